From an optimization exercise on the open Yosys and OpenROAD flow, aimed at small area; shortcuts taken in it are not production practice.
The RTL was checked by simulation tests, not by an equivalence proof against the original design.
Runs are listed by start time; runs that overlapped did not see each other's results, and the first one shown may already differ from the original design.
Some runs may be left out. An edit can pass the tests and still lose a function that they never use.
Power and IR drop assume default switching activity.

[flow/design.v]
module fifo_registered #(
    parameter WIDTH_IN_BYTES = 4,
    parameter DEPTH_EXP = 16,
    parameter TID_WIDTH = 8,
    parameter WRITE_WHEN_FULL = 1
) (
    input clk,
    input reset_n,
    input in_tvalid,
    output in_tready,
    input [8*WIDTH_IN_BYTES-1:0] in_tdata,
    input [WIDTH_IN_BYTES-1:0] in_tkeep,
    input in_tlast,
    input [TID_WIDTH-1:0] in_tid,
    output reg out_tvalid,
    input out_tready,
    output reg [8*WIDTH_IN_BYTES-1:0] out_tdata,
    output reg [WIDTH_IN_BYTES-1:0] out_tkeep,
    output reg out_tlast,
    output reg [TID_WIDTH-1:0] out_tid,
    output [DEPTH_EXP:0] num_free,
    output reg [DEPTH_EXP:0] num_used
);
    reg [DEPTH_EXP:0] next_num_used;
    reg [DEPTH_EXP-1:0] newest;
    reg [DEPTH_EXP-1:0] oldest;
    reg [WIDTH_IN_BYTES*8-1:0] storage [0:2**DEPTH_EXP-1];
    reg tlast [0:2**DEPTH_EXP-1];
    reg [WIDTH_IN_BYTES-1:0] tkeep [0:2**DEPTH_EXP-1];
    reg [TID_WIDTH-1:0] tid [0:2**DEPTH_EXP-1];
    assign num_free = 2**DEPTH_EXP - num_used;
    assign in_tready = !num_used[DEPTH_EXP] || WRITE_WHEN_FULL;
    always @(posedge clk)
    begin
        if (!reset_n)
        begin
            oldest <= 0;
            newest <= 0;
            out_tvalid <= 0;
            num_used <= 0;
        end
        else
        begin
            next_num_used = num_used;
            if (out_tready && out_tvalid)
            begin
                out_tvalid <= 0;
                next_num_used = next_num_used - 1;
            end
            if (in_tvalid && in_tready)
            begin
                storage[newest] <= in_tdata;
                tlast[newest] <= in_tlast;
                tkeep[newest] <= in_tkeep;
                tid[newest] <= in_tid;
                newest <= newest + 1;
                if (num_used[DEPTH_EXP])
                    oldest <= oldest + 1;
                if (!next_num_used[DEPTH_EXP])
                    next_num_used = next_num_used + 1;
            end
            if (!out_tvalid || out_tready)
            begin
                if (newest != oldest)
                begin
                    out_tvalid <= 1;
                    out_tdata <= storage[oldest];
                    out_tlast <= tlast[oldest];
                    out_tkeep <= tkeep[oldest];
                    out_tid <= tid[oldest];
                    oldest <= oldest + 1;
                end
            end
            num_used <= next_num_used;
        end
    end
endmodule
module labeler #(
    parameter DATA_WIDTH = 8
) (
    input aclk,
    input aresetn,
    input in_tvalid,
    output in_tready,
    input [DATA_WIDTH-1:0] in_tdata,
    input in_tlast,
    input [DATA_WIDTH-1:0] in_tid,
    output reg out_tvalid,
    input out_tready,
    output reg [DATA_WIDTH-1:0] out_tdata,
    output reg out_tlast
);
    reg next_beat_is_first;
    assign in_tready = (!out_tvalid || out_tready) && !hold_valid;
    reg hold_valid;
    reg [7:0] hold_data;
    reg hold_last;
    always @(posedge aclk)
    begin
        if (!aresetn)
        begin
            out_tvalid <= 0;
            next_beat_is_first <= 1;
            hold_valid <= 0;
        end
        else
        begin
            if (out_tready)
                out_tvalid <= 0;
            if (in_tready && in_tvalid)
            begin
                if (next_beat_is_first)
                begin
                    out_tvalid <= 1;
                    out_tdata <= in_tid;
                    out_tlast <= 0;
                    hold_valid <= 1;
                    hold_data <= in_tdata;
                    hold_last <= in_tlast;
                    next_beat_is_first <= 0;
                end
                else
                begin
                    out_tvalid <= 1;
                    out_tdata <= in_tdata;
                    out_tlast <= in_tlast;
                end
                if (in_tlast)
                    next_beat_is_first <= 1;
            end
            if (hold_valid && (!out_tvalid || out_tready))
            begin
                out_tvalid <= 1;
                out_tdata <= hold_data;
                out_tlast <= hold_last;
                hold_valid <= 0;
            end
        end
    end
endmodule
module unlabeler #(
    parameter DATA_WIDTH = 8
) (
    input aclk,
    input aresetn,
    input in_tvalid,
    output in_tready,
    input [DATA_WIDTH-1:0] in_tdata,
    input in_tlast,
    output reg out_tvalid,
    input out_tready,
    output reg [DATA_WIDTH-1:0] out_tdata,
    output reg out_tlast,
    output reg [DATA_WIDTH-1:0] out_tid
);
    reg next_beat_is_first;
    assign in_tready = !out_tvalid || out_tready;
    always @(posedge aclk)
    begin
        if (!aresetn)
        begin
            out_tvalid <= 0;
            next_beat_is_first <= 1;
        end
        else
        begin
            if (out_tready)
                out_tvalid <= 0;
            if (in_tready && in_tvalid)
            begin
                if (next_beat_is_first)
                begin
                    out_tid <= in_tdata;
                    next_beat_is_first <= 0;
                end
                else
                begin
                    out_tvalid <= 1;
                    out_tdata <= in_tdata;
                    out_tlast <= in_tlast;
                end
                if (in_tlast)
                    next_beat_is_first <= 1;
            end
        end
    end
endmodule
module axi_esdi_cmd_controller #(
    parameter DATA_SETUP = 6,  
    parameter ACK_TO_NREQ = 6,  
    parameter ATTN_TO_CMPL = 10,
    parameter BIT_TIMEOUT = 10_000_00  
) (
    input csr_aclk,
    input csr_aresetn,
    input csr_awvalid,
    output csr_awready,
    input [4:0] csr_awaddr,
    input [2:0] csr_awprot,
    input csr_wvalid,
    output csr_wready,
    input [31:0] csr_wdata,
    input [3:0] csr_wstrb,
    output reg csr_bvalid,
    input csr_bready,
    output reg [1:0] csr_bresp,
    input csr_arvalid,
    output csr_arready,
    input [4:0] csr_araddr,
    input [2:0] csr_arprot,
    output reg csr_rvalid,
    input csr_rready,
    output reg [31:0] csr_rdata,
    output reg [1:0] csr_rresp,
    (* X_INTERFACE_INFO = "xilinx.com:signal:interrupt:1.0 intr INTERRUPT" *) 
    (* X_INTERFACE_PARAMETER = "SENSITIVITY LEVEL_HIGH" *)
    output interrupt,
    input esdi_transfer_req,
    input esdi_command_data,
    output esdi_transfer_ack,
    output esdi_confstat_data,
    output esdi_command_complete,
    output esdi_attention,
    output esdi_ready,
    output esdi_drive_selected
);
    reg write_addr_valid;
    reg write_data_valid;
    reg [4:0] write_addr;
    reg [31:0] write_data;
    assign csr_awready = !write_addr_valid;
    assign csr_wready = !write_data_valid;
    assign csr_arready = !csr_rvalid || csr_rready;
    reg [31:0] control_register;
    wire soft_reset = control_register[0];
    wire interface_enable = control_register[1];
    wire drive_selected = control_register[2];
    wire drive_ready = control_register[3];
    reg buffered_data_out_valid;
    reg [31:0] buffered_data_out;
    reg buffered_data_in_valid;
    reg [31:0] buffered_data_in;
    reg [2:0] state;
    reg sending;
    reg [5:0] bit_count;
    reg [31:0] cycle_count;
    reg [16:0] data_out;     
    reg [16:0] data_in;
    reg transfer_ack;
    reg confstat_data;
    reg command_complete;
    reg command_pending;
    reg attention;
    reg [2:0] esdi_transfer_req_shift;
    reg [2:0] esdi_command_data_shift;
    assign esdi_transfer_ack = transfer_ack && drive_selected;
    assign esdi_confstat_data = confstat_data && drive_selected;
    assign esdi_command_complete = command_complete && interface_enable && drive_selected;
    assign esdi_attention = attention && drive_selected;
    assign esdi_ready = drive_ready && drive_selected;
    assign esdi_drive_selected = drive_selected;
    assign interrupt = command_pending;
    always @(posedge csr_aclk)
    begin
        if (!csr_aresetn)
        begin
            control_register <= 0;
            transfer_ack <= 0;
            confstat_data <= 0;
            command_complete <= 1;
            attention <= 0;
            state <= 0;
            bit_count <= 0;
            sending <= 0;
            buffered_data_out_valid <= 0;
            buffered_data_in_valid <= 0;
            buffered_data_in <= 0;
            command_pending <= 0;
            write_addr_valid <= 0;
            write_data_valid <= 0;
            csr_bvalid <= 0;
            csr_rvalid <= 0;
            csr_rdata <= 0;
        end
        else
        begin
            cycle_count <= cycle_count + 1;
            esdi_transfer_req_shift <= {esdi_transfer_req, esdi_transfer_req_shift[2:1]};
            esdi_command_data_shift <= {esdi_command_data, esdi_command_data_shift[2:1]};
            if (state == 0)
            begin
                if (esdi_transfer_req_shift[0] && interface_enable)
                begin
                    if (!sending)
                    begin
                        data_in <= {data_in[15:0], esdi_command_data_shift[0]};
                    end
                    else
                    begin
                        confstat_data <= data_out[16];
                        data_out <= data_out << 1;
                    end
                    bit_count <= bit_count + 1;
                    state <= 1;
                    cycle_count <= 0;
                    if (bit_count == 0)
                    begin
                        command_complete <= 0;
                    end
                end
                else if ((bit_count | sending) && (cycle_count == BIT_TIMEOUT))
                begin
                    state <= 4;
                    cycle_count <= 0;
                end
            end
            else if (state == 1)
            begin
                if (cycle_count == DATA_SETUP)
                begin
                    transfer_ack <= 1;
                    cycle_count <= 0;
                    state <= 2;
                end
            end
            else if (state == 2)
            begin
                if (!esdi_transfer_req_shift[0])
                begin
                    cycle_count <= 0;
                    transfer_ack <= 0;
                    if (bit_count == 17)
                    begin
                        bit_count <= 0;
                        if (!sending)
                        begin
                            buffered_data_in_valid <= 1;
                            buffered_data_in <= {15'h0, (~^data_in[16:1] != data_in[0]), data_in[16:1]};
                            command_pending <= 1;
                            state <= 3;
                        end
                        else
                        begin
                            command_complete <= 1;
                            confstat_data <= 0;
                            state <= 0;
                            sending <= 0;
                        end
                    end
                    else
                    begin
                        state <= 0;
                    end
                end
                else if (cycle_count == BIT_TIMEOUT)
                begin
                    state <= 4;
                    cycle_count <= 0;
                end
            end
            else if (state == 3)
            begin
                if (!command_pending)
                begin
                    state <= 0;
                    cycle_count <= 0;
                    if (buffered_data_out_valid)
                    begin
                        sending <= 1;
                        buffered_data_out_valid <= 0;
                        data_out <= {buffered_data_out[15:0], ~^buffered_data_out[15:0]};
                    end
                    else
                    begin
                        sending <= 0;
                        command_complete <= 1;
                    end
                end
            end
            else if (state == 4)
            begin
                if (cycle_count == 0)
                begin
                    attention <= 1;
                end
                else if (cycle_count == ATTN_TO_CMPL)
                begin
                    state <= 0;
                    bit_count <= 0;
                    sending <= 0;
                    command_complete <= 1;
                    transfer_ack <= 0;
                end
            end
            if (soft_reset)
            begin
                attention <= 0;
                command_pending <= 0;
                buffered_data_out_valid <= 0;
                buffered_data_in_valid <= 0;
            end
            if (csr_bready)
                csr_bvalid <= 0;
            if (csr_rready)
                csr_rvalid <= 0;
            if (csr_awvalid && csr_awready)
            begin
                write_addr_valid <= 1;
                write_addr <= csr_awaddr;
            end
            if (csr_wvalid && csr_wready)
            begin
                write_data_valid <= 1;
                write_data <= csr_wdata;
            end
            if (write_addr_valid && write_data_valid && (!csr_bvalid || csr_bready))
            begin
                write_addr_valid <= 0;
                write_data_valid <= 0;
                case (write_addr[4:2])
                    0 : control_register <= write_data;
                    2 : begin
                        buffered_data_out_valid <= 1;
                        buffered_data_out <= write_data;
                    end
                    3 : if (write_data[0] == 0) command_pending <= 0;    
                    4 : attention <= write_data[0];
                endcase
                csr_bvalid <= 1;
                csr_bresp <= 2'b00;
            end
            if (csr_arvalid && (!csr_rvalid || csr_rready))
            begin
                case (csr_araddr[4:2])
                    0 : csr_rdata <= control_register;
                    1 : csr_rdata <= {28'h0, attention, command_pending, buffered_data_in_valid, buffered_data_out_valid};
                    2 : begin
                        csr_rdata <= buffered_data_in;
                        buffered_data_in_valid <= 0;
                    end
                    3 : csr_rdata <= {31'h0, command_pending};
                    4 : csr_rdata <= {31'h0, attention};
                endcase
                csr_rvalid <= 1;
                csr_rresp <= 2'b00;
            end
        end
    end
endmodule
module sector_timer #(
    parameter PULSE_WIDTH = 500  
) (
    input csr_aclk,
    input csr_aresetn,
    input csr_awvalid,
    output csr_awready,
    input [4:0] csr_awaddr,
    input [2:0] csr_awprot,
    input csr_wvalid,
    output csr_wready,
    input [31:0] csr_wdata,
    input [3:0] csr_wstrb,
    output reg csr_bvalid,
    input csr_bready,
    output reg [1:0] csr_bresp,
    input csr_arvalid,
    output csr_arready,
    input [4:0] csr_araddr,
    input [2:0] csr_arprot,
    output reg csr_rvalid,
    input csr_rready,
    output reg [31:0] csr_rdata,
    output reg [1:0] csr_rresp,
    output reg esdi_index,
    output reg esdi_sector,
    output reg [31:0] cycle_count,
    output reg [7:0] sector_number,
    (* X_INTERFACE_INFO = "xilinx.com:signal:interrupt:1.0 intr INTERRUPT" *) 
    (* X_INTERFACE_PARAMETER = "SENSITIVITY LEVEL_HIGH" *)
    output interrupt
);
    reg write_addr_valid;
    reg write_data_valid;
    reg [4:0] write_addr;
    reg [31:0] write_data;
    assign csr_awready = !write_addr_valid;
    assign csr_wready = !write_data_valid;
    assign csr_arready = !csr_rvalid || csr_rready;
    reg [31:0] control_register;
    wire enable = control_register[0];
    wire interrupt_enable = control_register[1];
    reg [31:0] sector_length;
    reg [31:0] interrupt_time;
    reg [7:0] num_sectors;
    reg interrupt_time_reached;
    assign interrupt = interrupt_time_reached && interrupt_enable;
    always @(posedge csr_aclk)
    begin
        if (!csr_aresetn)
        begin
            control_register <= 32'b0000;
            sector_length <= 0;
            num_sectors <= 0;
            cycle_count <= 0;
            sector_number <= 0;
            esdi_index <= 0;
            esdi_sector <= 0;
            write_addr_valid <= 0;
            write_data_valid <= 0;
            csr_bvalid <= 0;
            csr_rvalid <= 0;
            csr_rdata <= 0;
            interrupt_time_reached <= 0;
            interrupt_time <= 0;
        end
        else
        begin
            if (enable)
            begin
                cycle_count <= cycle_count + 1;
                if (cycle_count == 0)
                begin
                    if (sector_number == 0)
                        esdi_index <= 1;
                    else
                        esdi_sector <= 1;
                end
                else if (cycle_count == PULSE_WIDTH)
                begin
                    esdi_index <= 0;
                    esdi_sector <= 0;
                end
                else if (cycle_count == sector_length)
                begin
                    cycle_count <= 0;
                    if (sector_number == (num_sectors - 1))
                    begin
                        sector_number <= 0;
                    end
                    else
                    begin
                        sector_number <= sector_number + 1;
                    end
                end
                if (cycle_count == interrupt_time)
                begin
                    interrupt_time_reached <= 1;
                end
            end
            else
            begin
                cycle_count <= 0;
                sector_number <= 0;
                esdi_index <= 0;
                esdi_sector <= 0;
            end
            if (csr_bready)
                csr_bvalid <= 0;
            if (csr_rready)
                csr_rvalid <= 0;
            if (csr_awvalid && csr_awready)
            begin
                write_addr_valid <= 1;
                write_addr <= csr_awaddr;
            end
            if (csr_wvalid && csr_wready)
            begin
                write_data_valid <= 1;
                write_data <= csr_wdata;
            end
            if (write_addr_valid && write_data_valid && (!csr_bvalid || csr_bready))
            begin
                write_addr_valid <= 0;
                write_data_valid <= 0;
                case (write_addr[4:2])
                    0 : control_register <= write_data;
                    1 : sector_length <= write_data;            
                    2 : num_sectors <= write_data[7:0];
                    5 : interrupt_time <= write_data;
                endcase
                csr_bvalid <= 1;
                csr_bresp <= 2'b00;
            end
            if (csr_arvalid && (!csr_rvalid || csr_rready))
            begin
                case (csr_araddr[4:2])
                    0 : begin
                        csr_rdata <= {29'b0, interrupt_time_reached, control_register[1:0]};
                        interrupt_time_reached <= 0;
                    end
                    1 : csr_rdata <= sector_length;
                    2 : csr_rdata <= {24'b0, num_sectors};
                    3 : csr_rdata <= {24'b0, sector_number};
                    4 : csr_rdata <= cycle_count;
                    5 : csr_rdata <= interrupt_time;
                endcase
                csr_rvalid <= 1;
                csr_rresp <= 2'b00;
            end
        end
    end
endmodule
module read_datapath (
    input csr_aclk,
    input csr_aresetn,
    output trig_out, 
    input trig_out_ack, 
    input trig_in, 
    output trig_in_ack, 
    input parallel_aclk,
    input parallel_aresetn,
    input csr_awvalid,
    output csr_awready,
    input [4:0] csr_awaddr,
    input [2:0] csr_awprot,
    input csr_wvalid,
    output csr_wready,
    input [31:0] csr_wdata,
    input [3:0] csr_wstrb,
    output reg csr_bvalid,
    input csr_bready,
    output reg [1:0] csr_bresp,
    input csr_arvalid,
    output csr_arready,
    input [4:0] csr_araddr,
    input [2:0] csr_arprot,
    output reg csr_rvalid,
    input csr_rready,
    output reg [31:0] csr_rdata,
    output reg [1:0] csr_rresp,
    input parallel_tvalid,
    output parallel_tready,
    input [7:0] parallel_tdata,
    input parallel_tlast,
    input [7:0] parallel_tid,
    input [7:0] sector_number,
    input [31:0] cycle_count,
    input esdi_read_gate,
    output esdi_read_data,
    output reg esdi_read_clock,
    output reg read_data_valid,
    output reg esdi_read_data_ungated
);
    reg write_addr_valid;
    reg write_data_valid;
    reg [4:0] write_addr;
    reg [31:0] write_data;
    assign csr_awready = !write_addr_valid;
    assign csr_wready = !write_data_valid;
    assign csr_arready = !csr_rvalid || csr_rready;
    reg [31:0] control_register;
    wire silence = control_register[0];
    reg [6:0] clocks_per_halfbit;
    reg [3:0] esdi_read_gate_shift;
    reg [7:0] clock_counter;
    reg reading;
    reg hold_valid;
    reg [7:0] hold_data;
    reg hold_last;
    reg [7:0] hold_id;
    reg [6:0] shift_reg;
    reg shift_reg_last;
    reg [2:0] bit_count;
    reg underflow;
    reg missed_deadline;
    assign parallel_tready = !hold_valid;
    assign esdi_read_data = esdi_read_data_ungated && !esdi_read_gate_shift[1] && !silence;
    always @(posedge csr_aclk)
    begin
        esdi_read_gate_shift <= {esdi_read_gate, esdi_read_gate_shift[3:1]};
        if (!csr_aresetn)
        begin
            control_register <= 0;
            clocks_per_halfbit <= 5;
            write_addr_valid <= 0;
            write_data_valid <= 0;
            csr_bvalid <= 0;
            csr_rvalid <= 0;
            csr_rdata <= 0;
            hold_valid <= 0;
            clock_counter <= 0;
            reading <= 0;
            underflow <= 0;
            missed_deadline <= 0;
            read_data_valid <= 0;
            esdi_read_clock <= 0;
            esdi_read_data_ungated <= 0;
        end
        else
        begin
            read_data_valid <= 0;
            if (parallel_tvalid && parallel_tready)
            begin
                hold_valid <= 1;
                hold_data <= parallel_tdata;
                hold_last <= parallel_tlast;
                hold_id <= parallel_tid;
            end
            if (cycle_count == 0 && hold_valid && hold_id == sector_number)
            begin
                reading <= 1;
                shift_reg_last <= 0;
                bit_count <= 3'b111;  
            end
            clock_counter <= clock_counter + 1;
            if (clock_counter == (clocks_per_halfbit - 1))
            begin
                esdi_read_clock <= 1;
            end
            else if (clock_counter == ((clocks_per_halfbit << 1) - 1))
            begin
                clock_counter <= 0;
                esdi_read_clock <= 0;
                read_data_valid <= 1;
                if (reading)
                begin
                    bit_count <= bit_count + 1;
                    if (bit_count == 3'b111)
                    begin
                        if (shift_reg_last)
                        begin
                            reading <= 0;
                            esdi_read_data_ungated <= 0;
                        end
                        else
                        begin
                            if (!hold_valid)
                                underflow <= 1;
                            shift_reg <= hold_data[6:0];
                            shift_reg_last <= hold_last;
                            hold_valid <= 0;
                            esdi_read_data_ungated <= hold_data[7];
                        end
                    end
                    else
                    begin
                        shift_reg <= {shift_reg[5:0], 1'b0};
                        esdi_read_data_ungated <= shift_reg[6];
                    end
                end
                else
                begin
                    esdi_read_data_ungated <= 0;
                end
            end
            if (!esdi_read_gate_shift[1] && esdi_read_gate_shift[0])
            begin
                if (!reading)
                    missed_deadline <= 1;
            end
            if (csr_bready)
                csr_bvalid <= 0;
            if (csr_rready)
                csr_rvalid <= 0;
            if (csr_awvalid && csr_awready)
            begin
                write_addr_valid <= 1;
                write_addr <= csr_awaddr;
            end
            if (csr_wvalid && csr_wready)
            begin
                write_data_valid <= 1;
                write_data <= csr_wdata;
            end
            if (write_addr_valid && write_data_valid && (!csr_bvalid || csr_bready))
            begin
                write_addr_valid <= 0;
                write_data_valid <= 0;
                case (write_addr[4:2])
                    0 : control_register <= write_data;
                    1 : begin
                            missed_deadline <= write_data[1];
                            underflow <= write_data[0];
                        end
                    2 : clocks_per_halfbit <= write_data[6:0];
                endcase
                csr_bvalid <= 1;
                csr_bresp <= 2'b00;
            end
            if (csr_arvalid && (!csr_rvalid || csr_rready))
            begin
                case (csr_araddr[4:2])
                    0 : csr_rdata <= control_register;
                    1 : csr_rdata <= {30'b0, missed_deadline, underflow};
                    2 : csr_rdata <= {25'h0, clocks_per_halfbit};
                endcase
                csr_rvalid <= 1;
                csr_rresp <= 2'b00;
            end
        end
    end
endmodule
module write_datapath (
    input aclk,
    input aresetn,
    input csr_awvalid,
    output csr_awready,
    input [4:0] csr_awaddr,
    input [2:0] csr_awprot,
    input csr_wvalid,
    output csr_wready,
    input [31:0] csr_wdata,
    input [3:0] csr_wstrb,
    output reg csr_bvalid,
    input csr_bready,
    output reg [1:0] csr_bresp,
    input csr_arvalid,
    output csr_arready,
    input [4:0] csr_araddr,
    input [2:0] csr_arprot,
    output reg csr_rvalid,
    input csr_rready,
    output reg [31:0] csr_rdata,
    output reg [1:0] csr_rresp,
    input [7:0] sector_number,
    input [31:0] cycle_count,
    input esdi_write_gate,
    input esdi_write_clock,
    input esdi_write_data,
    input esdi_read_data_ungated,
    input read_data_valid,
    (* X_INTERFACE_INFO = "xilinx.com:signal:interrupt:1.0 intr INTERRUPT" *) 
    (* X_INTERFACE_PARAMETER = "SENSITIVITY LEVEL_HIGH" *)
    output interrupt,
    output parallel_tvalid,
    input parallel_tready,
    output [7:0] parallel_tdata,
    output parallel_tlast,
    output reg [7:0] parallel_tid
);
    reg write_addr_valid;
    reg write_data_valid;
    reg [4:0] write_addr;
    reg [31:0] write_data;
    assign csr_awready = !write_addr_valid;
    assign csr_wready = !write_data_valid;
    assign csr_arready = !csr_rvalid || csr_rready;
    reg [3:0] esdi_write_gate_shift;
    reg [3:0] esdi_write_clock_shift;
    reg [3:0] esdi_write_data_shift;
    reg [31:0] control_register;
    wire enable;
    wire soft_reset;
    wire interrupt_enable;
    assign enable = control_register[0];
    assign soft_reset = control_register[1];
    assign interrupt_enable = control_register[2];
    reg [9:0] unformatted_sector_length;
    reg sector_complete;
    reg sector_dirty;
    reg send_out;
    reg sector_discard;
    reg fifo_in_valid;
    wire fifo_in_ready;
    reg [7:0] fifo_in_data;
    reg fifo_in_last;
    wire fifo_out_valid;
    reg write_clock_edge;
    reg new_bit_valid;
    reg new_bit;
    reg active;
    reg [7:0] current_sector;
    reg new_byte_valid;
    reg [7:0] data_in;
    reg [2:0] bit_count;
    reg [9:0] byte_count;
    reg overflow;
    reg new_sector;
    reg new_sector_dirty;
    reg sector_missed;
    reg [7:0] new_sector_number;
    assign interrupt = new_sector & interrupt_enable;
    fifo_registered #(1, 6, 8, 0) fifo_of_uncertainty (
        .clk            (aclk),
        .reset_n        (!(sector_discard | !aresetn | soft_reset)),
        .in_tvalid      (fifo_in_valid),
        .in_tready      (fifo_in_ready),
        .in_tdata       (fifo_in_data),
        .in_tkeep       (1'b1),
        .in_tlast       (fifo_in_last),
        .in_tid         (8'b0),
        .out_tvalid     (fifo_out_valid),
        .out_tready     (parallel_tready & send_out),
        .out_tdata      (parallel_tdata),
        .out_tlast      (parallel_tlast),
        .num_free       (),
        .num_used       ()
    );
    assign parallel_tvalid = fifo_out_valid & send_out;
    always @(posedge aclk)
    begin
        esdi_write_gate_shift <= {esdi_write_gate, esdi_write_gate_shift[3:1]};
        esdi_write_clock_shift <= {esdi_write_clock, esdi_write_clock_shift[3:1]};
        esdi_write_data_shift <= {esdi_write_data, esdi_write_data_shift[3:1]};
        write_clock_edge <= 0;
        new_bit_valid <= 0;
        new_byte_valid <= 0;
        sector_discard <= 0;
        if (!aresetn)
        begin
            control_register <= 0;
            write_addr_valid <= 0;
            write_data_valid <= 0;
            csr_bvalid <= 0;
            csr_rvalid <= 0;
            csr_rdata <= 0;
            active <= 0;
            overflow <= 0;
            new_sector <= 0;
            new_sector_dirty <= 0;
            sector_missed <= 0;
            fifo_in_valid <= 0;
            send_out <= 0;
            sector_complete <= 0;
            unformatted_sector_length <= 0;
            new_sector_number <= 0;
        end
        else
        begin
            if (!esdi_write_clock_shift[0] && esdi_write_clock_shift[1])         
                write_clock_edge <= 1;
            if (!esdi_write_gate_shift[0])
            begin
                if (write_clock_edge)
                begin
                    new_bit_valid <= 1;
                    new_bit <= esdi_write_data_shift[0];
                end
            end
            else if (read_data_valid)
            begin
                new_bit_valid <= 1;
                new_bit <= esdi_read_data_ungated;
            end
            if (fifo_in_ready)
                fifo_in_valid <= 0;
            if (parallel_tvalid && parallel_tready && parallel_tlast)
                send_out <= 0;
            if (enable)
            begin
                if (cycle_count == 2) 
                begin
                    active <= 1;
                    bit_count <= 0;
                    byte_count <= 0;
                    sector_dirty <= 0;
                    current_sector <= sector_number;
                end
                if (new_bit_valid && active)
                begin
                    bit_count <= bit_count + 1;
                    data_in <= {data_in[6:0], new_bit};
                    if (bit_count == 3'b111)
                    begin
                        byte_count <= byte_count + 1;
                        new_byte_valid <= 1;
                    end
                end
                if (new_byte_valid && active)
                begin
                    fifo_in_valid <= 1;
                    fifo_in_data <= data_in;
                    if (byte_count == unformatted_sector_length)
                    begin
                        fifo_in_last <= 1;
                        active <= 0;
                        sector_complete <= 1;
                    end
                    else
                    begin
                        fifo_in_last <= 0;
                    end
                    if (fifo_in_valid)
                        overflow <= 1;
                end
                if (!esdi_write_gate_shift[1] && active)
                    sector_dirty <= 1;
                if (sector_complete)
                begin
                    sector_complete <= 0;
                    new_sector <= 1;
                    if (new_sector)
                        sector_missed <= 1;
                    new_sector_dirty <= sector_dirty;
                    new_sector_number <= current_sector;
                    if (sector_dirty)
                    begin
                        send_out <= 1;
                        parallel_tid <= current_sector;
                    end
                    else
                    begin
                        fifo_in_valid <= 0;
                        sector_discard <= 1;
                    end
                end
            end
            if (soft_reset)
            begin
                control_register <= 0;
                active <= 0;
                fifo_in_valid <= 0;
                overflow <= 0;
                sector_complete <= 0;
                new_sector <= 0;
                new_sector_dirty <= 0;
                sector_missed <= 0;
                send_out <= 0;
            end
            if (csr_bready)
                csr_bvalid <= 0;
            if (csr_rready)
                csr_rvalid <= 0;
            if (csr_awvalid && csr_awready)
            begin
                write_addr_valid <= 1;
                write_addr <= csr_awaddr;
            end
            if (csr_wvalid && csr_wready)
            begin
                write_data_valid <= 1;
                write_data <= csr_wdata;
            end
            if (write_addr_valid && write_data_valid && (!csr_bvalid || csr_bready))
            begin
                write_addr_valid <= 0;
                write_data_valid <= 0;
                case (write_addr[4:2])
                    0 : control_register <= write_data;
                    1 : begin
                        sector_missed <= write_data[3];
                        new_sector <= write_data[1];
                        overflow <= write_data[0];
                    end
                    3 : unformatted_sector_length <= write_data[9:0];
                endcase
                csr_bvalid <= 1;
                csr_bresp <= 2'b00;
            end
            if (csr_arvalid && (!csr_rvalid || csr_rready))
            begin
                case (csr_araddr[4:2])
                    0 : csr_rdata <= control_register;
                    1 : csr_rdata <= {29'b0, sector_missed, new_sector_dirty, new_sector, overflow};
                    2 : csr_rdata <= {24'b0, new_sector_number};
                    3 : csr_rdata <= {22'b0, unformatted_sector_length};
                endcase
                csr_rvalid <= 1;
                csr_rresp <= 2'b00;
            end
        end
    end
endmodule
module esdi_core (
    input  clk,
    input  rst_n,
    input  cmd_awvalid,
    output cmd_awready,
    input  [4:0] cmd_awaddr,
    input  cmd_wvalid,
    output cmd_wready,
    input  [31:0] cmd_wdata,
    output cmd_bvalid,
    input  cmd_bready,
    output [1:0] cmd_bresp,
    input  cmd_arvalid,
    output cmd_arready,
    input  [4:0] cmd_araddr,
    output cmd_rvalid,
    input  cmd_rready,
    output [31:0] cmd_rdata,
    output [1:0] cmd_rresp,
    input  tmr_awvalid,
    output tmr_awready,
    input  [4:0] tmr_awaddr,
    input  tmr_wvalid,
    output tmr_wready,
    input  [31:0] tmr_wdata,
    output tmr_bvalid,
    input  tmr_bready,
    output [1:0] tmr_bresp,
    input  tmr_arvalid,
    output tmr_arready,
    input  [4:0] tmr_araddr,
    output tmr_rvalid,
    input  tmr_rready,
    output [31:0] tmr_rdata,
    output [1:0] tmr_rresp,
    input  rd_awvalid,
    output rd_awready,
    input  [4:0] rd_awaddr,
    input  rd_wvalid,
    output rd_wready,
    input  [31:0] rd_wdata,
    output rd_bvalid,
    input  rd_bready,
    output [1:0] rd_bresp,
    input  rd_arvalid,
    output rd_arready,
    input  [4:0] rd_araddr,
    output rd_rvalid,
    input  rd_rready,
    output [31:0] rd_rdata,
    output [1:0] rd_rresp,
    input  wr_awvalid,
    output wr_awready,
    input  [4:0] wr_awaddr,
    input  wr_wvalid,
    output wr_wready,
    input  [31:0] wr_wdata,
    output wr_bvalid,
    input  wr_bready,
    output [1:0] wr_bresp,
    input  wr_arvalid,
    output wr_arready,
    input  [4:0] wr_araddr,
    output wr_rvalid,
    input  wr_rready,
    output [31:0] wr_rdata,
    output [1:0] wr_rresp,
    input  mm2s_tvalid,
    output mm2s_tready,
    input  [7:0] mm2s_tdata,
    input  mm2s_tlast,
    output s2mm_tvalid,
    input  s2mm_tready,
    output [7:0] s2mm_tdata,
    output s2mm_tlast,
    output cmd_irq,
    output tmr_irq,
    output wr_irq,
    input  esdi_transfer_req,
    input  esdi_command_data,
    output esdi_transfer_ack,
    output esdi_confstat_data,
    output esdi_command_complete,
    output esdi_attention,
    output esdi_ready,
    output esdi_drive_selected,
    output esdi_index,
    output esdi_sector,
    input  esdi_read_gate,
    output esdi_read_data,
    output esdi_read_clock,
    input  esdi_write_gate,
    input  esdi_write_clock,
    input  esdi_write_data
);
    wire [31:0] cycle_count;
    wire [7:0]  sector_number;
    wire        rd_in_tvalid;
    wire        rd_in_tready;
    wire [7:0]  rd_in_tdata;
    wire        rd_in_tlast;
    wire [7:0]  rd_in_tid;
    wire        wr_out_tvalid;
    wire        wr_out_tready;
    wire [7:0]  wr_out_tdata;
    wire        wr_out_tlast;
    wire [7:0]  wr_out_tid;
    wire        read_data_valid;
    wire        esdi_read_data_ungated;
    axi_esdi_cmd_controller #(
        .BIT_TIMEOUT    (4000)
    ) u_cmd (
        .csr_aclk       (clk),
        .csr_aresetn    (rst_n),
        .csr_awvalid   (cmd_awvalid),
        .csr_awready   (cmd_awready),
        .csr_awaddr    (cmd_awaddr),
        .csr_wvalid    (cmd_wvalid),
        .csr_wready    (cmd_wready),
        .csr_wdata     (cmd_wdata),
        .csr_bvalid    (cmd_bvalid),
        .csr_bready    (cmd_bready),
        .csr_bresp     (cmd_bresp),
        .csr_arvalid   (cmd_arvalid),
        .csr_arready   (cmd_arready),
        .csr_araddr    (cmd_araddr),
        .csr_rvalid    (cmd_rvalid),
        .csr_rready    (cmd_rready),
        .csr_rdata     (cmd_rdata),
        .csr_rresp     (cmd_rresp),
        .csr_awprot    (3'b000),
        .csr_wstrb     (4'hf),
        .csr_arprot    (3'b000),
        .interrupt      (cmd_irq),
        .esdi_transfer_req      (esdi_transfer_req),
        .esdi_command_data      (esdi_command_data),
        .esdi_transfer_ack      (esdi_transfer_ack),
        .esdi_confstat_data     (esdi_confstat_data),
        .esdi_command_complete  (esdi_command_complete),
        .esdi_attention         (esdi_attention),
        .esdi_ready             (esdi_ready),
        .esdi_drive_selected    (esdi_drive_selected)
    );
    sector_timer u_tmr (
        .csr_aclk       (clk),
        .csr_aresetn    (rst_n),
        .csr_awvalid   (tmr_awvalid),
        .csr_awready   (tmr_awready),
        .csr_awaddr    (tmr_awaddr),
        .csr_wvalid    (tmr_wvalid),
        .csr_wready    (tmr_wready),
        .csr_wdata     (tmr_wdata),
        .csr_bvalid    (tmr_bvalid),
        .csr_bready    (tmr_bready),
        .csr_bresp     (tmr_bresp),
        .csr_arvalid   (tmr_arvalid),
        .csr_arready   (tmr_arready),
        .csr_araddr    (tmr_araddr),
        .csr_rvalid    (tmr_rvalid),
        .csr_rready    (tmr_rready),
        .csr_rdata     (tmr_rdata),
        .csr_rresp     (tmr_rresp),
        .csr_awprot    (3'b000),
        .csr_wstrb     (4'hf),
        .csr_arprot    (3'b000),
        .esdi_index     (esdi_index),
        .esdi_sector    (esdi_sector),
        .cycle_count    (cycle_count),
        .sector_number  (sector_number),
        .interrupt      (tmr_irq)
    );
    unlabeler u_unlabel (
        .aclk           (clk),
        .aresetn        (rst_n),
        .in_tvalid      (mm2s_tvalid),
        .in_tready      (mm2s_tready),
        .in_tdata       (mm2s_tdata),
        .in_tlast       (mm2s_tlast),
        .out_tvalid     (rd_in_tvalid),
        .out_tready     (rd_in_tready),
        .out_tdata      (rd_in_tdata),
        .out_tlast      (rd_in_tlast),
        .out_tid        (rd_in_tid)
    );
    read_datapath u_rd (
        .csr_aclk       (clk),
        .csr_aresetn    (rst_n),
        .trig_out       (),
        .trig_out_ack   (1'b0),
        .trig_in        (1'b0),
        .trig_in_ack    (),
        .parallel_aclk  (clk),
        .parallel_aresetn (rst_n),
        .csr_awvalid   (rd_awvalid),
        .csr_awready   (rd_awready),
        .csr_awaddr    (rd_awaddr),
        .csr_wvalid    (rd_wvalid),
        .csr_wready    (rd_wready),
        .csr_wdata     (rd_wdata),
        .csr_bvalid    (rd_bvalid),
        .csr_bready    (rd_bready),
        .csr_bresp     (rd_bresp),
        .csr_arvalid   (rd_arvalid),
        .csr_arready   (rd_arready),
        .csr_araddr    (rd_araddr),
        .csr_rvalid    (rd_rvalid),
        .csr_rready    (rd_rready),
        .csr_rdata     (rd_rdata),
        .csr_rresp     (rd_rresp),
        .csr_awprot    (3'b000),
        .csr_wstrb     (4'hf),
        .csr_arprot    (3'b000),
        .parallel_tvalid (rd_in_tvalid),
        .parallel_tready (rd_in_tready),
        .parallel_tdata  (rd_in_tdata),
        .parallel_tlast  (rd_in_tlast),
        .parallel_tid    (rd_in_tid),
        .sector_number  (sector_number),
        .cycle_count    (cycle_count),
        .esdi_read_gate (esdi_read_gate),
        .esdi_read_data (esdi_read_data),
        .esdi_read_clock (esdi_read_clock),
        .read_data_valid (read_data_valid),
        .esdi_read_data_ungated (esdi_read_data_ungated)
    );
    write_datapath u_wr (
        .aclk           (clk),
        .aresetn        (rst_n),
        .csr_awvalid   (wr_awvalid),
        .csr_awready   (wr_awready),
        .csr_awaddr    (wr_awaddr),
        .csr_wvalid    (wr_wvalid),
        .csr_wready    (wr_wready),
        .csr_wdata     (wr_wdata),
        .csr_bvalid    (wr_bvalid),
        .csr_bready    (wr_bready),
        .csr_bresp     (wr_bresp),
        .csr_arvalid   (wr_arvalid),
        .csr_arready   (wr_arready),
        .csr_araddr    (wr_araddr),
        .csr_rvalid    (wr_rvalid),
        .csr_rready    (wr_rready),
        .csr_rdata     (wr_rdata),
        .csr_rresp     (wr_rresp),
        .csr_awprot    (3'b000),
        .csr_wstrb     (4'hf),
        .csr_arprot    (3'b000),
        .sector_number  (sector_number),
        .cycle_count    (cycle_count),
        .esdi_write_gate  (esdi_write_gate),
        .esdi_write_clock (esdi_write_clock),
        .esdi_write_data  (esdi_write_data),
        .esdi_read_data_ungated (esdi_read_data_ungated),
        .read_data_valid (read_data_valid),
        .interrupt      (wr_irq),
        .parallel_tvalid (wr_out_tvalid),
        .parallel_tready (wr_out_tready),
        .parallel_tdata  (wr_out_tdata),
        .parallel_tlast  (wr_out_tlast),
        .parallel_tid    (wr_out_tid)
    );
    labeler u_label (
        .aclk           (clk),
        .aresetn        (rst_n),
        .in_tvalid      (wr_out_tvalid),
        .in_tready      (wr_out_tready),
        .in_tdata       (wr_out_tdata),
        .in_tlast       (wr_out_tlast),
        .in_tid         (wr_out_tid),
        .out_tvalid     (s2mm_tvalid),
        .out_tready     (s2mm_tready),
        .out_tdata      (s2mm_tdata),
        .out_tlast      (s2mm_tlast)
    );
endmodule
[flow/run.sh]
#!/bin/bash
# synth_recipe.tcl (not shown) runs the flow's synth.tcl, then flattens the netlist and writes it again
# the make line also repeats each setting of config.mk as NAME=value (left out here)
make -C /OpenROAD-flow-scripts/flow DESIGN_CONFIG=/design/flow/config.mk WORK_HOME=/design/flow/orfs CLKGATE_MAP_FILE= SYNTH_SCRIPT=/design/flow/synth_recipe.tcl finish
[flow/config.mk]
export PLATFORM = sky130hd
export DESIGN_NAME = esdi_core
export DESIGN_NICKNAME = esdi_core
export VERILOG_FILES = /design/flow/design.v
export SDC_FILE = /design/flow/constraint.sdc
export NUM_CORES = 4
export LEC_CHECK = 0
export CAP_MARGIN = 20
export CORE_MARGIN = 2
export CORE_UTILIZATION = 40
export SLEW_MARGIN = 20
[flow/constraint.sdc]
create_clock -name core_clock -period 10.0 [get_ports {clk}]
set_input_delay 2.0000 -clock core_clock [delete_from_list [all_inputs] [get_ports {clk}]]
set_output_delay 2.0000 -clock core_clock [all_outputs]
set_load 0.01 [all_outputs]
==> results of run 1 <==
[worst reg2reg max path, delay by kind of cell (launching register included)]
family	cells	cell delay [ns]
muxes	2	1.20
AOI/OAI and AO/OA	1	0.43
and+or+nand+nor	1	0.18
buffers and inverters	2	1.57
DFF	1	0.79
[how the worst max path moves through the flow]
stage          startpoint  cells after the start                                 endpoint  slack [ns]
4_1_cts        tmr_rready                      3                              tmr_arready        4.72
3_3_place_gp        rst_n                      7  u_wr.fifo_of_uncertainty.storage[26][6]        4.59
3_5_place_dp        rst_n                      7  u_wr.fifo_of_uncertainty.storage[28][2]        4.56
2_1_floorplan   wr_rready                      2                               wr_arready        5.75
6_report       tmr_rready                      3                              tmr_arready        4.74
5_1_grt        cmd_rready                      3                              cmd_arready        4.68
[metal layers]
metal  part of all wire [%]  wire [um]  track usage (%)
met5                  0.040         54                0
met4                    2.2       3010             5.53
met3                    6.1       8360             3.71
met2                     46      63100             29.1
met1                     45      62100             26.6
[cell families after synthesis]
logic type,after synthesis,synth area share [%]
AO/OA/AOI/OAI,534,5.99
XOR/XNOR,237,3.80
adder cells (fa/ha/maj),23,0.513
buffers and inverters,328,2.52
flip-flops,1408,66.7
multiplexers,296,9.32
other,1,0.00668
AND/OR/NAND/NOR,1357,11.2
[power by group]
part	switching (mW)	internal, mW	leakage [nW]	total, mW
clock	2.21	3.19	2.33	5.40
combinational	0.396	0.423	7.20	0.819
sequential	0.0846	6.23	12.1	6.31
total	2.69	9.84	21.6	12.5
[stage by stage]
stage / hold WS, ns / utilization, % / total power, mW
after detailed placement: 0.315 / 44.1 / 7.27
after global routing: 0.338 / 47.5 / 13.0
after CTS: 0.329 / 47.5 / 12.7
after floorplan: 0.310 / - / 6.97
after global placement: 0.318 / 44.1 / 7.27
final: 0.328 / 47.5 / 12.5
[final cells by class]
cell class	instances	share of cell area, %
Antenna cell	4	0.0151
Multi-Input combinational cell	2463	26.3
Inverter	53	0.312
Timing Repair Buffer	416	6.11
Tap cell	1876	3.54
Clock inverter	55	0.823
Clock buffer	208	6.36
Sequential cell	1408	56.5
[synthesized netlist by cell type (all sizes together), types with 23 or more instances]
master    n  area, um2
edfxtp  924      27700
dfxtp   484       9690
nor2    474       1780
nand2   448       1680
a21oi   244       1220
clkbuf  188        706
mux4    180       4050
xor2    123       1090
a22oi   114        856
xnor2   111        972
mux2i   103       1030
nand3    89        445
buf      87        512
nor3     64        335
inv      53        199
o21ai    52        260
nor4     50        375
nor3b    46        350
and3     38        239
nand2b   27        169
a221oi   26        228
nand4    26        181
nor2b    24        150
ha       23        288
==> run notes, run 1 <==
placed inst area 61500 um2; post_cts resized 0; worst r2r src u_wr.fifo_of_uncertainty.oldest[0]; Top Ports 395; Crit path arrival time 3.26 ns; Tmin final 5.26 ns; Cell variety after synth 81; Slew Limit Fails 0; pre-CTS setup slack 4.56 ns; flops & latches, synth 1408; Die ar. 143000 um2; reg2reg setup slack 5.55 ns; worst hold path class register to register; RSZ-0062 raised after global routing false; clock skew 0.0220 ns; Initial Util 40.3%; All-Layer GR Usage 18.7%; Mapped Avg Cell Area 13.4 um2; area grow syn2layout 18.0%; most frequent cells in the layout 924 x edfxtp_1, 481 x dfxtp_1, 471 x nor2_1, 448 x nand2_1, 360 x clkdlybuf4s50_1; PwrDens 189 nW/um2; Mapped Area 56100 um2; placer congestion estimate 0.816; Critical path buffers and inverters 2; crit-path most repeated cell clkdlybuf4s50_1; wire per inst 21.1 um; WS Path Type input pin to primary output; final setup vio count 0; total wire length 137000 um; Clock Root Buffer clkbuf_16; FP Rows 137; most common cell after layout, fill and taps aside edfxtp_1; die height 379 um; final hold violations 0; combined area of the multi-input logic cells 17400 um2; CTS max path bufs 3; worst hold endpoint u_wr.esdi_write_gate_shift[2]; global route overflow 0; relative slew slack 28.5%; Fill cells 12200; first-pass GRT wire length 204000 um; post-CTS setup buffer count 0; CTS tree done; Final WS setup 4.74 ns; Cell Chain, Critical Path clkdlybuf4s50_1 -> nand2b_1 -> clkdlybuf4s50_1; cells on worst reg2reg path 6; EDFF count, synth 924; latest clock arrival within the worst-skew pair 0.77 ns; 1st-iter DRT viols 2672; slowest CP cell clkdlybuf4s50_1; register with the most flip-flops u_wr.fifo_of_uncertainty.storage; status no timing/DRC/antenna violations; CP Launch Type input pin; hold wc startpoint u_wr.esdi_write_gate_shift[3]; f_max 190 MHz; Nets 4717; Port Buffers 362; Seq/Total Area, Yosys 66.7%; DRC 0; largest net degree at the start of global routing 193; Vias/cell 5.25; Routed Antenna Nets 0; # Max-Cap Violations 0; clock sinks 1408; core box area 139000 um2; Non-Filler Instances 6483; fin crit share 52.6%; Reg clk slew, reported paths 0.06 ns; drt first pass iters 5; Num CTS Buffers 145; CP max stage delay 0.58 ns; ys flop type edfxtp_1; critical path capture point type primary output; Reg area 37400 um2; Async SR Flop Fraction 0%; Syn. warnings 7; H-tree depth 4; leakage power 21.6 nW; initial antenna violation count 10; max FFs per register 512; finished layout cell area 66300 um2; detailed-route via count 34100; die width 379 um; Req. time, crit path 8.00 ns; r2r endpoint u_wr.fifo_of_uncertainty.out_tdata[6]; DP Wirelength 88500 um; CTS Hold Bufs 0; Hold Path Cell Cnt 0; critical path's top delay family buffers and inverters; worst-path fanout max 4; TNS Setup 0 ns; Regs by FF count u_wr.fifo_of_uncertainty.storage (512), u_wr.fifo_of_uncertainty.tlast (64); Syn Inst Count 4184; # placed instances 6216; Least-Margin Pin Slew 1.07 ns; Worst VDD drop 0.143 mV; vias in the first global route 32700; share of layout cells above drive strength 1 11.2%
==> inputs of run 2 (changes only) <==
--- a/flow/design.v
+++ b/flow/design.v
@@ -1,39 +1,33 @@
-module fifo_registered #(
-    parameter WIDTH_IN_BYTES = 4,
-    parameter DEPTH_EXP = 16,
-    parameter TID_WIDTH = 8,
-    parameter WRITE_WHEN_FULL = 1
-) (
+module fifo_registered (
     input clk,
     input reset_n,
     input in_tvalid,
     output in_tready,
-    input [8*WIDTH_IN_BYTES-1:0] in_tdata,
-    input [WIDTH_IN_BYTES-1:0] in_tkeep,
+    input [7:0] in_tdata,
     input in_tlast,
-    input [TID_WIDTH-1:0] in_tid,
     output reg out_tvalid,
     input out_tready,
-    output reg [8*WIDTH_IN_BYTES-1:0] out_tdata,
-    output reg [WIDTH_IN_BYTES-1:0] out_tkeep,
-    output reg out_tlast,
-    output reg [TID_WIDTH-1:0] out_tid,
-    output [DEPTH_EXP:0] num_free,
-    output reg [DEPTH_EXP:0] num_used
+    output [7:0] out_tdata,
+    output out_tlast
 );
-    reg [DEPTH_EXP:0] next_num_used;
-    reg [DEPTH_EXP-1:0] newest;
-    reg [DEPTH_EXP-1:0] oldest;
-    reg [WIDTH_IN_BYTES*8-1:0] storage [0:2**DEPTH_EXP-1];
-    reg tlast [0:2**DEPTH_EXP-1];
-    reg [WIDTH_IN_BYTES-1:0] tkeep [0:2**DEPTH_EXP-1];
-    reg [TID_WIDTH-1:0] tid [0:2**DEPTH_EXP-1];
-    assign num_free = 2**DEPTH_EXP - num_used;
-    assign in_tready = !num_used[DEPTH_EXP] || WRITE_WHEN_FULL;
+    reg [6:0] num_used;
+    reg [5:0] newest;
+    reg [5:0] head;          
+    reg [8:0] storage [0:63];
+    wire [5:0] oldest = head + 1'b1;
+    assign in_tready = !num_used[6];
+    assign {out_tlast, out_tdata} = storage[head];
+    wire wr = in_tvalid && !num_used[6];
+    wire rd = out_tready && out_tvalid;
+    always @(posedge clk)
+    begin
+        if (wr)
+            storage[newest] <= {in_tlast, in_tdata};
+    end
     always @(posedge clk)
     begin
         if (!reset_n)
         begin
-            oldest <= 0;
+            head <= 6'd63;
             newest <= 0;
             out_tvalid <= 0;
@@ -42,22 +36,8 @@
         else
         begin
-            next_num_used = num_used;
-            if (out_tready && out_tvalid)
-            begin
+            if (rd)
                 out_tvalid <= 0;
-                next_num_used = next_num_used - 1;
-            end
-            if (in_tvalid && in_tready)
-            begin
-                storage[newest] <= in_tdata;
-                tlast[newest] <= in_tlast;
-                tkeep[newest] <= in_tkeep;
-                tid[newest] <= in_tid;
-                newest <= newest + 1;
-                if (num_used[DEPTH_EXP])
-                    oldest <= oldest + 1;
-                if (!next_num_used[DEPTH_EXP])
-                    next_num_used = next_num_used + 1;
-            end
+            if (wr)
+                newest <= newest + 1'b1;
             if (!out_tvalid || out_tready)
             begin
@@ -65,12 +45,8 @@
                 begin
                     out_tvalid <= 1;
-                    out_tdata <= storage[oldest];
-                    out_tlast <= tlast[oldest];
-                    out_tkeep <= tkeep[oldest];
-                    out_tid <= tid[oldest];
-                    oldest <= oldest + 1;
+                    head <= oldest;
                 end
             end
-            num_used <= next_num_used;
+            num_used <= num_used + {{6{rd & ~wr}}, rd ^ wr};
         end
     end
@@ -187,32 +163,25 @@
 endmodule
 module axi_esdi_cmd_controller #(
-    parameter DATA_SETUP = 6,  
-    parameter ACK_TO_NREQ = 6,  
+    parameter DATA_SETUP = 6,
+    parameter ACK_TO_NREQ = 6,
     parameter ATTN_TO_CMPL = 10,
-    parameter BIT_TIMEOUT = 10_000_00  
+    parameter BIT_TIMEOUT = 4000
 ) (
-    input csr_aclk,
-    input csr_aresetn,
+    input clk,
+    input rst_n,
     input csr_awvalid,
     output csr_awready,
     input [4:0] csr_awaddr,
-    input [2:0] csr_awprot,
     input csr_wvalid,
     output csr_wready,
     input [31:0] csr_wdata,
-    input [3:0] csr_wstrb,
     output reg csr_bvalid,
     input csr_bready,
-    output reg [1:0] csr_bresp,
     input csr_arvalid,
     output csr_arready,
     input [4:0] csr_araddr,
-    input [2:0] csr_arprot,
     output reg csr_rvalid,
     input csr_rready,
     output reg [31:0] csr_rdata,
-    output reg [1:0] csr_rresp,
-    (* X_INTERFACE_INFO = "xilinx.com:signal:interrupt:1.0 intr INTERRUPT" *) 
-    (* X_INTERFACE_PARAMETER = "SENSITIVITY LEVEL_HIGH" *)
     output interrupt,
     input esdi_transfer_req,
@@ -227,5 +196,5 @@
     reg write_addr_valid;
     reg write_data_valid;
-    reg [4:0] write_addr;
+    reg [2:0] write_addr;
     reg [31:0] write_data;
     assign csr_awready = !write_addr_valid;
@@ -238,13 +207,12 @@
     wire drive_ready = control_register[3];
     reg buffered_data_out_valid;
-    reg [31:0] buffered_data_out;
+    reg [15:0] buffered_data_out;
     reg buffered_data_in_valid;
-    reg [31:0] buffered_data_in;
+    reg [16:0] buffered_data_in;
     reg [2:0] state;
     reg sending;
-    reg [5:0] bit_count;
-    reg [31:0] cycle_count;
-    reg [16:0] data_out;     
-    reg [16:0] data_in;
+    reg [4:0] bit_count;
+    reg [11:0] cycle_count;
+    reg [16:0] shreg;        
     reg transfer_ack;
     reg confstat_data;
@@ -261,7 +229,7 @@
     assign esdi_drive_selected = drive_selected;
     assign interrupt = command_pending;
-    always @(posedge csr_aclk)
+    always @(posedge clk)
     begin
-        if (!csr_aresetn)
+        if (!rst_n)
         begin
             control_register <= 0;
@@ -285,29 +253,21 @@
         else
         begin
-            cycle_count <= cycle_count + 1;
+            cycle_count <= cycle_count + 1'b1;
             esdi_transfer_req_shift <= {esdi_transfer_req, esdi_transfer_req_shift[2:1]};
             esdi_command_data_shift <= {esdi_command_data, esdi_command_data_shift[2:1]};
-            if (state == 0)
-            begin
+            case (state)
+            3'd0: begin
                 if (esdi_transfer_req_shift[0] && interface_enable)
                 begin
-                    if (!sending)
-                    begin
-                        data_in <= {data_in[15:0], esdi_command_data_shift[0]};
-                    end
-                    else
-                    begin
-                        confstat_data <= data_out[16];
-                        data_out <= data_out << 1;
-                    end
-                    bit_count <= bit_count + 1;
+                    shreg <= {shreg[15:0], esdi_command_data_shift[0]};
+                    if (sending)
+                        confstat_data <= shreg[16];
+                    bit_count <= bit_count + 1'b1;
                     state <= 1;
                     cycle_count <= 0;
                     if (bit_count == 0)
-                    begin
                         command_complete <= 0;
-                    end
                 end
-                else if ((bit_count | sending) && (cycle_count == BIT_TIMEOUT))
+                else if ((bit_count != 0 || sending) && (cycle_count == BIT_TIMEOUT))
                 begin
                     state <= 4;
@@ -315,6 +275,5 @@
                 end
             end
-            else if (state == 1)
-            begin
+            3'd1: begin
                 if (cycle_count == DATA_SETUP)
                 begin
@@ -324,6 +283,5 @@
                 end
             end
-            else if (state == 2)
-            begin
+            3'd2: begin
                 if (!esdi_transfer_req_shift[0])
                 begin
@@ -336,5 +294,5 @@
                         begin
                             buffered_data_in_valid <= 1;
-                            buffered_data_in <= {15'h0, (~^data_in[16:1] != data_in[0]), data_in[16:1]};
+                            buffered_data_in <= {(~^shreg[16:1] != shreg[0]), shreg[16:1]};
                             command_pending <= 1;
                             state <= 3;
@@ -349,7 +307,5 @@
                     end
                     else
-                    begin
                         state <= 0;
-                    end
                 end
                 else if (cycle_count == BIT_TIMEOUT)
@@ -359,6 +315,5 @@
                 end
             end
-            else if (state == 3)
-            begin
+            3'd3: begin
                 if (!command_pending)
                 begin
@@ -369,5 +324,5 @@
                         sending <= 1;
                         buffered_data_out_valid <= 0;
-                        data_out <= {buffered_data_out[15:0], ~^buffered_data_out[15:0]};
+                        shreg <= {buffered_data_out, ~^buffered_data_out};
                     end
                     else
@@ -378,10 +333,7 @@
                 end
             end
-            else if (state == 4)
-            begin
+            3'd4: begin
                 if (cycle_count == 0)
-                begin
                     attention <= 1;
-                end
                 else if (cycle_count == ATTN_TO_CMPL)
                 begin
@@ -393,4 +345,6 @@
                 end
             end
+            default: ;
+            endcase
             if (soft_reset)
             begin
@@ -404,10 +358,10 @@
             if (csr_rready)
                 csr_rvalid <= 0;
-            if (csr_awvalid && csr_awready)
+            if (csr_awvalid && !write_addr_valid)
             begin
                 write_addr_valid <= 1;
-                write_addr <= csr_awaddr;
+                write_addr <= csr_awaddr[4:2];
             end
-            if (csr_wvalid && csr_wready)
+            if (csr_wvalid && !write_data_valid)
             begin
                 write_data_valid <= 1;
@@ -418,15 +372,15 @@
                 write_addr_valid <= 0;
                 write_data_valid <= 0;
-                case (write_addr[4:2])
+                case (write_addr)
                     0 : control_register <= write_data;
                     2 : begin
                         buffered_data_out_valid <= 1;
-                        buffered_data_out <= write_data;
+                        buffered_data_out <= write_data[15:0];
                     end
-                    3 : if (write_data[0] == 0) command_pending <= 0;    
+                    3 : if (write_data[0] == 0) command_pending <= 0;
                     4 : attention <= write_data[0];
+                    default: ;
                 endcase
                 csr_bvalid <= 1;
-                csr_bresp <= 2'b00;
             end
             if (csr_arvalid && (!csr_rvalid || csr_rready))
@@ -436,12 +390,12 @@
                     1 : csr_rdata <= {28'h0, attention, command_pending, buffered_data_in_valid, buffered_data_out_valid};
                     2 : begin
-                        csr_rdata <= buffered_data_in;
+                        csr_rdata <= {15'h0, buffered_data_in};
                         buffered_data_in_valid <= 0;
                     end
                     3 : csr_rdata <= {31'h0, command_pending};
                     4 : csr_rdata <= {31'h0, attention};
+                    default: ;
                 endcase
                 csr_rvalid <= 1;
-                csr_rresp <= 2'b00;
             end
         end
@@ -449,45 +403,37 @@
 endmodule
 module sector_timer #(
-    parameter PULSE_WIDTH = 500  
+    parameter PULSE_WIDTH = 500
 ) (
-    input csr_aclk,
-    input csr_aresetn,
+    input clk,
+    input rst_n,
     input csr_awvalid,
     output csr_awready,
     input [4:0] csr_awaddr,
-    input [2:0] csr_awprot,
     input csr_wvalid,
     output csr_wready,
     input [31:0] csr_wdata,
-    input [3:0] csr_wstrb,
     output reg csr_bvalid,
     input csr_bready,
-    output reg [1:0] csr_bresp,
     input csr_arvalid,
     output csr_arready,
     input [4:0] csr_araddr,
-    input [2:0] csr_arprot,
     output reg csr_rvalid,
     input csr_rready,
     output reg [31:0] csr_rdata,
-    output reg [1:0] csr_rresp,
     output reg esdi_index,
     output reg esdi_sector,
     output reg [31:0] cycle_count,
     output reg [7:0] sector_number,
-    (* X_INTERFACE_INFO = "xilinx.com:signal:interrupt:1.0 intr INTERRUPT" *) 
-    (* X_INTERFACE_PARAMETER = "SENSITIVITY LEVEL_HIGH" *)
     output interrupt
 );
     reg write_addr_valid;
     reg write_data_valid;
-    reg [4:0] write_addr;
+    reg [2:0] write_addr;
     reg [31:0] write_data;
     assign csr_awready = !write_addr_valid;
     assign csr_wready = !write_data_valid;
     assign csr_arready = !csr_rvalid || csr_rready;
-    reg [31:0] control_register;
-    wire enable = control_register[0];
-    wire interrupt_enable = control_register[1];
+    reg enable;
+    reg interrupt_enable;
     reg [31:0] sector_length;
     reg [31:0] interrupt_time;
@@ -495,9 +441,10 @@
     reg interrupt_time_reached;
     assign interrupt = interrupt_time_reached && interrupt_enable;
-    always @(posedge csr_aclk)
+    always @(posedge clk)
     begin
-        if (!csr_aresetn)
+        if (!rst_n)
         begin
-            control_register <= 32'b0000;
+            enable <= 0;
+            interrupt_enable <= 0;
             sector_length <= 0;
             num_sectors <= 0;
@@ -518,5 +465,5 @@
             if (enable)
             begin
-                cycle_count <= cycle_count + 1;
+                cycle_count <= cycle_count + 1'b1;
                 if (cycle_count == 0)
                 begin
@@ -534,17 +481,11 @@
                 begin
                     cycle_count <= 0;
-                    if (sector_number == (num_sectors - 1))
-                    begin
+                    if (sector_number == num_sectors - 1'b1)
                         sector_number <= 0;
-                    end
                     else
-                    begin
-                        sector_number <= sector_number + 1;
-                    end
+                        sector_number <= sector_number + 1'b1;
                 end
                 if (cycle_count == interrupt_time)
-                begin
                     interrupt_time_reached <= 1;
-                end
             end
             else
@@ -559,10 +500,10 @@
             if (csr_rready)
                 csr_rvalid <= 0;
-            if (csr_awvalid && csr_awready)
+            if (csr_awvalid && !write_addr_valid)
             begin
                 write_addr_valid <= 1;
-                write_addr <= csr_awaddr;
+                write_addr <= csr_awaddr[4:2];
             end
-            if (csr_wvalid && csr_wready)
+            if (csr_wvalid && !write_data_valid)
             begin
                 write_data_valid <= 1;
@@ -573,12 +514,15 @@
                 write_addr_valid <= 0;
                 write_data_valid <= 0;
-                case (write_addr[4:2])
-                    0 : control_register <= write_data;
-                    1 : sector_length <= write_data;            
+                case (write_addr)
+                    0 : begin
+                        enable <= write_data[0];
+                        interrupt_enable <= write_data[1];
+                    end
+                    1 : sector_length <= write_data;
                     2 : num_sectors <= write_data[7:0];
                     5 : interrupt_time <= write_data;
+                    default: ;
                 endcase
                 csr_bvalid <= 1;
-                csr_bresp <= 2'b00;
             end
             if (csr_arvalid && (!csr_rvalid || csr_rready))
@@ -586,5 +530,5 @@
                 case (csr_araddr[4:2])
                     0 : begin
-                        csr_rdata <= {29'b0, interrupt_time_reached, control_register[1:0]};
+                        csr_rdata <= {29'b0, interrupt_time_reached, interrupt_enable, enable};
                         interrupt_time_reached <= 0;
                     end
@@ -594,7 +538,7 @@
                     4 : csr_rdata <= cycle_count;
                     5 : csr_rdata <= interrupt_time;
+                    default: ;
                 endcase
                 csr_rvalid <= 1;
-                csr_rresp <= 2'b00;
             end
         end
@@ -602,31 +546,20 @@
 endmodule
 module read_datapath (
-    input csr_aclk,
-    input csr_aresetn,
-    output trig_out, 
-    input trig_out_ack, 
-    input trig_in, 
-    output trig_in_ack, 
-    input parallel_aclk,
-    input parallel_aresetn,
+    input clk,
+    input rst_n,
     input csr_awvalid,
     output csr_awready,
     input [4:0] csr_awaddr,
-    input [2:0] csr_awprot,
     input csr_wvalid,
     output csr_wready,
     input [31:0] csr_wdata,
-    input [3:0] csr_wstrb,
     output reg csr_bvalid,
     input csr_bready,
-    output reg [1:0] csr_bresp,
     input csr_arvalid,
     output csr_arready,
     input [4:0] csr_araddr,
-    input [2:0] csr_arprot,
     output reg csr_rvalid,
     input csr_rready,
     output reg [31:0] csr_rdata,
-    output reg [1:0] csr_rresp,
     input parallel_tvalid,
     output parallel_tready,
@@ -635,5 +568,5 @@
     input [7:0] parallel_tid,
     input [7:0] sector_number,
-    input [31:0] cycle_count,
+    input cycle_count_zero,
     input esdi_read_gate,
     output esdi_read_data,
@@ -644,5 +577,5 @@
     reg write_addr_valid;
     reg write_data_valid;
-    reg [4:0] write_addr;
+    reg [2:0] write_addr;
     reg [31:0] write_data;
     assign csr_awready = !write_addr_valid;
@@ -666,8 +599,11 @@
     assign parallel_tready = !hold_valid;
     assign esdi_read_data = esdi_read_data_ungated && !esdi_read_gate_shift[1] && !silence;
-    always @(posedge csr_aclk)
+    wire cph_nz = |clocks_per_halfbit;
+    wire half_match = cph_nz && (clock_counter == {1'b0, clocks_per_halfbit} - 1'b1);
+    wire full_match = cph_nz && (clock_counter == {clocks_per_halfbit, 1'b0} - 1'b1);
+    always @(posedge clk)
     begin
         esdi_read_gate_shift <= {esdi_read_gate, esdi_read_gate_shift[3:1]};
-        if (!csr_aresetn)
+        if (!rst_n)
         begin
             control_register <= 0;
@@ -690,5 +626,5 @@
         begin
             read_data_valid <= 0;
-            if (parallel_tvalid && parallel_tready)
+            if (parallel_tvalid && !hold_valid)
             begin
                 hold_valid <= 1;
@@ -697,16 +633,16 @@
                 hold_id <= parallel_tid;
             end
-            if (cycle_count == 0 && hold_valid && hold_id == sector_number)
+            if (cycle_count_zero && hold_valid && hold_id == sector_number)
             begin
                 reading <= 1;
                 shift_reg_last <= 0;
-                bit_count <= 3'b111;  
+                bit_count <= 3'b111;
             end
-            clock_counter <= clock_counter + 1;
-            if (clock_counter == (clocks_per_halfbit - 1))
+            clock_counter <= clock_counter + 1'b1;
+            if (half_match)
             begin
                 esdi_read_clock <= 1;
             end
-            else if (clock_counter == ((clocks_per_halfbit << 1) - 1))
+            else if (full_match)
             begin
                 clock_counter <= 0;
@@ -715,5 +651,5 @@
                 if (reading)
                 begin
-                    bit_count <= bit_count + 1;
+                    bit_count <= bit_count + 1'b1;
                     if (bit_count == 3'b111)
                     begin
@@ -753,10 +689,10 @@
             if (csr_rready)
                 csr_rvalid <= 0;
-            if (csr_awvalid && csr_awready)
+            if (csr_awvalid && !write_addr_valid)
             begin
                 write_addr_valid <= 1;
-                write_addr <= csr_awaddr;
+                write_addr <= csr_awaddr[4:2];
             end
-            if (csr_wvalid && csr_wready)
+            if (csr_wvalid && !write_data_valid)
             begin
                 write_data_valid <= 1;
@@ -767,5 +703,5 @@
                 write_addr_valid <= 0;
                 write_data_valid <= 0;
-                case (write_addr[4:2])
+                case (write_addr)
                     0 : control_register <= write_data;
                     1 : begin
@@ -774,7 +710,7 @@
                         end
                     2 : clocks_per_halfbit <= write_data[6:0];
+                    default: ;
                 endcase
                 csr_bvalid <= 1;
-                csr_bresp <= 2'b00;
             end
             if (csr_arvalid && (!csr_rvalid || csr_rready))
@@ -784,7 +720,7 @@
                     1 : csr_rdata <= {30'b0, missed_deadline, underflow};
                     2 : csr_rdata <= {25'h0, clocks_per_halfbit};
+                    default: ;
                 endcase
                 csr_rvalid <= 1;
-                csr_rresp <= 2'b00;
             end
         end
@@ -797,22 +733,17 @@
     output csr_awready,
     input [4:0] csr_awaddr,
-    input [2:0] csr_awprot,
     input csr_wvalid,
     output csr_wready,
     input [31:0] csr_wdata,
-    input [3:0] csr_wstrb,
     output reg csr_bvalid,
     input csr_bready,
-    output reg [1:0] csr_bresp,
     input csr_arvalid,
     output csr_arready,
     input [4:0] csr_araddr,
-    input [2:0] csr_arprot,
     output reg csr_rvalid,
     input csr_rready,
     output reg [31:0] csr_rdata,
-    output reg [1:0] csr_rresp,
     input [7:0] sector_number,
-    input [31:0] cycle_count,
+    input cycle_count_two,
     input esdi_write_gate,
     input esdi_write_clock,
@@ -820,6 +751,4 @@
     input esdi_read_data_ungated,
     input read_data_valid,
-    (* X_INTERFACE_INFO = "xilinx.com:signal:interrupt:1.0 intr INTERRUPT" *) 
-    (* X_INTERFACE_PARAMETER = "SENSITIVITY LEVEL_HIGH" *)
     output interrupt,
     output parallel_tvalid,
@@ -831,5 +760,5 @@
     reg write_addr_valid;
     reg write_data_valid;
-    reg [4:0] write_addr;
+    reg [2:0] write_addr;
     reg [31:0] write_data;
     assign csr_awready = !write_addr_valid;
@@ -871,5 +800,5 @@
     reg [7:0] new_sector_number;
     assign interrupt = new_sector & interrupt_enable;
-    fifo_registered #(1, 6, 8, 0) fifo_of_uncertainty (
+    fifo_registered fifo_of_uncertainty (
         .clk            (aclk),
         .reset_n        (!(sector_discard | !aresetn | soft_reset)),
@@ -877,13 +806,9 @@
         .in_tready      (fifo_in_ready),
         .in_tdata       (fifo_in_data),
-        .in_tkeep       (1'b1),
         .in_tlast       (fifo_in_last),
-        .in_tid         (8'b0),
         .out_tvalid     (fifo_out_valid),
         .out_tready     (parallel_tready & send_out),
         .out_tdata      (parallel_tdata),
-        .out_tlast      (parallel_tlast),
-        .num_free       (),
-        .num_used       ()
+        .out_tlast      (parallel_tlast)
     );
     assign parallel_tvalid = fifo_out_valid & send_out;
@@ -939,5 +864,5 @@
             if (enable)
             begin
-                if (cycle_count == 2) 
+                if (cycle_count_two)
                 begin
                     active <= 1;
@@ -1015,5 +940,5 @@
             begin
                 write_addr_valid <= 1;
-                write_addr <= csr_awaddr;
+                write_addr <= csr_awaddr[4:2];
             end
             if (csr_wvalid && csr_wready)
@@ -1026,5 +951,5 @@
                 write_addr_valid <= 0;
                 write_data_valid <= 0;
-                case (write_addr[4:2])
+                case (write_addr)
                     0 : control_register <= write_data;
                     1 : begin
@@ -1036,5 +961,4 @@
                 endcase
                 csr_bvalid <= 1;
-                csr_bresp <= 2'b00;
             end
             if (csr_arvalid && (!csr_rvalid || csr_rready))
@@ -1047,5 +971,4 @@
                 endcase
                 csr_rvalid <= 1;
-                csr_rresp <= 2'b00;
             end
         end
@@ -1149,4 +1072,6 @@
     wire [31:0] cycle_count;
     wire [7:0]  sector_number;
+    wire        cc_zero = (cycle_count == 32'd0);
+    wire        cc_two  = (cycle_count == 32'd2);
     wire        rd_in_tvalid;
     wire        rd_in_tready;
@@ -1161,65 +1086,61 @@
     wire        read_data_valid;
     wire        esdi_read_data_ungated;
-    axi_esdi_cmd_controller #(
-        .BIT_TIMEOUT    (4000)
-    ) u_cmd (
-        .csr_aclk       (clk),
-        .csr_aresetn    (rst_n),
-        .csr_awvalid   (cmd_awvalid),
-        .csr_awready   (cmd_awready),
-        .csr_awaddr    (cmd_awaddr),
-        .csr_wvalid    (cmd_wvalid),
-        .csr_wready    (cmd_wready),
-        .csr_wdata     (cmd_wdata),
-        .csr_bvalid    (cmd_bvalid),
-        .csr_bready    (cmd_bready),
-        .csr_bresp     (cmd_bresp),
-        .csr_arvalid   (cmd_arvalid),
-        .csr_arready   (cmd_arready),
-        .csr_araddr    (cmd_araddr),
-        .csr_rvalid    (cmd_rvalid),
-        .csr_rready    (cmd_rready),
-        .csr_rdata     (cmd_rdata),
-        .csr_rresp     (cmd_rresp),
-        .csr_awprot    (3'b000),
-        .csr_wstrb     (4'hf),
-        .csr_arprot    (3'b000),
-        .interrupt      (cmd_irq),
-        .esdi_transfer_req      (esdi_transfer_req),
-        .esdi_command_data      (esdi_command_data),
-        .esdi_transfer_ack      (esdi_transfer_ack),
-        .esdi_confstat_data     (esdi_confstat_data),
-        .esdi_command_complete  (esdi_command_complete),
-        .esdi_attention         (esdi_attention),
-        .esdi_ready             (esdi_ready),
-        .esdi_drive_selected    (esdi_drive_selected)
+    assign cmd_bresp = 2'b00;
+    assign cmd_rresp = 2'b00;
+    assign tmr_bresp = 2'b00;
+    assign tmr_rresp = 2'b00;
+    assign rd_bresp = 2'b00;
+    assign rd_rresp = 2'b00;
+    assign wr_bresp = 2'b00;
+    assign wr_rresp = 2'b00;
+    axi_esdi_cmd_controller #(.BIT_TIMEOUT(4000)) u_cmd (
+        .clk (clk),
+        .rst_n (rst_n),
+        .csr_awvalid (cmd_awvalid),
+        .csr_awready (cmd_awready),
+        .csr_awaddr (cmd_awaddr),
+        .csr_wvalid (cmd_wvalid),
+        .csr_wready (cmd_wready),
+        .csr_wdata (cmd_wdata),
+        .csr_bvalid (cmd_bvalid),
+        .csr_bready (cmd_bready),
+        .csr_arvalid (cmd_arvalid),
+        .csr_arready (cmd_arready),
+        .csr_araddr (cmd_araddr),
+        .csr_rvalid (cmd_rvalid),
+        .csr_rready (cmd_rready),
+        .csr_rdata (cmd_rdata),
+        .interrupt (cmd_irq),
+        .esdi_transfer_req (esdi_transfer_req),
+        .esdi_command_data (esdi_command_data),
+        .esdi_transfer_ack (esdi_transfer_ack),
+        .esdi_confstat_data (esdi_confstat_data),
+        .esdi_command_complete (esdi_command_complete),
+        .esdi_attention (esdi_attention),
+        .esdi_ready (esdi_ready),
+        .esdi_drive_selected (esdi_drive_selected)
     );
     sector_timer u_tmr (
-        .csr_aclk       (clk),
-        .csr_aresetn    (rst_n),
-        .csr_awvalid   (tmr_awvalid),
-        .csr_awready   (tmr_awready),
-        .csr_awaddr    (tmr_awaddr),
-        .csr_wvalid    (tmr_wvalid),
-        .csr_wready    (tmr_wready),
-        .csr_wdata     (tmr_wdata),
-        .csr_bvalid    (tmr_bvalid),
-        .csr_bready    (tmr_bready),
-        .csr_bresp     (tmr_bresp),
-        .csr_arvalid   (tmr_arvalid),
-        .csr_arready   (tmr_arready),
-        .csr_araddr    (tmr_araddr),
-        .csr_rvalid    (tmr_rvalid),
-        .csr_rready    (tmr_rready),
-        .csr_rdata     (tmr_rdata),
-        .csr_rresp     (tmr_rresp),
-        .csr_awprot    (3'b000),
-        .csr_wstrb     (4'hf),
-        .csr_arprot    (3'b000),
-        .esdi_index     (esdi_index),
-        .esdi_sector    (esdi_sector),
-        .cycle_count    (cycle_count),
-        .sector_number  (sector_number),
-        .interrupt      (tmr_irq)
+        .clk (clk),
+        .rst_n (rst_n),
+        .csr_awvalid (tmr_awvalid),
+        .csr_awready (tmr_awready),
+        .csr_awaddr (tmr_awaddr),
+        .csr_wvalid (tmr_wvalid),
+        .csr_wready (tmr_wready),
+        .csr_wdata (tmr_wdata),
+        .csr_bvalid (tmr_bvalid),
+        .csr_bready (tmr_bready),
+        .csr_arvalid (tmr_arvalid),
+        .csr_arready (tmr_arready),
+        .csr_araddr (tmr_araddr),
+        .csr_rvalid (tmr_rvalid),
+        .csr_rready (tmr_rready),
+        .csr_rdata (tmr_rdata),
+        .esdi_index (esdi_index),
+        .esdi_sector (esdi_sector),
+        .cycle_count (cycle_count),
+        .sector_number (sector_number),
+        .interrupt (tmr_irq)
     );
     unlabeler u_unlabel (
@@ -1237,38 +1158,27 @@
     );
     read_datapath u_rd (
-        .csr_aclk       (clk),
-        .csr_aresetn    (rst_n),
-        .trig_out       (),
-        .trig_out_ack   (1'b0),
-        .trig_in        (1'b0),
-        .trig_in_ack    (),
-        .parallel_aclk  (clk),
-        .parallel_aresetn (rst_n),
-        .csr_awvalid   (rd_awvalid),
-        .csr_awready   (rd_awready),
-        .csr_awaddr    (rd_awaddr),
-        .csr_wvalid    (rd_wvalid),
-        .csr_wready    (rd_wready),
-        .csr_wdata     (rd_wdata),
-        .csr_bvalid    (rd_bvalid),
-        .csr_bready    (rd_bready),
-        .csr_bresp     (rd_bresp),
-        .csr_arvalid   (rd_arvalid),
-        .csr_arready   (rd_arready),
-        .csr_araddr    (rd_araddr),
-        .csr_rvalid    (rd_rvalid),
-        .csr_rready    (rd_rready),
-        .csr_rdata     (rd_rdata),
-        .csr_rresp     (rd_rresp),
-        .csr_awprot    (3'b000),
-        .csr_wstrb     (4'hf),
-        .csr_arprot    (3'b000),
+        .clk (clk),
+        .rst_n (rst_n),
+        .csr_awvalid (rd_awvalid),
+        .csr_awready (rd_awready),
+        .csr_awaddr (rd_awaddr),
+        .csr_wvalid (rd_wvalid),
+        .csr_wready (rd_wready),
+        .csr_wdata (rd_wdata),
+        .csr_bvalid (rd_bvalid),
+        .csr_bready (rd_bready),
+        .csr_arvalid (rd_arvalid),
+        .csr_arready (rd_arready),
+        .csr_araddr (rd_araddr),
+        .csr_rvalid (rd_rvalid),
+        .csr_rready (rd_rready),
+        .csr_rdata (rd_rdata),
         .parallel_tvalid (rd_in_tvalid),
         .parallel_tready (rd_in_tready),
-        .parallel_tdata  (rd_in_tdata),
-        .parallel_tlast  (rd_in_tlast),
-        .parallel_tid    (rd_in_tid),
-        .sector_number  (sector_number),
-        .cycle_count    (cycle_count),
+        .parallel_tdata (rd_in_tdata),
+        .parallel_tlast (rd_in_tlast),
+        .parallel_tid (rd_in_tid),
+        .sector_number (sector_number),
+        .cycle_count_zero (cc_zero),
         .esdi_read_gate (esdi_read_gate),
         .esdi_read_data (esdi_read_data),
@@ -1278,38 +1188,33 @@
     );
     write_datapath u_wr (
-        .aclk           (clk),
-        .aresetn        (rst_n),
-        .csr_awvalid   (wr_awvalid),
-        .csr_awready   (wr_awready),
-        .csr_awaddr    (wr_awaddr),
-        .csr_wvalid    (wr_wvalid),
-        .csr_wready    (wr_wready),
-        .csr_wdata     (wr_wdata),
-        .csr_bvalid    (wr_bvalid),
-        .csr_bready    (wr_bready),
-        .csr_bresp     (wr_bresp),
-        .csr_arvalid   (wr_arvalid),
-        .csr_arready   (wr_arready),
-        .csr_araddr    (wr_araddr),
-        .csr_rvalid    (wr_rvalid),
-        .csr_rready    (wr_rready),
-        .csr_rdata     (wr_rdata),
-        .csr_rresp     (wr_rresp),
-        .csr_awprot    (3'b000),
-        .csr_wstrb     (4'hf),
-        .csr_arprot    (3'b000),
-        .sector_number  (sector_number),
-        .cycle_count    (cycle_count),
-        .esdi_write_gate  (esdi_write_gate),
+        .aclk (clk),
+        .aresetn (rst_n),
+        .csr_awvalid (wr_awvalid),
+        .csr_awready (wr_awready),
+        .csr_awaddr (wr_awaddr),
+        .csr_wvalid (wr_wvalid),
+        .csr_wready (wr_wready),
+        .csr_wdata (wr_wdata),
+        .csr_bvalid (wr_bvalid),
+        .csr_bready (wr_bready),
+        .csr_arvalid (wr_arvalid),
+        .csr_arready (wr_arready),
+        .csr_araddr (wr_araddr),
+        .csr_rvalid (wr_rvalid),
+        .csr_rready (wr_rready),
+        .csr_rdata (wr_rdata),
+        .sector_number (sector_number),
+        .cycle_count_two (cc_two),
+        .esdi_write_gate (esdi_write_gate),
         .esdi_write_clock (esdi_write_clock),
-        .esdi_write_data  (esdi_write_data),
+        .esdi_write_data (esdi_write_data),
         .esdi_read_data_ungated (esdi_read_data_ungated),
         .read_data_valid (read_data_valid),
-        .interrupt      (wr_irq),
+        .interrupt (wr_irq),
         .parallel_tvalid (wr_out_tvalid),
         .parallel_tready (wr_out_tready),
-        .parallel_tdata  (wr_out_tdata),
-        .parallel_tlast  (wr_out_tlast),
-        .parallel_tid    (wr_out_tid)
+        .parallel_tdata (wr_out_tdata),
+        .parallel_tlast (wr_out_tlast),
+        .parallel_tid (wr_out_tid)
     );
     labeler u_label (
==> run 2 against run 1 <==
- still clean
- total power is 5.1% higher
- maximum frequency is 0.93% higher
- count of clock-buffer cells in the layout is 10 lower
- critical path depth is 1 higher
- die area is 3.5% lower
- cell count is 2.9% lower
- via count is 1.9% lower
- core utilization is 0.11 points higher
- clock power hardly changed
==> run notes, run 2 <==
status no timing/DRC/antenna violations; detailed-route via count 33400 (-1.9%); Clock Root Buffer clkbuf_16; crit-path most repeated cell clkdlybuf4s50_1; final setup vio count 0 (unchanged); initial antenna violation count 12 (+2); Mapped Area 54200 um2 (-3.5%); CP max stage delay 0.48 ns (-0.10 ns); synth top area cells edfxtp_1 49%, dfxtp_1 18%, mux4_2 6.1%; Internal Power 9.85 mW (+0.13%); core box area 135000 um2 (-3.2%); cell with the most instances after synthesis edfxtp_1; TNS Setup 0 ns (unchanged); Port Buffers 362 (unchanged); final hold violations 0 (unchanged); cells on worst reg2reg path 7 (+1); wire per inst 21.3 um (+1.0%); Async SR Flop Fraction 0% (unchanged); EDFF count, synth 878 (-5.0%); Nets 4623 (-2.0%); Cell variety after synth 74 (-8.6%); critical path capture point type primary output; Num CTS Buffers 146 (+0.69%); Worst VDD drop 0.179 mV (+25%); Top Ports 395 (unchanged); total chip power 13.2 mW (+5.1%); Sw Share 25.2% (+3.7 points); CTS max path bufs 3 (unchanged); leakage power 22.0 nW (+2.0%); Synth top area share 48.7% (-0.76 points); cell taking the most area after synthesis edfxtp_1; clock share of power 41.2% (-1.9 points); post_cts resized 0 (unchanged); Mapped Avg Cell Area 13.3 um2 (-1.1%); CTS tree done; area grow syn2layout 18.7%; FP Rows 135 (-1.5%); synth cell count leaders 878 x edfxtp_1, 489 x dfxtp_1, 464 x nor2_1; clock skew 0.0329 ns (+0.0109 ns); Critical path buffers and inverters 3 (+1); RSZ-0062 raised after global routing false; Cell Chain, Critical Path clkdlybuf4s50_1 -> nor2b_1 -> inv_1 -> clkdlybuf4s50_1; Reg clk slew, reported paths 0.06 ns (about the same); clock sinks 1367 (-2.9%); critical path's top delay family buffers and inverters; global route overflow 0 (unchanged); die width 372 um (-1.7%); die height 372 um (-1.7%); Slew Limit Fails 0 (unchanged); ys flop type edfxtp_1; PwrDens 205 nW/um2 (+8.2%); worst hold path class register to register; All-Layer GR Usage 19.1% (+0.40 points); Vias/cell 5.31 (+1.1%); placer congestion estimate 0.834 (+2.2%); most common cell after layout, fill and taps aside edfxtp_1; Crit path arrival time 3.21 ns (-0.05 ns); WS Path Type input pin to primary output; drt first pass iters 6 (+1); Core Util, Final 47.7% (+0.11 points); first-pass GRT wire length 201000 um (-1.7%); relative slew slack 20.5% (-8.0 points); post-CTS setup buffer count 0 (unchanged); DRC 0 (unchanged); # Max-Cap Violations 0 (unchanged); f_max 192 MHz (+0.93%); slowest CP cell clkdlybuf4s50_1; vias in the first global route 32300 (-1.3%); Syn. warnings 7 (unchanged); 1st-iter DRT viols 2687 (+0.56%); largest net degree at the start of global routing 103 (-47%); stages on the worst setup path 4 (+1); register with the most flip-flops u_wr.fifo_of_uncertainty.storage; Initial Util 40.1% (-0.14 points); sw power 3.31 mW (+23%); Syn Inst Count 4082 (-2.4%); Hold Path Cell Cnt 0 (unchanged); most frequent cells in the layout 878 x edfxtp_1, 487 x dfxtp_1, 462 x nor2_1, 360 x clkdlybuf4s50_1, 355 x nand2_1; total wire length 134000 um (-1.9%); worst-path fanout max 3 (-1); fin crit share 52.1% (-0.49 points); Die ar. 138000 um2 (-3.5%); share of layout cells above drive strength 1 10.6% (-0.61 points); latest clock arrival within the worst-skew pair 0.80 ns (+0.03 ns); Req. time, crit path 8.00 ns (about the same); H-tree depth 4 (unchanged); max FFs per register 576 (+13%); Seq/Total Area, Yosys 66.7% (about the same); Flop pwr share 47.1% (-3.3 points); Tmin final 5.21 ns (-0.0486 ns); CP Launch Type input pin; CTS Hold Bufs 0 (unchanged); combinational power share 11.6% (+5.1 points); Routed Antenna Nets 0 (unchanged); DP Wirelength 87900 um (-0.72%); flops & latches, synth 1367 (-2.9%); Least-Margin Pin Slew 1.19 ns (+0.116 ns)
run 2: power groups by stage:
stage | clock (mW) | combinational, mW | sequential [mW]
after CTS | 5.54 | 1.54 | 6.21
after floorplan | 0 | 1.06 | 6.22
after global placement | 0 | 1.52 | 6.33
after detailed placement | 0 | 1.53 | 6.33
after global routing | 5.76 | 1.63 | 6.22
final | 5.43 | 1.53 | 6.21
run 2: cell type report:
type                    count  area, um2
flip-flops and latches   1367      36200
clock inverters            70        865
repair buffers            413       4020
clock buffers             198       4000
inverters                  69        267
diodes                      4       10.0
well taps                1781       2230
multi-input cells        2390      16800
fillers                 11800      70600
run 2: path summary, 6_finish.rpt:
path / start / endpoint / slack [ns]
worst min-delay path: u_rd.esdi_read_gate_shift[2] / u_rd.esdi_read_gate_shift[1] / 0.32
worst max register to register: register / u_label.out_tdata[0] / 5.78
worst min register to register: u_rd.esdi_read_gate_shift[2] / u_rd.esdi_read_gate_shift[1] / 0.32
worst max-delay path: wr_rready / wr_arready / 4.79
run 2: metrics by stage:
step,setup WS [ns],instance area [um2],std cells,hold slack (ns)
finish,4.79,64300,6292,0.324
global route,4.71,64300,6292,0.335
CTS,4.80,64300,6287,0.327
detailed placement,4.57,59400,6019,0.316
global placement,4.58,59400,6018,0.316
floorplan,5.64,54200,4097,0.310
run 2: worst register-to-register path: stages, from the launching register on:
cell and delay, ns:
dfxtp_4 0.94, buf_12 0.62, mux4_2 0.80, and2_1 0.18
a211oi_1 0.47, nor4_1 0.23, or3_1 0.51, o21a_1 0.22
run 2: cells by family (layout without fill, tap and decap cells):
logic type                 after synthesis  after routing  share of synthesized area, %
AOI/OAI and AO/OA                      604            604                          7.20
muxes                                  294            294                          8.89
DFF                                   1367           1367                          66.7
xor gates and xnor gates               214            214                          3.54
adders and majority gates               29             29                         0.684
other                                    1             20                       0.00692
and+or+nand+nor                       1233           1233                          10.4
buffers and inverters                  340            750                          2.54
run 2: metal layers:
metal  vias up  global-route usage (%)  share of wire [%]
met5         -                       0              0.043
met1     16600                    26.1                 43
met3       210                    4.38                6.6
li1      15600                       -                  -
met2       947                    30.4                 47
met4        10                    5.75                2.4
==> inputs of run 3 (changes only) <==
--- a/flow/config.mk
+++ b/flow/config.mk
@@ -8,4 +8,7 @@
 export CAP_MARGIN = 20
 export CORE_MARGIN = 2
-export CORE_UTILIZATION = 40
+export CORE_UTILIZATION = 65
+export CTS_CLUSTER_DIAMETER = 100
+export CTS_CLUSTER_SIZE = 30
+export PLACE_DENSITY = 0.75
 export SLEW_MARGIN = 20
==> run 3 against run 2 <==
- die area down 38%
- sequential power about the same
- still clean on timing, DRC and antenna
- via count down 0.70%
- non-clock buffer count up 4
- global-route usage up 10 points
- area after synthesis unchanged
- count of clock-buffer cells in the layout down 105
- largest power group unchanged
- core utilization up 25 points
- clock power down 51%
- highest routed layer unchanged
- sequential share of layout area up 3.9 points
==> run notes, run 3 <==
wire per inst 23.2 um (+9.0%); vias in the first global route 31800 (-1.5%); Final WS setup 4.80 ns (+0.00927 ns); Initial Util 65.9% (+26 points); core box area 82200 um2 (-39%); Nets 4532 (-2.0%); Synth top area share 48.7% (unchanged); final hold violations 0 (unchanged); Clock Root Buffer clkbuf_16; total wire length 126000 um (-6.3%); Num CTS Buffers 51 (-65%); GR Layer Usage met2 48.1% (+18 points); Worst VDD drop 0.188 mV (+5.0%); CP Launch Point tmr_rready; PwrDens 172 nW/um2 (-16%); combined area of the multi-input logic cells 16800 um2 (about the same); Vias/cell 6.13 (+15%); clock sinks 1367 (unchanged); most common cell after layout, fill and taps aside edfxtp_1; critical path capture point type primary output; Tmin final 5.20 ns (-0.00927 ns); H-tree depth 2 (-2); CTS Hold Bufs 0 (unchanged); synth cell count leaders 878 x edfxtp_1, 489 x dfxtp_1, 464 x nor2_1; Fill cells 5557 (-53%); EDFF count, synth 878 (unchanged); Syn. warnings 7 (unchanged); Core Util, Final 73.1% (+25 points); Mapped Avg Cell Area 13.3 um2 (unchanged); post-CTS setup buffer count 0 (unchanged); max FFs per register 576 (unchanged); Routed Antenna Nets 0 (unchanged); die width 293 um (-21%); drt first pass iters 5 (-1); detailed-route via count 33200 (-0.70%); Syn Inst Count 4082 (unchanged); register with the most flip-flops u_wr.fifo_of_uncertainty.storage; Reg area 36200 um2 (unchanged); area grow syn2layout 11.0%; final setup vio count 0 (unchanged); Die ar. 85700 um2 (-38%); most frequent cells in the layout 878 x edfxtp_1, 487 x dfxtp_1, 462 x nor2_1, 360 x clkdlybuf4s50_1, 355 x nand2_1; 1st-iter DRT viols 3123 (+16%); crit-path most repeated cell clkdlybuf4s50_1; FP Rows 105 (-22%); DP Wirelength 84400 um (-3.9%); cell taking the most area after synthesis edfxtp_1; first-pass GRT wire length 191000 um (-4.7%); # Max-Cap Violations 0 (unchanged); GR peak layer met2; CP Launch Type input pin; post_cts resized 0 (unchanged); RSZ-0062 raised after global routing false; CP max stage delay 0.57 ns (+0.09 ns); die height 293 um (-21%); f_max 192 MHz (+0.18%); share of layout cells above drive strength 1 7.45% (-3.1 points); slowest CP cell clkdlybuf4s50_1; Crit path arrival time 3.20 ns (about the same); fin crit share 52.0% (-0.093 points); clock skew 0.0238 ns (-0.00912 ns); Async SR Flop Fraction 0% (unchanged); total chip power 10.3 mW (-21%); pre-CTS setup slack 4.79 ns (+0.221 ns); flops & latches, synth 1367 (unchanged); Mapped Area 54200 um2 (unchanged); hold wc startpoint u_wr.esdi_write_data_shift[2]; CTS max path bufs 3 (unchanged); worst hold path class register to register; status no timing/DRC/antenna violations; ys flop type edfxtp_1; CTS tree done; largest net degree at the start of global routing 134 (+30%); global route overflow 0 (unchanged); latest clock arrival within the worst-skew pair 0.66 ns (-0.14 ns); Reg clk slew, reported paths 0.12 ns (+0.06 ns); Req. time, crit path 8.00 ns (about the same); Seq/Total Area, Yosys 66.7% (unchanged); synth top area cells edfxtp_1 49%, dfxtp_1 18%, mux4_2 6.1%; TNS Setup 0 ns (unchanged); Least-Margin Pin Slew 1.05 ns (-0.138 ns); Top Ports 395 (unchanged); All-Layer GR Usage 29.1% (+10 points); relative slew slack 29.8% (+9.3 points); met1 Resource Use GR 40.8% (+15 points); initial antenna violation count 5 (-7); Fin Hold WS 0.329 ns (+0.00497 ns); Cell variety after synth 74 (unchanged); GRT met3 Usage 4.10% (-0.28 points); leakage power 20.4 nW (-7.4%); WS Path Type input pin to primary output; cell with the most instances after synthesis edfxtp_1; DRC 0 (unchanged); Port Buffers 362 (unchanged); worst-path fanout max 4 (+1); placer congestion estimate 0.904 (+8.4%); Slew Limit Fails 0 (unchanged); Cell Chain, Critical Path clkdlybuf4s50_1 -> nand2b_1 -> clkdlybuf4s50_1
==> run 3: critical path: cells and delay by family <==
| kind | cells | cell delay [ns] |
|---|---|---|
| buf+inv | 2 | 1.02 |
| simple gates | 1 | 0.18 |
==> run 3: kinds of logic after synthesis <==
kind of cell	share of synthesized area, %
adder cells (fa/ha/maj)	0.684
buffers and inverters	2.54
multiplexers	8.89
AND/OR/NAND/NOR	10.4
AO/OA/AOI/OAI	7.20
other	0.00692
flip-flops	66.7
XOR/XNOR	3.54
==> run 3: path summary, 6_finish.rpt <==
check	end	slack [ns]	depth (start not counted)
worst min register to register	u_wr.esdi_write_data_shift[1]	0.33	0
worst max-delay path	tmr_arready	4.80	3
worst min-delay path	u_wr.esdi_write_data_shift[1]	0.33	0
worst max register to register	u_label.out_tdata[2]	6.17	6
==> run 3: area by class of cell <==
cell class / instances / area share (%)
inverter: 69 / 0.443
tap: 1070 / 2.23
sequential: 1367 / 60.2
clock inverter: 2 / 0.0333
antenna: 2 / 0.00833
timing repair buffer: 417 / 6.78
clock buffer: 93 / 2.46
multi-input combinational: 2390 / 27.9
==> run 3: routing by layer <==
| metal | wire length, um | vias up |
|---|---|---|
| met4 | 3720 | 6 |
| met3 | 8510 | 195 |
| met5 | 34 | - |
| met2 | 61600 | 1112 |
| li1 | - | 15300 |
| met1 | 51800 | 16600 |
==> run 3: stage by stage <==
step / std cells / area (um2)
after floorplan: 4097 / 54200
after global placement: 5312 / 58600
after detailed placement: 5312 / 58600
after CTS: 5407 / 60100
after global routing: 5408 / 60100
final: 5410 / 60100
==> run 3: report_power, final <==
group / internal (mW) / leakage (nW) / total, mW / switching [mW]
sequential: 6.05 / 12.1 / 6.19 / 0.138
combinational: 0.685 / 7.63 / 1.50 / 0.813
clock: 1.02 / 0.709 / 2.66 / 1.64
total: 7.75 / 20.4 / 10.3 / 2.59
==> inputs of run 4 (changes only) <==
--- a/flow/design.v
+++ b/flow/design.v
@@ -11,17 +11,35 @@
     output out_tlast
 );
-    reg [6:0] num_used;
-    reg [5:0] newest;
-    reg [5:0] head;          
-    reg [8:0] storage [0:63];
-    wire [5:0] oldest = head + 1'b1;
-    assign in_tready = !num_used[6];
-    assign {out_tlast, out_tdata} = storage[head];
-    wire wr = in_tvalid && !num_used[6];
-    wire rd = out_tready && out_tvalid;
+    reg [575:0] ring;        
+    reg [5:0] w;             
+    reg [5:0] q;             
+    reg p1v, p2v;            
+    reg [8:0] pa, pb;        
+    wire [8:0] din = {in_tlast, in_tdata};
+    wire q_is_w1 = (q == w + 6'd1);      
+    wire full = out_tvalid && (q == w);
+    assign in_tready = !full;
+    wire wr = in_tvalid && !full;
+    wire adv = (!out_tvalid || out_tready) && !q_is_w1;
+    wire land0 = wr && (w[2:0] == 3'd7);
+    wire land1 = p1v && (w[2:0] == 3'd6);
+    wire land2 = p2v && (w[2:0] == 3'd5);
+    wire land = land0 | land1 | land2;
+    wire [2:0] lrow = w[5:3] + 3'd1;
+    wire [8:0] ldata = land0 ? din : land1 ? pa : pb;
+    wire [8:0] ring_q = ring[9*q +: 9];
+    assign {out_tlast, out_tdata} = (p1v && q_is_w1) ? pa : ring_q;
+    integer i;
     always @(posedge clk)
     begin
+        ring <= {ring[566:0], ring[575:567]};
+        for (i = 0; i < 8; i = i + 1)
+            if (land && lrow == i)
+                ring[72*i +: 9] <= ldata;
         if (wr)
-            storage[newest] <= {in_tlast, in_tdata};
+        begin
+            pa <= din;
+            pb <= pa;
+        end
     end
     always @(posedge clk)
@@ -29,24 +47,32 @@
         if (!reset_n)
         begin
-            head <= 6'd63;
-            newest <= 0;
+            w <= 0;
+            q <= 6'd1;
             out_tvalid <= 0;
-            num_used <= 0;
+            p1v <= 0;
+            p2v <= 0;
         end
         else
         begin
-            if (rd)
+            if (out_tready && out_tvalid)
                 out_tvalid <= 0;
+            if (adv)
+                out_tvalid <= 1;
+            if (!wr)
+                w <= w + 6'd1;
+            if (!adv)
+                q <= q + 6'd1;
             if (wr)
-                newest <= newest + 1'b1;
-            if (!out_tvalid || out_tready)
             begin
-                if (newest != oldest)
-                begin
-                    out_tvalid <= 1;
-                    head <= oldest;
-                end
+                p1v <= !land0;
+                p2v <= p1v && !land1;
+            end
+            else
+            begin
+                if (land1)
+                    p1v <= 0;
+                if (land2)
+                    p2v <= 0;
             end
-            num_used <= num_used + {{6{rd & ~wr}}, rd ^ wr};
         end
     end
--- a/flow/config.mk
+++ b/flow/config.mk
@@ -9,6 +9,6 @@
 export CORE_MARGIN = 2
 export CORE_UTILIZATION = 65
-export CTS_CLUSTER_DIAMETER = 100
-export CTS_CLUSTER_SIZE = 30
+export CTS_CLUSTER_DIAMETER = 80
+export CTS_CLUSTER_SIZE = 24
 export PLACE_DENSITY = 0.75
 export SLEW_MARGIN = 20
==> run 4 against run 3 <==
- critical path depth unchanged
- register-to-register slack lost 0.07 ns
- clock skew increased by 0.0016 ns
- setup slack worse by 0.067 ns
- cell area down 7.4%
- core utilization grew 0.36 points
- area after synthesis shrank 8.3%
- sequential power down 4.7%
- first-iteration DRC count shrank 16%
- global-route usage decreased by 0.77 points
- critical path type unchanged
- largest power group unchanged
==> run notes, run 4 <==
finished layout cell area 55700 um2 (-7.4%); placed inst area 53700 um2 (-8.3%); CTS max path bufs 3 (unchanged); post-CTS setup buffer count 0 (unchanged); Crit path arrival time 3.27 ns (+0.07 ns); total chip power 10.0 mW (-3.1%); RSZ-0062 raised after global routing false; Vias/cell 5.88 (-4.1%); CTS tree done; post_cts resized 0 (unchanged); WS Path Type input pin to primary output; global route overflow 0 (unchanged); vias in the first global route 31400 (-1.1%); # Max-Cap Violations 0 (unchanged); critical path capture point type primary output; EDFF count, synth 320 (-64%); core box area 75800 um2 (-7.8%); CP Launch Point tmr_rready; Clock Root Buffer clkbuf_16; synth cell count leaders 1054 x dfxtp_1, 552 x nand2_1, 347 x nor2_1; fin crit share 52.7% (+0.67 points); Mapped Avg Cell Area 11.5 um2 (-13%); CTS Hold Bufs 0 (unchanged); Slew Limit Fails 0 (unchanged); f_max 190 MHz (-1.3%); Synth top area share 42.5% (-6.2 points); flops & latches, synth 1374 (+0.51%); CP Launch Type input pin; 1st-iter DRT viols 2630 (-16%); latest clock arrival within the worst-skew pair 0.65 ns (about the same); Initial Util 65.5% (-0.32 points); clock skew 0.0253 ns (+0.00156 ns); Nets 4743 (+4.7%); Worst VDD drop 0.191 mV (+1.7%); placer congestion estimate 0.894 (-1.2%); Cell variety after synth 99 (+34%); most frequent cells in the layout 1052 x dfxtp_1, 551 x nand2_1, 360 x clkdlybuf4s50_1, 346 x nor2_1, 320 x edfxtp_1; status no timing/DRC/antenna violations; Reg clk slew, reported paths 0.09 ns (-0.03 ns); clock sinks 1374 (+0.51%); die width 281 um (-4.2%); worst hold path class register to register; register with the most flip-flops u_wr.fifo_of_uncertainty.ring; TNS Setup 0 ns (unchanged); share of layout cells above drive strength 1 8.02% (+0.57 points); Req. time, crit path 8.00 ns (about the same); Non-Filler Instances 5534 (+2.3%); Async SR Flop Fraction 0% (unchanged); first-pass GRT wire length 176000 um (-8.2%); leakage power 19.7 nW (-3.2%); final hold violations 0 (unchanged); relative slew slack 27.9% (-1.9 points); Least-Margin Pin Slew 1.08 ns (+0.0318 ns); worst-path fanout max 4 (unchanged); All-Layer GR Usage 28.3% (-0.77 points); area grow syn2layout 12.0%; max FFs per register 576 (unchanged); synth top area cells dfxtp_1 42%, edfxtp_1 19%, mux4_2 5.3%; largest net degree at the start of global routing 191 (+43%); Tmin final 5.27 ns (+0.0667 ns); Top Ports 395 (unchanged); worst r2r src u_wr.fifo_of_uncertainty.q[0]; DRC 0 (unchanged); initial antenna violation count 12 (+7); Die ar. 78700 um2 (-8.1%); Routed Antenna Nets 0 (unchanged); Port Buffers 362 (unchanged); cell with the most instances after synthesis dfxtp_1; PwrDens 180 nW/um2 (+4.5%); total wire length 113000 um (-10%); Mapped Area 49700 um2 (-8.3%); detailed-route via count 32600 (-1.9%); drt first pass iters 5 (unchanged); FP Rows 101 (-3.8%); H-tree depth 3 (+1); die height 281 um (-4.2%); hold wc startpoint u_wr.fifo_of_uncertainty.ring[344]; Syn. warnings 7 (unchanged); # placed instances 5419 (+2.0%); final setup vio count 0 (unchanged); wire per inst 20.4 um (-12%); cell taking the most area after synthesis dfxtp_1; DP Wirelength 74300 um (-12%); Seq/Total Area, Yosys 61.8% (-5.0 points); most common cell after layout, fill and taps aside dfxtp_1; Num CTS Buffers 67 (+31%); ys flop type dfxtp_1; Syn Inst Count 4306 (+5.5%)
[run 4: cell types whose count changed after synthesis, sizes merged, moves of 14 or more]
cell	previous run	this run
dfxtp	489	1054
nor2	464	348
edfxtp	878	320
a21oi	226	313
mux2	28	67
mux4	147	117
a22o	7	36
o21ai	85	114
nand2	355	553
xor2	110	96
a211oi	21	40
mux2i	119	93
buf	68	93
[run 4: kinds of logic (layout without fill, tap and decap cells)]
logic type	Yosys count	count (layout)	share of synthesized area [%]
buffers and inverters	354	585	3.22
adders and majority gates	26	26	0.655
AOI/OAI and AO/OA	756	756	9.65
muxes	277	277	8.76
xor gates and xnor gates	209	209	3.73
other	1	20	0.00755
DFF	1374	1374	61.8
and+or+nand+nor	1309	1309	12.2
[run 4: report_power, final]
part           switching [mW]  internal, mW
logic                   0.608         0.488
clock network            1.73          1.30
registers               0.129          5.77
[run 4: worst max-delay path: stages]
cell and delay (ns):
clkdlybuf4s50_1 0.46, nand2b_1 0.23, clkdlybuf4s50_1 0.58
[run 4: worst paths after layout]
kind                                         to  slack [ns]  cells past startpoint
max                                 tmr_arready        4.73                      3
min          u_wr.fifo_of_uncertainty.ring[353]        0.33                      0
max reg2reg                u_label.out_tdata[2]        6.10                      9
min reg2reg  u_wr.fifo_of_uncertainty.ring[353]        0.33                      0
[run 4: routing by layer]
| layer | track usage (%) | vias to the layer above | wire length (um) |
|---|---|---|---|
| li1 | - | 15500 | - |
| met4 | 9.38 | 14 | 3510 |
| met5 | 0 | - | 86 |
| met2 | 47.1 | 832 | 55100 |
| met1 | 38.3 | 16000 | 48500 |
| met3 | 4.11 | 203 | 5510 |
[run 4: area by class of cell]
type                       instances  area (um2)
clock buffer                     101        1830
sequential                      1374       30700
inverter                          59         229
tap                              978        1220
timing repair buffer             415        4040
multi-input combinational       2593       17500
clock inverter                    10         134
fill                            5337       20100
antenna                            4        10.0
[run 4: stage by stage]
stage | util (%) | hold slack, ns | setup slack (ns)
floorplan | - | 0.310 | 5.72
global placement | 70.8 | 0.312 | 4.75
detailed placement | 70.8 | 0.312 | 4.73
CTS | 73.4 | 0.333 | 4.73
global route | 73.4 | 0.340 | 4.69
finish | 73.4 | 0.330 | 4.73
==> inputs of run 5 (changes only) <==
==> flow/flow/run.sh (new file) <==
#!/bin/bash
# Standard ORFS layout (standard synthesis unchanged), with two changes:
#  - port buffers use the smallest buffer (buf_1) instead of the default pick;
#  - clock tree synthesis does not add dummy loads.
set -euo pipefail
export BUFFER_PORTS_ARGS="-buffer_cell sky130_fd_sc_hd__buf_1"
export CTS_ARGS="-sink_clustering_enable -repair_clock_nets -dont_use_dummy_load -sink_clustering_size 24 -sink_clustering_max_diameter 80"
bash standard.sh synth > synth.log 2>&1
bash standard.sh finish > layout.log 2>&1
==> flow/standard.sh (new file) <==
#!/bin/bash
# synth_recipe.tcl (not shown) runs the flow's synth.tcl, then flattens the netlist and writes it again
# the make line also repeats each setting of config.mk as NAME=value (left out here)
make -C /OpenROAD-flow-scripts/flow DESIGN_CONFIG=/design/flow/config.mk WORK_HOME=/design/flow/orfs CLKGATE_MAP_FILE= SYNTH_SCRIPT=/design/flow/synth_recipe.tcl "${@:-finish}"
removed: flow/run.sh
==> run 5 against run 4 <==
- total power fell by 2.5%
- clock skew increased by 0.031 ns
- critical path depth increased by 1
- die area stayed put
- worst hold slack lost 0.032 ns
- maximum frequency is 17% higher
==> run notes, run 5 <==
Seq/Total Area, Yosys 61.8% (unchanged); worst-path fanout max 3 (-1); slowest CP cell nor2b_1; ys flop type dfxtp_1; cells on worst reg2reg path 8 (-1); share of layout cells above drive strength 1 7.83% (-0.18 points); Routed Antenna Nets 0 (unchanged); crit-path most repeated cell buf_1; placed inst area 51400 um2 (-4.2%); die width 281 um (unchanged); Tmin final 4.50 ns (-0.765 ns); Cell variety after synth 99 (unchanged); 1st-iter DRT viols 2665 (+1.3%); Internal Power 7.39 mW (-2.2%); DP Wirelength 71800 um (-3.3%); final setup vio count 0 (unchanged); CP Launch Type input pin; CP max stage delay 0.18 ns (-0.40 ns); largest net degree at the start of global routing 118 (-38%); Top Ports 395 (unchanged); Mapped Avg Cell Area 11.5 um2 (unchanged); clock skew 0.0566 ns (+0.0312 ns); worst hold path class register to register; PwrDens 184 nW/um2 (+2.1%); global route overflow 0 (unchanged); Async SR Flop Fraction 0% (unchanged); Req. time, crit path 8.00 ns (about the same); Synth top area share 42.5% (unchanged); CTS tree done; Critical path buffers and inverters 3 (+1); post-CTS setup buffer count 0 (unchanged); H-tree depth 3 (unchanged); detailed-route via count 32200 (-1.1%); Port Buffers 362 (unchanged); vias in the first global route 31000 (-1.3%); total chip power 9.77 mW (-2.5%); combinational power share 10.0% (-0.9 points); Flop pwr share 61.0% (+2.1 points); Sw Share 24.3% (-0.28 points); max FFs per register 576 (unchanged); synth cell count leaders 1054 x dfxtp_1, 552 x nand2_1, 347 x nor2_1; All-Layer GR Usage 27.4% (-0.87 points); Cell Chain, Critical Path buf_1 -> nor2b_1 -> inv_1 -> buf_1; EDFF count, synth 320 (unchanged); cell with the most instances after synthesis dfxtp_1; worst r2r src u_wr.fifo_of_uncertainty.q[0]; critical path's top delay family buffers and inverters; reg2reg setup slack 5.65 ns (-0.45 ns); latest clock arrival within the worst-skew pair 0.63 ns (-0.02 ns); most common cell after layout, fill and taps aside dfxtp_1; total wire length 110000 um (-2.7%); Reg clk slew, reported paths 0.09 ns (about the same); Crit path arrival time 2.50 ns (-0.77 ns); relative slew slack 23.3% (-4.6 points); DRC 0 (unchanged); initial antenna violation count 11 (-1); synth top area cells dfxtp_1 42%, edfxtp_1 19%, mux4_2 5.3%; clock share of power 29.0% (-1.2 points); Mapped Area 49700 um2 (unchanged); TNS Setup 0 ns (unchanged); Clock Root Buffer clkbuf_16; Syn. warnings 7 (unchanged); sw power 2.37 mW (-3.7%); register with the most flip-flops u_wr.fifo_of_uncertainty.ring; RSZ-0062 raised after global routing false; area grow syn2layout 6.89%; Die ar. 78700 um2 (unchanged); Syn Inst Count 4306 (unchanged); Least-Margin Pin Slew 1.15 ns (+0.0674 ns); Vias/cell 5.87 (-0.28%); CTS Hold Bufs 0 (unchanged); Nets 4741 (-0.042%); Slew Limit Fails 0 (unchanged); clock sinks 1374 (unchanged); f_max 222 MHz (+17%); Core Util, Final 70.1% (-3.4 points); final hold violations 0 (unchanged); Num CTS Buffers 67 (unchanged); # Max-Cap Violations 0 (unchanged); CTS max path bufs 3 (unchanged); WS Path Type input pin to primary output; wire per inst 20.0 um (-1.9%); fin crit share 45.0% (-7.6 points); placer congestion estimate 0.885 (-0.98%); Initial Util 65.5% (unchanged); hold wc startpoint u_wr.fifo_of_uncertainty.ring[491]; first-pass GRT wire length 170000 um (-3.1%); cell taking the most area after synthesis dfxtp_1; Hold Path Cell Cnt 0 (unchanged); drt first pass iters 7 (+2); finished layout cell area 53100 um2 (-4.6%); most frequent cells in the layout 1051 x dfxtp_1, 551 x nand2_1, 359 x buf_1, 346 x nor2_1, 320 x edfxtp_1; post_cts resized 0 (unchanged); core box area 75800 um2 (unchanged); FP Rows 101 (unchanged); critical path capture point type primary output; worst hold endpoint u_wr.fifo_of_uncertainty.ring[500]; status no timing/DRC/antenna violations; leakage power 18.7 nW (-5.3%); die height 281 um (unchanged); Worst VDD drop 0.173 mV (-9.4%); flops & latches, synth 1374 (unchanged); r2r endpoint u_label.out_tdata[1]
run 5: cell counts after synthesis:
No cell type changed its count.
run 5: area by class of cell:
cell class / count / area (um2)
antenna: 4 / 10.0
clock buffer: 67 / 1680
fill: 5627 / 22700
inverter: 59 / 229
multi-input combinational: 2593 / 17500
sequential: 1374 / 30700
tap: 978 / 1220
timing repair buffer: 413 / 1760
run 5: metrics by stage:
stage	hold slack (ns)	instances	setup WS [ns]
floorplan	0.310	4321	5.72
global placement	0.312	5417	5.50
detailed placement	0.312	5417	5.51
CTS	0.303	5484	5.49
global route	0.314	5488	5.29
finish	0.298	5488	5.50
run 5: worst max path at each step:
stage | from | endpoint | cells past startpoint
2_1_floorplan | rst_n | u_cmd.buffered_data_out[0] | 4
5_1_grt | u_wr.fifo_of_uncertainty.q[0] | u_label.out_tlast | 8
6_report | wr_rready | wr_arready | 4
3_3_place_gp | u_wr.fifo_of_uncertainty.q[0] | u_label.out_tdata[1] | 8
3_5_place_dp | wr_rready | wr_arready | 4
4_1_cts | u_wr.fifo_of_uncertainty.q[0] | u_label.out_tdata[1] | 8
run 5: cell families after synthesis:
logic type | synth area share (%)
adders and majority gates | 0.655
AOI/OAI and AO/OA | 9.65
DFF | 61.8
buffers and inverters | 3.22
xor gates and xnor gates | 3.73
other | 0.00755
and+or+nand+nor | 12.2
muxes | 8.76
run 5: per-layer routing:
| metal | track usage, % | up-vias | share of wire [%] | wire [um] |
|---|---|---|---|---|
| li1 | - | 15500 | - | - |
| met1 | 36.6 | 15600 | 43 | 47100 |
| met2 | 45.2 | 867 | 48 | 52500 |
| met3 | 4.70 | 223 | 5.5 | 6030 |
| met4 | 10.2 | 14 | 3.5 | 3870 |
| met5 | 0 | - | 0.084 | 92 |
run 5: power groups by stage:
stage / logic, mW / registers (mW) / clock network [mW]
4_1_cts: 0.977 / 5.96 / 2.89
3_3_place_gp: 0.962 / 6.08 / 0
6_report: 0.972 / 5.96 / 2.84
5_1_grt: 1.05 / 5.98 / 3.07
3_5_place_dp: 0.976 / 6.09 / 0
2_1_floorplan: 0.910 / 5.95 / 0
==> inputs of run 6 (changes only) <==
--- a/flow/design.v
+++ b/flow/design.v
@@ -240,5 +240,6 @@
     reg [4:0] bit_count;
     reg [11:0] cycle_count;
-    reg [16:0] shreg;        
+    reg [15:0] shreg;        
+    reg par;                 
     reg transfer_ack;
     reg confstat_data;
@@ -255,9 +256,31 @@
     assign esdi_drive_selected = drive_selected;
     assign interrupt = command_pending;
+    wire wfire = write_addr_valid && write_data_valid && (!csr_bvalid || csr_bready);
+    wire rfire = csr_arvalid && (!csr_rvalid || csr_rready);
+    wire [2:0] ra = csr_araddr[4:2];
+    always @(posedge clk)
+        if (!rst_n || (wfire && write_addr == 3'd0))
+            control_register <= write_data & {32{rst_n}};
+    wire bdi_load = state == 3'd2 && !esdi_transfer_req_shift[0] && bit_count == 17 && !sending;
+    always @(posedge clk)
+        if (!rst_n || bdi_load)
+            buffered_data_in <= {!par, shreg} & {17{rst_n}};
+    wire rs0 = rst_n && ra == 3'd0;
+    wire rs1 = rst_n && ra == 3'd1;
+    wire rs2 = rst_n && ra == 3'd2;
+    wire rs3 = rst_n && ra == 3'd3;
+    wire rs4 = rst_n && ra == 3'd4;
+    wire [31:0] rnext = ({32{rs0}} & control_register)
+                      | ({32{rs1}} & {28'h0, attention, command_pending, buffered_data_in_valid, buffered_data_out_valid})
+                      | ({32{rs2}} & {15'h0, buffered_data_in})
+                      | ({32{rs3}} & {31'h0, command_pending})
+                      | ({32{rs4}} & {31'h0, attention});
+    always @(posedge clk)
+        if (!rst_n || (rfire && ra <= 3'd4))
+            csr_rdata <= rnext;
     always @(posedge clk)
     begin
         if (!rst_n)
         begin
-            control_register <= 0;
             transfer_ack <= 0;
             confstat_data <= 0;
@@ -269,5 +292,4 @@
             buffered_data_out_valid <= 0;
             buffered_data_in_valid <= 0;
-            buffered_data_in <= 0;
             command_pending <= 0;
             write_addr_valid <= 0;
@@ -275,5 +297,4 @@
             csr_bvalid <= 0;
             csr_rvalid <= 0;
-            csr_rdata <= 0;
         end
         else
@@ -286,7 +307,9 @@
                 if (esdi_transfer_req_shift[0] && interface_enable)
                 begin
-                    shreg <= {shreg[15:0], esdi_command_data_shift[0]};
+                    if (bit_count != 16)
+                        shreg <= {shreg[14:0], esdi_command_data_shift[0]};
+                    par <= (bit_count != 0 && par) ^ (sending ? shreg[15] : esdi_command_data_shift[0]);
                     if (sending)
-                        confstat_data <= shreg[16];
+                        confstat_data <= (bit_count == 16) ? !par : shreg[15];
                     bit_count <= bit_count + 1'b1;
                     state <= 1;
@@ -320,5 +343,4 @@
                         begin
                             buffered_data_in_valid <= 1;
-                            buffered_data_in <= {(~^shreg[16:1] != shreg[0]), shreg[16:1]};
                             command_pending <= 1;
                             state <= 3;
@@ -350,5 +372,5 @@
                         sending <= 1;
                         buffered_data_out_valid <= 0;
-                        shreg <= {buffered_data_out, ~^buffered_data_out};
+                        shreg <= buffered_data_out;
                     end
                     else
@@ -399,5 +421,4 @@
                 write_data_valid <= 0;
                 case (write_addr)
-                    0 : control_register <= write_data;
                     2 : begin
                         buffered_data_out_valid <= 1;
@@ -412,15 +433,6 @@
             if (csr_arvalid && (!csr_rvalid || csr_rready))
             begin
-                case (csr_araddr[4:2])
-                    0 : csr_rdata <= control_register;
-                    1 : csr_rdata <= {28'h0, attention, command_pending, buffered_data_in_valid, buffered_data_out_valid};
-                    2 : begin
-                        csr_rdata <= {15'h0, buffered_data_in};
-                        buffered_data_in_valid <= 0;
-                    end
-                    3 : csr_rdata <= {31'h0, command_pending};
-                    4 : csr_rdata <= {31'h0, attention};
-                    default: ;
-                endcase
+                if (csr_araddr[4:2] == 3'd2)
+                    buffered_data_in_valid <= 0;
                 csr_rvalid <= 1;
             end
==> run 6 against run 5 <==
- sequential power rose by 0.8%
- cell count fell by 4.2%
- worst hold slack improved by 0.014 ns
- clock power barely moved
- synthesized cell count fell by 5.6%
- via count fell by 4.0%
- global-route usage fell by 0.92 points
- first-iteration DRC count fell by 8.4%
- wire length fell by 3.9%
- non-clock buffer count fell by 7
- sequential share of layout area rose by 1.9 points
==> run notes, run 6 <==
sw power 2.38 mW (+0.17%); relative slew slack 25.1% (+1.9 points); Core Util, Final 70.7% (+0.62 points); core box area 74700 um2 (-1.5%); post-synthesis share of cell area spent on xor and xnor gates 3.32% (-0.41 points); Die ar. 77800 um2 (-1.1%); ys flop type dfxtp_1; max FFs per register 576 (unchanged); worst r2r src u_wr.fifo_of_uncertainty.q[0]; largest family of logic cells by synthesized area simple AND/OR/NAND/NOR gates; post-CTS setup buffer count 0 (unchanged); vias in the first global route 29400 (-5.2%); area grow syn2layout 7.45%; Cell variety after synth 78 (-21%); Top Ports 395 (unchanged); Seq/Total Area, Yosys 64.2% (+2.4 points); Sw Share 24.1% (-0.22 points); clock share of power 28.7% (-0.3 points); # placed instances 5177 (-4.4%); DRC 0 (unchanged); combined area of the multi-input logic cells 16300 um2 (-6.8%); simple-gate share of the synthesized area 11.1% (-1.1 points); Synth Area in Compound Gates 8.36% (-1.3 points); Mapped Avg Cell Area 12.1 um2 (+4.8%); detailed-route via count 30900 (-4.0%); most frequent cells in the layout 971 x dfxtp_1, 401 x edfxtp_1, 399 x nand2_1, 360 x buf_1, 340 x nor2_1; cells on worst reg2reg path 9 (+1); share of layout cells above drive strength 1 7.39% (-0.45 points); final setup vio count 0 (unchanged); FP Rows 100 (-0.99%); drt first pass iters 5 (-2); Final WS setup 5.40 ns (-0.102 ns); synth cell count leaders 973 x dfxtp_1, 401 x edfxtp_1, 399 x nand2_1; finished layout cell area 52800 um2 (-0.61%); EDFF count, synth 401 (+25%); Setup crit end u_label.out_tdata[3]; Syn. warnings 7 (unchanged); die height 279 um (-0.56%); Routed Antenna Nets 0 (unchanged); r2r endpoint u_label.out_tdata[3]; synth top area cells dfxtp_1 40%, edfxtp_1 25%, mux4_2 5.4%; PwrDens 187 nW/um2 (+1.7%); # Max-Cap Violations 0 (unchanged); register with the most flip-flops u_wr.fifo_of_uncertainty.ring; DP Wirelength 68900 um (-4.1%); clock sinks 1374 (unchanged); Tmin final 4.60 ns (+0.102 ns); latest clock arrival within the worst-skew pair 0.64 ns (about the same); worst hold path class register to register; Mapped Area 49100 um2 (-1.1%); worst-path fanout max 46 (+43); die width 279 um (-0.56%); TNS Setup 0 ns (unchanged); pre-CTS setup slack 5.10 ns (-0.407 ns); Adder-Cell Fraction of Synth Area 0.662% (+0.0075 points); CTS max path bufs 3 (unchanged); post-synthesis mux area share 9.45% (+0.69 points); post_cts resized 0 (unchanged); global route overflow 0 (unchanged); Flop pwr share 60.9% (about the same); most common cell after layout, fill and taps aside dfxtp_1; Req. time, crit path 10.39 ns (+2.39 ns); initial antenna violation count 6 (-5); Synth top area share 39.6% (-2.8 points); fin crit share 46.0% (+1.0 points); largest net degree at the start of global routing 150 (+27%); critical path capture point type register; status no timing/DRC/antenna violations; Reg clk slew, reported paths 0.09 ns (about the same); wire per inst 20.1 um (+0.38%); All-Layer GR Usage 26.5% (-0.92 points); final hold violations 0 (unchanged); Syn Inst Count 4063 (-5.6%); Worst VDD drop 0.207 mV (+20%); cell taking the most area after synthesis dfxtp_1; Fill cells 5367 (-4.6%); first-pass GRT wire length 163000 um (-4.3%); combinational power share 10.4% (+0.4 points); WS Path Type register to register; Internal Power 7.50 mW (+1.4%); Initial Util 65.8% (+0.23 points); CP Launch Type register; CTS Hold Bufs 0 (unchanged); cell with the most instances after synthesis dfxtp_1; Reg area 31500 um2 (+2.6%); placer congestion estimate 0.872 (-1.5%); Crit path arrival time 4.99 ns (+2.49 ns); f_max 217 MHz (-2.2%); flops & latches, synth 1374 (unchanged); Least-Margin Pin Slew 1.12 ns (-0.0274 ns); Fin Hold WS 0.313 ns (+0.0143 ns); H-tree depth 3 (unchanged); total wire length 105000 um (-3.9%); Port Buffers 362 (unchanged); Slew Limit Fails 0 (unchanged); 1st-iter DRT viols 2441 (-8.4%); Nets 4512 (-4.8%); Async SR Flop Fraction 0% (unchanged); leakage power 18.6 nW (-0.72%); total chip power 9.87 mW (+1.1%); Vias/cell 5.88 (+0.23%); RSZ-0062 raised after global routing false; CP Launch Point u_wr.fifo_of_uncertainty.q[0]; clock skew 0.0448 ns (-0.0117 ns); CTS tree done; reg2reg setup slack 5.40 ns (-0.25 ns); Clock Root Buffer clkbuf_16; Non-Filler Instances 5255 (-4.2%); Num CTS Buffers 67 (unchanged); placed inst area 51100 um2 (-0.72%)
## run 6: cell count changes after synthesis, sizes merged, moves of 16 or more
cell / previous run / this run
a21oi: 313 / 243
nand2: 553 / 399
xor2: 96 / 48
nand3: 90 / 74
inv: 57 / 81
nor2b: 34 / 15
dfxtp: 1054 / 973
xnor2: 112 / 133
edfxtp: 320 / 401
buf: 93 / 59
mux2i: 93 / 142
and2: 20 / 77
## run 6: kinds of logic (layout without fill, tap and decap cells)
| kind of cell | Yosys count | in the layout |
|---|---|---|
| XOR/XNOR | 183 | 183 |
| buffers and inverters | 356 | 555 |
| adder cells (fa/ha/maj) | 26 | 26 |
| multiplexers | 311 | 311 |
| other | 1 | 25 |
| AND/OR/NAND/NOR | 1169 | 1169 |
| flip-flops | 1374 | 1374 |
| AO/OA/AOI/OAI | 643 | 643 |
## run 6: how the worst min path moves through the flow
stage	start	end	slack, ns	cells past startpoint
2_1_floorplan	u_rd.esdi_read_gate_shift[2]	u_rd.esdi_read_gate_shift[1]	0.31	0
3_3_place_gp	u_wr.esdi_write_clock_shift[2]	u_wr.esdi_write_clock_shift[1]	0.31	0
3_5_place_dp	u_wr.esdi_write_clock_shift[3]	u_wr.esdi_write_clock_shift[2]	0.31	0
4_1_cts	u_wr.fifo_of_uncertainty.ring[371]	u_wr.fifo_of_uncertainty.ring[380]	0.32	0
5_1_grt	u_wr.fifo_of_uncertainty.ring[389]	u_wr.fifo_of_uncertainty.ring[398]	0.33	0
6_report	u_wr.fifo_of_uncertainty.ring[371]	u_wr.fifo_of_uncertainty.ring[380]	0.31	0
## run 6: layer usage
layer | global-route usage, % | routed length (um) | vias up
li1 | - | - | 14700
met5 | 0 | 0 | -
met3 | 3.37 | 5340 | 162
met2 | 43.1 | 50300 | 886
met1 | 38.0 | 47000 | 15200
met4 | 7.17 | 2750 | 0
## run 6: layout make-up
cell class | instances | area share [%]
diodes | 9 | 0.0427
clock buffers | 67 | 3.18
inverters | 82 | 0.597
multi-input cells | 2348 | 30.9
flip-flops and latches | 1374 | 59.7
well taps | 969 | 2.30
repair buffers | 406 | 3.27
## run 6: worst max-delay path: stages (launching register included)
cell,delay (ns)
dfxtp_4,0.83
buf_4,0.82
buf_4,0.75
mux4_2,0.59
a22o_1,0.25
a211oi_1,0.24
a21oi_1,0.11
a22oi_1,0.32
a21oi_1,0.17
a21o_1,0.22
## run 6: power groups by stage
| stage | Clock [mW] | Combinational, mW | Sequential [mW] |
|---|---|---|---|
| finish | 2.83 | 1.03 | 6.01 |
| CTS | 2.89 | 1.03 | 6.02 |
| detailed placement | 0 | 1.03 | 6.14 |
| global route | 3.07 | 1.12 | 6.04 |
| floorplan | 0 | 0.866 | 6.04 |
| global placement | 0 | 1.02 | 6.14 |
==> inputs of run 7 (changes only) <==
--- a/flow/config.mk
+++ b/flow/config.mk
@@ -8,7 +8,7 @@
 export CAP_MARGIN = 20
 export CORE_MARGIN = 2
-export CORE_UTILIZATION = 65
+export CORE_UTILIZATION = 80
 export CTS_CLUSTER_DIAMETER = 80
 export CTS_CLUSTER_SIZE = 24
-export PLACE_DENSITY = 0.75
+export PLACE_DENSITY = 0.88
 export SLEW_MARGIN = 20
==> run 7 against run 6 <==
- core utilization up 16 points
- still clean
- clock skew shrank 0.0031 ns
- total power is 0.18% higher
- first-iteration DRC count increased by 50%
- cell count down 3.8%
- sequential share of layout area rose by 0.32 points
- global-route usage grew 8.3 points
- sequential power hardly changed
- clock power about the same
==> run notes, run 7 <==
Core Util, Final 86.7% (+16 points); Num CTS Buffers 67 (unchanged); clock sinks 1374 (unchanged); f_max 212 MHz (-2.4%); max FFs per register 576 (unchanged); core box area 60600 um2 (-19%); # Max-Cap Violations 0 (unchanged); WS Path Type register to register; Vias/cell 6.38 (+8.5%); DR top layer met5; critical path capture point type register; Seq/Total Area, Yosys 64.2% (unchanged); Cell variety after synth 78 (unchanged); post_cts resized 0 (unchanged); DP Wirelength 70400 um (+2.2%); Slew Limit Fails 0 (unchanged); clock share of power 28.6% (about the same); sw power 2.39 mW (+0.77%); detailed-route via count 32300 (+4.4%); critical path's top delay family buffers and inverters; die width 252 um (-9.7%); CP max stage delay 0.89 ns (+0.06 ns); Mapped Area 49100 um2 (unchanged); Port Buffers 362 (unchanged); die height 252 um (-9.7%); Worst VDD drop 0.204 mV (-1.4%); H-tree depth 3 (unchanged); Critical path buffers and inverters 2 (unchanged); most frequent cells in the layout 971 x dfxtp_1, 401 x edfxtp_1, 399 x nand2_1, 360 x buf_1, 339 x nor2_1; Routed Antenna Nets 0 (unchanged); TNS Setup 0 ns (unchanged); Least-Margin Pin Slew 1.19 ns (+0.0678 ns); All-Layer GR Usage 34.8% (+8.3 points); Synth top area share 39.6% (unchanged); Cell Chain, Critical Path buf_4 -> buf_4 -> mux4_2 -> a22o_1 -> a211oi_1 -> a21oi_1 -> a22oi_1 -> a21oi_1 -> a21o_1; Internal Power 7.50 mW (about the same); Die ar. 63400 um2 (-18%); Sw Share 24.2% (+0.14 points); 1st-iter DRT viols 3652 (+50%); Syn Inst Count 4063 (unchanged); Async SR Flop Fraction 0% (unchanged); Nets 4509 (-0.066%); global route overflow 0 (unchanged); Reg clk slew, reported paths 0.10 ns (about the same); routed wire length on met3 8090 um (+51%); worst-path fanout max 43 (-6.5%); pre-CTS setup slack 5.27 ns (+0.169 ns); wire per inst 22.2 um (+11%); relative slew slack 20.8% (-4.3 points); Crit path arrival time 5.10 ns (+0.11 ns); Mapped Avg Cell Area 12.1 um2 (unchanged); DRC 0 (unchanged); share of layout cells above drive strength 1 7.30% (-0.088 points); flops & latches, synth 1374 (unchanged); final setup vio count 0 (unchanged); total wire length 112000 um (+6.7%); drt first pass iters 7 (+2); status no timing/DRC/antenna violations; combinational power share 10.5% (about the same); synth top area cells dfxtp_1 40%, edfxtp_1 25%, mux4_2 5.4%; area grow syn2layout 6.88%; Tmin final 4.71 ns (+0.111 ns); leakage power 18.5 nW (about the same); slowest CP cell dfxtp_4; synth cell count leaders 973 x dfxtp_1, 401 x edfxtp_1, 399 x nand2_1; post-CTS setup buffer count 0 (unchanged); FP Rows 90 (-10%); initial antenna violation count 3 (-3); CP Launch Type register; register with the most flip-flops u_wr.fifo_of_uncertainty.ring; Top Ports 395 (unchanged); Syn. warnings 7 (unchanged); reg2reg setup slack 5.29 ns (-0.11 ns); Flop pwr share 61.0% (about the same); most common cell after layout, fill and taps aside dfxtp_1; clock skew 0.0417 ns (-0.00311 ns); largest net degree at the start of global routing 142 (-5.3%); Initial Util 81.1% (+15 points); placer congestion estimate 0.873 (+0.11%); worst hold path class register to register; placed inst area 50800 um2 (-0.50%); total chip power 9.89 mW (+0.18%); final hold violations 0 (unchanged); cell with the most instances after synthesis dfxtp_1; Final WS setup 5.29 ns (-0.111 ns); CTS max path bufs 3 (unchanged); finished layout cell area 52500 um2 (-0.54%); RSZ-0062 raised after global routing false; routed length on met2 56000 um (+11%); vias in the first global route 31500 (+7.0%); PwrDens 188 nW/um2 (+0.72%); fin crit share 47.1% (+1.1 points); CTS tree done; CTS Hold Bufs 0 (unchanged); Req. time, crit path 10.38 ns (about the same); cell taking the most area after synthesis dfxtp_1; first-pass GRT wire length 172000 um (+5.6%); ys flop type dfxtp_1; EDFF count, synth 401 (unchanged); latest clock arrival within the worst-skew pair 0.63 ns (about the same); Clock Root Buffer clkbuf_16; M1 WL 43900 um (-6.5%)
-- run 7: cell counts after synthesis --
Identical to the previous run, type by type.
-- run 7: path summary, 6_finish.rpt --
| path | endpoint | start | depth (start not counted) |
|---|---|---|---|
| worst min-delay path | u_wr.fifo_of_uncertainty.ring[370] | u_wr.fifo_of_uncertainty.ring[361] | 0 |
| worst max-delay path | u_label.out_tdata[3] | u_wr.fifo_of_uncertainty.q[0] | 9 |
| worst max register to register | u_label.out_tdata[3] | u_wr.fifo_of_uncertainty.q[0] | 9 |
| worst min register to register | u_wr.fifo_of_uncertainty.ring[370] | u_wr.fifo_of_uncertainty.ring[361] | 0 |
-- run 7: metrics by stage --
step                hold slack, ns  std cells
floorplan                    0.310       4078
global placement             0.310       4986
detailed placement           0.313       4987
CTS                          0.326       5054
global route                 0.334       5057
finish                       0.324       5057
-- run 7: final cells by class --
| class | instances | area (um2) |
|---|---|---|
| antenna | 1 | 2.50 |
| clock buffer | 67 | 1680 |
| fill | 2878 | 8070 |
| inverter | 82 | 315 |
| multi-input combinational | 2348 | 16300 |
| sequential | 1374 | 31500 |
| tap | 782 | 978 |
| timing repair buffer | 403 | 1700 |
-- run 7: cells by family (layout without fill, tap and decap cells) --
logic type | after synthesis | count (layout) | share of synthesized area [%]
AO/OA/AOI/OAI | 643 | 643 | 8.36
XOR/XNOR | 183 | 183 | 3.32
adder cells (fa/ha/maj) | 26 | 26 | 0.662
buffers and inverters | 356 | 552 | 2.96
flip-flops | 1374 | 1374 | 64.2
multiplexers | 311 | 311 | 9.45
other | 1 | 17 | 0.00763
AND/OR/NAND/NOR | 1169 | 1169 | 11.1
-- run 7: metal layers --
metal | GRT usage [%] | up-vias
met1 | 46.4 | 15800
met4 | 13.1 | 2
met3 | 4.99 | 305
li1 | - | 14700
met2 | 58.8 | 1453
met5 | 0 | -
-- run 7: power groups by stage --
stage	clock (mW)	sequential, mW	combinational (mW)
2_1_floorplan	0	6.04	0.866
3_3_place_gp	0	6.15	0.992
3_5_place_dp	0	6.15	1.02
4_1_cts	2.83	6.03	1.03
5_1_grt	3.02	6.05	1.12
6_report	2.83	6.03	1.04
==> inputs of run 8 (changes only) <==
--- a/flow/design.v
+++ b/flow/design.v
@@ -15,5 +15,5 @@
     reg [5:0] q;             
     reg p1v, p2v;            
-    reg [8:0] pa, pb;        
+    reg [8:0] pa;            
     wire [8:0] din = {in_tlast, in_tdata};
     wire q_is_w1 = (q == w + 6'd1);      
@@ -27,5 +27,5 @@
     wire land = land0 | land1 | land2;
     wire [2:0] lrow = w[5:3] + 3'd1;
-    wire [8:0] ldata = land0 ? din : land1 ? pa : pb;
+    wire [8:0] ldata = land0 ? din : pa;
     wire [8:0] ring_q = ring[9*q +: 9];
     assign {out_tlast, out_tdata} = (p1v && q_is_w1) ? pa : ring_q;
@@ -37,9 +37,6 @@
             if (land && lrow == i)
                 ring[72*i +: 9] <= ldata;
-        if (wr)
-        begin
+        if ((wr && !land0 && !(p1v && !land1)) || (land2 && p1v))
             pa <= din;
-            pb <= pa;
-        end
     end
     always @(posedge clk)
==> flow/flow/run.sh (replaced) <==
#!/bin/bash
# The standard ORFS layout with these changes:
#  - synthesis: the standard flow's synthesis script with an area-oriented ABC script
#    for the combinational logic (registers are mapped as in the standard
#    synthesis);
#  - port buffers use the smallest buffer (buf_1);
#  - clock tree synthesis uses small clock buffers and adds no dummy loads.
# Each step's full output is in synth.log / layout.log here and in ORFS's
# own logs under orfs/logs/.
set -euo pipefail
here=$(pwd)
export AREA_ABC_SCRIPT="$here/flow/abc_area.script"
cat flow/abc_override.tcl synth_recipe.tcl > synth_area.tcl
sed "s|SYNTH_SCRIPT=[^ ]*|SYNTH_SCRIPT=$here/synth_area.tcl|" standard.sh > standard_area.sh
grep -q "SYNTH_SCRIPT=$here/synth_area.tcl" standard_area.sh
export BUFFER_PORTS_ARGS="-buffer_cell sky130_fd_sc_hd__buf_1"
export CTS_ARGS="-sink_clustering_enable -repair_clock_nets -dont_use_dummy_load -sink_clustering_size 16 -sink_clustering_max_diameter 60 -buf_list sky130_fd_sc_hd__clkbuf_8"
bash standard_area.sh synth > synth.log 2>&1
bash standard_area.sh finish > layout.log 2>&1
==> flow/flow/abc_area.script (new file) <==
strash
 dc2
 strash
 dch -f
 map -a
 amap -m
 topo
 dnsize -c
==> flow/flow/abc_override.tcl (new file) <==
# Prepended to the standard synthesis script (synth_recipe.tcl): ABC maps
# the combinational logic with an area-oriented script (flow/abc_area.script)
# instead of ORFS's speed script. Flip-flop mapping and every other step are
# unchanged, so the registers are the standard synthesis's.
proc abc {args} {
  set i [lsearch -exact $args -script]
  if {$i >= 0} {
    set args [lreplace $args $i [expr {$i + 1}] -script $::env(AREA_ABC_SCRIPT)]
  }
  yosys abc {*}$args
}
--- a/flow/config.mk
+++ b/flow/config.mk
@@ -8,7 +8,5 @@
 export CAP_MARGIN = 20
 export CORE_MARGIN = 2
-export CORE_UTILIZATION = 80
-export CTS_CLUSTER_DIAMETER = 80
-export CTS_CLUSTER_SIZE = 24
-export PLACE_DENSITY = 0.88
+export CORE_UTILIZATION = 70
+export PLACE_DENSITY = 0.8
 export SLEW_MARGIN = 20
==> run 8 against run 7 <==
- still clean
- worst hold slack improved by 0.0091 ns
- die area rose by 8.7%
- flip-flop and latch count fell by 9
- global-route usage decreased by 2.6 points
- wire length up 2.0%
- setup slack got worse by 0.71 ns
- area after synthesis decreased by 4.8%
- non-clock buffer count up 19
- cell count increased by 7.0%
- clock power down 13%
- register-to-register slack lost 0.71 ns
- highest routed layer unchanged
==> run notes, run 8 <==
status no timing/DRC/antenna violations; Synth top area share 41.6% (+2.0 points); Syn. warnings 7 (unchanged); fin crit share 54.2% (+7.1 points); Nets 4781 (+6.0%); register with the most flip-flops u_wr.fifo_of_uncertainty.ring; clock skew 0.0426 ns (+0.000935 ns); final hold violations 0 (unchanged); CTS max path bufs 3 (unchanged); Mapped Area 46800 um2 (-4.8%); synth cell count leaders 973 x dfxtp_1, 461 x nor2_1, 392 x edfxtp_1; H-tree depth 3 (unchanged); Syn Inst Count 4030 (-0.81%); Reg clk slew, reported paths 0.10 ns (about the same); All-Layer GR Usage 32.2% (-2.6 points); worst hold path class register to register; Num CTS Buffers 96 (+43%); Least-Margin Pin Slew 1.20 ns (+0.0112 ns); FP Rows 94 (+4.4%); Async SR Flop Fraction 0% (unchanged); Tmin final 5.42 ns (+0.706 ns); finished layout cell area 51100 um2 (-2.7%); initial antenna violation count 4 (+1); # Max-Cap Violations 0 (unchanged); Initial Util 70.9% (-10 points); drt first pass iters 8 (+1); CTS tree done; DRC 0 (unchanged); EDFF count, synth 392 (-2.2%); Seq/Total Area, Yosys 66.8% (+2.6 points); 1st-iter DRT viols 3761 (+3.0%); latest clock arrival within the worst-skew pair 0.73 ns (+0.10 ns); Cell variety after synth 60 (-23%); flops & latches, synth 1365 (-0.66%); share of layout cells above drive strength 1 4.09% (-3.2 points); largest net degree at the start of global routing 125 (-12%); CP Launch Type register; critical path capture point type register; Top Ports 395 (unchanged); cells on worst reg2reg path 13 (+4); Non-Filler Instances 5413 (+7.0%); Mapped Avg Cell Area 11.6 um2 (-4.0%); Routed Antenna Nets 0 (unchanged); Worst VDD drop 0.149 mV (-27%); PwrDens 190 nW/um2 (+0.64%); total wire length 115000 um (+2.0%); post_cts resized 0 (unchanged); # placed instances 5312 (+6.5%); Die ar. 68900 um2 (+8.7%); f_max 185 MHz (-13%); first-pass GRT wire length 177000 um (+3.1%); synth top area cells dfxtp_1 42%, edfxtp_1 25%, nor2_1 3.7%; worst-path fanout max 124 (+190%); placer congestion estimate 0.962 (+10%); final setup vio count 0 (unchanged); Port Buffers 362 (unchanged); most common cell after layout, fill and taps aside dfxtp_1; ys flop type dfxtp_1; relative slew slack 20.0% (-0.75 points); vias in the first global route 32500 (+3.2%); post-CTS setup buffer count 0 (unchanged); most frequent cells in the layout 969 x dfxtp_1, 458 x nor2_1, 392 x edfxtp_1, 362 x clkinv_1, 361 x buf_1; die height 263 um (+4.2%); cell with the most instances after synthesis dfxtp_1; RSZ-0062 raised after global routing false; clock sinks 1365 (-0.66%); die width 263 um (+4.2%); TNS Setup 0 ns (unchanged); max FFs per register 576 (unchanged); DP Wirelength 75800 um (+7.7%); Hold Path Cell Cnt 0 (unchanged); placed inst area 49700 um2 (-2.1%); wire per inst 21.2 um (-4.7%); detailed-route via count 34800 (+7.8%); Clock Root Buffer clkbuf_8; Crit path arrival time 6.00 ns (+0.90 ns); Core Util, Final 77.5% (-9.2 points); Vias/cell 6.43 (+0.69%); CTS Hold Bufs 0 (unchanged); WS Path Type register to register; Fin Hold WS 0.333 ns (+0.00911 ns); core box area 66000 um2 (+8.9%); Slew Limit Fails 0 (unchanged); global route overflow 0 (unchanged); area grow syn2layout 9.26%; leakage power 17.5 nW (-5.7%); Req. time, crit path 10.58 ns (+0.20 ns); cell taking the most area after synthesis dfxtp_1
[run 8: changes by cell type after synthesis, moves of 80 or more]
cell,before,now
clkinv_1,1,366
nand2_1,399,131
clkbuf_1,215,0
o21ai_0,85,274
mux2i_1,142,0
xnor2_1,133,0
o221a_1,0,120
nor2_1,342,461
mux4_2,117,0
o22ai_1,15,108
o221ai_1,19,104
inv_1,80,0
[run 8: where the power goes]
group / switching (mW) / internal (mW) / total, mW
Sequential: 0.128 / 5.84 / 5.97
Clock: 1.59 / 0.861 / 2.45
Combinational: 0.840 / 0.427 / 1.27
Total: 2.56 / 7.13 / 9.69
[run 8: final timing paths]
| check | startpoint | endpoint | slack, ns |
|---|---|---|---|
| worst max-delay path | u_wr.fifo_of_uncertainty.q[2] | u_wr.fifo_of_uncertainty.ring[7] | 4.58 |
| worst min-delay path | u_wr.fifo_of_uncertainty.ring[220] | u_wr.fifo_of_uncertainty.ring[229] | 0.33 |
| worst max register to register | u_wr.fifo_of_uncertainty.q[2] | u_wr.fifo_of_uncertainty.ring[7] | 4.58 |
| worst min register to register | u_wr.fifo_of_uncertainty.ring[220] | u_wr.fifo_of_uncertainty.ring[229] | 0.33 |
[run 8: routing by layer]
layer  routed length (um)  share of wire, %  global-route usage, %
met5                   26             0.023                      0
met4                 4130               3.6                   11.9
met3                 8780               7.7                   5.15
met2                54200                47                   52.3
met1                47500                41                   44.2
[run 8: critical path, stage by stage (launching register included)]
cell and delay [ns]:
dfxtp_4 0.94, inv_8 0.45, o22ai_1 0.30, clkinv_1 0.12, o221ai_1 0.11, o21ai_0 0.12, buf_4 0.18, nor2_2 0.40
clkinv_1 0.44, and3_1 0.36, nor2b_1 0.59, clkinv_1 0.82, nand2_1 0.25, o21ai_0 0.12
[run 8: per-stage QoR]
step	power (mW)	worst slack, ns
CTS	9.70	4.73
floorplan	6.91	-0.00490
finish	9.69	4.58
global route	10.0	4.26
detailed placement	7.34	4.74
global placement	7.31	4.85
[run 8: logic make-up after synthesis]
logic type / count (synthesis) / share of synthesized area [%]
flops: 1365 / 66.8
compound gates: 1295 / 20.0
simple gates: 959 / 9.31
buf+inv: 383 / 3.20
fa+ha+maj: 26 / 0.695
xor+xnor: 1 / 0.0187
other cells: 1 / 0.00802
[run 8: layout make-up]
type | instances | area [um2]
antenna | 3 | 7.51
clock buffer | 96 | 1320
fill | 4397 | 14900
inverter | 366 | 1390
multi-input combinational | 2297 | 14200
sequential | 1365 | 31300
tap | 864 | 1080
timing repair buffer | 422 | 1850
==> inputs of run 9 (changes only) <==
--- a/flow/flow/run.sh
+++ b/flow/flow/run.sh
@@ -15,5 +15,5 @@
 grep -q "SYNTH_SCRIPT=$here/synth_area.tcl" standard_area.sh
 export BUFFER_PORTS_ARGS="-buffer_cell sky130_fd_sc_hd__buf_1"
-export CTS_ARGS="-sink_clustering_enable -repair_clock_nets -dont_use_dummy_load -sink_clustering_size 16 -sink_clustering_max_diameter 60 -buf_list sky130_fd_sc_hd__clkbuf_8"
+export CTS_ARGS="-sink_clustering_enable -repair_clock_nets -dont_use_dummy_load -sink_clustering_size 24 -sink_clustering_max_diameter 80"
 bash standard_area.sh synth > synth.log 2>&1
 bash standard_area.sh finish > layout.log 2>&1
==> run 9 against run 8 <==
- global-route usage grew 0.17 points
- critical endpoint unchanged
- synthesized cell count is the same
- register-to-register slack is essentially flat
- sequential power is essentially flat
- total power grew 3.5%
==> run notes, run 9 <==
post_cts resized 0 (unchanged); # Max-Cap Violations 0 (unchanged); H-tree depth 3 (unchanged); Fill cells 4346 (-1.2%); post-CTS setup buffer count 0 (unchanged); Worst VDD drop 0.193 mV (+29%); Syn Inst Count 4030 (unchanged); Cell variety after synth 60 (unchanged); Seq/Total Area, Yosys 66.8% (unchanged); worst-path fanout max 124 (unchanged); Non-Filler Instances 5384 (-0.54%); All-Layer GR Usage 32.4% (+0.17 points); # placed instances 5312 (unchanged); Synth top area share 41.6% (unchanged); share of layout cells above drive strength 1 3.43% (-0.66 points); Req. time, crit path 10.49 ns (-0.09 ns); Fin Hold WS 0.322 ns (-0.0110 ns); cell with the most instances after synthesis dfxtp_1; Clock Root Buffer clkbuf_16; FP Rows 94 (unchanged); Routed Antenna Nets 0 (unchanged); CTS max path bufs 3 (unchanged); final hold violations 0 (unchanged); CP Launch Type register; synth top area cells dfxtp_1 42%, edfxtp_1 25%, nor2_1 3.7%; die width 263 um (unchanged); Initial Util 70.9% (unchanged); max FFs per register 576 (unchanged); core box area 66000 um2 (unchanged); CTS tree done; status no timing/DRC/antenna violations; Critical path buffers and inverters 5 (unchanged); CP max stage delay 0.93 ns (about the same); synth cell count leaders 973 x dfxtp_1, 461 x nor2_1, 392 x edfxtp_1; Cell Chain, Critical Path inv_8 -> o22ai_1 -> clkinv_1 -> o221ai_1 -> o21ai_0 -> buf_4 -> nor2_2 -> clkinv_1 -> and3_1 -> nor2b_1 -> clkinv_1 -> nand2_1 -> o21ai_0; flops & latches, synth 1365 (unchanged); Reg clk slew, reported paths 0.09 ns (about the same); f_max 185 MHz (+0.19%); RSZ-0062 raised after global routing false; Die ar. 68900 um2 (unchanged); final setup vio count 0 (unchanged); fin crit share 54.1% (-0.10 points); DP Wirelength 75800 um (unchanged); first-pass GRT wire length 178000 um (+0.23%); critical path's top delay family buffers and inverters; pre-CTS setup slack 4.74 ns (unchanged); PwrDens 195 nW/um2 (+2.9%); most frequent cells in the layout 969 x dfxtp_1, 458 x nor2_1, 392 x edfxtp_1, 362 x clkinv_1, 361 x buf_1; Mapped Avg Cell Area 11.6 um2 (unchanged); combined area of the multi-input logic cells 14200 um2 (unchanged); Least-Margin Pin Slew 1.21 ns (+0.0140 ns); Syn. warnings 7 (unchanged); most common cell after layout, fill and taps aside dfxtp_1; Port Buffers 362 (unchanged); die height 263 um (unchanged); 1st-iter DRT viols 4006 (+6.5%); slowest CP cell dfxtp_4; leakage power 17.6 nW (+0.62%); wire per inst 21.4 um (+1.2%); Async SR Flop Fraction 0% (unchanged); total chip power 10.0 mW (+3.5%); placer congestion estimate 0.962 (unchanged); Slew Limit Fails 0 (unchanged); Crit path arrival time 5.90 ns (-0.10 ns); relative slew slack 19.1% (-0.93 points); total wire length 115000 um (+0.64%); Num CTS Buffers 66 (-31%); clock sinks 1365 (unchanged); Top Ports 395 (unchanged); ys flop type dfxtp_1; vias in the first global route 32500 (-0.22%); EDFF count, synth 392 (unchanged); critical path capture point type register; Reg area 31300 um2 (unchanged); initial antenna violation count 6 (+2); placed inst area 49700 um2 (unchanged); Nets 4750 (-0.65%); finished layout cell area 51400 um2 (+0.60%); Core Util, Final 77.9% (+0.47 points); Mapped Area 46800 um2 (unchanged); worst hold path class register to register; TNS Setup 0 ns (unchanged); CTS Hold Bufs 0 (unchanged); area grow syn2layout 9.91%; Final WS setup 4.59 ns (+0.0100 ns); detailed-route via count 34700 (-0.40%); largest net degree at the start of global routing 125 (unchanged); Tmin final 5.41 ns (-0.0100 ns); register with the most flip-flops u_wr.fifo_of_uncertainty.ring; clock skew 0.0456 ns (+0.00296 ns); Vias/cell 6.44 (+0.13%); cell taking the most area after synthesis dfxtp_1; WS Path Type register to register; crit-path most repeated cell clkinv_1; DRC 0 (unchanged); global route overflow 0 (unchanged); drt first pass iters 6 (-2); latest clock arrival within the worst-skew pair 0.64 ns (-0.09 ns)
run 9: cell counts after synthesis:
Identical to the previous run, type by type.
run 9: layout make-up:
type | instances | area share (%)
diodes | 5 | 0.0243
clock buffers | 66 | 3.21
inverters | 366 | 2.70
multi-input cells | 2297 | 27.6
flip-flops and latches | 1365 | 60.8
well taps | 864 | 2.10
repair buffers | 421 | 3.55
run 9: logic make-up after synthesis:
logic type,after synthesis,share of synthesized area (%)
compound gates,1295,20.0
xor+xnor,1,0.0187
fa+ha+maj,26,0.695
buf+inv,383,3.20
flops,1365,66.8
other cells,1,0.00802
simple gates,959,9.31
run 9: worst paths after layout:
kind                                      start                                 end  slack, ns  cells after the start
max reg2reg       u_wr.fifo_of_uncertainty.q[2]    u_wr.fifo_of_uncertainty.ring[7]       4.59                     13
min reg2reg  u_wr.fifo_of_uncertainty.ring[168]  u_wr.fifo_of_uncertainty.ring[177]       0.32                      0
min          u_wr.fifo_of_uncertainty.ring[168]  u_wr.fifo_of_uncertainty.ring[177]       0.32                      0
max               u_wr.fifo_of_uncertainty.q[2]    u_wr.fifo_of_uncertainty.ring[7]       4.59                     13
run 9: power breakdown:
part	internal, mW	switching [mW]	leakage [nW]
clock	1.19	1.61	0.813
sequential	5.84	0.128	11.6
combinational	0.427	0.844	5.22
run 9: layer usage:
metal	part of all wire [%]	vias up	routed length, um	GRT usage [%]
met2	47	1429	54100	52.1
met4	4.3	4	4960	13.2
li1	-	16200	-	-
met1	41	16700	47200	44.0
met5	0.019	-	22	0
met3	7.9	284	9100	5.74
==> inputs of run 10 (changes only) <==
--- a/flow/flow/run.sh
+++ b/flow/flow/run.sh
@@ -15,5 +15,5 @@
 grep -q "SYNTH_SCRIPT=$here/synth_area.tcl" standard_area.sh
 export BUFFER_PORTS_ARGS="-buffer_cell sky130_fd_sc_hd__buf_1"
-export CTS_ARGS="-sink_clustering_enable -repair_clock_nets -dont_use_dummy_load -sink_clustering_size 24 -sink_clustering_max_diameter 80"
+export CTS_ARGS="-sink_clustering_enable -repair_clock_nets -dont_use_dummy_load -sink_clustering_size 16 -sink_clustering_max_diameter 60 -buf_list sky130_fd_sc_hd__clkbuf_8"
 bash standard_area.sh synth > synth.log 2>&1
 bash standard_area.sh finish > layout.log 2>&1
==> flow/flow/abc_area.script (replaced) <==
strash
 dc2
 dc2
 strash
 dch -f
 amap -m -F 4 -A 10
 topo
 dnsize -c
==> run 10 against run 9 <==
- synthesized cell count is 3.2% lower
- largest power group unchanged
- register-to-register slack worse by 0.65 ns
- setup slack worse by 0.65 ns
- first-iteration DRC count is 3.1% higher
- die area is 1.4% lower
- global-route usage is 0.36 points lower
- core utilization is 0.95 points lower
==> run notes, run 10 <==
status no timing/DRC/antenna violations; f_max 165 MHz (-11%); Reg area 31300 um2 (about the same); All-Layer GR Usage 32.0% (-0.36 points); critical path capture point type register; clock skew 0.0459 ns (+0.000255 ns); Port Buffers 362 (unchanged); Num CTS Buffers 95 (+44%); Syn Inst Count 3900 (-3.2%); core box area 65500 um2 (-0.71%); Req. time, crit path 10.61 ns (+0.12 ns); Critical path buffers and inverters 6 (+1); drt first pass iters 7 (+1); synth top area cells dfxtp_1 42%, edfxtp_1 26%, nor2_1 3.5%; register with the most flip-flops u_wr.fifo_of_uncertainty.ring; Worst VDD drop 0.142 mV (-26%); wire per inst 21.1 um (-1.4%); H-tree depth 3 (unchanged); Die ar. 68000 um2 (-1.4%); DP Wirelength 73600 um (-3.0%); Slew Limit Fails 0 (unchanged); Vias/cell 6.44 (about the same); flops & latches, synth 1365 (unchanged); Nets 4654 (-2.0%); critical path's top delay family buffers and inverters; TNS Setup 0 ns (unchanged); CP max stage delay 0.87 ns (-0.06 ns); CTS Hold Bufs 0 (unchanged); slowest CP cell dfxtp_4; worst-path fanout max 67 (-46%); first-pass GRT wire length 172000 um (-3.2%); combined area of the multi-input logic cells 13800 um2 (-2.8%); ys flop type dfxtp_1; clock sinks 1365 (unchanged); Crit path arrival time 6.68 ns (+0.78 ns); Cell variety after synth 56 (-6.7%); detailed-route via count 34100 (-1.7%); share of layout cells above drive strength 1 4.21% (+0.78 points); largest net degree at the start of global routing 82 (-34%); CTS tree done; initial antenna violation count 9 (+3); Mapped Area 46100 um2 (-1.4%); Synth top area share 42.2% (+0.59 points); Mapped Avg Cell Area 11.8 um2 (+1.9%); fin crit share 60.6% (+6.5 points); placer congestion estimate 0.943 (-2.0%); CTS max path bufs 3 (unchanged); most common cell after layout, fill and taps aside dfxtp_1; vias in the first global route 31700 (-2.2%); Routed Antenna Nets 0 (unchanged); cell taking the most area after synthesis dfxtp_1; total chip power 9.91 mW (-1.2%); PwrDens 196 nW/um2 (+0.70%); WS Path Type register to register; synth cell count leaders 973 x dfxtp_1, 429 x nor2_1, 392 x edfxtp_1; Top Ports 395 (unchanged); most frequent cells in the layout 969 x dfxtp_1, 425 x nor2_1, 392 x edfxtp_1, 361 x buf_1, 284 x clkinv_1; post_cts resized 0 (unchanged); Seq/Total Area, Yosys 67.7% (+0.95 points); total wire length 112000 um (-3.1%); cell with the most instances after synthesis dfxtp_1; Async SR Flop Fraction 0% (unchanged); Clock Root Buffer clkbuf_8; leakage power 17.0 nW (-3.4%); 1st-iter DRT viols 4131 (+3.1%); CP Launch Type register; # Max-Cap Violations 0 (unchanged); DRC 0 (unchanged); crit-path most repeated cell clkinv_1; FP Rows 94 (unchanged); die height 261 um (-0.69%); worst hold path class register to register; die width 261 um (-0.69%); Initial Util 70.4% (-0.49 points); RSZ-0062 raised after global routing false; final hold violations 0 (unchanged); Tmin final 6.06 ns (+0.654 ns); Least-Margin Pin Slew 1.09 ns (-0.121 ns); relative slew slack 26.6% (+7.5 points); Syn. warnings 7 (unchanged); global route overflow 0 (unchanged); Reg clk slew, reported paths 0.10 ns (about the same); final setup vio count 0 (unchanged); latest clock arrival within the worst-skew pair 0.73 ns (+0.09 ns); post-CTS setup buffer count 0 (unchanged); area grow syn2layout 9.32%; EDFF count, synth 392 (unchanged); max FFs per register 576 (unchanged); Cell Chain, Critical Path inv_4 -> o22ai_1 -> a2111oi_0 -> nor4bb_1 -> nor2_1 -> clkinv_1 -> nor3_1 -> buf_4 -> clkinv_1 -> nand2_1 -> a31oi_1 -> nand2b_1 -> nor3_1 -> buf_4 -> clkinv_1 -> o22a_1; Fill cells 4354 (+0.18%)
run 10: changes by cell type in the layout (fill, tap and decap cells not counted), sizes merged, moves of 34 or more:
cell / delta
o21ai: -66
o221a: -110
nand3: -53
o22a: +115
a221o: -41
o22ai: +86
a221oi: +34
a22oi: +72
a31oi: -38
clkinv: -78
run 10: kinds of logic (layout without fill, tap and decap cells):
logic type	count (synthesis)	in the layout	share of synthesized area, %
DFF	1365	1365	67.7
AOI/OAI and AO/OA	1343	1343	20.5
and+or+nand+nor	859	859	8.44
buffers and inverters	305	809	2.61
adders and majority gates	26	26	0.705
other	1	22	0.00813
muxes	1	1	0.0217
run 10: area by class of cell:
| type | count | area share (%) |
|---|---|---|
| Inverter | 288 | 2.17 |
| Antenna cell | 6 | 0.0298 |
| Clock buffer | 95 | 2.59 |
| Tap cell | 864 | 2.14 |
| Timing Repair Buffer | 426 | 3.69 |
| Multi-Input combinational cell | 2245 | 27.4 |
| Sequential cell | 1365 | 62.0 |
run 10: worst paths after layout:
kind	startpoint	endpoint	slack, ns	depth (start not counted)
worst max-delay path	u_wr.fifo_of_uncertainty.q[1]	u_wr.fifo_of_uncertainty.ring[76]	3.94	16
worst min-delay path	u_wr.fifo_of_uncertainty.ring[234]	u_wr.fifo_of_uncertainty.ring[243]	0.32	0
worst max register to register	u_wr.fifo_of_uncertainty.q[1]	u_wr.fifo_of_uncertainty.ring[76]	3.94	16
worst min register to register	u_wr.fifo_of_uncertainty.ring[234]	u_wr.fifo_of_uncertainty.ring[243]	0.32	0
run 10: power breakdown:
| part | total, mW | internal (mW) | switching, mW |
|---|---|---|---|
| clock network | 2.44 | 0.853 | 1.59 |
| registers | 5.99 | 5.84 | 0.145 |
| logic | 1.48 | 0.482 | 0.998 |
run 10: per-layer routing:
| layer | track usage (%) | part of all wire [%] | wire length, um |
|---|---|---|---|
| met5 | 0 | 0.050 | 56 |
| met4 | 13.2 | 4.0 | 4440 |
| met3 | 5.50 | 7.9 | 8880 |
| met2 | 51.1 | 47 | 52800 |
| met1 | 43.8 | 41 | 45600 |
run 10: stage by stage:
stage	utilization [%]	setup slack (ns)	area (um2)	hold slack, ns	instances
floorplan	-	0.702	46200	0.310	3915
global placement	74.9	4.15	49100	0.310	5186
detailed placement	74.9	4.09	49100	0.315	5187
CTS	76.9	4.10	50400	0.323	5282
global route	77.0	3.58	50400	0.331	5288
finish	77.0	3.94	50400	0.324	5289
==> inputs of run 11 (changes only) <==
--- a/flow/config.mk
+++ b/flow/config.mk
@@ -8,5 +8,5 @@
 export CAP_MARGIN = 20
 export CORE_MARGIN = 2
-export CORE_UTILIZATION = 70
-export PLACE_DENSITY = 0.8
+export CORE_UTILIZATION = 80
+export PLACE_DENSITY = 0.88
 export SLEW_MARGIN = 20
==> run 11 against run 10 <==
- critical path type unchanged
- highest routed layer unchanged
- largest cell class unchanged
- core utilization rose by 11 points
- area after synthesis is the same
- critical endpoint is now u_wr.fifo_of_uncertainty.ring[218]
- critical path depth unchanged
==> run notes, run 11 <==
1st-iter DRT viols 4739 (+15%); pre-CTS setup slack 4.62 ns (+0.530 ns); # Max-Cap Violations 0 (unchanged); GRT met3 Usage 7.93% (+2.4 points); Hold Path Cell Cnt 0 (unchanged); synth cell count leaders 973 x dfxtp_1, 429 x nor2_1, 392 x edfxtp_1; register with the most flip-flops u_wr.fifo_of_uncertainty.ring; Routed Antenna Nets 0 (unchanged); # placed instances 5083 (-2.0%); die height 244 um (-6.4%); DP Wirelength 80100 um (+8.9%); Tmin final 5.71 ns (-0.353 ns); WS Path Type register to register; relative slew slack 25.2% (-1.4 points); most frequent cells in the layout 969 x dfxtp_1, 424 x nor2_1, 392 x edfxtp_1, 361 x buf_1, 283 x clkinv_1; Num CTS Buffers 95 (unchanged); CTS max path bufs 3 (unchanged); first-pass GRT wire length 191000 um (+11%); worst-path fanout max 74 (+10%); CTS Hold Bufs 0 (unchanged); final hold violations 0 (unchanged); vias in the first global route 35100 (+11%); H-tree depth 3 (unchanged); clock skew 0.0505 ns (+0.00465 ns); Reg clk slew, reported paths 0.10 ns (about the same); latest clock arrival within the worst-skew pair 0.74 ns (about the same); Req. time, crit path 10.61 ns (about the same); core box area 57400 um2 (-12%); EDFF count, synth 392 (unchanged); Vias/cell 6.98 (+8.4%); largest net degree at the start of global routing 129 (+57%); Non-Filler Instances 5184 (-2.0%); most common cell after layout, fill and taps aside dfxtp_1; GR Layer Usage met2 65.7% (+15 points); Final WS setup 4.29 ns (+0.353 ns); cell taking the most area after synthesis dfxtp_1; Top Ports 395 (unchanged); TNS Setup 0 ns (unchanged); cells on worst reg2reg path 16 (unchanged); detailed-route via count 36200 (+6.3%); f_max 175 MHz (+6.2%); Synth top area share 42.2% (unchanged); Core Util, Final 87.6% (+11 points); drt first pass iters 6 (-1); critical path capture point type register; Nets 4648 (-0.13%); Mapped Avg Cell Area 11.8 um2 (unchanged); Least-Margin Pin Slew 1.12 ns (+0.0240 ns); Clock Root Buffer clkbuf_8; Syn Inst Count 3900 (unchanged); initial antenna violation count 9 (unchanged); wire per inst 24.0 um (+13%); Worst VDD drop 0.162 mV (+14%); Fill cells 2759 (-37%); CP Launch Type register; Crit path arrival time 6.32 ns (-0.36 ns); DRC 0 (unchanged); Async SR Flop Fraction 0% (unchanged); final setup vio count 0 (unchanged); placer congestion estimate 1.03 (+9.0%); synth top area cells dfxtp_1 42%, edfxtp_1 26%, nor2_1 3.5%; cell with the most instances after synthesis dfxtp_1; FP Rows 88 (-6.4%); Port Buffers 362 (unchanged); share of layout cells above drive strength 1 4.15% (-0.062 points); max FFs per register 576 (unchanged); met1 Resource Use GR 51.6% (+7.8 points); Seq/Total Area, Yosys 67.7% (unchanged); Slew Limit Fails 0 (unchanged); Cell variety after synth 56 (unchanged); Initial Util 80.4% (+10 points); GR peak layer met2; Syn. warnings 7 (unchanged); finished layout cell area 50300 um2 (-0.33%); Fin Hold WS 0.327 ns (+0.00378 ns); total chip power 9.98 mW (+0.72%); placed inst area 48900 um2 (-0.31%); flops & latches, synth 1365 (unchanged); Mapped Area 46100 um2 (unchanged); die width 244 um (-6.4%); leakage power 17.0 nW (-0.20%); status no timing/DRC/antenna violations; fin crit share 57.1% (-3.5 points); worst hold path class register to register; total wire length 124000 um (+11%); Die ar. 59600 um2 (-12%); global route overflow 0 (unchanged); clock sinks 1365 (unchanged); post-CTS setup buffer count 0 (unchanged); PwrDens 199 nW/um2 (+1.1%); RSZ-0062 raised after global routing false; area grow syn2layout 8.96%; ys flop type dfxtp_1; CTS tree done; post_cts resized 0 (unchanged); All-Layer GR Usage 40.8% (+8.7 points)
-- run 11: cells by family (layout without fill, tap and decap cells) --
family,count (synthesis),in the layout,synth area share (%)
flip-flops,1365,1365,67.7
buffers and inverters,305,803,2.61
adder cells (fa/ha/maj),26,26,0.705
multiplexers,1,1,0.0217
other,1,22,0.00813
AO/OA/AOI/OAI,1343,1343,20.5
AND/OR/NAND/NOR,859,859,8.44
-- run 11: worst max-delay path: stages, from the launching register on --
cell and delay [ns]:
dfxtp_4 0.62, clkinv_2 0.12, buf_4 0.71, a2111oi_0 0.26, nor4bb_1 0.21, nor2_1 0.48
clkinv_1 0.39, nor3_1 0.24, buf_4 0.22, clkinv_1 0.28, nand2_1 0.14, a31oi_1 0.10
nand2b_1 0.24, nor3_1 0.15, buf_4 0.30, clkinv_1 0.66, o22a_1 0.48
-- run 11: final timing paths --
path | start | to | slack [ns]
hold reg to reg | u_wr.fifo_of_uncertainty.ring[75] | u_wr.fifo_of_uncertainty.ring[84] | 0.33
hold / removal | u_wr.fifo_of_uncertainty.ring[75] | u_wr.fifo_of_uncertainty.ring[84] | 0.33
setup reg to reg | u_wr.fifo_of_uncertainty.q[1] | u_wr.fifo_of_uncertainty.ring[218] | 4.29
setup / recovery | u_wr.fifo_of_uncertainty.q[1] | u_wr.fifo_of_uncertainty.ring[218] | 4.29
-- run 11: routing by layer --
layer,part of all wire (%),wire (um)
met1,36,44900
met2,47,58800
met3,9.7,12000
met4,6.8,8470
met5,0.020,25
-- run 11: layout make-up --
type | count | area [um2] | area share, %
inverters | 288 | 1090 | 2.17
flip-flops and latches | 1365 | 31300 | 62.2
clock buffers | 95 | 1310 | 2.60
multi-input cells | 2245 | 13800 | 27.5
repair buffers | 420 | 1800 | 3.58
well taps | 765 | 957 | 1.90
diodes | 6 | 15.0 | 0.0299
-- run 11: where the power goes --
part / leakage [nW] / internal, mW / switching [mW]
Sequential: 11.5 / 5.84 / 0.162
Clock: 0.683 / 0.853 / 1.60
Combinational: 4.74 / 0.481 / 1.04
==> inputs of run 12 (changes only) <==
--- a/flow/design.v
+++ b/flow/design.v
@@ -28,5 +28,16 @@
     wire [2:0] lrow = w[5:3] + 3'd1;
     wire [8:0] ldata = land0 ? din : pa;
-    wire [8:0] ring_q = ring[9*q +: 9];
+    wire [8:0] ent [0:63];
+    wire [8:0] row_q [0:7];
+    genvar g;
+    generate
+        for (g = 0; g < 64; g = g + 1) begin : ents
+            assign ent[g] = ring[9*g +: 9];
+        end
+        for (g = 0; g < 8; g = g + 1) begin : rows
+            assign row_q[g] = ent[{g[2:0], q[2:0]}];
+        end
+    endgenerate
+    wire [8:0] ring_q = row_q[q[5:3]];
     assign {out_tlast, out_tdata} = (p1v && q_is_w1) ? pa : ring_q;
     integer i;
@@ -516,5 +527,5 @@
                 begin
                     cycle_count <= 0;
-                    if (sector_number == num_sectors - 1'b1)
+                    if (sector_number + 1'b1 == num_sectors)
                         sector_number <= 0;
                     else
@@ -634,7 +645,8 @@
     assign parallel_tready = !hold_valid;
     assign esdi_read_data = esdi_read_data_ungated && !esdi_read_gate_shift[1] && !silence;
+    wire [7:0] clock_counter_inc = clock_counter + 1'b1;
     wire cph_nz = |clocks_per_halfbit;
-    wire half_match = cph_nz && (clock_counter == {1'b0, clocks_per_halfbit} - 1'b1);
-    wire full_match = cph_nz && (clock_counter == {clocks_per_halfbit, 1'b0} - 1'b1);
+    wire half_match = cph_nz && (clock_counter_inc == {1'b0, clocks_per_halfbit});
+    wire full_match = cph_nz && (clock_counter_inc == {clocks_per_halfbit, 1'b0});
     always @(posedge clk)
     begin
@@ -674,5 +686,5 @@
                 bit_count <= 3'b111;
             end
-            clock_counter <= clock_counter + 1'b1;
+            clock_counter <= clock_counter_inc;
             if (half_match)
             begin
--- a/flow/config.mk
+++ b/flow/config.mk
@@ -8,5 +8,5 @@
 export CAP_MARGIN = 20
 export CORE_MARGIN = 2
-export CORE_UTILIZATION = 80
-export PLACE_DENSITY = 0.88
+export CORE_UTILIZATION = 70
+export PLACE_DENSITY = 0.8
 export SLEW_MARGIN = 20
==> run 12 against run 11 <==
- setup slack improved by 0.84 ns
- area after synthesis decreased by 2.1%
- cell count decreased by 1.5%
- first-iteration DRC count is 6.1% lower
- flip-flop and latch count did not move
- sequential share of layout area increased by 0.87 points
- global-route usage down 7.1 points
- count of clock-buffer cells in the layout increased by 1
- non-clock buffer count up 7
- synthesized cell count is 4.5% lower
- largest cell class unchanged
- total power fell by 3.7%
==> run notes, run 12 <==
clock skew 0.0938 ns (+0.0433 ns); critical path capture point type register; share of layout cells above drive strength 1 4.48% (+0.33 points); WS Path Type register to register; status no timing/DRC/antenna violations; drt first pass iters 11 (+5); flops & latches, synth 1365 (unchanged); Slew Limit Fails 0 (unchanged); Cell variety after synth 57 (+1.8%); largest net degree at the start of global routing 93 (-28%); wire per inst 22.4 um (-6.5%); critical path's top delay family simple AND/OR/NAND/NOR gates; Worst VDD drop 0.170 mV (+5.2%); PwrDens 194 nW/um2 (-2.3%); die height 258 um (+5.7%); Mapped Avg Cell Area 12.1 um2 (+2.5%); leakage power 16.6 nW (-2.0%); max FFs per register 576 (unchanged); Mapped Area 45200 um2 (-2.1%); RSZ-0062 raised after global routing false; latest clock arrival within the worst-skew pair 0.77 ns (+0.03 ns); post-synthesis share of cell area spent on xor and xnor gates 0.0388% (+0.039 points); synth cell count leaders 973 x dfxtp_1, 408 x nor2_1, 392 x edfxtp_1; Nets 4483 (-3.5%); 1st-iter DRT viols 4448 (-6.1%); most frequent cells in the layout 973 x dfxtp_1, 403 x nor2_1, 392 x edfxtp_1, 361 x buf_1, 297 x clkinv_1; worst-path fanout max 6 (-92%); Routed Antenna Nets 0 (unchanged); Async SR Flop Fraction 0% (unchanged); first-pass GRT wire length 176000 um (-8.1%); simple-gate share of the synthesized area 8.15% (-0.29 points); crit-path most repeated cell and3_1; # Max-Cap Violations 0 (unchanged); Syn. warnings 7 (unchanged); register with the most flip-flops u_wr.fifo_of_uncertainty.ring; Num CTS Buffers 96 (+1.1%); Synth Area in Compound Gates 19.0% (-1.4 points); Critical path buffers and inverters 2 (-5); post-CTS setup buffer count 0 (unchanged); post_cts resized 0 (unchanged); most common cell after layout, fill and taps aside dfxtp_1; Die ar. 66600 um2 (+12%); CP max stage delay 0.55 ns (-0.16 ns); Clock Root Buffer clkbuf_8; Least-Margin Pin Slew 1.10 ns (-0.0164 ns); CTS max path bufs 3 (unchanged); cell with the most instances after synthesis dfxtp_1; Flop pwr share 61.8% (+1.6 points); combinational power share 12.6% (-2.6 points); TNS Setup 0 ns (unchanged); fin crit share 48.7% (-8.4 points); worst hold path class register to register; clock share of power 25.6% (+1.0 points); Port Buffers 362 (unchanged); largest family of logic cells by synthesized area compound AO/OA/AOI/OAI gates; Fill cells 4221 (+53%); All-Layer GR Usage 33.6% (-7.1 points); synth top area cells dfxtp_1 43%, edfxtp_1 26%, a22oi_1 3.5%; Internal Power 7.03 mW (-2.0%); Initial Util 70.4% (-10 points); total wire length 115000 um (-7.9%); global route overflow 0 (unchanged); final hold violations 0 (unchanged); Adder-Cell Fraction of Synth Area 0.803% (+0.098 points); clock sinks 1365 (unchanged); Non-Filler Instances 5108 (-1.5%); Seq/Total Area, Yosys 69.2% (+1.4 points); initial antenna violation count 10 (+1); EDFF count, synth 392 (unchanged); detailed-route via count 33200 (-8.3%); Cell Chain, Critical Path clkinv_1 -> nor3_1 -> nand2_1 -> nor2_1 -> clkinv_1 -> nor2_1 -> nand2_1 -> nor3_1 -> nand2_1 -> nor4_1 -> and3_1 -> and3_1 -> and3_1 -> and3_1 -> and3_1 -> nand3_1 -> nor4_1 -> a21oi_1 -> a311oi_1; DP Wirelength 75200 um (-6.1%); core box area 64100 um2 (+12%); placer congestion estimate 0.972 (-5.5%); final setup vio count 0 (unchanged); cell taking the most area after synthesis dfxtp_1; # placed instances 5002 (-1.6%); ys flop type dfxtp_1; Synth top area share 43.1% (+0.90 points); total chip power 9.61 mW (-3.7%); vias in the first global route 31700 (-9.8%); Reg clk slew, reported paths 0.11 ns (about the same); Sw Share 26.8% (-1.2 points); Vias/cell 6.50 (-7.0%); DRC 0 (unchanged); relative slew slack 26.5% (+1.3 points); Req. time, crit path 10.61 ns (about the same); area grow syn2layout 9.71%; die width 258 um (+5.7%); slowest CP cell nor4_1; Syn Inst Count 3724 (-4.5%); post-synthesis mux area share 0.0222% (+0.00046 points); CTS Hold Bufs 0 (unchanged); CP Launch Type register; CTS tree done; f_max 206 MHz (+17%); Crit path arrival time 5.48 ns (-0.84 ns); FP Rows 93 (+5.7%); Tmin final 4.87 ns (-0.845 ns); Top Ports 395 (unchanged); sw power 2.58 mW (-8.0%); H-tree depth 3 (unchanged)
-- run 12: final cells by class --
| class | count | area, um2 | share of cell area [%] |
|---|---|---|---|
| Antenna cell | 8 | 20.0 | 0.0404 |
| Clock buffer | 96 | 1320 | 2.67 |
| Inverter | 298 | 1130 | 2.27 |
| Multi-Input combinational cell | 2059 | 12900 | 26.0 |
| Sequential cell | 1365 | 31300 | 63.1 |
| Tap cell | 855 | 1070 | 2.16 |
| Timing Repair Buffer | 427 | 1890 | 3.82 |
-- run 12: cell families after synthesis --
logic type,after synthesis
compound gates,1203
xor+xnor,2
fa+ha+maj,29
buf+inv,315
flops,1365
mux,1
other cells,1
simple gates,808
-- run 12: final timing paths --
check | from | end | slack [ns] | cells past startpoint
setup / recovery | u_tmr.cycle_count[0] | u_tmr.cycle_count[31] | 5.13 | 19
hold / removal | u_wr.fifo_of_uncertainty.ring[117] | u_wr.fifo_of_uncertainty.ring[126] | 0.31 | 0
setup reg to reg | u_tmr.cycle_count[0] | u_tmr.cycle_count[31] | 5.13 | 19
hold reg to reg | u_wr.fifo_of_uncertainty.ring[117] | u_wr.fifo_of_uncertainty.ring[126] | 0.31 | 0
-- run 12: worst register-to-register path, cell delays in order (launching register included) --
cell and delay (ns):
dfxtp_1 0.49, clkinv_1 0.29, nor3_1 0.29, nand2_1 0.10, nor2_1 0.19, clkinv_1 0.12
nor2_1 0.15, nand2_1 0.14, nor3_1 0.21, nand2_1 0.16, nor4_1 0.55, and3_1 0.28
and3_1 0.19, and3_1 0.19, and3_1 0.20, and3_1 0.24, nand3_1 0.16, nor4_1 0.46
a21oi_1 0.14, a311oi_1 0.22
-- run 12: power groups by stage --
stage	clock network (mW)	registers [mW]	logic, mW
floorplan	0	6.04	0.702
global placement	0	6.06	1.15
detailed placement	0	6.06	1.18
CTS	2.48	5.93	1.19
global route	2.68	5.95	1.31
finish	2.46	5.93	1.21
-- run 12: metrics by stage --
step                cell area [um2]  util [%]  hold slack (ns)  worst slack [ns]
finish                        49600      77.3            0.306              5.13
global route                  49500      77.3            0.319              4.62
CTS                           49500      77.2            0.299              5.24
detailed placement            48100      75.1            0.312              5.12
global placement              48100      75.1            0.311              5.23
floorplan                     45200         -            0.310             0.876
-- run 12: layer usage --
layer	GRT usage, %	up-vias	wire (um)
li1	-	15200	-
met1	45.4	15900	45100
met2	53.9	1669	53800
met3	5.50	364	9990
met4	15.5	10	5580
met5	0	-	61
==> inputs of run 13 (changes only) <==
==> flow/flow/abc_area.script (replaced) <==
strash
 &get -n
 &deepsyn -T 30
 &put
 dc2
 dch -f
 amap -m -F 4 -A 10
 topo
 dnsize -c
==> run 13 against run 12 <==
- clock skew fell by 0.029 ns
- count of clock-buffer cells in the layout did not move
- critical path depth fell by 12
- worst hold slack improved by 0.010 ns
- sequential share of layout area rose by 1.0 points
- maximum frequency fell by 15%
- setup slack got worse by 0.85 ns
- cell area fell by 1.6%
- cell count fell by 3.1%
- first-iteration DRC count rose by 0.52%
- critical path type is now input pin to register
- critical endpoint is now u_tmr.interrupt_time[13]
==> run notes, run 13 <==
status no timing/DRC/antenna violations; post-CTS setup buffer count 0 (unchanged); final hold violations 0 (unchanged); CTS Hold Bufs 0 (unchanged); fin crit share 57.1% (+8.5 points); drt first pass iters 10 (-1); DP Wirelength 77500 um (+3.0%); latest clock arrival within the worst-skew pair 0.73 ns (-0.04 ns); Syn Inst Count 3590 (-3.6%); critical path capture point type register; leakage power 16.4 nW (-1.4%); DRC 0 (unchanged); Port Buffers 362 (unchanged); Mapped Avg Cell Area 12.4 um2 (+2.4%); FP Rows 92 (-1.1%); most common cell after layout, fill and taps aside dfxtp_1; Clock Root Buffer clkbuf_8; Seq/Total Area, Yosys 70.1% (+0.92 points); worst hold path class register to register; clock skew 0.0648 ns (-0.0290 ns); cell with the most instances after synthesis dfxtp_1; PwrDens 190 nW/um2 (-2.1%); H-tree depth 3 (unchanged); largest net degree at the start of global routing 65 (-30%); # Max-Cap Violations 0 (unchanged); register with the most flip-flops u_wr.fifo_of_uncertainty.ring; Top Ports 395 (unchanged); Least-Margin Pin Slew 1.12 ns (+0.0183 ns); post_cts resized 0 (unchanged); synth top area cells dfxtp_1 44%, edfxtp_1 26%, clkinv_1 3.6%; core box area 63000 um2 (-1.8%); cell taking the most area after synthesis dfxtp_1; CP max stage delay 1.19 ns (+0.64 ns); Crit path arrival time 6.28 ns (+0.80 ns); first-pass GRT wire length 176000 um (+0.15%); wire per inst 23.4 um (+4.3%); total wire length 116000 um (+1.0%); worst-path fanout max 31 (+25); Cell Chain, Critical Path clkbuf_4 -> clkinv_2 -> or3_1 -> nor2_1 -> clkinv_1 -> nand2_1 -> o21ai_0; 1st-iter DRT viols 4471 (+0.52%); Slew Limit Fails 0 (unchanged); synth cell count leaders 973 x dfxtp_1, 422 x clkinv_1, 392 x edfxtp_1; relative slew slack 25.2% (-1.3 points); Die ar. 65700 um2 (-1.3%); EDFF count, synth 392 (unchanged); Mapped Area 44600 um2 (-1.3%); share of layout cells above drive strength 1 4.37% (-0.11 points); All-Layer GR Usage 34.4% (+0.80 points); f_max 175 MHz (-15%); vias in the first global route 30800 (-2.9%); Cell variety after synth 53 (-7.0%); Nets 4338 (-3.2%); Synth top area share 43.7% (+0.57 points); Worst VDD drop 0.157 mV (-7.9%); Req. time, crit path 10.57 ns (-0.04 ns); global route overflow 0 (unchanged); Reg clk slew, reported paths 0.10 ns (about the same); slowest CP cell nand2_1; WS Path Type input pin to register; Fin Hold WS 0.316 ns (+0.0102 ns); final setup vio count 0 (unchanged); Routed Antenna Nets 0 (unchanged); area grow syn2layout 9.44%; die height 256 um (-0.65%); CP Launch Type input pin; TNS Setup 0 ns (unchanged); critical path's top delay family simple AND/OR/NAND/NOR gates; detailed-route via count 32100 (-3.1%); CTS tree done; Async SR Flop Fraction 0% (unchanged); Vias/cell 6.49 (about the same); initial antenna violation count 5 (-5); placer congestion estimate 0.971 (-0.13%); Critical path buffers and inverters 3 (+1); most frequent cells in the layout 973 x dfxtp_1, 420 x clkinv_1, 392 x edfxtp_1, 361 x buf_1, 235 x o22ai_1; ys flop type dfxtp_1; Tmin final 5.71 ns (+0.847 ns); clock sinks 1365 (unchanged); Syn. warnings 7 (unchanged); RSZ-0062 raised after global routing false; Num CTS Buffers 96 (unchanged); die width 256 um (-0.65%); CTS max path bufs 3 (unchanged); flops & latches, synth 1365 (unchanged); max FFs per register 576 (unchanged); Initial Util 70.8% (+0.34 points)
==> run 13: changes by cell type in the layout (fill, tap and decap cells not counted), sizes merged, moves of 20 or more <==
cell and delta:
nor2 -230, o22ai +136, clkinv +124, a22oi -111
a21oi -105, nand2 +76, a32o +52, o21ai -45
a32oi -28, a222oi +24, nor3 -23, a22o +20
==> run 13: per-layer routing <==
layer	global-route usage [%]	share of wire [%]
met3	6.29	9.1
met4	13.7	4.1
met2	54.4	46
met1	47.7	41
met5	0	0.034
==> run 13: kinds of logic (layout without fill, tap and decap cells) <==
family                     Yosys count  in the layout  share of synthesized area (%)
and+or+nand+nor                    654            654                           6.98
adders and majority gates           29             29                          0.814
other                                1             19                        0.00841
muxes                                1              1                         0.0225
buffers and inverters              439            934                           3.83
DFF                               1365           1365                           70.1
xor gates and xnor gates             1              1                         0.0197
AOI/OAI and AO/OA                 1100           1100                           18.2
==> run 13: layout make-up <==
| cell class | count | area [um2] |
|---|---|---|
| Multi-Input combinational cell | 1801 | 11800 |
| Fill cell | 4098 | 14200 |
| Timing Repair Buffer | 416 | 1770 |
| Sequential cell | 1365 | 31300 |
| Clock buffer | 96 | 1320 |
| Tap cell | 846 | 1060 |
| Antenna cell | 3 | 7.51 |
| Inverter | 422 | 1590 |
==> run 13: worst paths after layout <==
kind,startpoint,end,slack (ns),cells past startpoint
max,rst_n,u_tmr.interrupt_time[13],4.29,7
min,u_wr.fifo_of_uncertainty.ring[26],u_wr.fifo_of_uncertainty.ring[35],0.32,0
max reg2reg,u_wr.fifo_of_uncertainty.q[2],u_wr.fifo_of_uncertainty.ring[151],4.73,11
min reg2reg,u_wr.fifo_of_uncertainty.ring[26],u_wr.fifo_of_uncertainty.ring[35],0.32,0
==> run 13: worst reg2reg max path: cells and delay by family (launching register included) <==
| family | cells | cell delay (ns) |
|---|---|---|
| compound gates | 4 | 1.18 |
| buf+inv | 3 | 1.32 |
| flops | 1 | 0.59 |
| simple gates | 4 | 2.09 |
==> run 13: power by group <==
| group | total (mW) | internal (mW) | switching, mW |
|---|---|---|---|
| clock | 2.45 | 0.860 | 1.59 |
| sequential | 5.88 | 5.81 | 0.0687 |
| combinational | 0.934 | 0.237 | 0.697 |
==> run 13: stage by stage <==
step / setup WS [ns] / utilization, % / instance area (um2) / power [mW] / cells
2_1_floorplan: 3.45 / - / 44600 / 6.49 / 3605
3_3_place_gp: 3.58 / 75.4 / 47400 / 6.89 / 4850
3_5_place_dp: 3.49 / 75.4 / 47400 / 6.91 / 4850
4_1_cts: 4.23 / 77.5 / 48800 / 9.26 / 4946
5_1_grt: 4.02 / 77.5 / 48800 / 9.55 / 4948
6_report: 4.29 / 77.5 / 48800 / 9.26 / 4949
==> inputs of run 14 (changes only) <==
--- a/flow/config.mk
+++ b/flow/config.mk
@@ -6,7 +6,7 @@
 export NUM_CORES = 4
 export LEC_CHECK = 0
-export CAP_MARGIN = 20
+export CAP_MARGIN = 5
 export CORE_MARGIN = 2
 export CORE_UTILIZATION = 70
 export PLACE_DENSITY = 0.8
-export SLEW_MARGIN = 20
+export SLEW_MARGIN = 5
==> run 14 against run 13 <==
- still clean on timing, DRC and antenna
- combinational power down 0.4%
- via count up 0.18%
- count of clock-buffer cells in the layout down 1
==> run notes, run 14 <==
status no timing/DRC/antenna violations; register with the most flip-flops u_wr.fifo_of_uncertainty.ring; Port Buffers 362 (unchanged); CTS max path bufs 3 (unchanged); Initial Util 70.8% (unchanged); Top Ports 395 (unchanged); reg2reg setup slack 4.83 ns (+0.10 ns); Syn Inst Count 3590 (unchanged); global route overflow 0 (unchanged); initial antenna violation count 5 (unchanged); Fin Hold WS 0.318 ns (+0.00167 ns); FP Rows 92 (unchanged); relative slew slack 20.2% (-5.0 points); Setup crit end u_tmr.sector_length[30]; CTS Hold Bufs 0 (unchanged); total chip power 9.25 mW (about the same); Syn. warnings 7 (unchanged); Clock Root Buffer clkbuf_8; Routed Antenna Nets 0 (unchanged); leakage power 16.4 nW (about the same); EDFF count, synth 392 (unchanged); die width 256 um (unchanged); RSZ-0062 raised after global routing false; Vias/cell 6.51 (+0.18%); Fill cells 4079 (-0.46%); worst hold path class register to register; DP Wirelength 77500 um (about the same); Core Util, Final 77.5% (about the same); cell taking the most area after synthesis dfxtp_1; Async SR Flop Fraction 0% (unchanged); CTS tree done; Slew Limit Fails 0 (unchanged); flops & latches, synth 1365 (unchanged); Worst VDD drop 0.132 mV (-16%); critical path capture point type register; Mapped Area 44600 um2 (unchanged); clock sinks 1365 (unchanged); core box area 63000 um2 (unchanged); pre-CTS setup slack 3.47 ns (-0.0199 ns); detailed-route via count 32200 (+0.18%); drt first pass iters 10 (unchanged); post_cts resized 0 (unchanged); PwrDens 190 nW/um2 (about the same); Req. time, crit path 10.53 ns (-0.04 ns); final hold violations 0 (unchanged); f_max 167 MHz (-4.4%); clock skew 0.0692 ns (+0.00442 ns); latest clock arrival within the worst-skew pair 0.75 ns (+0.02 ns); Seq/Total Area, Yosys 70.1% (unchanged); fin crit share 59.7% (+2.6 points); WS Path Type input pin to register; worst r2r src u_wr.fifo_of_uncertainty.q[2]; Tmin final 5.97 ns (+0.261 ns); share of layout cells above drive strength 1 4.24% (-0.12 points); worst-path fanout max 31 (unchanged); Cell variety after synth 53 (unchanged); vias in the first global route 30700 (-0.059%); first-pass GRT wire length 176000 um (about the same); TNS Setup 0 ns (unchanged); Crit path arrival time 6.51 ns (+0.23 ns); Mapped Avg Cell Area 12.4 um2 (unchanged); ys flop type dfxtp_1; All-Layer GR Usage 34.4% (about the same); total wire length 116000 um (about the same); Die ar. 65700 um2 (unchanged); cells on worst reg2reg path 11 (unchanged); placer congestion estimate 0.971 (unchanged); # Max-Cap Violations 0 (unchanged); wire per inst 23.4 um (about the same); area grow syn2layout 9.40% (about the same); die height 256 um (unchanged); Nets 4337 (-0.023%); r2r endpoint u_wr.fifo_of_uncertainty.ring[151]; DRC 0 (unchanged); final setup vio count 0 (unchanged); 1st-iter DRT viols 4546 (+1.7%); cell with the most instances after synthesis dfxtp_1; synth top area cells dfxtp_1 44%, edfxtp_1 26%, clkinv_1 3.6%; Final WS setup 4.03 ns (-0.261 ns); post-CTS setup buffer count 0 (unchanged); synth cell count leaders 973 x dfxtp_1, 422 x clkinv_1, 392 x edfxtp_1; most common cell after layout, fill and taps aside dfxtp_1; Least-Margin Pin Slew 1.20 ns (+0.0787 ns); largest net degree at the start of global routing 65 (unchanged); most frequent cells in the layout 973 x dfxtp_1, 421 x clkinv_1, 392 x edfxtp_1, 361 x buf_1, 235 x o22ai_1; CP Launch Point rst_n; CP Launch Type input pin; Num CTS Buffers 95 (-1.0%); Synth top area share 43.7% (unchanged); max FFs per register 576 (unchanged); H-tree depth 3 (unchanged); Reg clk slew, reported paths 0.09 ns (about the same)
## run 14: area by class of cell
cell class | instances | area, um2 | share of cell area, %
diodes | 4 | 10.0 | 0.0205
clock buffers | 95 | 1310 | 2.68
inverters | 422 | 1590 | 3.25
multi-input cells | 1801 | 11800 | 24.2
flip-flops and latches | 1365 | 31300 | 64.1
well taps | 846 | 1060 | 2.17
repair buffers | 416 | 1770 | 3.63
## run 14: cells by family (layout without fill, tap and decap cells)
kind of cell | count (synthesis) | after routing | synth area share (%)
simple gates | 654 | 654 | 6.98
compound gates | 1100 | 1100 | 18.2
other cells | 1 | 20 | 0.00841
buf+inv | 439 | 933 | 3.83
mux | 1 | 1 | 0.0225
flops | 1365 | 1365 | 70.1
fa+ha+maj | 29 | 29 | 0.814
xor+xnor | 1 | 1 | 0.0197
## run 14: worst min path at each step
stage	startpoint	endpoint	slack, ns	depth (start not counted)
global placement	u_wr.esdi_write_data_shift[3]	u_wr.esdi_write_data_shift[2]	0.31	0
CTS	u_wr.fifo_of_uncertainty.ring[26]	u_wr.fifo_of_uncertainty.ring[35]	0.33	0
detailed placement	u_rd.esdi_read_gate_shift[2]	u_rd.esdi_read_gate_shift[1]	0.31	0
finish	u_wr.fifo_of_uncertainty.ring[26]	u_wr.fifo_of_uncertainty.ring[35]	0.32	0
global route	u_wr.fifo_of_uncertainty.ring[539]	u_wr.fifo_of_uncertainty.ring[548]	0.33	0
floorplan	u_rd.esdi_read_gate_shift[2]	u_rd.esdi_read_gate_shift[1]	0.31	0
## run 14: critical path, stage by stage
cell	delay (ns)
clkbuf_4	0.35
clkinv_2	0.33
or3_1	0.46
nor2_1	0.72
clkinv_1	1.18
nand2_1	1.27
o21ai_0	0.17
## run 14: where the power goes
group	switching [mW]	total, mW	internal, mW
logic	0.694	0.930	0.236
registers	0.0692	5.88	5.81
clock network	1.59	2.44	0.853
## run 14: routing by layer
layer  wire length (um)  share of wire [%]  vias up  track usage, %
met1              46700                 40    15500            48.1
met4               4840                4.2        4            13.8
met5                 25              0.022        -               0
li1                   -                  -    14600               -
met3              10900                9.5      323            6.44
met2              53200                 46     1769            53.8
## run 14: through the flow
step / area (um2) / std cells
2_1_floorplan: 44600 / 3605
3_3_place_gp: 47400 / 4850
3_5_place_dp: 47400 / 4850
4_1_cts: 48800 / 4945
5_1_grt: 48800 / 4948
6_report: 48800 / 4949
==> inputs of run 15 (changes only) <==
--- a/flow/flow/run.sh
+++ b/flow/flow/run.sh
@@ -15,5 +15,5 @@
 grep -q "SYNTH_SCRIPT=$here/synth_area.tcl" standard_area.sh
 export BUFFER_PORTS_ARGS="-buffer_cell sky130_fd_sc_hd__buf_1"
-export CTS_ARGS="-sink_clustering_enable -repair_clock_nets -dont_use_dummy_load -sink_clustering_size 16 -sink_clustering_max_diameter 60 -buf_list sky130_fd_sc_hd__clkbuf_8"
+export CTS_ARGS="-sink_clustering_enable -repair_clock_nets -dont_use_dummy_load -sink_clustering_size 10 -sink_clustering_max_diameter 45 -buf_list sky130_fd_sc_hd__clkbuf_4"
 bash standard_area.sh synth > synth.log 2>&1
 bash standard_area.sh finish > layout.log 2>&1
--- a/flow/config.mk
+++ b/flow/config.mk
@@ -6,7 +6,7 @@
 export NUM_CORES = 4
 export LEC_CHECK = 0
-export CAP_MARGIN = 5
+export CAP_MARGIN = 20
 export CORE_MARGIN = 2
-export CORE_UTILIZATION = 70
-export PLACE_DENSITY = 0.8
-export SLEW_MARGIN = 5
+export CORE_UTILIZATION = 78
+export PLACE_DENSITY = 0.86
+export SLEW_MARGIN = 20
==> run 15 against run 14 <==
- area after synthesis unchanged
- clock skew up 0.027 ns
- critical path depth is the same
- die area shrank 10%
- critical path type unchanged
- sequential power about the same
- still clean on timing, DRC and antenna
- total power up 0.15%
- sequential share of layout area increased by 0.28 points
- worst hold slack worse by 0.041 ns
==> run notes, run 15 <==
status no timing/DRC/antenna violations; Seq/Total Area, Yosys 70.1% (unchanged); Port Buffers 362 (unchanged); post-synthesis mux area share 0.0225% (unchanged); Initial Util 78.9% (+8.1 points); synth top area cells dfxtp_1 44%, edfxtp_1 26%, clkinv_1 3.6%; Num CTS Buffers 157 (+65%); cell taking the most area after synthesis dfxtp_1; share of layout cells above drive strength 1 5.65% (+1.4 points); largest net degree at the start of global routing 61 (-6.2%); core box area 56500 um2 (-10%); wire per inst 26.8 um (+15%); Worst VDD drop 0.397 mV (+200%); Least-Margin Pin Slew 1.27 ns (+0.0771 ns); global route overflow 0 (unchanged); latest clock arrival within the worst-skew pair 1.09 ns (+0.34 ns); RSZ-0062 raised after global routing false; max FFs per register 576 (unchanged); Syn Inst Count 3590 (unchanged); Sw Share 26.9% (+1.5 points); Reg area 31300 um2 (unchanged); Tmin final 5.52 ns (-0.452 ns); Synth Area in Compound Gates 18.2% (unchanged); Mapped Area 44600 um2 (unchanged); 1st-iter DRT viols 5760 (+27%); Mapped Avg Cell Area 12.4 um2 (unchanged); first-pass GRT wire length 200000 um (+14%); placer congestion estimate 0.950 (-2.1%); fin crit share 55.2% (-4.5 points); Syn. warnings 7 (unchanged); largest family of logic cells by synthesized area compound AO/OA/AOI/OAI gates; post-synthesis share of cell area spent on xor and xnor gates 0.0196% (unchanged); combinational power share 10.6% (+0.5 points); DRC 0 (unchanged); Nets 4399 (+1.4%); die width 243 um (-5.2%); Reg clk slew, reported paths 0.10 ns (about the same); vias in the first global route 35100 (+14%); post_cts resized 0 (unchanged); Top Ports 395 (unchanged); Critical path buffers and inverters 3 (unchanged); combined area of the multi-input logic cells 11800 um2 (about the same); leakage power 16.4 nW (+0.21%); Fill cells 2562 (-37%); # Max-Cap Violations 0 (unchanged); area grow syn2layout 8.93%; CTS tree done; Async SR Flop Fraction 0% (unchanged); detailed-route via count 35000 (+8.8%); critical path capture point type register; ys flop type dfxtp_1; WS Path Type input pin to register; initial antenna violation count 3 (-2); clock sinks 1365 (unchanged); post-CTS setup buffer count 0 (unchanged); PwrDens 191 nW/um2 (+0.59%); slowest CP cell nand2_1; simple-gate share of the synthesized area 6.98% (unchanged); Cell Chain, Critical Path clkbuf_4 -> clkinv_2 -> or3_1 -> nor2_1 -> clkinv_1 -> nand2_1 -> o22ai_1; Clock Root Buffer clkbuf_4; worst hold path class register to register; Flop pwr share 63.6% (about the same); total chip power 9.26 mW (+0.15%); placed inst area 47300 um2 (-0.25%); CTS Hold Bufs 0 (unchanged); Vias/cell 7.11 (+9.3%); critical path's top delay family simple AND/OR/NAND/NOR gates; Crit path arrival time 6.36 ns (-0.15 ns); finished layout cell area 48600 um2 (-0.44%); Adder-Cell Fraction of Synth Area 0.814% (unchanged); die height 243 um (-5.2%); most frequent cells in the layout 973 x dfxtp_1, 421 x clkinv_1, 392 x edfxtp_1, 361 x buf_1, 235 x o22ai_1; Slew Limit Fails 0 (unchanged); final hold violations 0 (unchanged); Synth top area share 43.7% (unchanged); relative slew slack 14.8% (-5.4 points); CTS max path bufs 3 (unchanged); All-Layer GR Usage 44.1% (+9.7 points); synth cell count leaders 973 x dfxtp_1, 422 x clkinv_1, 392 x edfxtp_1; total wire length 132000 um (+14%); Internal Power 6.77 mW (-1.8%); reg2reg setup slack 5.09 ns (+0.26 ns); Routed Antenna Nets 0 (unchanged); register with the most flip-flops u_wr.fifo_of_uncertainty.ring; TNS Setup 0 ns (unchanged); DP Wirelength 87200 um (+13%); Die ar. 59100 um2 (-10%); clock share of power 25.9% (-0.5 points); clock skew 0.0965 ns (+0.0272 ns); f_max 181 MHz (+8.2%); H-tree depth 4 (+1); sw power 2.49 mW (+5.9%); CP max stage delay 1.23 ns (-0.04 ns); CP Launch Type input pin; flops & latches, synth 1365 (unchanged); FP Rows 87 (-5.4%); EDFF count, synth 392 (unchanged); final setup vio count 0 (unchanged); most common cell after layout, fill and taps aside dfxtp_1; Cell variety after synth 53 (unchanged); Req. time, crit path 10.84 ns (+0.31 ns); drt first pass iters 15 (+5); worst-path fanout max 28 (-9.7%); cell with the most instances after synthesis dfxtp_1
## run 15: cell counts after synthesis
Identical to the previous run, type by type.
## run 15: logic make-up (layout without fill, tap and decap cells)
logic type / after synthesis / count (layout)
multiplexers: 1 / 1
XOR/XNOR: 1 / 1
AND/OR/NAND/NOR: 654 / 654
adder cells (fa/ha/maj): 29 / 29
buffers and inverters: 439 / 995
flip-flops: 1365 / 1365
other: 1 / 24
AO/OA/AOI/OAI: 1100 / 1100
## run 15: area by class of cell
class | instances | area share (%)
clock buffer | 157 | 2.43
antenna | 8 | 0.0412
tap | 756 | 1.95
multi-input combinational | 1801 | 24.3
inverter | 422 | 3.26
timing repair buffer | 416 | 3.70
sequential | 1365 | 64.4
## run 15: metrics by stage
stage	setup WS (ns)	hold WS [ns]	util (%)	instances
2_1_floorplan	3.45	0.310	-	3605
3_3_place_gp	3.85	0.311	83.7	4758
3_5_place_dp	3.59	0.312	83.8	4759
4_1_cts	4.69	0.259	85.9	4916
5_1_grt	4.36	0.289	85.9	4922
6_report	4.48	0.277	85.9	4925
## run 15: worst paths after layout
path                                       from                                  to  cells after the start
max reg2reg                u_tmr.cycle_count[1]               u_tmr.cycle_count[30]                     19
max                                       rst_n            u_tmr.interrupt_time[10]                      7
min reg2reg  u_wr.fifo_of_uncertainty.ring[277]  u_wr.fifo_of_uncertainty.ring[286]                      0
min          u_wr.fifo_of_uncertainty.ring[277]  u_wr.fifo_of_uncertainty.ring[286]                      0
## run 15: layer usage
| metal | vias to the layer above | wire length, um | global-route usage, % |
|---|---|---|---|
| met5 | - | 8 | 0 |
| met4 | 2 | 8330 | 24.0 |
| met3 | 765 | 16900 | 12.5 |
| met2 | 2986 | 61100 | 70.2 |
| met1 | 16500 | 45600 | 55.0 |
| li1 | 14800 | - | - |
## run 15: power by group through the flow
stage / clock network (mW) / registers, mW / logic, mW
final: 2.40 / 5.89 / 0.980
after global routing: 2.57 / 5.90 / 1.01
after CTS: 2.37 / 5.88 / 0.926
after detailed placement: 0 / 6.01 / 0.917
after global placement: 0 / 6.00 / 0.859
after floorplan: 0 / 5.99 / 0.501
==> inputs of run 16 (changes only) <==
--- a/flow/config.mk
+++ b/flow/config.mk
@@ -8,5 +8,5 @@
 export CAP_MARGIN = 20
 export CORE_MARGIN = 2
-export CORE_UTILIZATION = 78
-export PLACE_DENSITY = 0.86
+export CORE_UTILIZATION = 70
+export PLACE_DENSITY = 0.8
 export SLEW_MARGIN = 20
==> run 16 against run 15 <==
- still clean
- critical path depth is the same
- clock skew shrank 0.014 ns
- global-route usage shrank 9.4 points
- cell count grew 1.8%
- total power shrank 1.0%
==> run notes, run 16 <==
worst hold path class register to register; leakage power 16.4 nW (about the same); Sw Share 26.1% (-0.79 points); CP Launch Type input pin; Clock Root Buffer clkbuf_4; synth cell count leaders 973 x dfxtp_1, 422 x clkinv_1, 392 x edfxtp_1; Mapped Avg Cell Area 12.4 um2 (unchanged); Nets 4400 (+0.023%); Req. time, crit path 10.81 ns (-0.03 ns); Syn Inst Count 3590 (unchanged); first-pass GRT wire length 177000 um (-12%); Port Buffers 362 (unchanged); most frequent cells in the layout 973 x dfxtp_1, 420 x clkinv_1, 392 x edfxtp_1, 361 x buf_1, 235 x o22ai_1; Flop pwr share 64.1% (+0.5 points); Cell variety after synth 53 (unchanged); EDFF count, synth 392 (unchanged); placer congestion estimate 0.971 (+2.2%); RSZ-0062 raised after global routing false; share of layout cells above drive strength 1 5.79% (+0.14 points); synth top area cells dfxtp_1 44%, edfxtp_1 26%, clkinv_1 3.6%; Async SR Flop Fraction 0% (unchanged); Mapped Area 44600 um2 (unchanged); post-CTS setup buffer count 0 (unchanged); most common cell after layout, fill and taps aside dfxtp_1; flops & latches, synth 1365 (unchanged); die height 256 um (+5.5%); die width 256 um (+5.5%); sw power 2.39 mW (-3.9%); Reg clk slew, reported paths 0.11 ns (about the same); CP max stage delay 1.17 ns (-0.06 ns); critical path capture point type register; Seq/Total Area, Yosys 70.1% (unchanged); FP Rows 92 (+5.7%); cell with the most instances after synthesis dfxtp_1; Cell Chain, Critical Path clkbuf_4 -> clkinv_2 -> or3_1 -> nor2_1 -> clkinv_1 -> nand2_1 -> o22ai_1; Least-Margin Pin Slew 1.19 ns (-0.0826 ns); Syn. warnings 7 (unchanged); clock share of power 25.7% (-0.2 points); Vias/cell 6.47 (-9.0%); Crit path arrival time 6.20 ns (-0.16 ns); final setup vio count 0 (unchanged); finished layout cell area 48700 um2 (+0.21%); Top Ports 395 (unchanged); PwrDens 188 nW/um2 (-1.3%); status no timing/DRC/antenna violations; wire per inst 23.1 um (-14%); CTS Hold Bufs 0 (unchanged); WS Path Type input pin to register; detailed-route via count 32500 (-7.3%); CTS tree done; initial antenna violation count 7 (+4); Slew Limit Fails 0 (unchanged); clock sinks 1365 (unchanged); Routed Antenna Nets 0 (unchanged); area grow syn2layout 9.16%; Worst VDD drop 0.133 mV (-66%); total wire length 116000 um (-12%); Die ar. 65700 um2 (+11%); core box area 63000 um2 (+11%); Internal Power 6.77 mW (about the same); H-tree depth 4 (unchanged); combinational power share 10.2% (-0.4 points); CTS max path bufs 3 (unchanged); global route overflow 0 (unchanged); clock skew 0.0829 ns (-0.0136 ns); vias in the first global route 31200 (-11%); Num CTS Buffers 158 (+0.64%); f_max 186 MHz (+2.6%); placed inst area 47400 um2 (+0.25%); slowest CP cell nand2_1; TNS Setup 0 ns (unchanged); Synth top area share 43.7% (unchanged); relative slew slack 20.3% (+5.5 points); ys flop type dfxtp_1; DRC 0 (unchanged); # Max-Cap Violations 0 (unchanged); 1st-iter DRT viols 4218 (-27%); post_cts resized 0 (unchanged); fin crit share 53.8% (-1.4 points); Tmin final 5.38 ns (-0.140 ns); largest net degree at the start of global routing 65 (+6.6%); worst-path fanout max 31 (+11%); register with the most flip-flops u_wr.fifo_of_uncertainty.ring; latest clock arrival within the worst-skew pair 1.07 ns (-0.02 ns); max FFs per register 576 (unchanged); cell taking the most area after synthesis dfxtp_1; drt first pass iters 8 (-7); Fill cells 4143 (+62%); final hold violations 0 (unchanged); All-Layer GR Usage 34.7% (-9.4 points); Initial Util 70.8% (-8.1 points); DP Wirelength 77500 um (-11%)
[run 16: metal layers]
metal  share of wire, %  global-route usage, %
met5              0.034                      0
met3                9.9                   7.41
met1                 40                   47.1
met4                4.2                   14.7
met2                 46                   54.7
[run 16: path summary, 6_finish.rpt]
| kind | slack, ns | from | to | depth (start not counted) |
|---|---|---|---|---|
| hold / removal | 0.31 | u_wr.fifo_of_uncertainty.ring[170] | u_wr.fifo_of_uncertainty.ring[179] | 0 |
| hold reg to reg | 0.31 | u_wr.fifo_of_uncertainty.ring[170] | u_wr.fifo_of_uncertainty.ring[179] | 0 |
| setup reg to reg | 4.65 | u_wr.fifo_of_uncertainty.q[2] | u_wr.fifo_of_uncertainty.ring[151] | 11 |
| setup / recovery | 4.62 | rst_n | u_tmr.interrupt_time[3] | 7 |
[run 16: power by group through the flow]
stage          sequential (mW)  clock [mW]  combinational [mW]
2_1_floorplan             5.99           0               0.501
3_3_place_gp              6.00           0               0.885
3_5_place_dp              6.00           0               0.904
4_1_cts                   5.88        2.39               0.907
5_1_grt                   5.89        2.58               0.985
6_report                  5.88        2.36               0.932
[run 16: logic make-up after synthesis]
group                      after synthesis  synth area share [%]
adders and majority gates               29                 0.814
other                                    1               0.00841
and+or+nand+nor                        654                  6.98
buffers and inverters                  439                  3.83
muxes                                    1                0.0225
xor gates and xnor gates                 1                0.0197
AOI/OAI and AO/OA                     1100                  18.2
DFF                                   1365                  70.1
[run 16: final cells by class]
class	instances	area [um2]	share of cell area, %
timing repair buffer	416	1770	3.63
antenna	7	17.5	0.0360
multi-input combinational	1801	11800	24.2
tap	846	1060	2.18
sequential	1365	31300	64.2
inverter	422	1590	3.26
clock buffer	158	1190	2.44
[run 16: through the flow]
stage          utilization [%]  worst slack, ns  instances  total power [mW]  hold WS (ns)
6_report                  77.3             4.62       5015              9.17         0.312
2_1_floorplan                -             3.45       3605              6.49         0.310
5_1_grt                   77.3             4.36       5011              9.46         0.316
3_3_place_gp              75.4             3.58       4850              6.89         0.311
4_1_cts                   77.2             4.57       5008              9.18         0.312
3_5_place_dp              75.4             3.49       4850              6.91         0.313
[run 16: worst max-delay path: cells and delay by family]
| kind | cells | cell delay, ns |
|---|---|---|
| AO/OA/AOI/OAI | 1 | 0.14 |
| AND/OR/NAND/NOR | 3 | 2.30 |
| buffers and inverters | 3 | 1.74 |

## separate check: timing with driven ports
No port has a modelled driver above. Below, the same layouts with a new extraction and two added sets of constraints.
Step 1: set_driving_cell puts a clkbuf_16 on clk and a buf_2 on each other input, an assumption about the parent block.
Step 2 times the ports against the registers' clock, not the clock port: input delays grow and output delays shrink by t, the midpoint of the rising clock arrivals with the driver on.
Three values: no drivers, after step 1, after step 2; two values: the first two.
run | t, ns | setup WS [ns] | worst hold slack (ns) | worst setup path at the end | worst slew at a driven data input, ns
run 1 | 0.835 | 4.743 / 4.716 / 4.578 | 0.328 / 0.328 / 0.328 | input to register | 0.13
run 2 | 0.865 | 4.792 / 4.759 / 4.484 | 0.324 / 0.324 / 0.324 | input to register | 0.12
run 3 | 0.721 | 4.801 / 4.777 / 4.757 | 0.329 / 0.329 / 0.329 | input to register | 0.18
run 4 | 0.714 | 4.735 / 4.687 / 4.687 | 0.330 / 0.330 / 0.330 | input to output | 0.12
run 5 | 0.679 | 5.499 / 5.477 / 5.477 | 0.298 / 0.298 / 0.298 | input to output | 0.13
run 6 | 0.683 | 5.398 / 5.398 / 5.125 | 0.313 / 0.313 / 0.313 | input to register | 0.11
run 7 | 0.689 | 5.287 / 5.287 / 5.287 | 0.324 / 0.324 / 0.324 | register to register | 0.13
run 8 | 0.780 | 4.581 / 4.581 / 4.581 | 0.333 / 0.333 / 0.333 | register to register | 0.11
run 9 | 0.685 | 4.591 / 4.591 / 4.591 | 0.322 / 0.322 / 0.322 | register to register | 0.11
run 10 | 0.776 | 3.937 / 3.937 / 3.937 | 0.324 / 0.324 / 0.324 | register to register | 0.11
run 11 | 0.774 | 4.289 / 4.289 / 4.289 | 0.327 / 0.327 / 0.327 | register to register | 0.10
run 12 | 0.790 | 5.134 / 5.134 / 5.134 | 0.306 / 0.306 / 0.306 | register to register | 0.11
run 13 | 0.777 | 4.287 / 4.329 / 3.552 | 0.316 / 0.316 / 0.316 | input to register | 0.12
run 14 | 0.776 | 4.026 / 4.067 / 3.290 | 0.318 / 0.318 / 0.318 | input to register | 0.11
run 15 | 1.127 | 4.478 / 4.521 / 3.395 | 0.277 / 0.277 / 0.277 | input to register | 0.07
run 16 | 1.085 | 4.618 / 4.654 / 3.570 | 0.312 / 0.312 / 0.312 | input to register | 0.11
After both steps setup and hold are still met in every run listed. For run 15, which loses most, drivers alone change the setup slack by +0.043 ns; drivers and shift together by -1.083 ns.
